Background: an optimization exercise with open tools, aiming at small area, a short achievable clock period and few clock cycles. Do not read the settings as production practice. Only simulation tests tie the RTL to the original design; equivalence was not proved. Runs are listed by start time; runs that overlapped did not see each other's results, and the first one shown may already differ from the original design. Some runs may be left out. An edit can pass the tests and still lose a function that they never use. Power is estimated from default activity; no workload was simulated.

File: design/flow/design.v
`timescale 1ns / 1ps
module SignExtension(in, out);
    input [15:0] in;
    output reg [31:0] out;
    always@(*) begin
    out[31:0] <= { {16{in[15]}}, in[15:0] };
    end
endmodule
`timescale 1ns / 1ps
module PCAdder(PCResult, PCAddResult);
    input [31:0] PCResult;
    output reg [31:0] PCAddResult;
    always @(PCResult, PCAddResult) begin
        PCAddResult <= PCResult + 4;
    end
endmodule
`timescale 1ns / 1ps
module ProgramCounter(Address, PCResult, Reset, Clk, PC_Enable);
	input [31:0] Address;
	input Reset, Clk;
	input PC_Enable;
	output reg [31:0] PCResult;
    always@(posedge Clk)
    begin
        if(Reset == 1)
            PCResult <= 0;
        else if (PC_Enable)
            PCResult <= Address;
    end
endmodule
`timescale 1ns / 1ps
module Mux32Bit2To1(out, inA, inB, sel);
    output reg [31:0] out;
    input [31:0] inA;
    input [31:0] inB;
    input sel;
    always @(sel or inA or inB)
        begin
            if(sel==0)
                out=inA;
            else
                out=inB;
        end
endmodule
`timescale 1ns / 1ps
module Mux5Bit2To1(out, inA, inB, sel);
    output reg [4:0] out;
    input [4:0] inA;
    input [4:0] inB;
    input sel;
    always @(sel or inA or inB)
        begin
            if(sel==0)
                out=inA;
            else
                out=inB;
        end
endmodule
`timescale 1ns / 1ps
module MUX32Bit5To1(out, in0, in1, in2, in3, in4, sel);
output reg [31:0] out;
    input [31:0] in0;
    input [31:0] in1;
    input [31:0] in2;
    input [31:0] in3;
    input [31:0] in4;
    input [2:0]sel;
    always @(sel or in0 or in1 or in2 or in3, in4)
        begin
            if(sel==1)
                out=in1;
            else if(sel==2)
                out=in2;
            else if(sel==3)
                out=in3;
            else if(sel==4)
                out=in4;
            else
                out=in0;
        end
endmodule
`timescale 1ns / 1ps
module JumpAddress(JumpImm, PCPlus4, JumpAddress);
input [27:0] JumpImm;
input [31:0] PCPlus4;
output reg [31:0] JumpAddress;
always @(*)begin
JumpAddress[31:28] <= PCPlus4[31:28];
JumpAddress[27:0] <= (JumpImm <<< 2);
end
endmodule
`timescale 1ns / 1ps
module BranchAdder(PCPlus4, ImmExt, BranchPC);
    input [31:0] PCPlus4;
    input [31:0] ImmExt;
    output reg [31:0] BranchPC;
    always @(*)
    begin
    BranchPC <= (PCPlus4) + (ImmExt * 4);
    end
endmodule
`timescale 1ns / 1ps
module Jump_pred(Instruction, jumpaddr, predict);
    input [31:0] Instruction;
    output reg [31:0] jumpaddr;
    output reg predict;
    always@(*) begin
        if(Instruction == 32'h0c000020) begin
            jumpaddr <= 128;
            predict <= 1;
        end
        else if(Instruction == 32'h0c000009) begin
            jumpaddr <= 36;
            predict <= 1;
        end
        else if(Instruction == 32'h0800001a) begin
            jumpaddr <= 104;
            predict <= 1;
        end
        else 
            jumpaddr <= 0;
            predict <= 0;
    end
endmodule
`timescale 1ns / 1ps
module Should_Flush(Flush, Branch, Predict);
    input Branch, Predict;
    output reg Flush;
    always@(*) begin
        if(Branch == 1 && Predict == 1)begin
            Flush <= 0;
        end
        else if(Branch == 1 && Predict == 0) begin
            Flush <= 1;
        end
        else if(Branch == 0 && Predict == 1) begin
            Flush <= 1;
        end
        else  
        begin
            Flush <= 0;
        end
    end
endmodule
`timescale 1ns / 1ps
module PCSelector(out, controlinput, comparatorinput, Predict);
    output reg [2:0]out;
    input [1:0] controlinput;
    input comparatorinput;
    input Predict;
    always @(*)begin
        if(comparatorinput == 0)
            out <= 0;
        else if (comparatorinput == 1 && Predict == 1)
            out <= 4; 
        else if (comparatorinput == 1 && Predict == 0)
            out <= controlinput; 
        else
            out <= 0;
    end
endmodule
`timescale 1ns / 1ps
module BranchComparator(BranchType, A, B, Branch, stall);
input [3:0] BranchType;
input [31:0] A, B;
input stall;
output reg Branch;
always @(*)
begin
if (stall) begin
    Branch <= 0;
end
else begin
case(BranchType)
4'b0011: begin 
 if (A[31] == 0)
    Branch <= 1;
 else
    Branch <= 0;
 end
4'b0100: begin 
 if (A == B)
    Branch <= 1;
 else
    Branch <= 0;
 end
4'b0101: begin  
 if (A != B)
    Branch <= 1;
 else
    Branch <= 0;
 end
4'b0110:  begin  
 if ((A[31] != 1) && (A != 0))
    Branch <= 1;
 else
    Branch <= 0;
 end
4'b0111: begin  
 if ((A[31] == 1) || (A == 0))
    Branch <= 1;
 else
    Branch <= 0;
 end
4'b1000: begin 
 if (A[31] == 1)
    Branch <= 1;
 else
    Branch <= 0;
 end
 4'b1001: Branch <= 1;
default: Branch <= 0;
endcase
end
end
endmodule
`timescale 1ns / 1ps
module Controller(InstCode, FunctCode, RegImm, NopCheck, RegDst, MemRead, MemToReg,
 ALUOp, MemWrite, ALUSrc, RegWrite, BranchType, jal, Display, hazardType);
input [5:0] InstCode;  
input [5:0] FunctCode;  
input [4:0] RegImm;  
input [31:0] NopCheck;
output reg RegDst;  
output reg MemRead;  
output reg MemToReg;  
output reg [3:0] ALUOp;  
output reg MemWrite;  
output reg ALUSrc;  
output reg RegWrite;  
output reg [1:0] BranchType;  
output reg jal;  
output reg Display;  
output reg hazardType;  
always @(*)
begin
case(InstCode)
6'b000000: begin 
if (FunctCode == 6'b001000) begin  
RegDst <= 0;
MemRead <= 0;
MemToReg <= 0;
ALUOp <= 4'b1001;
MemWrite <= 0;
ALUSrc <= 1;
RegWrite <=0; 
BranchType <= 2;
jal <= 0;
hazardType <= 1;
end
else begin  
RegDst <= 1;
MemRead <= 0;
MemToReg <= 0;
ALUOp <= 4'b0010;
MemWrite <= 0;
ALUSrc <= 0;
RegWrite <= 1; 
BranchType <= 0;
jal <= 0;
hazardType <= 0;
end
end
6'b001000: begin  
RegDst <= 0;
MemRead <= 0;
MemToReg <= 0;
ALUOp <= 4'b0001;
MemWrite <= 0;
ALUSrc <= 1;
RegWrite <=1; 
BranchType <= 0;
jal <= 0;
hazardType <= 1;
end
6'b100011: begin  
RegDst <= 0;
MemRead <= 1;
MemToReg <= 1;
ALUOp <= 4'b0000;
MemWrite <= 0;
ALUSrc <= 1;
RegWrite <=1; 
BranchType <= 0;
jal <= 0;
hazardType <= 1;
end
6'b100001: begin  
RegDst <= 0;
MemRead <= 1;
MemToReg <= 1;
ALUOp <= 4'b0000;
MemWrite <= 0;
ALUSrc <= 1;
RegWrite <=1; 
BranchType <= 0;
jal <= 0;
hazardType <= 1;
end
6'b100000: begin  
RegDst <= 0;
MemRead <= 1;
MemToReg <= 1;
ALUOp <= 4'b0000;
MemWrite <= 0;
ALUSrc <= 1;
RegWrite <=1;
BranchType <= 0;
jal <= 0;
hazardType <= 1;
end
6'b101011: begin  
RegDst <= 0;
MemRead <= 0;
MemToReg <= 0;
ALUOp <= 4'b0000;
MemWrite <= 1;
ALUSrc <= 1;
RegWrite <=0; 
BranchType <= 0;
jal <= 0;
hazardType <= 0;
end
6'b101001: begin  
RegDst <= 0;
MemRead <= 0;
MemToReg <= 0;
ALUOp <= 4'b0000;
MemWrite <= 1;
ALUSrc <= 1;
RegWrite <=0; 
BranchType <= 0;
jal <= 0;
hazardType <= 0;
end
6'b101000: begin  
RegDst <= 0;
MemRead <= 0;
MemToReg <= 0;
ALUOp <= 4'b0000;
MemWrite <= 1;
ALUSrc <= 1;
RegWrite <=0; 
BranchType <= 0;
jal <= 0;
hazardType <= 0;
end
6'b001100: begin  
RegDst <= 0;
MemRead <= 0;
MemToReg <= 0;
ALUOp <= 4'b1010;
MemWrite <= 0;
ALUSrc <= 1;
RegWrite <=1; 
BranchType <= 0;
jal <= 0;
hazardType <= 1;
end
6'b001101: begin  
RegDst <= 0;
MemRead <= 0;
MemToReg <= 0;
ALUOp <= 4'b1011;
MemWrite <= 0;
ALUSrc <= 1;
RegWrite <=1; 
BranchType <= 0;
jal <= 0;
hazardType <= 1;
end
6'b001110: begin  
RegDst <= 0;
MemRead <= 0;
MemToReg <= 0;
ALUOp <= 4'b1100;
MemWrite <= 0;
ALUSrc <= 1;
RegWrite <=1; 
BranchType <= 0;
jal <= 0;
hazardType <= 1;
end
6'b001010: begin  
RegDst <= 0;
MemRead <= 0;
MemToReg <= 0;
ALUOp <= 4'b1101;
MemWrite <= 0;
ALUSrc <= 1;
RegWrite <=1; 
BranchType <= 0;
jal <= 0;
hazardType <= 1;
end
6'b011100: begin  
RegDst <= 1;
MemRead <= 0;
MemToReg <= 0;
ALUOp <= 4'b1111;
MemWrite <= 0;
ALUSrc <= 0;
RegWrite <= 1; 
BranchType <= 0;
jal <= 0;
hazardType <= 0;
end
6'b000001: begin  
if (RegImm == 5'b00001) begin
RegDst <= 0;
MemRead <= 0;
MemToReg <= 0;
ALUOp <= 4'b0011;
MemWrite <= 0;
ALUSrc <= 0;
RegWrite <= 0; 
BranchType <= 3;
jal <= 0;
hazardType <= 1;
end
else  
begin
RegDst <= 0;
MemRead <= 0;
MemToReg <= 0;
ALUOp <= 4'b1000;
MemWrite <= 0;
ALUSrc <= 0;
RegWrite <= 0; 
BranchType <= 3;
jal <= 0;
hazardType <= 1;
end
end
6'b000100: begin  
RegDst <= 0;
MemRead <= 0;
MemToReg <= 0;
ALUOp <= 4'b0100;
MemWrite <= 0;
ALUSrc <= 0;
RegWrite <= 0; 
BranchType <= 3;
jal <= 0;
hazardType <= 0;
end
6'b000101: begin  
RegDst <= 0;
MemRead <= 0;
MemToReg <= 0;
ALUOp <= 4'b0101;
MemWrite <= 0;
ALUSrc <= 0;
RegWrite <= 0; 
BranchType <= 3;
jal <= 0;
hazardType <= 0;
end
6'b000111: begin  
RegDst <= 0;
MemRead <= 0;
MemToReg <= 0;
ALUOp <= 4'b0110;
MemWrite <= 0;
ALUSrc <= 0;
RegWrite <= 0; 
BranchType <= 3;
jal <= 0;
hazardType <= 1;
end
6'b000110: begin  
RegDst <= 0;
MemRead <= 0;
MemToReg <= 0;
ALUOp <= 4'b0111;
MemWrite <= 0;
ALUSrc <= 0;
RegWrite <= 0; 
BranchType <= 3;
jal <= 0;
hazardType <= 0;
end
6'b000010: begin  
RegDst <= 0;
MemRead <= 0;
MemToReg <= 0;
ALUOp <= 4'b1001;
MemWrite <= 0;
ALUSrc <= 0;
RegWrite <= 0; 
BranchType <= 1;
jal <= 0;
hazardType <= 1;
end
6'b000011: begin  
RegDst <= 0;
MemRead <= 0;
MemToReg <= 0;
ALUOp <= 4'b1001;
MemWrite <= 0;
ALUSrc <= 0;
RegWrite <= 1; 
BranchType <= 1;
jal <= 1;
hazardType <= 0;
end
default: begin  
RegDst <= 0;
MemRead <= 0;
MemToReg <= 0;
ALUOp <= 4'b0000;
MemWrite <= 0;
ALUSrc <= 0;
RegWrite <=0; 
BranchType <= 0;
jal <= 0;
hazardType <= 0;
end
endcase 
if (NopCheck == 0) begin
Display <= 1;
RegDst <= 0;
MemRead <= 0;
MemToReg <= 0;
ALUOp <= 4'b0000;
MemWrite <= 0;
ALUSrc <= 0;
RegWrite <=0; 
BranchType <= 0;
jal <= 0;
hazardType <= 0;
end
else
Display <= 1;
end
endmodule
`timescale 1ns / 1ps
module ALU_Controller(ALUOp, Funct, ALUControl);
input [3:0]ALUOp;
input [5:0]Funct;
output reg [3:0]ALUControl;
always @(*) begin
    case(ALUOp)
        4'b0000: ALUControl <= 4'b0001;  
        4'b0001: ALUControl <= 4'b0001;  
        4'b0010: begin  
            case(Funct)
                6'b100000: ALUControl <= 4'b0001;   
                6'b100010: ALUControl <= 4'b0010;   
                6'b100100: ALUControl <= 4'b1010;   
                6'b100101: ALUControl <= 4'b1011;   
                6'b100111: ALUControl <= 4'b1100;   
                6'b100110: ALUControl <= 4'b1101;   
                6'b000000: ALUControl <= 4'b1110;   
                6'b000010: ALUControl <= 4'b1111;   
               default: ALUControl <= 4'b1000;   
            endcase
        end
        4'b0011: ALUControl <= 4'b0100;   
        4'b0100: ALUControl <= 4'b0010;   
        4'b0101: ALUControl <= 4'b0101;   
        4'b0110: ALUControl <= 4'b0110;   
        4'b0111: ALUControl <= 4'b0111;   
        4'b1000: ALUControl <= 4'b1000;   
        4'b1001: ALUControl <= 4'b0000;   
        4'b1010: ALUControl <= 4'b1010;   
        4'b1011: ALUControl <= 4'b1011;   
        4'b1100: ALUControl <= 4'b1101;   
        4'b1101: ALUControl <= 4'b1000;   
        default: ALUControl <= 4'b0011;   
    endcase
end
endmodule
`timescale 1ns / 1ps
module ALU32Bit(ALUControl, A, B, ShftAmt, ALUResult, Zero);
	input [3:0] ALUControl;  
	input [31:0] A, B;	     
    input [4:0] ShftAmt;  
	output reg [31:0] ALUResult;	 
	output reg Zero;	     
always @(*)
begin 
if (ALUResult == 0)  
Zero <= 1;
else  
Zero <= 0; 
end 
always @(*)
begin
case(ALUControl)
4'b0000: ALUResult <= 0;  
4'b0001: ALUResult <= A + B;  
4'b0010: ALUResult <= A - B;  
4'b0011: ALUResult <= A * B;  
4'b0100: begin 
 if ((A[31:31] == 1) && (B[31:31] == 0))
    ALUResult <= 0;
 else if ((A[31:31] == 0) && (B[31:31] == 1))
    ALUResult <= 1;
 else
    ALUResult <= ((A > B) || (A == B));
 end
4'b0101: ALUResult <= (A != B);  
4'b0110:  begin  
if ((A[31:31] == 1) && (B[31:31] == 0))
    ALUResult <= 0;
 else if ((A[31:31] == 0) && (B[31:31] == 1))
    ALUResult <= 1;
 else
    ALUResult <= (A > B);  
end
4'b0111: begin  
if ((A[31:31] == 1) && (B[31:31] == 0))
    ALUResult <= 1;
 else if ((A[31:31] == 0) && (B[31:31] == 1))
    ALUResult <= 0;
 else
    ALUResult <= ((A < B) || (A == B)); 
end 
4'b1000: begin 
if ((A[31:31] == 1) && (B[31:31] == 0))
    ALUResult <= 1;
 else if ((A[31:31] == 0) && (B[31:31] == 1))
    ALUResult <= 0;
 else
    ALUResult <= (A < B); 
end 
4'b1010: ALUResult <= A & B;  
4'b1011: ALUResult <= A | B;  
4'b1100: ALUResult <= ~(A | B);  
4'b1101: ALUResult <= A ^ B;  
4'b1110: ALUResult <= B <<< ShftAmt;  
default: ALUResult <= B >>> ShftAmt;  
endcase 
end
endmodule
`timescale 1ns / 1ps
module RegisterFile(ReadRegister1, ReadRegister2, WriteRegister, WriteData, RegWrite, Clk, ReadData1, ReadData2, V0, V1);
	input [4:0] ReadRegister1, ReadRegister2, WriteRegister;
    input RegWrite;
    output reg [31:0] ReadData1, ReadData2;
    input [31:0] WriteData;
    input Clk;
    output reg [31:0] V0, V1;
    reg [31:0] RegFile [1:31];
    always @(posedge Clk) begin
        if ((RegWrite==1) && (WriteRegister != 5'd0)) begin
        RegFile[WriteRegister] <= WriteData;
        end
    end
     always @(*) begin
     ReadData1 = (ReadRegister1 == 5'd0) ? 32'd0 : RegFile[ReadRegister1];
     ReadData2 = (ReadRegister2 == 5'd0) ? 32'd0 : RegFile[ReadRegister2];
     V0 = RegFile[2];
     V1 = RegFile[3];
     end
endmodule
`timescale 1ns / 1ps
module Hazard_Detection_Unit(Exei, Memi, Deci, Wbi, exeh, memh, dech, wbh, Stall, RegWriteE,
 RegWriteM, RegWriteW);
input [31:0] Exei, Memi, Deci, Wbi;
input exeh, memh, dech, wbh, RegWriteE, RegWriteM, RegWriteW;
output reg Stall;
wire [4:0]ExeRD = Exei[15:11]; 
wire [4:0]ExeRT = Exei[20:16];
wire [4:0]MemRD = Memi[15:11]; 
wire [4:0]MemRT = Memi[20:16];
wire [4:0]DecRS = Deci[25:21];
wire [4:0]DecRT = Deci[20:16];
wire [4:0]WbRD = Wbi[15:11];
wire [4:0]WbRT = Wbi[20:16];
wire [4:0] ExeDst = (Exei[31:26] == 6'b000011) ? 5'd31 : (exeh ? ExeRT : ExeRD);
wire [4:0] MemDst = (Memi[31:26] == 6'b000011) ? 5'd31 : (memh ? MemRT : MemRD);
wire [4:0] WbDst  = (Wbi[31:26]  == 6'b000011) ? 5'd31 : (wbh  ? WbRT  : WbRD);
always @(*) begin
    Stall <= 0;
    if (Deci[31:26] == 6'b000011) begin
        Stall <= 0;
    end
    else begin
        if ((ExeDst == DecRS || (dech == 0 && ExeDst == DecRT)) && (RegWriteE == 1))
            Stall <= 1;
        if ((MemDst == DecRS || (dech == 0 && MemDst == DecRT)) && (RegWriteM == 1))
            Stall <= 1;
        if ((WbDst == DecRS || (dech == 0 && WbDst == DecRT)) && (RegWriteW == 1))
            Stall <= 1;
    end
end
endmodule
`timescale 1ns / 1ps
module DataMemoryPort(Address, WriteData, MemWrite, MemRead, ReadData, MemType,
    dmem_addr, dmem_wdata, dmem_wstrb, dmem_rdata);
    input [31:0] Address;
    input [31:0] WriteData;
    input MemWrite;
    input MemRead;
    input [1:0] MemType;
    output reg [31:0] ReadData;
    output [31:0] dmem_addr;
    output reg [31:0] dmem_wdata;
    output reg [3:0] dmem_wstrb;
    input [31:0] dmem_rdata;
    assign dmem_addr = Address;
    always @(*) begin
        if (MemRead == 1'b1) begin
            if (MemType == 2'b11)                            
                ReadData = dmem_rdata;
            else if (MemType == 2'b01) begin                 
                if (Address[1:0] == 2'b10)
                    ReadData = {{16{dmem_rdata[15]}}, dmem_rdata[15:0]};
                else
                    ReadData = {{16{dmem_rdata[31]}}, dmem_rdata[31:16]};
            end
            else begin                                       
                if (Address[1:0] == 2'b11)
                    ReadData = {{24{dmem_rdata[7]}}, dmem_rdata[7:0]};
                else if (Address[1:0] == 2'b10)
                    ReadData = {{24{dmem_rdata[15]}}, dmem_rdata[15:8]};
                else if (Address[1:0] == 2'b01)
                    ReadData = {{24{dmem_rdata[23]}}, dmem_rdata[23:16]};
                else
                    ReadData = {{24{dmem_rdata[31]}}, dmem_rdata[31:24]};
            end
        end
        else
            ReadData = 32'b0;
    end
    always @(*) begin
        dmem_wdata = WriteData;
        dmem_wstrb = 4'b0000;
        if (MemWrite == 1'b1) begin
            if (MemType == 2'b11)                            
                dmem_wstrb = 4'b1111;
            else if (MemType == 2'b01) begin                 
                dmem_wdata = {2{WriteData[15:0]}};
                if (Address[1:0] == 2'b10)
                    dmem_wstrb = 4'b0011;
                else if (Address[1:0] == 2'b00)
                    dmem_wstrb = 4'b1100;
            end
            else if (MemType == 2'b00) begin                 
                dmem_wdata = {4{WriteData[7:0]}};
                case (Address[1:0])
                    2'b11: dmem_wstrb = 4'b0001;
                    2'b10: dmem_wstrb = 4'b0010;
                    2'b01: dmem_wstrb = 4'b0100;
                    default: dmem_wstrb = 4'b1000;
                endcase
            end
        end
    end
endmodule
`timescale 1ns / 1ps
module Pipline_Fetch(Clk, PCPlus4F, InstructionF, PCPlus4D, InstructionD,
 Fetch_Enable, Flush, Reset, predictF, predictD);
    input Clk;
    input [31:0] PCPlus4F;
    input [31:0] InstructionF;
    input Fetch_Enable;
    input Flush;
    input Reset;
    input predictF;
    output reg [31:0] PCPlus4D;
    output reg [31:0] InstructionD;
    output reg predictD;
    always @(posedge Clk) begin
    if(Reset) begin
        PCPlus4D <= 4;
        InstructionD <= 0;
        predictD <= 0;
    end
    else begin
        if (Flush) begin
        PCPlus4D <= 6969;
        InstructionD <= 0;
        predictD <= 0;
        end
        else if (Fetch_Enable) begin
        PCPlus4D <= PCPlus4F;
        InstructionD <= InstructionF;
        predictD <= predictF;
        end
    end
    end
endmodule
`timescale 1ns / 1ps
module Pipline_Decode(Clk,
MemReadD, MemToRegD, MemWriteD, ALUSrcD, RegWriteD, MemTypeD,
ALUOpD, WriteRegD, ImmExtD, ReadData1D, ReadData2D, ShftAmtD,
MemReadE, MemToRegE, MemWriteE, ALUSrcE, RegWriteE, MemTypeE,
ALUOpE, WriteRegE, ImmExtE, ReadData1E, ReadData2E, ShftAmtE,
PCPlus4D, PCPlus4E, jalD, jalE, DisplayD, DisplayE, BranchTypeD, BranchTypeE,
hazardTypeD, hazardTypeE, instructionD, test, Decode_On, Reset, BranchD, BranchE
);
input Clk, MemReadD, MemToRegD, MemWriteD, ALUSrcD, RegWriteD;
input [3:0] ALUOpD;
input [4:0] WriteRegD;
input [31:0] ImmExtD, ReadData1D, ReadData2D;
input [4:0] ShftAmtD;
input [1:0] MemTypeD;
input [31:0] PCPlus4D;
input jalD, DisplayD;
input [1:0] BranchTypeD;
input hazardTypeD;
input [31:0] instructionD;
input Decode_On;
input Reset;
input BranchD;
output reg MemReadE, MemToRegE, MemWriteE, ALUSrcE, RegWriteE;
output reg [3:0] ALUOpE;
output reg [4:0] WriteRegE;
output reg [31:0] ImmExtE, ReadData1E, ReadData2E;
output reg [4:0] ShftAmtE;
output reg [1:0] MemTypeE;
output reg [31:0] PCPlus4E;
output reg jalE, DisplayE;
output reg [1:0] BranchTypeE;
output reg hazardTypeE;
output reg [31:0] test;
output reg BranchE;
always @(posedge Clk)
begin
if(Reset) begin
test <= 0;
MemReadE <= 0;
MemToRegE <= 0;
MemWriteE <= 0;
ALUSrcE <= 0;
RegWriteE <= 0;
ALUOpE <= 0;
WriteRegE <= 0;
ImmExtE <= 0;
ReadData1E <= 0;
ReadData2E <= 0;
ShftAmtE <= 0;
MemTypeE <= 0;
PCPlus4E <= 0;
jalE <= 0;
DisplayE <= 0;
BranchTypeE <= 0;
hazardTypeE <= 0;
BranchE <=0;
end
else begin
if(Decode_On) begin
test <= instructionD;
MemReadE <= MemReadD;
MemToRegE <= MemToRegD;
MemWriteE <= MemWriteD;
ALUSrcE <= ALUSrcD;
RegWriteE <= RegWriteD;
ALUOpE <= ALUOpD;
WriteRegE <= WriteRegD;
ImmExtE <= ImmExtD;
ReadData1E <= ReadData1D;
ReadData2E <= ReadData2D;
ShftAmtE <= ShftAmtD;
MemTypeE <= MemTypeD;
PCPlus4E <= PCPlus4D;
jalE <= jalD;
DisplayE <= DisplayD;
BranchTypeE <= BranchTypeD;
hazardTypeE <= hazardTypeD;
BranchE <= BranchD;
end
else begin
test <= 0;
MemReadE <= 0;
MemToRegE <= 0;
MemWriteE <= 0;
ALUSrcE <= 0;
RegWriteE <= 0;
ALUOpE <= 0;
WriteRegE <= 0;
ImmExtE <= 0;
ReadData1E <= 0;
ReadData2E <= 0;
ShftAmtE <= 0;
MemTypeE <= 0;
PCPlus4E <= 0;
jalE <= 0;
DisplayE <= 0;
BranchTypeE <= 0;
hazardTypeE <= 0;
BranchE <= 0;
end
end
end
endmodule
`timescale 1ns / 1ps
module Pipline_Execute(Clk, MemReadE, MemToRegE, MemWriteE, RegWriteE, ALUresultE, ReadData2E, WriteRegE, MemReadM, MemToRegM, MemWriteM, RegWriteM, ALUresultM, ReadData2M, WriteRegM,
MemTypeE, MemTypeM, PCPlus4E, PCPlus4M, jalE, jalM, DisplayE, DisplayM, BranchTypeE, BranchTypeM,
hazardTypeE, hazardTypeM, InstructionE, InstructionM, Reset, BranchE, BranchM);
    input Clk;
    input MemReadE;
    input MemToRegE;
    input MemWriteE;
    input RegWriteE;
    input [31:0] ALUresultE;
    input [31:0] ReadData2E;
    input [4:0] WriteRegE;
    input [1:0] MemTypeE;
    input [31:0] PCPlus4E;
    input jalE, DisplayE;
    input [1:0] BranchTypeE;
    input hazardTypeE;
    input [31:0] InstructionE;
    input Reset;
    input BranchE;
    output reg MemReadM;
    output reg MemToRegM;
    output reg MemWriteM;
    output reg RegWriteM;
    output reg [31:0] ALUresultM;
    output reg [31:0] ReadData2M;
    output reg [4:0] WriteRegM;
    output reg [1:0] MemTypeM;
    output reg [31:0] PCPlus4M;
    output reg jalM, DisplayM;
    output reg [1:0] BranchTypeM;
    output reg hazardTypeM;
    output reg [31:0] InstructionM;
    output reg BranchM;
    always @(posedge Clk) begin
    if(Reset) begin
    MemReadM <= 0;
    MemToRegM <= 0;
    MemWriteM <= 0;
    RegWriteM <= 0;
    ALUresultM <= 0;
    ReadData2M <= 0;
    WriteRegM <= 0;
    MemTypeM <= 0;
    PCPlus4M <= 0;
    jalM <= 0;
    DisplayM <= 0;
    BranchTypeM <= 0;
    hazardTypeM <= 0;
    InstructionM <= 0;
    BranchM <= 0;
    end
    else begin
    MemReadM <= MemReadE;
    MemToRegM <= MemToRegE;
    MemWriteM <= MemWriteE;
    RegWriteM <= RegWriteE;
    ALUresultM <= ALUresultE;
    ReadData2M <= ReadData2E;
    WriteRegM <= WriteRegE;
    MemTypeM <= MemTypeE;
    PCPlus4M <= PCPlus4E;
    jalM <= jalE;
    DisplayM <= DisplayE;
    BranchTypeM <= BranchTypeE;
    hazardTypeM <= hazardTypeE;
    InstructionM <= InstructionE;
    BranchM <= BranchE;
    end
    end
endmodule
`timescale 1ns / 1ps
module Pipline_Memory(Clk, MemtoRegM, RegWriteM, MemReadDataM, ALUResultM, WriteRegM, MemtoRegW, RegWriteW, MemReadDataW, ALUResultW, WriteRegW,
PCPlus4M, PCPlus4W, jalM, jalW, DisplayM, DisplayW, BranchTypeM, BranchTypeW, Reset,
hazardTypeM, hazardTypeW, instructionM, instructionW, BranchM, BranchW);
input Clk;
input MemtoRegM;
input RegWriteM;
input [31:0] MemReadDataM;
input [31:0] ALUResultM;
input [4:0] WriteRegM;
input [31:0] PCPlus4M;
input jalM, DisplayM;
input [1:0] BranchTypeM;
input Reset;
input hazardTypeM;
input [31:0]instructionM;
input BranchM;
output reg MemtoRegW;
output reg RegWriteW;
output reg [31:0] MemReadDataW;
output reg [31:0] ALUResultW;
output reg [4:0] WriteRegW;
output reg [31:0]PCPlus4W;
output reg jalW, DisplayW;
output reg [1:0] BranchTypeW;
output reg hazardTypeW;
output reg [31:0]instructionW;
output reg BranchW;
always @(posedge Clk) begin
        if(Reset) begin
        MemtoRegW <= 0;
        RegWriteW <= 0;
        MemReadDataW <= 0;
        ALUResultW <= 0;
        WriteRegW <= 0;
        PCPlus4W <= 0;
        jalW <= 0;
        DisplayW <= 0;
        BranchTypeW <= 0;
        end
        else begin
        MemtoRegW <= MemtoRegM;
        RegWriteW <= RegWriteM;
        MemReadDataW <= MemReadDataM;
        ALUResultW <= ALUResultM;
        WriteRegW <= WriteRegM;
        PCPlus4W <= PCPlus4M;
        jalW <= jalM;
        DisplayW <= DisplayM;
        BranchTypeW <= BranchTypeM;
        hazardTypeW <= hazardTypeM;
        instructionW <= instructionM;
        BranchW <= BranchM;
        end
    end
endmodule
`timescale 1ns / 1ps
module top2(
Clk, Reset, V0, V1, imem_addr, imem_rdata, dmem_addr, dmem_wdata, dmem_wstrb, dmem_rdata
    );
    input Clk, Reset;
    wire [31:0] PCPlus4F;  
    wire [31:0] InstructionF;  
    wire [31:0] PCOutF;  
    wire [31:0] PCPlus4D;
    wire [31:0] InstructionD;
    wire MemReadD, MemToRegD, MemWriteD, ALUSrcD, RegWriteD, RegDst;
    wire [3:0] ALUOpD;
    wire [4:0] WriteRegD; 
    wire [4:0] WriteRegD1;
    wire [31:0] ImmExtD; 
    wire [31:0] ReadData1D;
    wire [31:0] ReadData2D;
    wire MemReadE;
    wire MemToRegE;
    wire MemWriteE;
    wire RegWriteE;
    wire [31:0] ALUResultE;
    wire [31:0] ReadData2E;
    wire [4:0] WriteRegE;
    wire [31:0] ALUSrcValE;
    wire [31:0] ImmExtE;
    wire ALUSrcE;
    wire [31:0] ReadData1E;
    wire [4:0] ShftAmtE;
    wire ZeroE;
    wire [3:0] ALUOpE;
    wire [3:0] ALUControlE;
    wire MemtoRegM;
    wire RegWriteM;
    wire [31:0] MemReadDataM;
    wire [31:0] ALUResultM;
    wire [31:0] ReadData2M;
    wire MemtoRegW;
    wire RegWriteW;
    wire [31:0] MemReadDataW;
    wire [31:0] ALUResultW;
     wire [4:0] WriteRegW;
    wire [4:0] WriteRegM;
    wire [31:0] WriteDataW;
     wire [31:0] WriteDataW1;
    wire MemWriteM;
    wire MemReadM;
    wire [1:0] MemTypeD, MemTypeE;
    wire [1:0] MemTypeM;
    wire [31:0] PCPlus4E, PCPlus4M;
     wire [31:0] PCPlus4W;
    wire [1:0] BranchTypeD;
     wire jalD;
    wire jalE, jalM; 
     wire jalW;
    wire BranchD;
    wire [2:0] PCSel;
    wire [31:0] PCInF;
    wire [31:0] JumpAddressD;
    wire [31:0] BranchAddressD;
    wire DisplayD, DisplayE, DisplayM, DisplayW;
    wire [1:0] BranchTypeE, BranchTypeM, BranchTypeW;
    wire hazardTypeD, hazardTypeE, hazardTypeM;
     wire Stall;
    wire [31:0] InstructionE, InstructionM;
     wire [31:0] InstructionW;
    wire  hazardTypeW;
    wire BranchE, BranchM;
    wire BranchW;
    output wire [31:0] V0, V1;
    output wire [31:0] imem_addr;
    input  wire [31:0] imem_rdata;
    output wire [31:0] dmem_addr;
    output wire [31:0] dmem_wdata;
    output wire [3:0]  dmem_wstrb;
    input  wire [31:0] dmem_rdata;
    wire [31:0] jumpaddr;
    wire predictF;
    wire predictD;
    wire [31:0] CurrPC;
     wire Flush;
    wire [31:0] PPCPlus4F;
    ProgramCounter PCCounter(PCInF, CurrPC, Reset, Clk, ~Stall);
    Jump_pred Jump_pred(InstructionD, jumpaddr, predictF);
    Mux32Bit2To1 Jump(PCOutF, CurrPC, jumpaddr, predictF);
    PCAdder PPCAdder(PCOutF, PPCPlus4F);
    PCAdder PCAdder(CurrPC, PCPlus4F);
    assign imem_addr = PCOutF;
    assign InstructionF = imem_rdata;
    Pipline_Fetch Pipline_Fetch(Clk, PCPlus4F, InstructionF, PCPlus4D, InstructionD,
     ~Stall, Flush, Reset, predictF, predictD);
    Controller Controller(InstructionD[31:26], InstructionD[5:0], InstructionD[20:16], InstructionD,
      RegDst, MemReadD, MemToRegD, ALUOpD, MemWriteD, ALUSrcD, RegWriteD, BranchTypeD, jalD, DisplayD,
      hazardTypeD);
    Mux5Bit2To1 RegDstMux(WriteRegD1, InstructionD[20:16], InstructionD[15:11], RegDst);
    RegisterFile RegisterFile(InstructionD[25:21], InstructionD[20:16], WriteRegW, WriteDataW, 
    RegWriteW, Clk, ReadData1D, ReadData2D, V0, V1);
    SignExtension SignExtender(InstructionD[15:0], ImmExtD);
    Hazard_Detection_Unit Unit(InstructionE, InstructionM, InstructionD, InstructionW, 
    hazardTypeE, hazardTypeM, hazardTypeD, hazardTypeW, Stall, RegWriteE, RegWriteM, RegWriteW
    );
    BranchComparator BranchComparator(ALUOpD, ReadData1D, ReadData2D, BranchD, Stall);
    Should_Flush Should_Flush(Flush, BranchD, predictF);
    PCSelector PCSelector(PCSel, BranchTypeD, BranchD, predictD);
    JumpAddress JumpAddressCalc(InstructionD[27:0], PCPlus4D, JumpAddressD);
    BranchAdder BranchAdder(PCPlus4D, ImmExtD, BranchAddressD);
    MUX32Bit5To1 PCMux(PCInF, PCPlus4F, JumpAddressD, ReadData1D, BranchAddressD, PPCPlus4F+4, PCSel);
    Mux5Bit2To1 JALMuxRegister(WriteRegD, WriteRegD1, 5'd31, jalD);
    Pipline_Decode Pipline_Decode(Clk,
        MemReadD, MemToRegD, MemWriteD, ALUSrcD, RegWriteD, InstructionD[27:26],
        ALUOpD, WriteRegD, ImmExtD, ReadData1D, ReadData2D, InstructionD[10:6], 
        MemReadE, MemToRegE, MemWriteE, ALUSrcE, RegWriteE, MemTypeE,
        ALUOpE, WriteRegE, ImmExtE, ReadData1E, ReadData2E, ShftAmtE,
        PCPlus4D, PCPlus4E, jalD, jalE, DisplayD, DisplayE, BranchTypeD, BranchTypeE,
        hazardTypeD, hazardTypeE, InstructionD, InstructionE, ~Stall, Reset, BranchD, BranchE);
    Mux32Bit2To1 ALUSrcMux(ALUSrcValE, ReadData2E, ImmExtE, ALUSrcE);
    ALU_Controller ALU_Controller(ALUOpE, ImmExtE[5:0], ALUControlE);
    ALU32Bit ALU(ALUControlE, ReadData1E, ALUSrcValE, ShftAmtE, ALUResultE, ZeroE);
    Pipline_Execute Pipline_Execute(
        Clk, MemReadE, MemToRegE, MemWriteE, 
        RegWriteE, ALUResultE, ReadData2E, WriteRegE,
        MemReadM, MemtoRegM, MemWriteM, RegWriteM,
        ALUResultM, ReadData2M, WriteRegM,
        MemTypeE, MemTypeM, PCPlus4E, PCPlus4M,
        jalE, jalM, DisplayE, DisplayM, BranchTypeE, BranchTypeM,
        hazardTypeE, hazardTypeM, InstructionE, InstructionM, Reset, BranchE, BranchM);
    DataMemoryPort DataMemory(ALUResultM, ReadData2M, MemWriteM, MemReadM,
     MemReadDataM, MemTypeM, dmem_addr, dmem_wdata, dmem_wstrb, dmem_rdata);     
    Pipline_Memory Pipline_Memory(Clk, 
    MemtoRegM, RegWriteM, MemReadDataM, ALUResultM, WriteRegM,
    MemtoRegW, RegWriteW, MemReadDataW, ALUResultW, WriteRegW,
    PCPlus4M, PCPlus4W, jalM, jalW, DisplayM, DisplayW, BranchTypeM, BranchTypeW, Reset,
    hazardTypeM, hazardTypeW, InstructionM, InstructionW, BranchM, BranchW);
    Mux32Bit2To1 MemToRegMux(WriteDataW1, ALUResultW, MemReadDataW, MemtoRegW);
    Mux32Bit2To1 JALMuxData(WriteDataW, WriteDataW1, (PCPlus4W), jalW);
endmodule
File: design/flow/config.mk
export PLATFORM = sky130hd
export DESIGN_NAME = top2
export DESIGN_NICKNAME = top2
export VERILOG_FILES = /design/flow/design.v
export SDC_FILE = /design/flow/constraint.sdc
export NUM_CORES = 4
export LEC_CHECK = 0
export CAP_MARGIN = 20
export CORE_MARGIN = 2
export CORE_UTILIZATION = 40
export PLACE_DENSITY = 0.6
export SLEW_MARGIN = 20
File: design/flow/run.sh
#!/bin/bash
# synth_recipe.tcl (not shown) runs the flow's synth.tcl, then flattens the netlist and writes it again
# the make line also repeats each setting of config.mk as NAME=value (left out here)
make -C /OpenROAD-flow-scripts/flow DESIGN_CONFIG=/design/flow/config.mk WORK_HOME=/design/flow/orfs CLKGATE_MAP_FILE= SYNTH_SCRIPT=/design/flow/synth_recipe.tcl finish
File: design/flow/constraint.sdc
create_clock -name core_clock -period 12.0 [get_ports {Clk}]
set_input_delay 2.4000 -clock core_clock [delete_from_list [all_inputs] [get_ports {Clk}]]
set_output_delay 2.4000 -clock core_clock [all_outputs]
set_load 0.01 [all_outputs]
==> notes.md, run 1 <==
Global routing
The met1 track demand over resource in global routing is 39.7%. The initial antenna violation count is 8. After global routing, the most crowded layer is met2. In the global route stage, met2 resource usage came out at 46.4%. Global routing used 5.68% of the available met3 tracks. The maximum number of pins on one net before global-route repair is 106. The first global-routing pass estimated 494000 um of wire.

After global routing the overflow that remains totals 0. Across every metal layer, demand over resource in global routing totals 29.9%. The number of global-route vias before repair is 66000.

CTS
Post-CTS timing repair inserted 0 buffers for setup. Counting the buffers created by CTS gives 161. The clock tree buffer depth is 3. After clock tree synthesis, the flow added hold-fix buffers numbering 0. The clock tree root buffer cell is sky130_fd_sc_hd__clkbuf_16.

At the later pin of the worst-skew pair, clock insertion delay measures 0.83 ns. The number of cells upsized or downsized after cts is 0. TritonCTS built the clock tree. The total number of clock tree sinks is 1511. The register clock-pin slew on the reported worst setup and hold paths is 0.08 ns. The H-tree was split into 4 levels.

Timing
The max-slew violation count came to 0. The worst path needs 9.53 ns of the cycle, external delays included. The worst path uses 79.5% of the clock period. Setup total negative slack on the finished layout was measured at 0 ns. Setup repair after global routing left no endpoint under its margin. Headroom to the max-slew limit came out at 25.2%.

The slew of the pin with the lowest slew margin is 1.11 ns. Setup violations remaining at the end of the flow were counted as 0. The number of hold violations in the final report is 0. The peak clock frequency supported by timing is 105 MHz. On the final layout, the worst clock skew is 0.0942 ns.

Route
The overall via count from detail_route is 67000. The DRC violations left is 0. Using the TritonRoute via totals, the vias-per-cell ratio works out to 6.24. The first routing iteration left 8768 violations. The detail route stage leaves a number of antenna-violating nets equal to 0. After detailed routing, the average wire length per cell comes to 32.6 um. For this run, the detailed router's first-pass iteration total came to 8. The aggregate routed wire length is 350000 um.

Die
From bottom edge to top edge, the die measures 480 um. The floorplan step defined a die boundary enclosing 0.230 mm^2. Once the floorplan was initialized, standard cells occupied 40.3% of the core. During I/O placement, the number of pins put on the boundary was 230.

The placeable core area is 0.225 mm^2. Row generation in the floorplan step produced 174 rows. The die span in x is 480 um.

Critical path
At the worst endpoint, the required time is 12.72 ns. By startpoint and endpoint, the worst setup path is classified as reg2reg. STA classifies the critical path startpoint as a register. The worst path arrival time is 10.25 ns. In this run the worst path has a maximum fanout of 21. The worst setup path is captured at a register.

Yosys
The share of the Yosys chip area taken by registers is 44.9%. The proportion of netlist area held by the largest area contributor is 34.5%. The complex-gate fraction of the synthesized area is 9.26%. The simple-gate portion of the synthesized area is 9.83%. The synthesized area divided by synthesized cell count is 12.1 um^2. Summing every instance area after synthesis gives 0.0906 mm^2. During synthesis, Yosys emitted a total of 22 warnings. The XOR/XNOR share of the synthesized area is 1.81%. The number of synthesized register bits is 1511.

The post-synthesis adder-cell area fraction is 12.6%. The portion of netlist area occupied by mux cells is 16.7%. The most used flip-flop cell after synthesis is sky130_fd_sc_hd__edfxtp_1. Counting flops with a built-in enable in the synthesized netlist gives 1041. The post-synthesis instance total is 7466.

In the post-synthesis netlist, the biggest area contributors are sky130_fd_sc_hd__edfxtp_1 35%, sky130_fd_sc_hd__mux4_2 12%, sky130_fd_sc_hd__dfxtp_1 10%. The synthesized netlist contains 103 unique library cells. The async set-reset flop share out of synthesis is 0%.

The cell accounting for the most synthesized area is sky130_fd_sc_hd__edfxtp_1. The main combinational cell family by area after synthesis is multiplexers.

Layout
Fill cells in the final layout number 20200. Summing all flip-flop and latch instances after layout gives 0.0407 mm^2. The library cells used most frequently in the layout, excluding fill and tap cells, are 1041 x sky130_fd_sc_hd__edfxtp_1, 750 x sky130_fd_sc_hd__nor2_1, 548 x sky130_fd_sc_hd__nand2_1.

The utilization after layout is 45.3%. The post-route netlist has 15.2% of its cells at a drive strength greater than 1. Summing all multi-input logic gate instances after layout gives 0.0460 mm^2. From synthesis to final layout, the design area changed by 12.4%. The most common cell after layout, fill and taps aside is sky130_fd_sc_hd__edfxtp_1. The number of nets in the layout is 8337.

Pwr
The cell area power density is 237 mW/mm^2. For this design the static power due to leakage is 36.7 nW. VDD sags by at most 0.239 mV.

Placed design
Routability-driven placement finished with a final weighted congestion of 1.03. The post-detailed-placement half-perimeter wirelength is 247000 um. The number of input and output port buffers inserted is 229.

Run status
The flow ran to the end and the layout has no timing, DRC or antenna violations.

Worst hold path
The worst min-delay path category is reg2reg.

Job
The max-cap violation count is 0.
-- worst max-delay path: stages, from the launching register on --
cell                       delay (ns)
sky130_fd_sc_hd__dfxtp_1         0.65
sky130_fd_sc_hd__buf_4           0.39
sky130_fd_sc_hd__mux2_2          0.59
sky130_fd_sc_hd__inv_1           0.45
sky130_fd_sc_hd__nor2_1          0.13
sky130_fd_sc_hd__fa_1            0.45
sky130_fd_sc_hd__fa_1            0.41
sky130_fd_sc_hd__fa_1            0.42
sky130_fd_sc_hd__inv_1           0.10
sky130_fd_sc_hd__fa_1            0.42
sky130_fd_sc_hd__inv_1           0.09
sky130_fd_sc_hd__fa_1            0.42
sky130_fd_sc_hd__ha_1            0.30
sky130_fd_sc_hd__fa_1            0.50
sky130_fd_sc_hd__fa_1            0.42
sky130_fd_sc_hd__ha_1            0.36
sky130_fd_sc_hd__a21o_1          0.18
sky130_fd_sc_hd__a21o_1          0.17
sky130_fd_sc_hd__a21o_1          0.19
sky130_fd_sc_hd__o21ai_0         0.32
sky130_fd_sc_hd__nand2_1         0.12
sky130_fd_sc_hd__o211ai_1        0.48
sky130_fd_sc_hd__a21oi_1         0.22
sky130_fd_sc_hd__o41ai_2         0.90
sky130_fd_sc_hd__o21ai_0         0.27
sky130_fd_sc_hd__xnor2_1         0.21
sky130_fd_sc_hd__nand2_1         0.08
sky130_fd_sc_hd__a41oi_1         0.20
-- metrics by stage --
stage                     setup WS, ns  power (mW)  hold WS (ns)  cells  area, um^2
after floorplan                   3.64        13.8         0.403   7497       90700
after global placement            2.91        18.7         0.408  10400       96500
after detailed placement          2.78        18.8         0.414  10400       96500
after CTS                         2.75        23.8         0.425  10700      102000
after global routing              2.21        25.1         0.434  10700      102000
final                             2.47        24.1         0.426  10700      102000
-- final cells by class --
cell class	instances	share of cell area, %
clock buffers	205	4.33
well taps	2992	3.68
repair buffers	455	4.00
flip-flops and latches	1511	40.0
diodes	2	0.00492
inverters	528	1.95
clock inverters	91	0.831
multi-input cells	4952	45.2
-- metal layers --
layer  part of all wire (%)  vias to the layer above
met5                 0.0051                        -
met4                    6.6                        2
met3                    9.8                      850
met2                     45                     4192
met1                     38                    34300
li1                       -                    27700
-- cells by family after synthesis --
kind of cell / count (synthesis)
XOR/XNOR: 187
other: 1
flip-flops: 1511
AO/OA/AOI/OAI: 1256
buffers and inverters: 1034
multiplexers: 861
adder cells (fa/ha/maj): 662
AND/OR/NAND/NOR: 1954
-- final timing paths --
path                                               start  slack [ns]                                   endpoint  cells after the start
min reg2reg  Pipline_Execute.InstructionM[17]$_SDFF_PP0_        0.43  Pipline_Memory.instructionW[17]$_DFFE_PN_                      0
min          Pipline_Execute.InstructionM[17]$_SDFF_PP0_        0.43  Pipline_Memory.instructionW[17]$_DFFE_PN_                      0
max                    Pipline_Decode.ALUSrcE$_SDFF_PP0_        2.47  Pipline_Execute.ALUresultM[31]$_SDFF_PP0_                     27
max reg2reg            Pipline_Decode.ALUSrcE$_SDFF_PP0_        2.47  Pipline_Execute.ALUresultM[31]$_SDFF_PP0_                     27
-- registers in the layout, summed over array words and instances, names as in the netlist, 5 cells and up, named ones only --
signal and cells:
PCCounter.PCResult 32, Pipline_Decode.ImmExtE 11, Pipline_Decode.PCPlus4E 32, Pipline_Decode.ReadData1E 32, Pipline_Decode.ReadData2E 32, Pipline_Decode.WriteRegE 5
Pipline_Decode.test 11, Pipline_Execute.ALUresultM 32, Pipline_Execute.InstructionM 16, Pipline_Execute.PCPlus4M 32, Pipline_Execute.ReadData2M 32, Pipline_Execute.WriteRegM 5
Pipline_Fetch.InstructionD 32, Pipline_Fetch.PCPlus4D 32, Pipline_Memory.ALUResultW 32, Pipline_Memory.MemReadDataW 32, Pipline_Memory.PCPlus4W 32, Pipline_Memory.WriteRegW 5
Pipline_Memory.instructionW 16, RegisterFile.RegFile 1024
-- power breakdown --
part | total [mW] | switching (mW) | internal, mW
registers | 6.49 | 0.501 | 5.99
logic | 12.6 | 8.29 | 4.33
clock network | 5.01 | 2.19 | 2.82
total | 24.1 | 11.0 | 13.1
-- Yosys cell counts (69+ instances only) --
cell                       count
sky130_fd_sc_hd__nand2_1     550
sky130_fd_sc_hd__o22ai_1      97
sky130_fd_sc_hd__nand3_1      71
sky130_fd_sc_hd__nor2b_1     184
sky130_fd_sc_hd__inv_1       498
sky130_fd_sc_hd__nor2_1      783
sky130_fd_sc_hd__fa_1        411
sky130_fd_sc_hd__edfxtp_1   1041
sky130_fd_sc_hd__mux4_2      489
sky130_fd_sc_hd__dfxtp_1     470
sky130_fd_sc_hd__clkbuf_1    302
sky130_fd_sc_hd__a21oi_1     293
sky130_fd_sc_hd__a211oi_1     86
sky130_fd_sc_hd__and3_1       73
sky130_fd_sc_hd__buf_2        69
sky130_fd_sc_hd__mux2i_1     298
sky130_fd_sc_hd__xnor2_1     119
sky130_fd_sc_hd__o21ai_0     224
sky130_fd_sc_hd__ha_1        251
Testbench counts, summed over its fixed seeds: cycles 117,434.
==> run 2, diff against run 1 <==
==> design/flow/design.v (replaced) <==
module mul_cs(input [31:0] a, input [31:0] b, output [31:0] s, output [31:0] c, output x);
  wire pp0_0 = a[0] & b[0];
  wire pp0_1 = a[1] & b[0];
  wire pp0_2 = a[2] & b[0];
  wire pp0_3 = a[3] & b[0];
  wire pp0_4 = a[4] & b[0];
  wire pp0_5 = a[5] & b[0];
  wire pp0_6 = a[6] & b[0];
  wire pp0_7 = a[7] & b[0];
  wire pp0_8 = a[8] & b[0];
  wire pp0_9 = a[9] & b[0];
  wire pp0_10 = a[10] & b[0];
  wire pp0_11 = a[11] & b[0];
  wire pp0_12 = a[12] & b[0];
  wire pp0_13 = a[13] & b[0];
  wire pp0_14 = a[14] & b[0];
  wire pp0_15 = a[15] & b[0];
  wire pp0_16 = a[16] & b[0];
  wire pp0_17 = a[17] & b[0];
  wire pp0_18 = a[18] & b[0];
  wire pp0_19 = a[19] & b[0];
  wire pp0_20 = a[20] & b[0];
  wire pp0_21 = a[21] & b[0];
  wire pp0_22 = a[22] & b[0];
  wire pp0_23 = a[23] & b[0];
  wire pp0_24 = a[24] & b[0];
  wire pp0_25 = a[25] & b[0];
  wire pp0_26 = a[26] & b[0];
  wire pp0_27 = a[27] & b[0];
  wire pp0_28 = a[28] & b[0];
  wire pp0_29 = a[29] & b[0];
  wire pp0_30 = a[30] & b[0];
  wire pp0_31 = a[31] & b[0];
  wire pp1_0 = a[0] & b[1];
  wire pp1_1 = a[1] & b[1];
  wire pp1_2 = a[2] & b[1];
  wire pp1_3 = a[3] & b[1];
  wire pp1_4 = a[4] & b[1];
  wire pp1_5 = a[5] & b[1];
  wire pp1_6 = a[6] & b[1];
  wire pp1_7 = a[7] & b[1];
  wire pp1_8 = a[8] & b[1];
  wire pp1_9 = a[9] & b[1];
  wire pp1_10 = a[10] & b[1];
  wire pp1_11 = a[11] & b[1];
  wire pp1_12 = a[12] & b[1];
  wire pp1_13 = a[13] & b[1];
  wire pp1_14 = a[14] & b[1];
  wire pp1_15 = a[15] & b[1];
  wire pp1_16 = a[16] & b[1];
  wire pp1_17 = a[17] & b[1];
  wire pp1_18 = a[18] & b[1];
  wire pp1_19 = a[19] & b[1];
  wire pp1_20 = a[20] & b[1];
  wire pp1_21 = a[21] & b[1];
  wire pp1_22 = a[22] & b[1];
  wire pp1_23 = a[23] & b[1];
  wire pp1_24 = a[24] & b[1];
  wire pp1_25 = a[25] & b[1];
  wire pp1_26 = a[26] & b[1];
  wire pp1_27 = a[27] & b[1];
  wire pp1_28 = a[28] & b[1];
  wire pp1_29 = a[29] & b[1];
  wire pp1_30 = a[30] & b[1];
  wire pp2_0 = a[0] & b[2];
  wire pp2_1 = a[1] & b[2];
  wire pp2_2 = a[2] & b[2];
  wire pp2_3 = a[3] & b[2];
  wire pp2_4 = a[4] & b[2];
  wire pp2_5 = a[5] & b[2];
  wire pp2_6 = a[6] & b[2];
  wire pp2_7 = a[7] & b[2];
  wire pp2_8 = a[8] & b[2];
  wire pp2_9 = a[9] & b[2];
  wire pp2_10 = a[10] & b[2];
  wire pp2_11 = a[11] & b[2];
  wire pp2_12 = a[12] & b[2];
  wire pp2_13 = a[13] & b[2];
  wire pp2_14 = a[14] & b[2];
  wire pp2_15 = a[15] & b[2];
  wire pp2_16 = a[16] & b[2];
  wire pp2_17 = a[17] & b[2];
  wire pp2_18 = a[18] & b[2];
  wire pp2_19 = a[19] & b[2];
  wire pp2_20 = a[20] & b[2];
  wire pp2_21 = a[21] & b[2];
  wire pp2_22 = a[22] & b[2];
  wire pp2_23 = a[23] & b[2];
  wire pp2_24 = a[24] & b[2];
  wire pp2_25 = a[25] & b[2];
  wire pp2_26 = a[26] & b[2];
  wire pp2_27 = a[27] & b[2];
  wire pp2_28 = a[28] & b[2];
  wire pp2_29 = a[29] & b[2];
  wire pp3_0 = a[0] & b[3];
  wire pp3_1 = a[1] & b[3];
  wire pp3_2 = a[2] & b[3];
  wire pp3_3 = a[3] & b[3];
  wire pp3_4 = a[4] & b[3];
  wire pp3_5 = a[5] & b[3];
  wire pp3_6 = a[6] & b[3];
  wire pp3_7 = a[7] & b[3];
  wire pp3_8 = a[8] & b[3];
  wire pp3_9 = a[9] & b[3];
  wire pp3_10 = a[10] & b[3];
  wire pp3_11 = a[11] & b[3];
  wire pp3_12 = a[12] & b[3];
  wire pp3_13 = a[13] & b[3];
  wire pp3_14 = a[14] & b[3];
  wire pp3_15 = a[15] & b[3];
  wire pp3_16 = a[16] & b[3];
  wire pp3_17 = a[17] & b[3];
  wire pp3_18 = a[18] & b[3];
  wire pp3_19 = a[19] & b[3];
  wire pp3_20 = a[20] & b[3];
  wire pp3_21 = a[21] & b[3];
  wire pp3_22 = a[22] & b[3];
  wire pp3_23 = a[23] & b[3];
  wire pp3_24 = a[24] & b[3];
  wire pp3_25 = a[25] & b[3];
  wire pp3_26 = a[26] & b[3];
  wire pp3_27 = a[27] & b[3];
  wire pp3_28 = a[28] & b[3];
  wire pp4_0 = a[0] & b[4];
  wire pp4_1 = a[1] & b[4];
  wire pp4_2 = a[2] & b[4];
  wire pp4_3 = a[3] & b[4];
  wire pp4_4 = a[4] & b[4];
  wire pp4_5 = a[5] & b[4];
  wire pp4_6 = a[6] & b[4];
  wire pp4_7 = a[7] & b[4];
  wire pp4_8 = a[8] & b[4];
  wire pp4_9 = a[9] & b[4];
  wire pp4_10 = a[10] & b[4];
  wire pp4_11 = a[11] & b[4];
  wire pp4_12 = a[12] & b[4];
  wire pp4_13 = a[13] & b[4];
  wire pp4_14 = a[14] & b[4];
  wire pp4_15 = a[15] & b[4];
  wire pp4_16 = a[16] & b[4];
  wire pp4_17 = a[17] & b[4];
  wire pp4_18 = a[18] & b[4];
  wire pp4_19 = a[19] & b[4];
  wire pp4_20 = a[20] & b[4];
  wire pp4_21 = a[21] & b[4];
  wire pp4_22 = a[22] & b[4];
  wire pp4_23 = a[23] & b[4];
  wire pp4_24 = a[24] & b[4];
  wire pp4_25 = a[25] & b[4];
  wire pp4_26 = a[26] & b[4];
  wire pp4_27 = a[27] & b[4];
  wire pp5_0 = a[0] & b[5];
  wire pp5_1 = a[1] & b[5];
  wire pp5_2 = a[2] & b[5];
  wire pp5_3 = a[3] & b[5];
  wire pp5_4 = a[4] & b[5];
  wire pp5_5 = a[5] & b[5];
  wire pp5_6 = a[6] & b[5];
  wire pp5_7 = a[7] & b[5];
  wire pp5_8 = a[8] & b[5];
  wire pp5_9 = a[9] & b[5];
  wire pp5_10 = a[10] & b[5];
  wire pp5_11 = a[11] & b[5];
  wire pp5_12 = a[12] & b[5];
  wire pp5_13 = a[13] & b[5];
  wire pp5_14 = a[14] & b[5];
  wire pp5_15 = a[15] & b[5];
  wire pp5_16 = a[16] & b[5];
  wire pp5_17 = a[17] & b[5];
  wire pp5_18 = a[18] & b[5];
  wire pp5_19 = a[19] & b[5];
  wire pp5_20 = a[20] & b[5];
  wire pp5_21 = a[21] & b[5];
  wire pp5_22 = a[22] & b[5];
  wire pp5_23 = a[23] & b[5];
  wire pp5_24 = a[24] & b[5];
  wire pp5_25 = a[25] & b[5];
  wire pp5_26 = a[26] & b[5];
  wire pp6_0 = a[0] & b[6];
  wire pp6_1 = a[1] & b[6];
  wire pp6_2 = a[2] & b[6];
  wire pp6_3 = a[3] & b[6];
  wire pp6_4 = a[4] & b[6];
  wire pp6_5 = a[5] & b[6];
  wire pp6_6 = a[6] & b[6];
  wire pp6_7 = a[7] & b[6];
  wire pp6_8 = a[8] & b[6];
  wire pp6_9 = a[9] & b[6];
  wire pp6_10 = a[10] & b[6];
  wire pp6_11 = a[11] & b[6];
  wire pp6_12 = a[12] & b[6];
  wire pp6_13 = a[13] & b[6];
  wire pp6_14 = a[14] & b[6];
  wire pp6_15 = a[15] & b[6];
  wire pp6_16 = a[16] & b[6];
  wire pp6_17 = a[17] & b[6];
  wire pp6_18 = a[18] & b[6];
  wire pp6_19 = a[19] & b[6];
  wire pp6_20 = a[20] & b[6];
  wire pp6_21 = a[21] & b[6];
  wire pp6_22 = a[22] & b[6];
  wire pp6_23 = a[23] & b[6];
  wire pp6_24 = a[24] & b[6];
  wire pp6_25 = a[25] & b[6];
  wire pp7_0 = a[0] & b[7];
  wire pp7_1 = a[1] & b[7];
  wire pp7_2 = a[2] & b[7];
  wire pp7_3 = a[3] & b[7];
  wire pp7_4 = a[4] & b[7];
  wire pp7_5 = a[5] & b[7];
  wire pp7_6 = a[6] & b[7];
  wire pp7_7 = a[7] & b[7];
  wire pp7_8 = a[8] & b[7];
  wire pp7_9 = a[9] & b[7];
  wire pp7_10 = a[10] & b[7];
  wire pp7_11 = a[11] & b[7];
  wire pp7_12 = a[12] & b[7];
  wire pp7_13 = a[13] & b[7];
  wire pp7_14 = a[14] & b[7];
  wire pp7_15 = a[15] & b[7];
  wire pp7_16 = a[16] & b[7];
  wire pp7_17 = a[17] & b[7];
  wire pp7_18 = a[18] & b[7];
  wire pp7_19 = a[19] & b[7];
  wire pp7_20 = a[20] & b[7];
  wire pp7_21 = a[21] & b[7];
  wire pp7_22 = a[22] & b[7];
  wire pp7_23 = a[23] & b[7];
  wire pp7_24 = a[24] & b[7];
  wire pp8_0 = a[0] & b[8];
  wire pp8_1 = a[1] & b[8];
  wire pp8_2 = a[2] & b[8];
  wire pp8_3 = a[3] & b[8];
  wire pp8_4 = a[4] & b[8];
  wire pp8_5 = a[5] & b[8];
  wire pp8_6 = a[6] & b[8];
  wire pp8_7 = a[7] & b[8];
  wire pp8_8 = a[8] & b[8];
  wire pp8_9 = a[9] & b[8];
  wire pp8_10 = a[10] & b[8];
  wire pp8_11 = a[11] & b[8];
  wire pp8_12 = a[12] & b[8];
  wire pp8_13 = a[13] & b[8];
  wire pp8_14 = a[14] & b[8];
  wire pp8_15 = a[15] & b[8];
  wire pp8_16 = a[16] & b[8];
  wire pp8_17 = a[17] & b[8];
  wire pp8_18 = a[18] & b[8];
  wire pp8_19 = a[19] & b[8];
  wire pp8_20 = a[20] & b[8];
  wire pp8_21 = a[21] & b[8];
  wire pp8_22 = a[22] & b[8];
  wire pp8_23 = a[23] & b[8];
  wire pp9_0 = a[0] & b[9];
  wire pp9_1 = a[1] & b[9];
  wire pp9_2 = a[2] & b[9];
  wire pp9_3 = a[3] & b[9];
  wire pp9_4 = a[4] & b[9];
  wire pp9_5 = a[5] & b[9];
  wire pp9_6 = a[6] & b[9];
  wire pp9_7 = a[7] & b[9];
  wire pp9_8 = a[8] & b[9];
  wire pp9_9 = a[9] & b[9];
  wire pp9_10 = a[10] & b[9];
  wire pp9_11 = a[11] & b[9];
  wire pp9_12 = a[12] & b[9];
  wire pp9_13 = a[13] & b[9];
  wire pp9_14 = a[14] & b[9];
  wire pp9_15 = a[15] & b[9];
  wire pp9_16 = a[16] & b[9];
  wire pp9_17 = a[17] & b[9];
  wire pp9_18 = a[18] & b[9];
  wire pp9_19 = a[19] & b[9];
  wire pp9_20 = a[20] & b[9];
  wire pp9_21 = a[21] & b[9];
  wire pp9_22 = a[22] & b[9];
  wire pp10_0 = a[0] & b[10];
  wire pp10_1 = a[1] & b[10];
  wire pp10_2 = a[2] & b[10];
  wire pp10_3 = a[3] & b[10];
  wire pp10_4 = a[4] & b[10];
  wire pp10_5 = a[5] & b[10];
  wire pp10_6 = a[6] & b[10];
  wire pp10_7 = a[7] & b[10];
  wire pp10_8 = a[8] & b[10];
  wire pp10_9 = a[9] & b[10];
  wire pp10_10 = a[10] & b[10];
  wire pp10_11 = a[11] & b[10];
  wire pp10_12 = a[12] & b[10];
  wire pp10_13 = a[13] & b[10];
  wire pp10_14 = a[14] & b[10];
  wire pp10_15 = a[15] & b[10];
  wire pp10_16 = a[16] & b[10];
  wire pp10_17 = a[17] & b[10];
  wire pp10_18 = a[18] & b[10];
  wire pp10_19 = a[19] & b[10];
  wire pp10_20 = a[20] & b[10];
  wire pp10_21 = a[21] & b[10];
  wire pp11_0 = a[0] & b[11];
  wire pp11_1 = a[1] & b[11];
  wire pp11_2 = a[2] & b[11];
  wire pp11_3 = a[3] & b[11];
  wire pp11_4 = a[4] & b[11];
  wire pp11_5 = a[5] & b[11];
  wire pp11_6 = a[6] & b[11];
  wire pp11_7 = a[7] & b[11];
  wire pp11_8 = a[8] & b[11];
  wire pp11_9 = a[9] & b[11];
  wire pp11_10 = a[10] & b[11];
  wire pp11_11 = a[11] & b[11];
  wire pp11_12 = a[12] & b[11];
  wire pp11_13 = a[13] & b[11];
  wire pp11_14 = a[14] & b[11];
  wire pp11_15 = a[15] & b[11];
  wire pp11_16 = a[16] & b[11];
  wire pp11_17 = a[17] & b[11];
  wire pp11_18 = a[18] & b[11];
  wire pp11_19 = a[19] & b[11];
  wire pp11_20 = a[20] & b[11];
  wire pp12_0 = a[0] & b[12];
  wire pp12_1 = a[1] & b[12];
  wire pp12_2 = a[2] & b[12];
  wire pp12_3 = a[3] & b[12];
  wire pp12_4 = a[4] & b[12];
  wire pp12_5 = a[5] & b[12];
  wire pp12_6 = a[6] & b[12];
  wire pp12_7 = a[7] & b[12];
  wire pp12_8 = a[8] & b[12];
  wire pp12_9 = a[9] & b[12];
  wire pp12_10 = a[10] & b[12];
  wire pp12_11 = a[11] & b[12];
  wire pp12_12 = a[12] & b[12];
  wire pp12_13 = a[13] & b[12];
  wire pp12_14 = a[14] & b[12];
  wire pp12_15 = a[15] & b[12];
  wire pp12_16 = a[16] & b[12];
  wire pp12_17 = a[17] & b[12];
  wire pp12_18 = a[18] & b[12];
  wire pp12_19 = a[19] & b[12];
  wire pp13_0 = a[0] & b[13];
  wire pp13_1 = a[1] & b[13];
  wire pp13_2 = a[2] & b[13];
  wire pp13_3 = a[3] & b[13];
  wire pp13_4 = a[4] & b[13];
  wire pp13_5 = a[5] & b[13];
  wire pp13_6 = a[6] & b[13];
  wire pp13_7 = a[7] & b[13];
  wire pp13_8 = a[8] & b[13];
  wire pp13_9 = a[9] & b[13];
  wire pp13_10 = a[10] & b[13];
  wire pp13_11 = a[11] & b[13];
  wire pp13_12 = a[12] & b[13];
  wire pp13_13 = a[13] & b[13];
  wire pp13_14 = a[14] & b[13];
  wire pp13_15 = a[15] & b[13];
  wire pp13_16 = a[16] & b[13];
  wire pp13_17 = a[17] & b[13];
  wire pp13_18 = a[18] & b[13];
  wire pp14_0 = a[0] & b[14];
  wire pp14_1 = a[1] & b[14];
  wire pp14_2 = a[2] & b[14];
  wire pp14_3 = a[3] & b[14];
  wire pp14_4 = a[4] & b[14];
  wire pp14_5 = a[5] & b[14];
  wire pp14_6 = a[6] & b[14];
  wire pp14_7 = a[7] & b[14];
  wire pp14_8 = a[8] & b[14];
  wire pp14_9 = a[9] & b[14];
  wire pp14_10 = a[10] & b[14];
  wire pp14_11 = a[11] & b[14];
  wire pp14_12 = a[12] & b[14];
  wire pp14_13 = a[13] & b[14];
  wire pp14_14 = a[14] & b[14];
  wire pp14_15 = a[15] & b[14];
  wire pp14_16 = a[16] & b[14];
  wire pp14_17 = a[17] & b[14];
  wire pp15_0 = a[0] & b[15];
  wire pp15_1 = a[1] & b[15];
  wire pp15_2 = a[2] & b[15];
  wire pp15_3 = a[3] & b[15];
  wire pp15_4 = a[4] & b[15];
  wire pp15_5 = a[5] & b[15];
  wire pp15_6 = a[6] & b[15];
  wire pp15_7 = a[7] & b[15];
  wire pp15_8 = a[8] & b[15];
  wire pp15_9 = a[9] & b[15];
  wire pp15_10 = a[10] & b[15];
  wire pp15_11 = a[11] & b[15];
  wire pp15_12 = a[12] & b[15];
  wire pp15_13 = a[13] & b[15];
  wire pp15_14 = a[14] & b[15];
  wire pp15_15 = a[15] & b[15];
  wire pp15_16 = a[16] & b[15];
  wire pp16_0 = a[0] & b[16];
  wire pp16_1 = a[1] & b[16];
  wire pp16_2 = a[2] & b[16];
  wire pp16_3 = a[3] & b[16];
  wire pp16_4 = a[4] & b[16];
  wire pp16_5 = a[5] & b[16];
  wire pp16_6 = a[6] & b[16];
  wire pp16_7 = a[7] & b[16];
  wire pp16_8 = a[8] & b[16];
  wire pp16_9 = a[9] & b[16];
  wire pp16_10 = a[10] & b[16];
  wire pp16_11 = a[11] & b[16];
  wire pp16_12 = a[12] & b[16];
  wire pp16_13 = a[13] & b[16];
  wire pp16_14 = a[14] & b[16];
  wire pp16_15 = a[15] & b[16];
  wire pp17_0 = a[0] & b[17];
  wire pp17_1 = a[1] & b[17];
  wire pp17_2 = a[2] & b[17];
  wire pp17_3 = a[3] & b[17];
  wire pp17_4 = a[4] & b[17];
  wire pp17_5 = a[5] & b[17];
  wire pp17_6 = a[6] & b[17];
  wire pp17_7 = a[7] & b[17];
  wire pp17_8 = a[8] & b[17];
  wire pp17_9 = a[9] & b[17];
  wire pp17_10 = a[10] & b[17];
  wire pp17_11 = a[11] & b[17];
  wire pp17_12 = a[12] & b[17];
  wire pp17_13 = a[13] & b[17];
  wire pp17_14 = a[14] & b[17];
  wire pp18_0 = a[0] & b[18];
  wire pp18_1 = a[1] & b[18];
  wire pp18_2 = a[2] & b[18];
  wire pp18_3 = a[3] & b[18];
  wire pp18_4 = a[4] & b[18];
  wire pp18_5 = a[5] & b[18];
  wire pp18_6 = a[6] & b[18];
  wire pp18_7 = a[7] & b[18];
  wire pp18_8 = a[8] & b[18];
  wire pp18_9 = a[9] & b[18];
  wire pp18_10 = a[10] & b[18];
  wire pp18_11 = a[11] & b[18];
  wire pp18_12 = a[12] & b[18];
  wire pp18_13 = a[13] & b[18];
  wire pp19_0 = a[0] & b[19];
  wire pp19_1 = a[1] & b[19];
  wire pp19_2 = a[2] & b[19];
  wire pp19_3 = a[3] & b[19];
  wire pp19_4 = a[4] & b[19];
  wire pp19_5 = a[5] & b[19];
  wire pp19_6 = a[6] & b[19];
  wire pp19_7 = a[7] & b[19];
  wire pp19_8 = a[8] & b[19];
  wire pp19_9 = a[9] & b[19];
  wire pp19_10 = a[10] & b[19];
  wire pp19_11 = a[11] & b[19];
  wire pp19_12 = a[12] & b[19];
  wire pp20_0 = a[0] & b[20];
  wire pp20_1 = a[1] & b[20];
  wire pp20_2 = a[2] & b[20];
  wire pp20_3 = a[3] & b[20];
  wire pp20_4 = a[4] & b[20];
  wire pp20_5 = a[5] & b[20];
  wire pp20_6 = a[6] & b[20];
  wire pp20_7 = a[7] & b[20];
  wire pp20_8 = a[8] & b[20];
  wire pp20_9 = a[9] & b[20];
  wire pp20_10 = a[10] & b[20];
  wire pp20_11 = a[11] & b[20];
  wire pp21_0 = a[0] & b[21];
  wire pp21_1 = a[1] & b[21];
  wire pp21_2 = a[2] & b[21];
  wire pp21_3 = a[3] & b[21];
  wire pp21_4 = a[4] & b[21];
  wire pp21_5 = a[5] & b[21];
  wire pp21_6 = a[6] & b[21];
  wire pp21_7 = a[7] & b[21];
  wire pp21_8 = a[8] & b[21];
  wire pp21_9 = a[9] & b[21];
  wire pp21_10 = a[10] & b[21];
  wire pp22_0 = a[0] & b[22];
  wire pp22_1 = a[1] & b[22];
  wire pp22_2 = a[2] & b[22];
  wire pp22_3 = a[3] & b[22];
  wire pp22_4 = a[4] & b[22];
  wire pp22_5 = a[5] & b[22];
  wire pp22_6 = a[6] & b[22];
  wire pp22_7 = a[7] & b[22];
  wire pp22_8 = a[8] & b[22];
  wire pp22_9 = a[9] & b[22];
  wire pp23_0 = a[0] & b[23];
  wire pp23_1 = a[1] & b[23];
  wire pp23_2 = a[2] & b[23];
  wire pp23_3 = a[3] & b[23];
  wire pp23_4 = a[4] & b[23];
  wire pp23_5 = a[5] & b[23];
  wire pp23_6 = a[6] & b[23];
  wire pp23_7 = a[7] & b[23];
  wire pp23_8 = a[8] & b[23];
  wire pp24_0 = a[0] & b[24];
  wire pp24_1 = a[1] & b[24];
  wire pp24_2 = a[2] & b[24];
  wire pp24_3 = a[3] & b[24];
  wire pp24_4 = a[4] & b[24];
  wire pp24_5 = a[5] & b[24];
  wire pp24_6 = a[6] & b[24];
  wire pp24_7 = a[7] & b[24];
  wire pp25_0 = a[0] & b[25];
  wire pp25_1 = a[1] & b[25];
  wire pp25_2 = a[2] & b[25];
  wire pp25_3 = a[3] & b[25];
  wire pp25_4 = a[4] & b[25];
  wire pp25_5 = a[5] & b[25];
  wire pp25_6 = a[6] & b[25];
  wire pp26_0 = a[0] & b[26];
  wire pp26_1 = a[1] & b[26];
  wire pp26_2 = a[2] & b[26];
  wire pp26_3 = a[3] & b[26];
  wire pp26_4 = a[4] & b[26];
  wire pp26_5 = a[5] & b[26];
  wire pp27_0 = a[0] & b[27];
  wire pp27_1 = a[1] & b[27];
  wire pp27_2 = a[2] & b[27];
  wire pp27_3 = a[3] & b[27];
  wire pp27_4 = a[4] & b[27];
  wire pp28_0 = a[0] & b[28];
  wire pp28_1 = a[1] & b[28];
  wire pp28_2 = a[2] & b[28];
  wire pp28_3 = a[3] & b[28];
  wire pp29_0 = a[0] & b[29];
  wire pp29_1 = a[1] & b[29];
  wire pp29_2 = a[2] & b[29];
  wire pp30_0 = a[0] & b[30];
  wire pp30_1 = a[1] & b[30];
  wire pp31_0 = a[0] & b[31];
  wire s1 = pp0_28 ^ pp10_18;
  wire c2 = pp0_28 & pp10_18;
  wire s3 = pp0_29 ^ pp10_19 ^ pp11_18;
  wire c4 = (pp0_29 & pp10_19) | (pp0_29 & pp11_18) | (pp10_19 & pp11_18);
  wire s5 = pp12_17 ^ pp13_16;
  wire c6 = pp12_17 & pp13_16;
  wire s7 = pp0_30 ^ pp10_20 ^ pp11_19;
  wire c8 = (pp0_30 & pp10_20) | (pp0_30 & pp11_19) | (pp10_20 & pp11_19);
  wire s9 = pp12_18 ^ pp13_17 ^ pp14_16;
  wire c10 = (pp12_18 & pp13_17) | (pp12_18 & pp14_16) | (pp13_17 & pp14_16);
  wire s11 = pp15_15 ^ pp16_14;
  wire c12 = pp15_15 & pp16_14;
  wire s13 = pp0_19 ^ pp10_9;
  wire c14 = pp0_19 & pp10_9;
  wire s15 = pp0_20 ^ pp10_10 ^ pp11_9;
  wire c16 = (pp0_20 & pp10_10) | (pp0_20 & pp11_9) | (pp10_10 & pp11_9);
  wire s17 = pp12_8 ^ pp13_7;
  wire c18 = pp12_8 & pp13_7;
  wire s19 = pp0_21 ^ pp10_11 ^ pp11_10;
  wire c20 = (pp0_21 & pp10_11) | (pp0_21 & pp11_10) | (pp10_11 & pp11_10);
  wire s21 = pp12_9 ^ pp13_8 ^ pp14_7;
  wire c22 = (pp12_9 & pp13_8) | (pp12_9 & pp14_7) | (pp13_8 & pp14_7);
  wire s23 = pp15_6 ^ pp16_5;
  wire c24 = pp15_6 & pp16_5;
  wire s25 = pp0_22 ^ pp10_12 ^ pp11_11;
  wire c26 = (pp0_22 & pp10_12) | (pp0_22 & pp11_11) | (pp10_12 & pp11_11);
  wire s27 = pp12_10 ^ pp13_9 ^ pp14_8;
  wire c28 = (pp12_10 & pp13_9) | (pp12_10 & pp14_8) | (pp13_9 & pp14_8);
  wire s29 = pp15_7 ^ pp16_6 ^ pp17_5;
  wire c30 = (pp15_7 & pp16_6) | (pp15_7 & pp17_5) | (pp16_6 & pp17_5);
  wire s31 = pp18_4 ^ pp19_3;
  wire c32 = pp18_4 & pp19_3;
  wire s33 = pp0_23 ^ pp10_13 ^ pp11_12;
  wire c34 = (pp0_23 & pp10_13) | (pp0_23 & pp11_12) | (pp10_13 & pp11_12);
  wire s35 = pp12_11 ^ pp13_10 ^ pp14_9;
  wire c36 = (pp12_11 & pp13_10) | (pp12_11 & pp14_9) | (pp13_10 & pp14_9);
  wire s37 = pp15_8 ^ pp16_7 ^ pp17_6;
  wire c38 = (pp15_8 & pp16_7) | (pp15_8 & pp17_6) | (pp16_7 & pp17_6);
  wire s39 = pp18_5 ^ pp19_4 ^ pp1_22;
  wire c40 = (pp18_5 & pp19_4) | (pp18_5 & pp1_22) | (pp19_4 & pp1_22);
  wire s41 = pp20_3 ^ pp21_2;
  wire c42 = pp20_3 & pp21_2;
  wire s43 = pp0_24 ^ pp10_14 ^ pp11_13;
  wire c44 = (pp0_24 & pp10_14) | (pp0_24 & pp11_13) | (pp10_14 & pp11_13);
  wire s45 = pp12_12 ^ pp13_11 ^ pp14_10;
  wire c46 = (pp12_12 & pp13_11) | (pp12_12 & pp14_10) | (pp13_11 & pp14_10);
  wire s47 = pp15_9 ^ pp16_8 ^ pp17_7;
  wire c48 = (pp15_9 & pp16_8) | (pp15_9 & pp17_7) | (pp16_8 & pp17_7);
  wire s49 = pp18_6 ^ pp19_5 ^ pp1_23;
  wire c50 = (pp18_6 & pp19_5) | (pp18_6 & pp1_23) | (pp19_5 & pp1_23);
  wire s51 = pp20_4 ^ pp21_3 ^ pp22_2;
  wire c52 = (pp20_4 & pp21_3) | (pp20_4 & pp22_2) | (pp21_3 & pp22_2);
  wire s53 = pp23_1 ^ pp24_0;
  wire c54 = pp23_1 & pp24_0;
  wire s55 = pp0_25 ^ pp10_15 ^ pp11_14;
  wire c56 = (pp0_25 & pp10_15) | (pp0_25 & pp11_14) | (pp10_15 & pp11_14);
  wire s57 = pp12_13 ^ pp13_12 ^ pp14_11;
  wire c58 = (pp12_13 & pp13_12) | (pp12_13 & pp14_11) | (pp13_12 & pp14_11);
  wire s59 = pp15_10 ^ pp16_9 ^ pp17_8;
  wire c60 = (pp15_10 & pp16_9) | (pp15_10 & pp17_8) | (pp16_9 & pp17_8);
  wire s61 = pp18_7 ^ pp19_6 ^ pp1_24;
  wire c62 = (pp18_7 & pp19_6) | (pp18_7 & pp1_24) | (pp19_6 & pp1_24);
  wire s63 = pp20_5 ^ pp21_4 ^ pp22_3;
  wire c64 = (pp20_5 & pp21_4) | (pp20_5 & pp22_3) | (pp21_4 & pp22_3);
  wire s65 = pp23_2 ^ pp24_1 ^ pp25_0;
  wire c66 = (pp23_2 & pp24_1) | (pp23_2 & pp25_0) | (pp24_1 & pp25_0);
  wire s67 = pp2_23 ^ pp3_22;
  wire c68 = pp2_23 & pp3_22;
  wire s69 = pp0_26 ^ pp10_16 ^ pp11_15;
  wire c70 = (pp0_26 & pp10_16) | (pp0_26 & pp11_15) | (pp10_16 & pp11_15);
  wire s71 = pp12_14 ^ pp13_13 ^ pp14_12;
  wire c72 = (pp12_14 & pp13_13) | (pp12_14 & pp14_12) | (pp13_13 & pp14_12);
  wire s73 = pp15_11 ^ pp16_10 ^ pp17_9;
  wire c74 = (pp15_11 & pp16_10) | (pp15_11 & pp17_9) | (pp16_10 & pp17_9);
  wire s75 = pp18_8 ^ pp19_7 ^ pp1_25;
  wire c76 = (pp18_8 & pp19_7) | (pp18_8 & pp1_25) | (pp19_7 & pp1_25);
  wire s77 = pp20_6 ^ pp21_5 ^ pp22_4;
  wire c78 = (pp20_6 & pp21_5) | (pp20_6 & pp22_4) | (pp21_5 & pp22_4);
  wire s79 = pp23_3 ^ pp24_2 ^ pp25_1;
  wire c80 = (pp23_3 & pp24_2) | (pp23_3 & pp25_1) | (pp24_2 & pp25_1);
  wire s81 = pp26_0 ^ pp2_24 ^ pp3_23;
  wire c82 = (pp26_0 & pp2_24) | (pp26_0 & pp3_23) | (pp2_24 & pp3_23);
  wire s83 = pp4_22 ^ pp5_21;
  wire c84 = pp4_22 & pp5_21;
  wire s85 = pp0_27 ^ pp10_17 ^ pp11_16;
  wire c86 = (pp0_27 & pp10_17) | (pp0_27 & pp11_16) | (pp10_17 & pp11_16);
  wire s87 = pp12_15 ^ pp13_14 ^ pp14_13;
  wire c88 = (pp12_15 & pp13_14) | (pp12_15 & pp14_13) | (pp13_14 & pp14_13);
  wire s89 = pp15_12 ^ pp16_11 ^ pp17_10;
  wire c90 = (pp15_12 & pp16_11) | (pp15_12 & pp17_10) | (pp16_11 & pp17_10);
  wire s91 = pp18_9 ^ pp19_8 ^ pp1_26;
  wire c92 = (pp18_9 & pp19_8) | (pp18_9 & pp1_26) | (pp19_8 & pp1_26);
  wire s93 = pp20_7 ^ pp21_6 ^ pp22_5;
  wire c94 = (pp20_7 & pp21_6) | (pp20_7 & pp22_5) | (pp21_6 & pp22_5);
  wire s95 = pp23_4 ^ pp24_3 ^ pp25_2;
  wire c96 = (pp23_4 & pp24_3) | (pp23_4 & pp25_2) | (pp24_3 & pp25_2);
  wire s97 = pp26_1 ^ pp27_0 ^ pp2_25;
  wire c98 = (pp26_1 & pp27_0) | (pp26_1 & pp2_25) | (pp27_0 & pp2_25);
  wire s99 = pp3_24 ^ pp4_23 ^ pp5_22;
  wire c100 = (pp3_24 & pp4_23) | (pp3_24 & pp5_22) | (pp4_23 & pp5_22);
  wire s101 = pp6_21 ^ pp7_20;
  wire c102 = pp6_21 & pp7_20;
  wire s103 = pp11_17 ^ pp12_16 ^ pp13_15;
  wire c104 = (pp11_17 & pp12_16) | (pp11_17 & pp13_15) | (pp12_16 & pp13_15);
  wire s105 = pp14_14 ^ pp15_13 ^ pp16_12;
  wire c106 = (pp14_14 & pp15_13) | (pp14_14 & pp16_12) | (pp15_13 & pp16_12);
  wire s107 = pp17_11 ^ pp18_10 ^ pp19_9;
  wire c108 = (pp17_11 & pp18_10) | (pp17_11 & pp19_9) | (pp18_10 & pp19_9);
  wire s109 = pp1_27 ^ pp20_8 ^ pp21_7;
  wire c110 = (pp1_27 & pp20_8) | (pp1_27 & pp21_7) | (pp20_8 & pp21_7);
  wire s111 = pp22_6 ^ pp23_5 ^ pp24_4;
  wire c112 = (pp22_6 & pp23_5) | (pp22_6 & pp24_4) | (pp23_5 & pp24_4);
  wire s113 = pp25_3 ^ pp26_2 ^ pp27_1;
  wire c114 = (pp25_3 & pp26_2) | (pp25_3 & pp27_1) | (pp26_2 & pp27_1);
  wire s115 = pp28_0 ^ pp2_26 ^ pp3_25;
  wire c116 = (pp28_0 & pp2_26) | (pp28_0 & pp3_25) | (pp2_26 & pp3_25);
  wire s117 = pp4_24 ^ pp5_23 ^ pp6_22;
  wire c118 = (pp4_24 & pp5_23) | (pp4_24 & pp6_22) | (pp5_23 & pp6_22);
  wire s119 = pp7_21 ^ pp8_20 ^ pp9_19;
  wire c120 = (pp7_21 & pp8_20) | (pp7_21 & pp9_19) | (pp8_20 & pp9_19);
  wire s121 = pp14_15 ^ pp15_14 ^ pp16_13;
  wire c122 = (pp14_15 & pp15_14) | (pp14_15 & pp16_13) | (pp15_14 & pp16_13);
  wire s123 = pp17_12 ^ pp18_11 ^ pp19_10;
  wire c124 = (pp17_12 & pp18_11) | (pp17_12 & pp19_10) | (pp18_11 & pp19_10);
  wire s125 = pp1_28 ^ pp20_9 ^ pp21_8;
  wire c126 = (pp1_28 & pp20_9) | (pp1_28 & pp21_8) | (pp20_9 & pp21_8);
  wire s127 = pp22_7 ^ pp23_6 ^ pp24_5;
  wire c128 = (pp22_7 & pp23_6) | (pp22_7 & pp24_5) | (pp23_6 & pp24_5);
  wire s129 = pp25_4 ^ pp26_3 ^ pp27_2;
  wire c130 = (pp25_4 & pp26_3) | (pp25_4 & pp27_2) | (pp26_3 & pp27_2);
  wire s131 = pp28_1 ^ pp29_0 ^ pp2_27;
  wire c132 = (pp28_1 & pp29_0) | (pp28_1 & pp2_27) | (pp29_0 & pp2_27);
  wire s133 = pp3_26 ^ pp4_25 ^ pp5_24;
  wire c134 = (pp3_26 & pp4_25) | (pp3_26 & pp5_24) | (pp4_25 & pp5_24);
  wire s135 = pp6_23 ^ pp7_22 ^ pp8_21;
  wire c136 = (pp6_23 & pp7_22) | (pp6_23 & pp8_21) | (pp7_22 & pp8_21);
  wire s137 = pp9_20 ^ c2 ^ s3;
  wire c138 = (pp9_20 & c2) | (pp9_20 & s3) | (c2 & s3);
  wire s139 = pp17_13 ^ pp18_12 ^ pp19_11;
  wire c140 = (pp17_13 & pp18_12) | (pp17_13 & pp19_11) | (pp18_12 & pp19_11);
  wire s141 = pp1_29 ^ pp20_10 ^ pp21_9;
  wire c142 = (pp1_29 & pp20_10) | (pp1_29 & pp21_9) | (pp20_10 & pp21_9);
  wire s143 = pp22_8 ^ pp23_7 ^ pp24_6;
  wire c144 = (pp22_8 & pp23_7) | (pp22_8 & pp24_6) | (pp23_7 & pp24_6);
  wire s145 = pp25_5 ^ pp26_4 ^ pp27_3;
  wire c146 = (pp25_5 & pp26_4) | (pp25_5 & pp27_3) | (pp26_4 & pp27_3);
  wire s147 = pp28_2 ^ pp29_1 ^ pp2_28;
  wire c148 = (pp28_2 & pp29_1) | (pp28_2 & pp2_28) | (pp29_1 & pp2_28);
  wire s149 = pp30_0 ^ pp3_27 ^ pp4_26;
  wire c150 = (pp30_0 & pp3_27) | (pp30_0 & pp4_26) | (pp3_27 & pp4_26);
  wire s151 = pp5_25 ^ pp6_24 ^ pp7_23;
  wire c152 = (pp5_25 & pp6_24) | (pp5_25 & pp7_23) | (pp6_24 & pp7_23);
  wire s153 = pp8_22 ^ pp9_21 ^ c4;
  wire c154 = (pp8_22 & pp9_21) | (pp8_22 & c4) | (pp9_21 & c4);
  wire s155 = c6 ^ s11 ^ s7;
  wire c156 = (c6 & s11) | (c6 & s7) | (s11 & s7);
  wire s157 = pp0_13 ^ pp10_3;
  wire c158 = pp0_13 & pp10_3;
  wire s159 = pp0_14 ^ pp10_4 ^ pp11_3;
  wire c160 = (pp0_14 & pp10_4) | (pp0_14 & pp11_3) | (pp10_4 & pp11_3);
  wire s161 = pp12_2 ^ pp13_1;
  wire c162 = pp12_2 & pp13_1;
  wire s163 = pp0_15 ^ pp10_5 ^ pp11_4;
  wire c164 = (pp0_15 & pp10_5) | (pp0_15 & pp11_4) | (pp10_5 & pp11_4);
  wire s165 = pp12_3 ^ pp13_2 ^ pp14_1;
  wire c166 = (pp12_3 & pp13_2) | (pp12_3 & pp14_1) | (pp13_2 & pp14_1);
  wire s167 = pp15_0 ^ pp1_14;
  wire c168 = pp15_0 & pp1_14;
  wire s169 = pp0_16 ^ pp10_6 ^ pp11_5;
  wire c170 = (pp0_16 & pp10_6) | (pp0_16 & pp11_5) | (pp10_6 & pp11_5);
  wire s171 = pp12_4 ^ pp13_3 ^ pp14_2;
  wire c172 = (pp12_4 & pp13_3) | (pp12_4 & pp14_2) | (pp13_3 & pp14_2);
  wire s173 = pp15_1 ^ pp16_0 ^ pp1_15;
  wire c174 = (pp15_1 & pp16_0) | (pp15_1 & pp1_15) | (pp16_0 & pp1_15);
  wire s175 = pp2_14 ^ pp3_13;
  wire c176 = pp2_14 & pp3_13;
  wire s177 = pp0_17 ^ pp10_7 ^ pp11_6;
  wire c178 = (pp0_17 & pp10_7) | (pp0_17 & pp11_6) | (pp10_7 & pp11_6);
  wire s179 = pp12_5 ^ pp13_4 ^ pp14_3;
  wire c180 = (pp12_5 & pp13_4) | (pp12_5 & pp14_3) | (pp13_4 & pp14_3);
  wire s181 = pp15_2 ^ pp16_1 ^ pp17_0;
  wire c182 = (pp15_2 & pp16_1) | (pp15_2 & pp17_0) | (pp16_1 & pp17_0);
  wire s183 = pp1_16 ^ pp2_15 ^ pp3_14;
  wire c184 = (pp1_16 & pp2_15) | (pp1_16 & pp3_14) | (pp2_15 & pp3_14);
  wire s185 = pp4_13 ^ pp5_12;
  wire c186 = pp4_13 & pp5_12;
  wire s187 = pp0_18 ^ pp10_8 ^ pp11_7;
  wire c188 = (pp0_18 & pp10_8) | (pp0_18 & pp11_7) | (pp10_8 & pp11_7);
  wire s189 = pp12_6 ^ pp13_5 ^ pp14_4;
  wire c190 = (pp12_6 & pp13_5) | (pp12_6 & pp14_4) | (pp13_5 & pp14_4);
  wire s191 = pp15_3 ^ pp16_2 ^ pp17_1;
  wire c192 = (pp15_3 & pp16_2) | (pp15_3 & pp17_1) | (pp16_2 & pp17_1);
  wire s193 = pp18_0 ^ pp1_17 ^ pp2_16;
  wire c194 = (pp18_0 & pp1_17) | (pp18_0 & pp2_16) | (pp1_17 & pp2_16);
  wire s195 = pp3_15 ^ pp4_14 ^ pp5_13;
  wire c196 = (pp3_15 & pp4_14) | (pp3_15 & pp5_13) | (pp4_14 & pp5_13);
  wire s197 = pp6_12 ^ pp7_11;
  wire c198 = pp6_12 & pp7_11;
  wire s199 = pp11_8 ^ pp12_7 ^ pp13_6;
  wire c200 = (pp11_8 & pp12_7) | (pp11_8 & pp13_6) | (pp12_7 & pp13_6);
  wire s201 = pp14_5 ^ pp15_4 ^ pp16_3;
  wire c202 = (pp14_5 & pp15_4) | (pp14_5 & pp16_3) | (pp15_4 & pp16_3);
  wire s203 = pp17_2 ^ pp18_1 ^ pp19_0;
  wire c204 = (pp17_2 & pp18_1) | (pp17_2 & pp19_0) | (pp18_1 & pp19_0);
  wire s205 = pp1_18 ^ pp2_17 ^ pp3_16;
  wire c206 = (pp1_18 & pp2_17) | (pp1_18 & pp3_16) | (pp2_17 & pp3_16);
  wire s207 = pp4_15 ^ pp5_14 ^ pp6_13;
  wire c208 = (pp4_15 & pp5_14) | (pp4_15 & pp6_13) | (pp5_14 & pp6_13);
  wire s209 = pp7_12 ^ pp8_11 ^ pp9_10;
  wire c210 = (pp7_12 & pp8_11) | (pp7_12 & pp9_10) | (pp8_11 & pp9_10);
  wire s211 = pp14_6 ^ pp15_5 ^ pp16_4;
  wire c212 = (pp14_6 & pp15_5) | (pp14_6 & pp16_4) | (pp15_5 & pp16_4);
  wire s213 = pp17_3 ^ pp18_2 ^ pp19_1;
  wire c214 = (pp17_3 & pp18_2) | (pp17_3 & pp19_1) | (pp18_2 & pp19_1);
  wire s215 = pp1_19 ^ pp20_0 ^ pp2_18;
  wire c216 = (pp1_19 & pp20_0) | (pp1_19 & pp2_18) | (pp20_0 & pp2_18);
  wire s217 = pp3_17 ^ pp4_16 ^ pp5_15;
  wire c218 = (pp3_17 & pp4_16) | (pp3_17 & pp5_15) | (pp4_16 & pp5_15);
  wire s219 = pp6_14 ^ pp7_13 ^ pp8_12;
  wire c220 = (pp6_14 & pp7_13) | (pp6_14 & pp8_12) | (pp7_13 & pp8_12);
  wire s221 = pp9_11 ^ c14 ^ s15;
  wire c222 = (pp9_11 & c14) | (pp9_11 & s15) | (c14 & s15);
  wire s223 = pp17_4 ^ pp18_3 ^ pp19_2;
  wire c224 = (pp17_4 & pp18_3) | (pp17_4 & pp19_2) | (pp18_3 & pp19_2);
  wire s225 = pp1_20 ^ pp20_1 ^ pp21_0;
  wire c226 = (pp1_20 & pp20_1) | (pp1_20 & pp21_0) | (pp20_1 & pp21_0);
  wire s227 = pp2_19 ^ pp3_18 ^ pp4_17;
  wire c228 = (pp2_19 & pp3_18) | (pp2_19 & pp4_17) | (pp3_18 & pp4_17);
  wire s229 = pp5_16 ^ pp6_15 ^ pp7_14;
  wire c230 = (pp5_16 & pp6_15) | (pp5_16 & pp7_14) | (pp6_15 & pp7_14);
  wire s231 = pp8_13 ^ pp9_12 ^ c16;
  wire c232 = (pp8_13 & pp9_12) | (pp8_13 & c16) | (pp9_12 & c16);
  wire s233 = c18 ^ s19 ^ s21;
  wire c234 = (c18 & s19) | (c18 & s21) | (s19 & s21);
  wire s235 = pp1_21 ^ pp20_2 ^ pp21_1;
  wire c236 = (pp1_21 & pp20_2) | (pp1_21 & pp21_1) | (pp20_2 & pp21_1);
  wire s237 = pp22_0 ^ pp2_20 ^ pp3_19;
  wire c238 = (pp22_0 & pp2_20) | (pp22_0 & pp3_19) | (pp2_20 & pp3_19);
  wire s239 = pp4_18 ^ pp5_17 ^ pp6_16;
  wire c240 = (pp4_18 & pp5_17) | (pp4_18 & pp6_16) | (pp5_17 & pp6_16);
  wire s241 = pp7_15 ^ pp8_14 ^ pp9_13;
  wire c242 = (pp7_15 & pp8_14) | (pp7_15 & pp9_13) | (pp8_14 & pp9_13);
  wire s243 = c20 ^ c22 ^ c24;
  wire c244 = (c20 & c22) | (c20 & c24) | (c22 & c24);
  wire s245 = s25 ^ s27 ^ s29;
  wire c246 = (s25 & s27) | (s25 & s29) | (s27 & s29);
  wire s247 = pp22_1 ^ pp23_0 ^ pp2_21;
  wire c248 = (pp22_1 & pp23_0) | (pp22_1 & pp2_21) | (pp23_0 & pp2_21);
  wire s249 = pp3_20 ^ pp4_19 ^ pp5_18;
  wire c250 = (pp3_20 & pp4_19) | (pp3_20 & pp5_18) | (pp4_19 & pp5_18);
  wire s251 = pp6_17 ^ pp7_16 ^ pp8_15;
  wire c252 = (pp6_17 & pp7_16) | (pp6_17 & pp8_15) | (pp7_16 & pp8_15);
  wire s253 = pp9_14 ^ c26 ^ c28;
  wire c254 = (pp9_14 & c26) | (pp9_14 & c28) | (c26 & c28);
  wire s255 = c30 ^ c32 ^ s33;
  wire c256 = (c30 & c32) | (c30 & s33) | (c32 & s33);
  wire s257 = s35 ^ s37 ^ s39;
  wire c258 = (s35 & s37) | (s35 & s39) | (s37 & s39);
  wire s259 = pp2_22 ^ pp3_21 ^ pp4_20;
  wire c260 = (pp2_22 & pp3_21) | (pp2_22 & pp4_20) | (pp3_21 & pp4_20);
  wire s261 = pp5_19 ^ pp6_18 ^ pp7_17;
  wire c262 = (pp5_19 & pp6_18) | (pp5_19 & pp7_17) | (pp6_18 & pp7_17);
  wire s263 = pp8_16 ^ pp9_15 ^ c34;
  wire c264 = (pp8_16 & pp9_15) | (pp8_16 & c34) | (pp9_15 & c34);
  wire s265 = c36 ^ c38 ^ c40;
  wire c266 = (c36 & c38) | (c36 & c40) | (c38 & c40);
  wire s267 = c42 ^ s43 ^ s45;
  wire c268 = (c42 & s43) | (c42 & s45) | (s43 & s45);
  wire s269 = s47 ^ s49 ^ s51;
  wire c270 = (s47 & s49) | (s47 & s51) | (s49 & s51);
  wire s271 = pp4_21 ^ pp5_20 ^ pp6_19;
  wire c272 = (pp4_21 & pp5_20) | (pp4_21 & pp6_19) | (pp5_20 & pp6_19);
  wire s273 = pp7_18 ^ pp8_17 ^ pp9_16;
  wire c274 = (pp7_18 & pp8_17) | (pp7_18 & pp9_16) | (pp8_17 & pp9_16);
  wire s275 = c44 ^ c46 ^ c48;
  wire c276 = (c44 & c46) | (c44 & c48) | (c46 & c48);
  wire s277 = c50 ^ c52 ^ c54;
  wire c278 = (c50 & c52) | (c50 & c54) | (c52 & c54);
  wire s279 = s55 ^ s57 ^ s59;
  wire c280 = (s55 & s57) | (s55 & s59) | (s57 & s59);
  wire s281 = s61 ^ s63 ^ s65;
  wire c282 = (s61 & s63) | (s61 & s65) | (s63 & s65);
  wire s283 = pp6_20 ^ pp7_19 ^ pp8_18;
  wire c284 = (pp6_20 & pp7_19) | (pp6_20 & pp8_18) | (pp7_19 & pp8_18);
  wire s285 = pp9_17 ^ c56 ^ c58;
  wire c286 = (pp9_17 & c56) | (pp9_17 & c58) | (c56 & c58);
  wire s287 = c60 ^ c62 ^ c64;
  wire c288 = (c60 & c62) | (c60 & c64) | (c62 & c64);
  wire s289 = c66 ^ c68 ^ s69;
  wire c290 = (c66 & c68) | (c66 & s69) | (c68 & s69);
  wire s291 = s71 ^ s73 ^ s75;
  wire c292 = (s71 & s73) | (s71 & s75) | (s73 & s75);
  wire s293 = s77 ^ s79 ^ s81;
  wire c294 = (s77 & s79) | (s77 & s81) | (s79 & s81);
  wire s295 = pp8_19 ^ pp9_18 ^ c70;
  wire c296 = (pp8_19 & pp9_18) | (pp8_19 & c70) | (pp9_18 & c70);
  wire s297 = c72 ^ c74 ^ c76;
  wire c298 = (c72 & c74) | (c72 & c76) | (c74 & c76);
  wire s299 = c78 ^ c80 ^ c82;
  wire c300 = (c78 & c80) | (c78 & c82) | (c80 & c82);
  wire s301 = c84 ^ s101 ^ s85;
  wire c302 = (c84 & s101) | (c84 & s85) | (s101 & s85);
  wire s303 = s87 ^ s89 ^ s91;
  wire c304 = (s87 & s89) | (s87 & s91) | (s89 & s91);
  wire s305 = s93 ^ s95 ^ s97;
  wire c306 = (s93 & s95) | (s93 & s97) | (s95 & s97);
  wire s307 = s1 ^ c100 ^ c102;
  wire c308 = (s1 & c100) | (s1 & c102) | (c100 & c102);
  wire s309 = c86 ^ c88 ^ c90;
  wire c310 = (c86 & c88) | (c86 & c90) | (c88 & c90);
  wire s311 = c92 ^ c94 ^ c96;
  wire c312 = (c92 & c94) | (c92 & c96) | (c94 & c96);
  wire s313 = c98 ^ s103 ^ s105;
  wire c314 = (c98 & s103) | (c98 & s105) | (s103 & s105);
  wire s315 = s107 ^ s109 ^ s111;
  wire c316 = (s107 & s109) | (s107 & s111) | (s109 & s111);
  wire s317 = s113 ^ s115 ^ s117;
  wire c318 = (s113 & s115) | (s113 & s117) | (s115 & s117);
  wire s319 = s5 ^ c104 ^ c106;
  wire c320 = (s5 & c104) | (s5 & c106) | (c104 & c106);
  wire s321 = c108 ^ c110 ^ c112;
  wire c322 = (c108 & c110) | (c108 & c112) | (c110 & c112);
  wire s323 = c114 ^ c116 ^ c118;
  wire c324 = (c114 & c116) | (c114 & c118) | (c116 & c118);
  wire s325 = c120 ^ s121 ^ s123;
  wire c326 = (c120 & s121) | (c120 & s123) | (s121 & s123);
  wire s327 = s125 ^ s127 ^ s129;
  wire c328 = (s125 & s127) | (s125 & s129) | (s127 & s129);
  wire s329 = s131 ^ s133 ^ s135;
  wire c330 = (s131 & s133) | (s131 & s135) | (s133 & s135);
  wire s331 = s9 ^ c122 ^ c124;
  wire c332 = (s9 & c122) | (s9 & c124) | (c122 & c124);
  wire s333 = c126 ^ c128 ^ c130;
  wire c334 = (c126 & c128) | (c126 & c130) | (c128 & c130);
  wire s335 = c132 ^ c134 ^ c136;
  wire c336 = (c132 & c134) | (c132 & c136) | (c134 & c136);
  wire s337 = c138 ^ s139 ^ s141;
  wire c338 = (c138 & s139) | (c138 & s141) | (s139 & s141);
  wire s339 = s143 ^ s145 ^ s147;
  wire c340 = (s143 & s145) | (s143 & s147) | (s145 & s147);
  wire s341 = s149 ^ s151 ^ s153;
  wire c342 = (s149 & s151) | (s149 & s153) | (s151 & s153);
  wire s343 = pp0_9 ^ pp1_8;
  wire c344 = pp0_9 & pp1_8;
  wire s345 = pp0_10 ^ pp10_0 ^ pp1_9;
  wire c346 = (pp0_10 & pp10_0) | (pp0_10 & pp1_9) | (pp10_0 & pp1_9);
  wire s347 = pp2_8 ^ pp3_7;
  wire c348 = pp2_8 & pp3_7;
  wire s349 = pp0_11 ^ pp10_1 ^ pp11_0;
  wire c350 = (pp0_11 & pp10_1) | (pp0_11 & pp11_0) | (pp10_1 & pp11_0);
  wire s351 = pp1_10 ^ pp2_9 ^ pp3_8;
  wire c352 = (pp1_10 & pp2_9) | (pp1_10 & pp3_8) | (pp2_9 & pp3_8);
  wire s353 = pp4_7 ^ pp5_6;
  wire c354 = pp4_7 & pp5_6;
  wire s355 = pp0_12 ^ pp10_2 ^ pp11_1;
  wire c356 = (pp0_12 & pp10_2) | (pp0_12 & pp11_1) | (pp10_2 & pp11_1);
  wire s357 = pp12_0 ^ pp1_11 ^ pp2_10;
  wire c358 = (pp12_0 & pp1_11) | (pp12_0 & pp2_10) | (pp1_11 & pp2_10);
  wire s359 = pp3_9 ^ pp4_8 ^ pp5_7;
  wire c360 = (pp3_9 & pp4_8) | (pp3_9 & pp5_7) | (pp4_8 & pp5_7);
  wire s361 = pp6_6 ^ pp7_5;
  wire c362 = pp6_6 & pp7_5;
  wire s363 = pp11_2 ^ pp12_1 ^ pp13_0;
  wire c364 = (pp11_2 & pp12_1) | (pp11_2 & pp13_0) | (pp12_1 & pp13_0);
  wire s365 = pp1_12 ^ pp2_11 ^ pp3_10;
  wire c366 = (pp1_12 & pp2_11) | (pp1_12 & pp3_10) | (pp2_11 & pp3_10);
  wire s367 = pp4_9 ^ pp5_8 ^ pp6_7;
  wire c368 = (pp4_9 & pp5_8) | (pp4_9 & pp6_7) | (pp5_8 & pp6_7);
  wire s369 = pp7_6 ^ pp8_5 ^ pp9_4;
  wire c370 = (pp7_6 & pp8_5) | (pp7_6 & pp9_4) | (pp8_5 & pp9_4);
  wire s371 = pp14_0 ^ pp1_13 ^ pp2_12;
  wire c372 = (pp14_0 & pp1_13) | (pp14_0 & pp2_12) | (pp1_13 & pp2_12);
  wire s373 = pp3_11 ^ pp4_10 ^ pp5_9;
  wire c374 = (pp3_11 & pp4_10) | (pp3_11 & pp5_9) | (pp4_10 & pp5_9);
  wire s375 = pp6_8 ^ pp7_7 ^ pp8_6;
  wire c376 = (pp6_8 & pp7_7) | (pp6_8 & pp8_6) | (pp7_7 & pp8_6);
  wire s377 = pp9_5 ^ c158 ^ s159;
  wire c378 = (pp9_5 & c158) | (pp9_5 & s159) | (c158 & s159);
  wire s379 = pp2_13 ^ pp3_12 ^ pp4_11;
  wire c380 = (pp2_13 & pp3_12) | (pp2_13 & pp4_11) | (pp3_12 & pp4_11);
  wire s381 = pp5_10 ^ pp6_9 ^ pp7_8;
  wire c382 = (pp5_10 & pp6_9) | (pp5_10 & pp7_8) | (pp6_9 & pp7_8);
  wire s383 = pp8_7 ^ pp9_6 ^ c160;
  wire c384 = (pp8_7 & pp9_6) | (pp8_7 & c160) | (pp9_6 & c160);
  wire s385 = c162 ^ s163 ^ s165;
  wire c386 = (c162 & s163) | (c162 & s165) | (s163 & s165);
  wire s387 = pp4_12 ^ pp5_11 ^ pp6_10;
  wire c388 = (pp4_12 & pp5_11) | (pp4_12 & pp6_10) | (pp5_11 & pp6_10);
  wire s389 = pp7_9 ^ pp8_8 ^ pp9_7;
  wire c390 = (pp7_9 & pp8_8) | (pp7_9 & pp9_7) | (pp8_8 & pp9_7);
  wire s391 = c164 ^ c166 ^ c168;
  wire c392 = (c164 & c166) | (c164 & c168) | (c166 & c168);
  wire s393 = s169 ^ s171 ^ s173;
  wire c394 = (s169 & s171) | (s169 & s173) | (s171 & s173);
  wire s395 = pp6_11 ^ pp7_10 ^ pp8_9;
  wire c396 = (pp6_11 & pp7_10) | (pp6_11 & pp8_9) | (pp7_10 & pp8_9);
  wire s397 = pp9_8 ^ c170 ^ c172;
  wire c398 = (pp9_8 & c170) | (pp9_8 & c172) | (c170 & c172);
  wire s399 = c174 ^ c176 ^ s177;
  wire c400 = (c174 & c176) | (c174 & s177) | (c176 & s177);
  wire s401 = s179 ^ s181 ^ s183;
  wire c402 = (s179 & s181) | (s179 & s183) | (s181 & s183);
  wire s403 = pp8_10 ^ pp9_9 ^ c178;
  wire c404 = (pp8_10 & pp9_9) | (pp8_10 & c178) | (pp9_9 & c178);
  wire s405 = c180 ^ c182 ^ c184;
  wire c406 = (c180 & c182) | (c180 & c184) | (c182 & c184);
  wire s407 = c186 ^ s187 ^ s189;
  wire c408 = (c186 & s187) | (c186 & s189) | (s187 & s189);
  wire s409 = s191 ^ s193 ^ s195;
  wire c410 = (s191 & s193) | (s191 & s195) | (s193 & s195);
  wire s411 = s13 ^ c188 ^ c190;
  wire c412 = (s13 & c188) | (s13 & c190) | (c188 & c190);
  wire s413 = c192 ^ c194 ^ c196;
  wire c414 = (c192 & c194) | (c192 & c196) | (c194 & c196);
  wire s415 = c198 ^ s199 ^ s201;
  wire c416 = (c198 & s199) | (c198 & s201) | (s199 & s201);
  wire s417 = s203 ^ s205 ^ s207;
  wire c418 = (s203 & s205) | (s203 & s207) | (s205 & s207);
  wire s419 = s17 ^ c200 ^ c202;
  wire c420 = (s17 & c200) | (s17 & c202) | (c200 & c202);
  wire s421 = c204 ^ c206 ^ c208;
  wire c422 = (c204 & c206) | (c204 & c208) | (c206 & c208);
  wire s423 = c210 ^ s211 ^ s213;
  wire c424 = (c210 & s211) | (c210 & s213) | (s211 & s213);
  wire s425 = s215 ^ s217 ^ s219;
  wire c426 = (s215 & s217) | (s215 & s219) | (s217 & s219);
  wire s427 = s23 ^ c212 ^ c214;
  wire c428 = (s23 & c212) | (s23 & c214) | (c212 & c214);
  wire s429 = c216 ^ c218 ^ c220;
  wire c430 = (c216 & c218) | (c216 & c220) | (c218 & c220);
  wire s431 = c222 ^ s223 ^ s225;
  wire c432 = (c222 & s223) | (c222 & s225) | (s223 & s225);
  wire s433 = s227 ^ s229 ^ s231;
  wire c434 = (s227 & s229) | (s227 & s231) | (s229 & s231);
  wire s435 = s31 ^ c224 ^ c226;
  wire c436 = (s31 & c224) | (s31 & c226) | (c224 & c226);
  wire s437 = c228 ^ c230 ^ c232;
  wire c438 = (c228 & c230) | (c228 & c232) | (c230 & c232);
  wire s439 = c234 ^ s235 ^ s237;
  wire c440 = (c234 & s235) | (c234 & s237) | (s235 & s237);
  wire s441 = s239 ^ s241 ^ s243;
  wire c442 = (s239 & s241) | (s239 & s243) | (s241 & s243);
  wire s443 = s41 ^ c236 ^ c238;
  wire c444 = (s41 & c236) | (s41 & c238) | (c236 & c238);
  wire s445 = c240 ^ c242 ^ c244;
  wire c446 = (c240 & c242) | (c240 & c244) | (c242 & c244);
  wire s447 = c246 ^ s247 ^ s249;
  wire c448 = (c246 & s247) | (c246 & s249) | (s247 & s249);
  wire s449 = s251 ^ s253 ^ s255;
  wire c450 = (s251 & s253) | (s251 & s255) | (s253 & s255);
  wire s451 = s53 ^ c248 ^ c250;
  wire c452 = (s53 & c248) | (s53 & c250) | (c248 & c250);
  wire s453 = c252 ^ c254 ^ c256;
  wire c454 = (c252 & c254) | (c252 & c256) | (c254 & c256);
  wire s455 = c258 ^ s259 ^ s261;
  wire c456 = (c258 & s259) | (c258 & s261) | (s259 & s261);
  wire s457 = s263 ^ s265 ^ s267;
  wire c458 = (s263 & s265) | (s263 & s267) | (s265 & s267);
  wire s459 = s67 ^ c260 ^ c262;
  wire c460 = (s67 & c260) | (s67 & c262) | (c260 & c262);
  wire s461 = c264 ^ c266 ^ c268;
  wire c462 = (c264 & c266) | (c264 & c268) | (c266 & c268);
  wire s463 = c270 ^ s271 ^ s273;
  wire c464 = (c270 & s271) | (c270 & s273) | (s271 & s273);
  wire s465 = s275 ^ s277 ^ s279;
  wire c466 = (s275 & s277) | (s275 & s279) | (s277 & s279);
  wire s467 = s83 ^ c272 ^ c274;
  wire c468 = (s83 & c272) | (s83 & c274) | (c272 & c274);
  wire s469 = c276 ^ c278 ^ c280;
  wire c470 = (c276 & c278) | (c276 & c280) | (c278 & c280);
  wire s471 = c282 ^ s283 ^ s285;
  wire c472 = (c282 & s283) | (c282 & s285) | (s283 & s285);
  wire s473 = s287 ^ s289 ^ s291;
  wire c474 = (s287 & s289) | (s287 & s291) | (s289 & s291);
  wire s475 = s99 ^ c284 ^ c286;
  wire c476 = (s99 & c284) | (s99 & c286) | (c284 & c286);
  wire s477 = c288 ^ c290 ^ c292;
  wire c478 = (c288 & c290) | (c288 & c292) | (c290 & c292);
  wire s479 = c294 ^ s295 ^ s297;
  wire c480 = (c294 & s295) | (c294 & s297) | (s295 & s297);
  wire s481 = s299 ^ s301 ^ s303;
  wire c482 = (s299 & s301) | (s299 & s303) | (s301 & s303);
  wire s483 = s119 ^ c296 ^ c298;
  wire c484 = (s119 & c296) | (s119 & c298) | (c296 & c298);
  wire s485 = c300 ^ c302 ^ c304;
  wire c486 = (c300 & c302) | (c300 & c304) | (c302 & c304);
  wire s487 = c306 ^ s307 ^ s309;
  wire c488 = (c306 & s307) | (c306 & s309) | (s307 & s309);
  wire s489 = s311 ^ s313 ^ s315;
  wire c490 = (s311 & s313) | (s311 & s315) | (s313 & s315);
  wire s491 = s137 ^ c308 ^ c310;
  wire c492 = (s137 & c308) | (s137 & c310) | (c308 & c310);
  wire s493 = c312 ^ c314 ^ c316;
  wire c494 = (c312 & c314) | (c312 & c316) | (c314 & c316);
  wire s495 = c318 ^ s319 ^ s321;
  wire c496 = (c318 & s319) | (c318 & s321) | (s319 & s321);
  wire s497 = s323 ^ s325 ^ s327;
  wire c498 = (s323 & s325) | (s323 & s327) | (s325 & s327);
  wire s499 = s155 ^ c320 ^ c322;
  wire c500 = (s155 & c320) | (s155 & c322) | (c320 & c322);
  wire s501 = c324 ^ c326 ^ c328;
  wire c502 = (c324 & c326) | (c324 & c328) | (c326 & c328);
  wire s503 = c330 ^ s331 ^ s333;
  wire c504 = (c330 & s331) | (c330 & s333) | (s331 & s333);
  wire s505 = s335 ^ s337 ^ s339;
  wire c506 = (s335 & s337) | (s335 & s339) | (s337 & s339);
  wire s507 = pp0_6 ^ pp1_5;
  wire c508 = pp0_6 & pp1_5;
  wire s509 = pp0_7 ^ pp1_6 ^ pp2_5;
  wire c510 = (pp0_7 & pp1_6) | (pp0_7 & pp2_5) | (pp1_6 & pp2_5);
  wire s511 = pp3_4 ^ pp4_3;
  wire c512 = pp3_4 & pp4_3;
  wire s513 = pp0_8 ^ pp1_7 ^ pp2_6;
  wire c514 = (pp0_8 & pp1_7) | (pp0_8 & pp2_6) | (pp1_7 & pp2_6);
  wire s515 = pp3_5 ^ pp4_4 ^ pp5_3;
  wire c516 = (pp3_5 & pp4_4) | (pp3_5 & pp5_3) | (pp4_4 & pp5_3);
  wire s517 = pp6_2 ^ pp7_1;
  wire c518 = pp6_2 & pp7_1;
  wire s519 = pp2_7 ^ pp3_6 ^ pp4_5;
  wire c520 = (pp2_7 & pp3_6) | (pp2_7 & pp4_5) | (pp3_6 & pp4_5);
  wire s521 = pp5_4 ^ pp6_3 ^ pp7_2;
  wire c522 = (pp5_4 & pp6_3) | (pp5_4 & pp7_2) | (pp6_3 & pp7_2);
  wire s523 = pp8_1 ^ pp9_0 ^ s343;
  wire c524 = (pp8_1 & pp9_0) | (pp8_1 & s343) | (pp9_0 & s343);
  wire s525 = pp4_6 ^ pp5_5 ^ pp6_4;
  wire c526 = (pp4_6 & pp5_5) | (pp4_6 & pp6_4) | (pp5_5 & pp6_4);
  wire s527 = pp7_3 ^ pp8_2 ^ pp9_1;
  wire c528 = (pp7_3 & pp8_2) | (pp7_3 & pp9_1) | (pp8_2 & pp9_1);
  wire s529 = c344 ^ s345 ^ s347;
  wire c530 = (c344 & s345) | (c344 & s347) | (s345 & s347);
  wire s531 = pp6_5 ^ pp7_4 ^ pp8_3;
  wire c532 = (pp6_5 & pp7_4) | (pp6_5 & pp8_3) | (pp7_4 & pp8_3);
  wire s533 = pp9_2 ^ c346 ^ c348;
  wire c534 = (pp9_2 & c346) | (pp9_2 & c348) | (c346 & c348);
  wire s535 = s349 ^ s351 ^ s353;
  wire c536 = (s349 & s351) | (s349 & s353) | (s351 & s353);
  wire s537 = pp8_4 ^ pp9_3 ^ c350;
  wire c538 = (pp8_4 & pp9_3) | (pp8_4 & c350) | (pp9_3 & c350);
  wire s539 = c352 ^ c354 ^ s355;
  wire c540 = (c352 & c354) | (c352 & s355) | (c354 & s355);
  wire s541 = s357 ^ s359 ^ s361;
  wire c542 = (s357 & s359) | (s357 & s361) | (s359 & s361);
  wire s543 = s157 ^ c356 ^ c358;
  wire c544 = (s157 & c356) | (s157 & c358) | (c356 & c358);
  wire s545 = c360 ^ c362 ^ s363;
  wire c546 = (c360 & c362) | (c360 & s363) | (c362 & s363);
  wire s547 = s365 ^ s367 ^ s369;
  wire c548 = (s365 & s367) | (s365 & s369) | (s367 & s369);
  wire s549 = s161 ^ c364 ^ c366;
  wire c550 = (s161 & c364) | (s161 & c366) | (c364 & c366);
  wire s551 = c368 ^ c370 ^ s371;
  wire c552 = (c368 & c370) | (c368 & s371) | (c370 & s371);
  wire s553 = s373 ^ s375 ^ s377;
  wire c554 = (s373 & s375) | (s373 & s377) | (s375 & s377);
  wire s555 = s167 ^ c372 ^ c374;
  wire c556 = (s167 & c372) | (s167 & c374) | (c372 & c374);
  wire s557 = c376 ^ c378 ^ s379;
  wire c558 = (c376 & c378) | (c376 & s379) | (c378 & s379);
  wire s559 = s381 ^ s383 ^ s385;
  wire c560 = (s381 & s383) | (s381 & s385) | (s383 & s385);
  wire s561 = s175 ^ c380 ^ c382;
  wire c562 = (s175 & c380) | (s175 & c382) | (c380 & c382);
  wire s563 = c384 ^ c386 ^ s387;
  wire c564 = (c384 & c386) | (c384 & s387) | (c386 & s387);
  wire s565 = s389 ^ s391 ^ s393;
  wire c566 = (s389 & s391) | (s389 & s393) | (s391 & s393);
  wire s567 = s185 ^ c388 ^ c390;
  wire c568 = (s185 & c388) | (s185 & c390) | (c388 & c390);
  wire s569 = c392 ^ c394 ^ s395;
  wire c570 = (c392 & c394) | (c392 & s395) | (c394 & s395);
  wire s571 = s397 ^ s399 ^ s401;
  wire c572 = (s397 & s399) | (s397 & s401) | (s399 & s401);
  wire s573 = s197 ^ c396 ^ c398;
  wire c574 = (s197 & c396) | (s197 & c398) | (c396 & c398);
  wire s575 = c400 ^ c402 ^ s403;
  wire c576 = (c400 & c402) | (c400 & s403) | (c402 & s403);
  wire s577 = s405 ^ s407 ^ s409;
  wire c578 = (s405 & s407) | (s405 & s409) | (s407 & s409);
  wire s579 = s209 ^ c404 ^ c406;
  wire c580 = (s209 & c404) | (s209 & c406) | (c404 & c406);
  wire s581 = c408 ^ c410 ^ s411;
  wire c582 = (c408 & c410) | (c408 & s411) | (c410 & s411);
  wire s583 = s413 ^ s415 ^ s417;
  wire c584 = (s413 & s415) | (s413 & s417) | (s415 & s417);
  wire s585 = s221 ^ c412 ^ c414;
  wire c586 = (s221 & c412) | (s221 & c414) | (c412 & c414);
  wire s587 = c416 ^ c418 ^ s419;
  wire c588 = (c416 & c418) | (c416 & s419) | (c418 & s419);
  wire s589 = s421 ^ s423 ^ s425;
  wire c590 = (s421 & s423) | (s421 & s425) | (s423 & s425);
  wire s591 = s233 ^ c420 ^ c422;
  wire c592 = (s233 & c420) | (s233 & c422) | (c420 & c422);
  wire s593 = c424 ^ c426 ^ s427;
  wire c594 = (c424 & c426) | (c424 & s427) | (c426 & s427);
  wire s595 = s429 ^ s431 ^ s433;
  wire c596 = (s429 & s431) | (s429 & s433) | (s431 & s433);
  wire s597 = s245 ^ c428 ^ c430;
  wire c598 = (s245 & c428) | (s245 & c430) | (c428 & c430);
  wire s599 = c432 ^ c434 ^ s435;
  wire c600 = (c432 & c434) | (c432 & s435) | (c434 & s435);
  wire s601 = s437 ^ s439 ^ s441;
  wire c602 = (s437 & s439) | (s437 & s441) | (s439 & s441);
  wire s603 = s257 ^ c436 ^ c438;
  wire c604 = (s257 & c436) | (s257 & c438) | (c436 & c438);
  wire s605 = c440 ^ c442 ^ s443;
  wire c606 = (c440 & c442) | (c440 & s443) | (c442 & s443);
  wire s607 = s445 ^ s447 ^ s449;
  wire c608 = (s445 & s447) | (s445 & s449) | (s447 & s449);
  wire s609 = s269 ^ c444 ^ c446;
  wire c610 = (s269 & c444) | (s269 & c446) | (c444 & c446);
  wire s611 = c448 ^ c450 ^ s451;
  wire c612 = (c448 & c450) | (c448 & s451) | (c450 & s451);
  wire s613 = s453 ^ s455 ^ s457;
  wire c614 = (s453 & s455) | (s453 & s457) | (s455 & s457);
  wire s615 = s281 ^ c452 ^ c454;
  wire c616 = (s281 & c452) | (s281 & c454) | (c452 & c454);
  wire s617 = c456 ^ c458 ^ s459;
  wire c618 = (c456 & c458) | (c456 & s459) | (c458 & s459);
  wire s619 = s461 ^ s463 ^ s465;
  wire c620 = (s461 & s463) | (s461 & s465) | (s463 & s465);
  wire s621 = s293 ^ c460 ^ c462;
  wire c622 = (s293 & c460) | (s293 & c462) | (c460 & c462);
  wire s623 = c464 ^ c466 ^ s467;
  wire c624 = (c464 & c466) | (c464 & s467) | (c466 & s467);
  wire s625 = s469 ^ s471 ^ s473;
  wire c626 = (s469 & s471) | (s469 & s473) | (s471 & s473);
  wire s627 = s305 ^ c468 ^ c470;
  wire c628 = (s305 & c468) | (s305 & c470) | (c468 & c470);
  wire s629 = c472 ^ c474 ^ s475;
  wire c630 = (c472 & c474) | (c472 & s475) | (c474 & s475);
  wire s631 = s477 ^ s479 ^ s481;
  wire c632 = (s477 & s479) | (s477 & s481) | (s479 & s481);
  wire s633 = s317 ^ c476 ^ c478;
  wire c634 = (s317 & c476) | (s317 & c478) | (c476 & c478);
  wire s635 = c480 ^ c482 ^ s483;
  wire c636 = (c480 & c482) | (c480 & s483) | (c482 & s483);
  wire s637 = s485 ^ s487 ^ s489;
  wire c638 = (s485 & s487) | (s485 & s489) | (s487 & s489);
  wire s639 = s329 ^ c484 ^ c486;
  wire c640 = (s329 & c484) | (s329 & c486) | (c484 & c486);
  wire s641 = c488 ^ c490 ^ s491;
  wire c642 = (c488 & c490) | (c488 & s491) | (c490 & s491);
  wire s643 = s493 ^ s495 ^ s497;
  wire c644 = (s493 & s495) | (s493 & s497) | (s495 & s497);
  wire s645 = s341 ^ c492 ^ c494;
  wire c646 = (s341 & c492) | (s341 & c494) | (c492 & c494);
  wire s647 = c496 ^ c498 ^ s499;
  wire c648 = (c496 & c498) | (c496 & s499) | (c498 & s499);
  wire s649 = s501 ^ s503 ^ s505;
  wire c650 = (s501 & s503) | (s501 & s505) | (s503 & s505);
  wire s651 = pp0_4 ^ pp1_3;
  wire c652 = pp0_4 & pp1_3;
  wire s653 = pp0_5 ^ pp1_4 ^ pp2_3;
  wire c654 = (pp0_5 & pp1_4) | (pp0_5 & pp2_3) | (pp1_4 & pp2_3);
  wire s655 = pp3_2 ^ pp4_1;
  wire c656 = pp3_2 & pp4_1;
  wire s657 = pp2_4 ^ pp3_3 ^ pp4_2;
  wire c658 = (pp2_4 & pp3_3) | (pp2_4 & pp4_2) | (pp3_3 & pp4_2);
  wire s659 = pp5_1 ^ pp6_0 ^ s507;
  wire c660 = (pp5_1 & pp6_0) | (pp5_1 & s507) | (pp6_0 & s507);
  wire s661 = pp5_2 ^ pp6_1 ^ pp7_0;
  wire c662 = (pp5_2 & pp6_1) | (pp5_2 & pp7_0) | (pp6_1 & pp7_0);
  wire s663 = c508 ^ s509 ^ s511;
  wire c664 = (c508 & s509) | (c508 & s511) | (s509 & s511);
  wire s665 = pp8_0 ^ c510 ^ c512;
  wire c666 = (pp8_0 & c510) | (pp8_0 & c512) | (c510 & c512);
  wire s667 = s513 ^ s515 ^ s517;
  wire c668 = (s513 & s515) | (s513 & s517) | (s515 & s517);
  wire s669 = c514 ^ c516 ^ c518;
  wire c670 = (c514 & c516) | (c514 & c518) | (c516 & c518);
  wire s671 = s519 ^ s521 ^ s523;
  wire c672 = (s519 & s521) | (s519 & s523) | (s521 & s523);
  wire s673 = c520 ^ c522 ^ c524;
  wire c674 = (c520 & c522) | (c520 & c524) | (c522 & c524);
  wire s675 = s525 ^ s527 ^ s529;
  wire c676 = (s525 & s527) | (s525 & s529) | (s527 & s529);
  wire s677 = c526 ^ c528 ^ c530;
  wire c678 = (c526 & c528) | (c526 & c530) | (c528 & c530);
  wire s679 = s531 ^ s533 ^ s535;
  wire c680 = (s531 & s533) | (s531 & s535) | (s533 & s535);
  wire s681 = c532 ^ c534 ^ c536;
  wire c682 = (c532 & c534) | (c532 & c536) | (c534 & c536);
  wire s683 = s537 ^ s539 ^ s541;
  wire c684 = (s537 & s539) | (s537 & s541) | (s539 & s541);
  wire s685 = c538 ^ c540 ^ c542;
  wire c686 = (c538 & c540) | (c538 & c542) | (c540 & c542);
  wire s687 = s543 ^ s545 ^ s547;
  wire c688 = (s543 & s545) | (s543 & s547) | (s545 & s547);
  wire s689 = c544 ^ c546 ^ c548;
  wire c690 = (c544 & c546) | (c544 & c548) | (c546 & c548);
  wire s691 = s549 ^ s551 ^ s553;
  wire c692 = (s549 & s551) | (s549 & s553) | (s551 & s553);
  wire s693 = c550 ^ c552 ^ c554;
  wire c694 = (c550 & c552) | (c550 & c554) | (c552 & c554);
  wire s695 = s555 ^ s557 ^ s559;
  wire c696 = (s555 & s557) | (s555 & s559) | (s557 & s559);
  wire s697 = c556 ^ c558 ^ c560;
  wire c698 = (c556 & c558) | (c556 & c560) | (c558 & c560);
  wire s699 = s561 ^ s563 ^ s565;
  wire c700 = (s561 & s563) | (s561 & s565) | (s563 & s565);
  wire s701 = c562 ^ c564 ^ c566;
  wire c702 = (c562 & c564) | (c562 & c566) | (c564 & c566);
  wire s703 = s567 ^ s569 ^ s571;
  wire c704 = (s567 & s569) | (s567 & s571) | (s569 & s571);
  wire s705 = c568 ^ c570 ^ c572;
  wire c706 = (c568 & c570) | (c568 & c572) | (c570 & c572);
  wire s707 = s573 ^ s575 ^ s577;
  wire c708 = (s573 & s575) | (s573 & s577) | (s575 & s577);
  wire s709 = c574 ^ c576 ^ c578;
  wire c710 = (c574 & c576) | (c574 & c578) | (c576 & c578);
  wire s711 = s579 ^ s581 ^ s583;
  wire c712 = (s579 & s581) | (s579 & s583) | (s581 & s583);
  wire s713 = c580 ^ c582 ^ c584;
  wire c714 = (c580 & c582) | (c580 & c584) | (c582 & c584);
  wire s715 = s585 ^ s587 ^ s589;
  wire c716 = (s585 & s587) | (s585 & s589) | (s587 & s589);
  wire s717 = c586 ^ c588 ^ c590;
  wire c718 = (c586 & c588) | (c586 & c590) | (c588 & c590);
  wire s719 = s591 ^ s593 ^ s595;
  wire c720 = (s591 & s593) | (s591 & s595) | (s593 & s595);
  wire s721 = c592 ^ c594 ^ c596;
  wire c722 = (c592 & c594) | (c592 & c596) | (c594 & c596);
  wire s723 = s597 ^ s599 ^ s601;
  wire c724 = (s597 & s599) | (s597 & s601) | (s599 & s601);
  wire s725 = c598 ^ c600 ^ c602;
  wire c726 = (c598 & c600) | (c598 & c602) | (c600 & c602);
  wire s727 = s603 ^ s605 ^ s607;
  wire c728 = (s603 & s605) | (s603 & s607) | (s605 & s607);
  wire s729 = c604 ^ c606 ^ c608;
  wire c730 = (c604 & c606) | (c604 & c608) | (c606 & c608);
  wire s731 = s609 ^ s611 ^ s613;
  wire c732 = (s609 & s611) | (s609 & s613) | (s611 & s613);
  wire s733 = c610 ^ c612 ^ c614;
  wire c734 = (c610 & c612) | (c610 & c614) | (c612 & c614);
  wire s735 = s615 ^ s617 ^ s619;
  wire c736 = (s615 & s617) | (s615 & s619) | (s617 & s619);
  wire s737 = c616 ^ c618 ^ c620;
  wire c738 = (c616 & c618) | (c616 & c620) | (c618 & c620);
  wire s739 = s621 ^ s623 ^ s625;
  wire c740 = (s621 & s623) | (s621 & s625) | (s623 & s625);
  wire s741 = c622 ^ c624 ^ c626;
  wire c742 = (c622 & c624) | (c622 & c626) | (c624 & c626);
  wire s743 = s627 ^ s629 ^ s631;
  wire c744 = (s627 & s629) | (s627 & s631) | (s629 & s631);
  wire s745 = c628 ^ c630 ^ c632;
  wire c746 = (c628 & c630) | (c628 & c632) | (c630 & c632);
  wire s747 = s633 ^ s635 ^ s637;
  wire c748 = (s633 & s635) | (s633 & s637) | (s635 & s637);
  wire s749 = c634 ^ c636 ^ c638;
  wire c750 = (c634 & c636) | (c634 & c638) | (c636 & c638);
  wire s751 = s639 ^ s641 ^ s643;
  wire c752 = (s639 & s641) | (s639 & s643) | (s641 & s643);
  wire s753 = c640 ^ c642 ^ c644;
  wire c754 = (c640 & c642) | (c640 & c644) | (c642 & c644);
  wire s755 = s645 ^ s647 ^ s649;
  wire c756 = (s645 & s647) | (s645 & s649) | (s647 & s649);
  wire s757 = pp0_3 ^ pp1_2;
  wire c758 = pp0_3 & pp1_2;
  wire s759 = pp2_2 ^ pp3_1 ^ pp4_0;
  wire c760 = (pp2_2 & pp3_1) | (pp2_2 & pp4_0) | (pp3_1 & pp4_0);
  wire s761 = pp5_0 ^ c652 ^ s653;
  wire c762 = (pp5_0 & c652) | (pp5_0 & s653) | (c652 & s653);
  wire s763 = c654 ^ c656 ^ s657;
  wire c764 = (c654 & c656) | (c654 & s657) | (c656 & s657);
  wire s765 = c658 ^ c660 ^ s661;
  wire c766 = (c658 & c660) | (c658 & s661) | (c660 & s661);
  wire s767 = c662 ^ c664 ^ s665;
  wire c768 = (c662 & c664) | (c662 & s665) | (c664 & s665);
  wire s769 = c666 ^ c668 ^ s669;
  wire c770 = (c666 & c668) | (c666 & s669) | (c668 & s669);
  wire s771 = c670 ^ c672 ^ s673;
  wire c772 = (c670 & c672) | (c670 & s673) | (c672 & s673);
  wire s773 = c674 ^ c676 ^ s677;
  wire c774 = (c674 & c676) | (c674 & s677) | (c676 & s677);
  wire s775 = c678 ^ c680 ^ s681;
  wire c776 = (c678 & c680) | (c678 & s681) | (c680 & s681);
  wire s777 = c682 ^ c684 ^ s685;
  wire c778 = (c682 & c684) | (c682 & s685) | (c684 & s685);
  wire s779 = c686 ^ c688 ^ s689;
  wire c780 = (c686 & c688) | (c686 & s689) | (c688 & s689);
  wire s781 = c690 ^ c692 ^ s693;
  wire c782 = (c690 & c692) | (c690 & s693) | (c692 & s693);
  wire s783 = c694 ^ c696 ^ s697;
  wire c784 = (c694 & c696) | (c694 & s697) | (c696 & s697);
  wire s785 = c698 ^ c700 ^ s701;
  wire c786 = (c698 & c700) | (c698 & s701) | (c700 & s701);
  wire s787 = c702 ^ c704 ^ s705;
  wire c788 = (c702 & c704) | (c702 & s705) | (c704 & s705);
  wire s789 = c706 ^ c708 ^ s709;
  wire c790 = (c706 & c708) | (c706 & s709) | (c708 & s709);
  wire s791 = c710 ^ c712 ^ s713;
  wire c792 = (c710 & c712) | (c710 & s713) | (c712 & s713);
  wire s793 = c714 ^ c716 ^ s717;
  wire c794 = (c714 & c716) | (c714 & s717) | (c716 & s717);
  wire s795 = c718 ^ c720 ^ s721;
  wire c796 = (c718 & c720) | (c718 & s721) | (c720 & s721);
  wire s797 = c722 ^ c724 ^ s725;
  wire c798 = (c722 & c724) | (c722 & s725) | (c724 & s725);
  wire s799 = c726 ^ c728 ^ s729;
  wire c800 = (c726 & c728) | (c726 & s729) | (c728 & s729);
  wire s801 = c730 ^ c732 ^ s733;
  wire c802 = (c730 & c732) | (c730 & s733) | (c732 & s733);
  wire s803 = c734 ^ c736 ^ s737;
  wire c804 = (c734 & c736) | (c734 & s737) | (c736 & s737);
  wire s805 = c738 ^ c740 ^ s741;
  wire c806 = (c738 & c740) | (c738 & s741) | (c740 & s741);
  wire s807 = c742 ^ c744 ^ s745;
  wire c808 = (c742 & c744) | (c742 & s745) | (c744 & s745);
  wire s809 = c746 ^ c748 ^ s749;
  wire c810 = (c746 & c748) | (c746 & s749) | (c748 & s749);
  wire s811 = c750 ^ c752 ^ s753;
  wire c812 = (c750 & c752) | (c750 & s753) | (c752 & s753);
  wire s813 = pp0_2 ^ pp1_1;
  wire c814 = pp0_2 & pp1_1;
  wire s815 = pp2_1 ^ pp3_0 ^ s757;
  wire c816 = (pp2_1 & pp3_0) | (pp2_1 & s757) | (pp3_0 & s757);
  wire s817 = s651 ^ c758 ^ s759;
  wire c818 = (s651 & c758) | (s651 & s759) | (c758 & s759);
  wire s819 = s655 ^ c760 ^ s761;
  wire c820 = (s655 & c760) | (s655 & s761) | (c760 & s761);
  wire s821 = s659 ^ c762 ^ s763;
  wire c822 = (s659 & c762) | (s659 & s763) | (c762 & s763);
  wire s823 = s663 ^ c764 ^ s765;
  wire c824 = (s663 & c764) | (s663 & s765) | (c764 & s765);
  wire s825 = s667 ^ c766 ^ s767;
  wire c826 = (s667 & c766) | (s667 & s767) | (c766 & s767);
  wire s827 = s671 ^ c768 ^ s769;
  wire c828 = (s671 & c768) | (s671 & s769) | (c768 & s769);
  wire s829 = s675 ^ c770 ^ s771;
  wire c830 = (s675 & c770) | (s675 & s771) | (c770 & s771);
  wire s831 = s679 ^ c772 ^ s773;
  wire c832 = (s679 & c772) | (s679 & s773) | (c772 & s773);
  wire s833 = s683 ^ c774 ^ s775;
  wire c834 = (s683 & c774) | (s683 & s775) | (c774 & s775);
  wire s835 = s687 ^ c776 ^ s777;
  wire c836 = (s687 & c776) | (s687 & s777) | (c776 & s777);
  wire s837 = s691 ^ c778 ^ s779;
  wire c838 = (s691 & c778) | (s691 & s779) | (c778 & s779);
  wire s839 = s695 ^ c780 ^ s781;
  wire c840 = (s695 & c780) | (s695 & s781) | (c780 & s781);
  wire s841 = s699 ^ c782 ^ s783;
  wire c842 = (s699 & c782) | (s699 & s783) | (c782 & s783);
  wire s843 = s703 ^ c784 ^ s785;
  wire c844 = (s703 & c784) | (s703 & s785) | (c784 & s785);
  wire s845 = s707 ^ c786 ^ s787;
  wire c846 = (s707 & c786) | (s707 & s787) | (c786 & s787);
  wire s847 = s711 ^ c788 ^ s789;
  wire c848 = (s711 & c788) | (s711 & s789) | (c788 & s789);
  wire s849 = s715 ^ c790 ^ s791;
  wire c850 = (s715 & c790) | (s715 & s791) | (c790 & s791);
  wire s851 = s719 ^ c792 ^ s793;
  wire c852 = (s719 & c792) | (s719 & s793) | (c792 & s793);
  wire s853 = s723 ^ c794 ^ s795;
  wire c854 = (s723 & c794) | (s723 & s795) | (c794 & s795);
  wire s855 = s727 ^ c796 ^ s797;
  wire c856 = (s727 & c796) | (s727 & s797) | (c796 & s797);
  wire s857 = s731 ^ c798 ^ s799;
  wire c858 = (s731 & c798) | (s731 & s799) | (c798 & s799);
  wire s859 = s735 ^ c800 ^ s801;
  wire c860 = (s735 & c800) | (s735 & s801) | (c800 & s801);
  wire s861 = s739 ^ c802 ^ s803;
  wire c862 = (s739 & c802) | (s739 & s803) | (c802 & s803);
  wire s863 = s743 ^ c804 ^ s805;
  wire c864 = (s743 & c804) | (s743 & s805) | (c804 & s805);
  wire s865 = s747 ^ c806 ^ s807;
  wire c866 = (s747 & c806) | (s747 & s807) | (c806 & s807);
  wire s867 = s751 ^ c808 ^ s809;
  wire c868 = (s751 & c808) | (s751 & s809) | (c808 & s809);
  wire s869 = s755 ^ c810 ^ s811;
  wire c870 = (s755 & c810) | (s755 & s811) | (c810 & s811);
  wire x871 = pp0_31 ^ pp10_21;
  wire x872 = pp11_20 ^ pp12_19;
  wire x873 = pp13_18 ^ pp14_17;
  wire x874 = pp15_16 ^ pp16_15;
  wire x875 = pp17_14 ^ pp18_13;
  wire x876 = pp19_12 ^ pp1_30;
  wire x877 = pp20_11 ^ pp21_10;
  wire x878 = pp22_9 ^ pp23_8;
  wire x879 = pp24_7 ^ pp25_6;
  wire x880 = pp26_5 ^ pp27_4;
  wire x881 = pp28_3 ^ pp29_2;
  wire x882 = pp2_29 ^ pp30_1;
  wire x883 = pp31_0 ^ pp3_28;
  wire x884 = pp4_27 ^ pp5_26;
  wire x885 = pp6_25 ^ pp7_24;
  wire x886 = pp8_23 ^ pp9_22;
  wire x887 = x871 ^ x872;
  wire x888 = x873 ^ x874;
  wire x889 = x875 ^ x876;
  wire x890 = x877 ^ x878;
  wire x891 = x879 ^ x880;
  wire x892 = x881 ^ x882;
  wire x893 = x883 ^ x884;
  wire x894 = x885 ^ x886;
  wire x895 = x887 ^ x888;
  wire x896 = x889 ^ x890;
  wire x897 = x891 ^ x892;
  wire x898 = x893 ^ x894;
  wire x899 = c10 ^ c12;
  wire x900 = c8 ^ x895;
  wire x901 = x896 ^ x897;
  wire x902 = x898 ^ x899;
  wire x903 = x900 ^ x901;
  wire x904 = x902 ^ c140;
  wire x905 = c142 ^ c144;
  wire x906 = c146 ^ c148;
  wire x907 = c150 ^ c152;
  wire x908 = c154 ^ c156;
  wire x909 = x903 ^ x904;
  wire x910 = x905 ^ x906;
  wire x911 = x907 ^ x908;
  wire x912 = x909 ^ x910;
  wire x913 = x911 ^ c332;
  wire x914 = c334 ^ c336;
  wire x915 = c338 ^ c340;
  wire x916 = c342 ^ x912;
  wire x917 = x913 ^ x914;
  wire x918 = x915 ^ x916;
  wire x919 = x917 ^ c500;
  wire x920 = c502 ^ c504;
  wire x921 = c506 ^ x918;
  wire x922 = x919 ^ x920;
  wire x923 = x921 ^ x922;
  wire x924 = c646 ^ c648;
  wire x925 = c650 ^ x923;
  wire x926 = x924 ^ x925;
  wire x927 = c754 ^ c756;
  wire x928 = x926 ^ x927;
  assign s = {x928, s869, s867, s865, s863, s861, s859, s857, s855, s853, s851, s849, s847, s845, s843, s841, s839, s837, s835, s833, s831, s829, s827, s825, s823, s821, s819, s817, s815, pp2_0, pp0_1, pp0_0};
  assign c = {c812, c868, c866, c864, c862, c860, c858, c856, c854, c852, c850, c848, c846, c844, c842, c840, c838, c836, c834, c832, c830, c828, c826, c824, c822, c820, c818, c816, c814, s813, pp1_0, 1'b0};
  assign x = c870;
endmodule
`timescale 1ns / 1ps
module top2(
Clk, Reset, V0, V1, imem_addr, imem_rdata, dmem_addr, dmem_wdata, dmem_wstrb, dmem_rdata
    );
    input Clk, Reset;
    output wire [31:0] V0, V1;
    output wire [31:0] imem_addr;
    input  wire [31:0] imem_rdata;
    output wire [31:0] dmem_addr;
    output wire [31:0] dmem_wdata;
    output wire [3:0]  dmem_wstrb;
    input  wire [31:0] dmem_rdata;
    reg [31:0] PC;
    reg [31:0] RAS;           
    reg        validX;
    reg [31:0] InstrX;
    reg [31:0] AltX;          
    reg        validM;
    reg        RegWriteM, LoadM, StoreM, MulM, MulPhaseM;
    reg [1:0]  MemTypeM;
    reg [4:0]  DestM;
    reg [31:0] ResultM;       
    reg [31:0] StoreDataM;    
    wire [31:0] wbdata;
    wire wb_en;
    reg [31:0] RF [1:31];
    wire [4:0] rsX = InstrX[25:21];
    wire [4:0] rtX = InstrX[20:16];
    reg [31:0] RSX, RTX;      
    assign V0 = RF[2];
    assign V1 = RF[3];
    wire [5:0] opX = InstrX[31:26];
    wire [5:0] fnX = InstrX[5:0];
    wire [15:0] immX = InstrX[15:0];
    wire [31:0] simmX = {{16{immX[15]}}, immX};
    wire rtypeX  = (opX == 6'h00);
    wire jrX     = rtypeX && (fnX == 6'h08);
    wire shiftX  = rtypeX && (fnX == 6'h00 || fnX == 6'h02);
    wire mulX    = (opX == 6'h1C);
    wire addiX   = (opX == 6'h08);
    wire andiX   = (opX == 6'h0C);
    wire oriX    = (opX == 6'h0D);
    wire xoriX   = (opX == 6'h0E);
    wire sltiX   = (opX == 6'h0A);
    wire loadX   = (opX == 6'h23) || (opX == 6'h21) || (opX == 6'h20);
    wire storeX  = (opX == 6'h2B) || (opX == 6'h29) || (opX == 6'h28);
    wire beqX    = (opX == 6'h04);
    wire bneX    = (opX == 6'h05);
    wire blezX   = (opX == 6'h06);
    wire bgtzX   = (opX == 6'h07);
    wire regimmX = (opX == 6'h01);
    wire branchX = beqX || bneX || blezX || bgtzX || regimmX;
    wire jalX    = (opX == 6'h03);
    wire itypeX  = addiX || andiX || oriX || xoriX || sltiX || loadX;
    wire use_rsX = (rtypeX && !shiftX) || mulX || itypeX || storeX || branchX;
    wire use_rtX = rtypeX || mulX || storeX || beqX || bneX;
    wire regwX = (rtypeX && !jrX) || mulX || itypeX || jalX;
    wire [4:0] destX = jalX ? 5'd31 : ((rtypeX || mulX) ? InstrX[15:11] : rtX);
    wire lateM   = validM && RegWriteM && (LoadM || MulM);
    wire mulholdM = validM && MulM && !MulPhaseM;
    reg HzX;
    wire stallX = mulholdM || (validX && HzX);
    reg FwdRsX, FwdRtX;
    wire [31:0] rsv = FwdRsX ? ResultM : RSX;
    wire [31:0] rtv = FwdRtX ? ResultM : RTX;
    reg BisRegX;    
    wire [31:0] bv = BisRegX ? rtv : simmX;
    wire [31:0] sum = rsv + bv;
    wire [31:0] dif = rsv - bv;
    wire slt = (rsv[31] != bv[31]) ? rsv[31] : dif[31];
    wire [4:0] shamt = InstrX[10:6];
    wire fn_known = (fnX == 6'h20) || (fnX == 6'h22) || (fnX == 6'h24) || (fnX == 6'h25) ||
                    (fnX == 6'h27) || (fnX == 6'h26) || (fnX == 6'h00) || (fnX == 6'h02);
    wire op_sum = addiX || loadX || storeX || (rtypeX && fnX == 6'h20);
    wire op_dif = rtypeX && (fnX == 6'h22);
    wire op_and = andiX || (rtypeX && fnX == 6'h24);
    wire op_or  = oriX  || (rtypeX && fnX == 6'h25);
    wire op_nor = rtypeX && (fnX == 6'h27);
    wire op_xor = xoriX || (rtypeX && fnX == 6'h26);
    wire op_sll = rtypeX && (fnX == 6'h00);
    wire op_srl = rtypeX && (fnX == 6'h02);
    wire op_slt = sltiX || (rtypeX && !fn_known);
    function [31:0] rev32(input [31:0] x);
        integer i;
        for (i = 0; i < 32; i = i + 1) rev32[i] = x[31 - i];
    endfunction
    wire [31:0] sh_in  = op_srl ? rtv : rev32(rtv);
    wire [31:0] sh_out = sh_in >> shamt;
    wire [31:0] sh_res = op_srl ? sh_out : rev32(sh_out);
    wire [31:0] aluX = ({32{op_sum}} & sum) |
                       ({32{op_dif}} & dif) |
                       ({32{op_and}} & (rsv & bv)) |
                       ({32{op_or}}  & (rsv | bv)) |
                       ({32{op_nor}} & ~(rsv | bv)) |
                       ({32{op_xor}} & (rsv ^ bv)) |
                       ({32{op_sll || op_srl}} & sh_res) |
                       ({32{op_slt}} & {31'd0, slt}) |
                       ({32{jalX}} & AltX) |
                       ({32{mulX}} & rsv);
    wire eq = (rsv == rtv);
    wire rs_zero = (rsv == 32'd0);
    reg taken;
    always @(*) begin
        case (opX)
            6'h04: taken = eq;
            6'h05: taken = !eq;
            6'h06: taken = rsv[31] || rs_zero;
            6'h07: taken = !rsv[31] && !rs_zero;
            default: taken = (rtX == 5'd1) ? !rsv[31] : rsv[31];   
        endcase
    end
    wire br_mis = branchX && (taken != immX[15]);
    wire jr_mis = jrX && (rsv != PC);
    wire redirect = validX && !stallX && (br_mis || jr_mis);
    wire [31:0] redirect_pc = jrX ? rsv : AltX;
    wire [5:0] opF = imem_rdata[31:26];
    wire jF   = (opF == 6'h02) || (opF == 6'h03);
    wire jalF = (opF == 6'h03);
    wire jrF  = (opF == 6'h00) && (imem_rdata[5:0] == 6'h08);
    wire brF  = (opF == 6'h01) || (opF == 6'h04) || (opF == 6'h05) ||
                (opF == 6'h06) || (opF == 6'h07);
    wire [31:0] pc4F = PC + 32'd4;
    wire [31:0] btF = pc4F + {{14{imem_rdata[15]}}, imem_rdata[15:0], 2'b00};
    wire [31:0] jtF = {pc4F[31:28], imem_rdata[25:0], 2'b00};
    wire bwF = brF && imem_rdata[15];
    wire [31:0] predF = jF ? jtF : (jrF ? RAS : (bwF ? btF : pc4F));
    wire [31:0] altF  = (brF && !imem_rdata[15]) ? btF : pc4F;
    assign imem_addr = PC;
    wire [4:0] rsF = imem_rdata[25:21];
    wire [4:0] rtF = imem_rdata[20:16];
    reg [31:0] rfrs, rfrt;
    integer ri;
    always @(*) begin
        rfrs = 32'd0;
        rfrt = 32'd0;
        for (ri = 1; ri < 32; ri = ri + 1) begin
            rfrs = rfrs | ({32{rsF == ri}} & RF[ri]);
            rfrt = rfrt | ({32{rtF == ri}} & RF[ri]);
        end
    end
    wire bprsF = wb_en && (DestM == rsF);
    wire bprtF = wb_en && (DestM == rtF);
    wire [31:0] rdrsF = bprsF ? wbdata : rfrs;
    wire [31:0] rdrtF = bprtF ? wbdata : rfrt;
    wire fwd_nextX = validX && regwX && !loadX && !mulX && (destX != 5'd0);
    always @(posedge Clk) begin
        if (Reset || redirect) begin
            FwdRsX <= 1'b0;
            FwdRtX <= 1'b0;
        end
        else if (stallX) begin
            FwdRsX <= 1'b0;
            FwdRtX <= 1'b0;
        end
        else begin
            FwdRsX <= fwd_nextX && (destX == rsF);
            FwdRtX <= fwd_nextX && (destX == rtF);
        end
    end
    wire [5:0] fnF = imem_rdata[5:0];
    wire rtypeF = (opF == 6'h00);
    wire shiftF = rtypeF && (fnF == 6'h00 || fnF == 6'h02);
    wire mulF   = (opF == 6'h1C);
    wire itypeF = (opF == 6'h08) || (opF == 6'h0C) || (opF == 6'h0D) || (opF == 6'h0E) ||
                  (opF == 6'h0A) || (opF == 6'h23) || (opF == 6'h21) || (opF == 6'h20);
    wire storeF = (opF == 6'h2B) || (opF == 6'h29) || (opF == 6'h28);
    wire use_rsF = (rtypeF && !shiftF) || mulF || itypeF || storeF || brF;
    wire use_rtF = rtypeF || mulF || storeF || (opF == 6'h04) || (opF == 6'h05);
    wire late_nextX = validX && regwX && (loadX || mulX) && (destX != 5'd0);
    always @(posedge Clk) begin
        if (Reset || redirect)
            HzX <= 1'b0;
        else if (stallX)
            HzX <= mulholdM ? HzX : 1'b0;
        else
            HzX <= late_nextX && ((use_rsF && destX == rsF) || (use_rtF && destX == rtF));
    end
    always @(posedge Clk) begin
        if (stallX) begin
            if (wb_en && DestM == rsX) RSX <= wbdata;
            if (wb_en && DestM == rtX) RTX <= wbdata;
        end
        if (Reset) begin
            PC <= 32'd0;
            RAS <= 32'd0;
            validX <= 1'b0;
        end
        else if (redirect) begin
            PC <= redirect_pc;
            validX <= 1'b0;
        end
        else if (!stallX) begin
            PC <= predF;
            InstrX <= imem_rdata;
            BisRegX <= rtypeF || mulF;
            RSX <= rdrsF;
            RTX <= rdrtF;
            AltX <= altF;
            validX <= 1'b1;
            if (jalF) RAS <= pc4F;
        end
    end
    wire [31:0] mul_s, mul_c;
    wire mul_x;
    reg MulXM;            
    mul_cs MUL(.a(ResultM), .b(StoreDataM), .s(mul_s), .c(mul_c), .x(mul_x));
    always @(posedge Clk) begin
        if (Reset) begin
            validM <= 1'b0;
            MulPhaseM <= 1'b0;
        end
        else if (mulholdM) begin
            ResultM <= mul_s;
            StoreDataM <= mul_c;
            MulXM <= mul_x;
            MulPhaseM <= 1'b1;
        end
        else begin
            validM <= validX && !stallX;
            RegWriteM <= regwX;
            LoadM <= loadX;
            StoreM <= storeX;
            MulM <= mulX;
            MulPhaseM <= 1'b0;
            MemTypeM <= opX[1:0];
            DestM <= destX;
            ResultM <= aluX;
            StoreDataM <= rtv;
        end
    end
    assign dmem_addr = ResultM;
    reg [31:0] wdata;
    reg [3:0]  wstrb;
    always @(*) begin
        wdata = StoreDataM;
        wstrb = 4'b0000;
        if (MemTypeM == 2'b11)
            wstrb = 4'b1111;
        else if (MemTypeM == 2'b01) begin
            wdata = {2{StoreDataM[15:0]}};
            if (ResultM[1:0] == 2'b10) wstrb = 4'b0011;
            else if (ResultM[1:0] == 2'b00) wstrb = 4'b1100;
        end
        else begin
            wdata = {4{StoreDataM[7:0]}};
            case (ResultM[1:0])
                2'b11: wstrb = 4'b0001;
                2'b10: wstrb = 4'b0010;
                2'b01: wstrb = 4'b0100;
                default: wstrb = 4'b1000;
            endcase
        end
    end
    assign dmem_wdata = wdata;
    assign dmem_wstrb = (validM && StoreM) ? wstrb : 4'b0000;
    reg [31:0] loadv;
    always @(*) begin
        if (MemTypeM == 2'b11) loadv = dmem_rdata;
        else if (MemTypeM == 2'b01)
            loadv = (ResultM[1:0] == 2'b10) ? {{16{dmem_rdata[15]}}, dmem_rdata[15:0]}
                                            : {{16{dmem_rdata[31]}}, dmem_rdata[31:16]};
        else begin
            case (ResultM[1:0])
                2'b11: loadv = {{24{dmem_rdata[7]}},  dmem_rdata[7:0]};
                2'b10: loadv = {{24{dmem_rdata[15]}}, dmem_rdata[15:8]};
                2'b01: loadv = {{24{dmem_rdata[23]}}, dmem_rdata[23:16]};
                default: loadv = {{24{dmem_rdata[31]}}, dmem_rdata[31:24]};
            endcase
        end
    end
    wire [31:0] mulsum = ResultM + StoreDataM;
    wire [31:0] mulres = {mulsum[31] ^ MulXM, mulsum[30:0]};
    assign wbdata = LoadM ? loadv : (MulM ? mulres : ResultM);
    assign wb_en = validM && RegWriteM && !mulholdM && (DestM != 5'd0);
    always @(posedge Clk) begin
        if (wb_en) RF[DestM] <= wbdata;
    end
endmodule
==> design/flow/flow/run.sh (new file) <==
#!/bin/bash
set -euo pipefail
bash standard.sh SETUP_SLACK_MARGIN=7.5 TNS_END_PERCENT=100 finish > standard_flow.log 2>&1
==> design/flow/standard.sh (new file) <==
#!/bin/bash
# synth_recipe.tcl (not shown) runs the flow's synth.tcl, then flattens the netlist and writes it again
# the make line also repeats each setting of config.mk as NAME=value (left out here)
make -C /OpenROAD-flow-scripts/flow DESIGN_CONFIG=/design/flow/config.mk WORK_HOME=/design/flow/orfs CLKGATE_MAP_FILE= SYNTH_SCRIPT=/design/flow/synth_recipe.tcl "${@:-finish}"
removed: design/flow/run.sh
==> run 2 against run 1 <==
Effect of this change: synthesized area fell by 8.3%; global-route usage rose by 8.5 points; clock skew fell by 0.0072 ns; combinational power increased by 33%; critical endpoint is now ResultM[31]$_DFFE_PN_; largest cell class unchanged.
==> notes.md, run 2 <==
Route
The overall via count from detail_route is 77800 (was 67000). The aggregate routed wire length is 421000 um (was 350000 um). The length of the first detailed-routing pass in iterations was 13 (was 8). The average wire length per cell after detail routing is 38.5 um (was 32.6 um). The violation count after the first detailed-routing iteration is 15800 (was 8768). The count of antenna-violating nets left after detailed routing is 0 (unchanged). The vias per cell is 7.11 (was 6.24).

The DRC violations left came to 0 (unchanged).

Critical path
The worst path arrival time is 5.84 ns (was 10.25 ns). The type of destination of the critical path is a register (unchanged). The worst-path maximum fanout was 4 (was 21). The end of the worst register-to-register path is ResultM[31]$_DFFE_PN_ (was Pipline_Execute.ALUresultM[31]$_SDFF_PP0_). The reg-to-reg startpoint is StoreDataM[10]$_DFFE_PN_ (was Pipline_Decode.ALUSrcE$_SDFF_PP0_). The kind of start point of the critical path is a register (unchanged). The required time of the critical path was 12.51 ns (was 12.72 ns).

The type of the worst setup path is reg2reg (unchanged). The minimum setup slack among reg-to-reg paths was 6.66 ns (was 2.47 ns). The worst-case reg-to-reg path depth is 17 (was 27).

CTS
The post-cts hold buffer count was 0 (unchanged). The total number of clock tree sinks is 1267 (was 1511). The H-tree depth is 4 (unchanged). The clock tree buffer depth is 3 (unchanged). The later-pin clock latency in the skew report came to 0.85 ns (was 0.83 ns). The clock tree root buffer cell is sky130_fd_sc_hd__clkbuf_16 (unchanged). The clock tree from TritonCTS was built (unchanged). The register clock-pin slew on the reported worst setup and hold paths is 0.07 ns (was 0.08 ns).

The number of buffers created by CTS is 138 (was 161).

Job
The max-cap violation count is 0 (unchanged).

Timing
The final count of negative-setup-slack endpoints is 0 (unchanged). RSZ-0062 raised after global routing: true (was false). The sum of negative setup slack came to 0 ns (unchanged).

The peak clock frequency supported by timing is 187 MHz (was 105 MHz). The max-slew violation count came to 0 (unchanged). The number of hold violations in the final report is 0 (unchanged). The least setup slack across all paths after layout was 6.66 ns (was 2.47 ns).

The share of the cycle needed by the critical path after routing was 44.5% (was 79.5%). The worst slew margin relative to its limit is 18.4% (was 25.2%). The worst clock skew on the final layout was 0.0869 ns (was 0.0942 ns).

The slew of the pin with the lowest slew margin is 1.22 ns (was 1.11 ns). The minimum clock period after layout is 5.34 ns (was 9.53 ns).

Layout
The area added between synthesis and finish is 20.3% (was 12.4%). The register with the most flip-flops was RF (was RegisterFile.RegFile). Leading cell types in the layout, fill and taps excluded: 1133 x sky130_fd_sc_hd__edfxtp_1, 534 x sky130_fd_sc_hd__inv_1, 455 x sky130_fd_sc_hd__nand2_1 (was 1041 x sky130_fd_sc_hd__edfxtp_1, 750 x sky130_fd_sc_hd__nor2_1, 548 x sky130_fd_sc_hd__nand2_1).

The share of layout cells above drive strength 1 is 18.0% (was 15.2%). The number of nets in the layout is 8769 (was 8337). The non-filler instance count after layout is 10900 (was 10700). The most common cell after layout, fill and taps aside is sky130_fd_sc_hd__edfxtp_1 (unchanged). The flip-flop count of the largest register, all copies and words added is 992 (was 1024).

Run status
Outcome: no timing/DRC/antenna violations (unchanged).

Yosys
The number of warnings issued by yosys was 1 (was 22). The proportion of netlist area held by the largest area contributor is 41.0% (was 34.5%). The dominant cell by count in the synthesized netlist is sky130_fd_sc_hd__edfxtp_1 (unchanged). The number of synthesized register bits came to 1267 (was 1511). The cell accounting for the most synthesized area is sky130_fd_sc_hd__edfxtp_1 (unchanged). The post-synth design cell area is 0.0831 mm^2 (was 0.0906 mm^2).

The distinct cell type count after synthesis is 96 (was 103). The share of synthesized area occupied by flip-flops and latches is 44.2% (was 44.9%). Most instantiated cells after synthesis: 1133 x sky130_fd_sc_hd__edfxtp_1, 569 x sky130_fd_sc_hd__inv_1, 492 x sky130_fd_sc_hd__nand2_1 (was 1041 x sky130_fd_sc_hd__edfxtp_1, 783 x sky130_fd_sc_hd__nor2_1, 550 x sky130_fd_sc_hd__nand2_1). The post-synthesis instance total is 7778 (was 7466). The async set-reset flop share out of synthesis is 0% (unchanged). The number of enable-type register cells in the synthesized netlist is 1133 (was 1041). The synthesized area divided by synthesized cell count is 10.7 um^2 (was 12.1 um^2). The most frequently used flop master after synthesis is sky130_fd_sc_hd__edfxtp_1 (unchanged).

Most area-consuming cells after synthesis: sky130_fd_sc_hd__edfxtp_1 41%, sky130_fd_sc_hd__fa_1 9.9%, sky130_fd_sc_hd__a22oi_1 4.0% (was sky130_fd_sc_hd__edfxtp_1 35%, sky130_fd_sc_hd__mux4_2 12%, sky130_fd_sc_hd__dfxtp_1 10%).

Worst hold path
The hold path depth is 2 (was 0). The worst min-delay path category is reg2reg (unchanged). The source of the worst hold timing path is RAS[1]$_SDFFE_PP0P_ (was Pipline_Execute.InstructionM[17]$_SDFF_PP0_). The endpoint of the worst hold path is RAS[1]$_SDFFE_PP0P_ (was Pipline_Memory.instructionW[17]$_DFFE_PN_).

Global routing
The number of global-route vias before repair is 73500 (was 66000). The first-pass GRT wire length is 575000 um (was 494000 um). The overall routing resource usage was 38.5% (was 29.9%). The maximum number of pins on one net before global-route repair is 74 (was 106).

The initial antenna violation count came to 28 (was 8). The overall overflow remaining after global route came to 0 (unchanged).

Placed design
The placement-stage worst setup slack is 5.40 ns (was 2.78 ns). The post-detailed-placement half-perimeter wirelength came to 249000 um (was 247000 um). The total placed cells including tap cells is 10400 (about the same). The number of input and output port buffers inserted came to 229 (unchanged). The weighted congestion at the end of routability-driven global placement is 1.01 (was 1.03).

Die
The number of top-level design ports came to 230 (unchanged). The die span in x is 460 um (was 480 um). The effective utilization at floorplan is 40.2% (was 40.3%). The placeable core area was 0.207 mm^2 (was 0.225 mm^2).

The die footprint is 0.211 mm^2 (was 0.230 mm^2). The number of rows created at floorplan is 167 (was 174). The y dimension of the die came to 460 um (was 480 um).

Pwr
The maximum resistive drop on vdd is 0.859 mV (was 0.239 mV). The static leakage is 36.0 nW (was 36.7 nW). The sum of internal, switching and leakage power came to 26.6 mW (was 24.1 mW). The cell area power density is 267 mW/mm^2 (was 237 mW/mm^2).
[run 2: cell types whose count changed in the layout (fill, tap and decap cells not counted), moves of 139 or more]
| cell | before | now |
|---|---|---|
| sky130_fd_sc_hd__a221oi_1 | 50 | 291 |
| sky130_fd_sc_hd__a22o_1 | 12 | 245 |
| sky130_fd_sc_hd__a22oi_1 | 53 | 443 |
| sky130_fd_sc_hd__and2_1 | 18 | 391 |
| sky130_fd_sc_hd__buf_4 | 220 | 359 |
| sky130_fd_sc_hd__dfxtp_1 | 454 | 121 |
| sky130_fd_sc_hd__mux4_2 | 489 | 27 |
| sky130_fd_sc_hd__nor2_1 | 750 | 349 |
| sky130_fd_sc_hd__nor2b_1 | 179 | 21 |
[run 2: power by group]
part	internal (mW)	switching, mW
sequential	5.32	0.265
combinational	6.60	10.1
clock	2.35	1.97
total	14.3	12.4
[run 2: cell type report]
type,instances,area (um^2)
tap,2704,3380
sequential,1267,36700
inverter,575,2210
multi-input combinational,5355,45000
antenna,16,40.0
timing repair buffer,768,8000
clock buffer,174,3630
timing repair inverter,2,20.0
fill,18500,107000
clock inverter,77,887
[run 2: cells by family (layout without fill, tap and decap cells)]
family	count (synthesis)	after routing	synth area share (%)
flip-flops	1267	1267	44.2
adder cells (fa/ha/maj)	596	596	12.7
AND/OR/NAND/NOR	1994	1998	11.8
buffers and inverters	1161	1596	5.51
AO/OA/AOI/OAI	2303	2304	20.1
other	0	16	0
multiplexers	219	219	3.11
XOR/XNOR	238	238	2.51
[run 2: repair_timing]
action / 4_1_cts / 5_1_grt
endpoints found under the hold margin: 0 / 0
pin swaps: 108 / 164
setup buffers: 141 / 88
gates cloned: 22 / 3
gates resized for setup: 581 / 390
endpoints found under the setup margin: 475 / 333
[run 2: through the flow]
| stage | cell area (um^2) | hold WS [ns] | util (%) |
|---|---|---|---|
| finish | 99900 | 0.495 | 48.3 |
| global route | 99900 | 0.523 | 48.3 |
| CTS | 97700 | 0.495 | 47.2 |
| detailed placement | 89900 | 0.481 | 43.5 |
| global placement | 89900 | 0.467 | 43.5 |
| floorplan | 84000 | 0.435 | - |
[run 2: how the worst max path moves through the flow]
stage	start	to	slack, ns	cells past startpoint
4_1_cts	StoreDataM[11]$_DFFE_PN_	ResultM[31]$_DFFE_PN_	6.72	18
5_1_grt	StoreDataM[11]$_DFFE_PN_	ResultM[31]$_DFFE_PN_	6.59	18
6_report	StoreDataM[10]$_DFFE_PN_	ResultM[31]$_DFFE_PN_	6.66	17
2_1_floorplan	ResultM[18]$_DFFE_PN_	ResultM[31]$_DFFE_PN_	7.10	18
3_3_place_gp	FwdRtX$_SDFF_PP0_	RTX[0]$_DFF_P_	5.37	15
3_5_place_dp	FwdRtX$_SDFF_PP0_	RTX[0]$_DFF_P_	5.40	15
[run 2: routing by layer]
| metal | GRT usage [%] | vias up | part of all wire [%] |
|---|---|---|---|
| met4 | 27.3 | 34 | 9.7 |
| met5 | 1.01 | - | 0.11 |
| met1 | 47.3 | 37500 | 34 |
| met2 | 55.0 | 7829 | 41 |
| li1 | - | 29900 | - |
| met3 | 15.0 | 2536 | 16 |
[run 2: worst max-delay path: stages, from the launching register on]
cell and delay, ns:
sky130_fd_sc_hd__edfxtp_1 0.54, sky130_fd_sc_hd__and2_4 0.23, sky130_fd_sc_hd__fa_1 0.45, sky130_fd_sc_hd__fa_2 0.35
sky130_fd_sc_hd__inv_2 0.07, sky130_fd_sc_hd__fa_1 0.43, sky130_fd_sc_hd__fa_1 0.51, sky130_fd_sc_hd__inv_1 0.05
sky130_fd_sc_hd__fa_1 0.47, sky130_fd_sc_hd__fa_2 0.37, sky130_fd_sc_hd__xnor2_2 0.15, sky130_fd_sc_hd__xnor2_2 0.19
sky130_fd_sc_hd__xnor2_1 0.16, sky130_fd_sc_hd__xnor2_1 0.16, sky130_fd_sc_hd__xnor2_1 0.16, sky130_fd_sc_hd__xnor2_1 0.13
sky130_fd_sc_hd__xnor2_2 0.39, sky130_fd_sc_hd__a22oi_1 0.16
Testbench counts for the RTL of run 2, summed over its fixed seeds: cycles 73,984.
==> run 3, diff against run 2 <==
==> design/flow/design.v (replaced) <==
module mul_cs(input [31:0] a, input [15:0] one, input [15:0] two, input [15:0] neg,
              output [31:0] s, output [31:0] c, output [2:0] x);
  wire pp0_0 = ((one[0] & a[0]) | (two[0] & 1'b0)) ^ neg[0];
  wire pp0_1 = ((one[0] & a[1]) | (two[0] & a[0])) ^ neg[0];
  wire pp0_2 = ((one[0] & a[2]) | (two[0] & a[1])) ^ neg[0];
  wire pp0_3 = ((one[0] & a[3]) | (two[0] & a[2])) ^ neg[0];
  wire pp0_4 = ((one[0] & a[4]) | (two[0] & a[3])) ^ neg[0];
  wire pp0_5 = ((one[0] & a[5]) | (two[0] & a[4])) ^ neg[0];
  wire pp0_6 = ((one[0] & a[6]) | (two[0] & a[5])) ^ neg[0];
  wire pp0_7 = ((one[0] & a[7]) | (two[0] & a[6])) ^ neg[0];
  wire pp0_8 = ((one[0] & a[8]) | (two[0] & a[7])) ^ neg[0];
  wire pp0_9 = ((one[0] & a[9]) | (two[0] & a[8])) ^ neg[0];
  wire pp0_10 = ((one[0] & a[10]) | (two[0] & a[9])) ^ neg[0];
  wire pp0_11 = ((one[0] & a[11]) | (two[0] & a[10])) ^ neg[0];
  wire pp0_12 = ((one[0] & a[12]) | (two[0] & a[11])) ^ neg[0];
  wire pp0_13 = ((one[0] & a[13]) | (two[0] & a[12])) ^ neg[0];
  wire pp0_14 = ((one[0] & a[14]) | (two[0] & a[13])) ^ neg[0];
  wire pp0_15 = ((one[0] & a[15]) | (two[0] & a[14])) ^ neg[0];
  wire pp0_16 = ((one[0] & a[16]) | (two[0] & a[15])) ^ neg[0];
  wire pp0_17 = ((one[0] & a[17]) | (two[0] & a[16])) ^ neg[0];
  wire pp0_18 = ((one[0] & a[18]) | (two[0] & a[17])) ^ neg[0];
  wire pp0_19 = ((one[0] & a[19]) | (two[0] & a[18])) ^ neg[0];
  wire pp0_20 = ((one[0] & a[20]) | (two[0] & a[19])) ^ neg[0];
  wire pp0_21 = ((one[0] & a[21]) | (two[0] & a[20])) ^ neg[0];
  wire pp0_22 = ((one[0] & a[22]) | (two[0] & a[21])) ^ neg[0];
  wire pp0_23 = ((one[0] & a[23]) | (two[0] & a[22])) ^ neg[0];
  wire pp0_24 = ((one[0] & a[24]) | (two[0] & a[23])) ^ neg[0];
  wire pp0_25 = ((one[0] & a[25]) | (two[0] & a[24])) ^ neg[0];
  wire pp0_26 = ((one[0] & a[26]) | (two[0] & a[25])) ^ neg[0];
  wire pp0_27 = ((one[0] & a[27]) | (two[0] & a[26])) ^ neg[0];
  wire pp0_28 = ((one[0] & a[28]) | (two[0] & a[27])) ^ neg[0];
  wire pp0_29 = ((one[0] & a[29]) | (two[0] & a[28])) ^ neg[0];
  wire pp0_30 = ((one[0] & a[30]) | (two[0] & a[29])) ^ neg[0];
  wire pp0_31 = ((one[0] & a[31]) | (two[0] & a[30])) ^ neg[0];
  wire pp1_0 = ((one[1] & a[0]) | (two[1] & 1'b0)) ^ neg[1];
  wire pp1_1 = ((one[1] & a[1]) | (two[1] & a[0])) ^ neg[1];
  wire pp1_2 = ((one[1] & a[2]) | (two[1] & a[1])) ^ neg[1];
  wire pp1_3 = ((one[1] & a[3]) | (two[1] & a[2])) ^ neg[1];
  wire pp1_4 = ((one[1] & a[4]) | (two[1] & a[3])) ^ neg[1];
  wire pp1_5 = ((one[1] & a[5]) | (two[1] & a[4])) ^ neg[1];
  wire pp1_6 = ((one[1] & a[6]) | (two[1] & a[5])) ^ neg[1];
  wire pp1_7 = ((one[1] & a[7]) | (two[1] & a[6])) ^ neg[1];
  wire pp1_8 = ((one[1] & a[8]) | (two[1] & a[7])) ^ neg[1];
  wire pp1_9 = ((one[1] & a[9]) | (two[1] & a[8])) ^ neg[1];
  wire pp1_10 = ((one[1] & a[10]) | (two[1] & a[9])) ^ neg[1];
  wire pp1_11 = ((one[1] & a[11]) | (two[1] & a[10])) ^ neg[1];
  wire pp1_12 = ((one[1] & a[12]) | (two[1] & a[11])) ^ neg[1];
  wire pp1_13 = ((one[1] & a[13]) | (two[1] & a[12])) ^ neg[1];
  wire pp1_14 = ((one[1] & a[14]) | (two[1] & a[13])) ^ neg[1];
  wire pp1_15 = ((one[1] & a[15]) | (two[1] & a[14])) ^ neg[1];
  wire pp1_16 = ((one[1] & a[16]) | (two[1] & a[15])) ^ neg[1];
  wire pp1_17 = ((one[1] & a[17]) | (two[1] & a[16])) ^ neg[1];
  wire pp1_18 = ((one[1] & a[18]) | (two[1] & a[17])) ^ neg[1];
  wire pp1_19 = ((one[1] & a[19]) | (two[1] & a[18])) ^ neg[1];
  wire pp1_20 = ((one[1] & a[20]) | (two[1] & a[19])) ^ neg[1];
  wire pp1_21 = ((one[1] & a[21]) | (two[1] & a[20])) ^ neg[1];
  wire pp1_22 = ((one[1] & a[22]) | (two[1] & a[21])) ^ neg[1];
  wire pp1_23 = ((one[1] & a[23]) | (two[1] & a[22])) ^ neg[1];
  wire pp1_24 = ((one[1] & a[24]) | (two[1] & a[23])) ^ neg[1];
  wire pp1_25 = ((one[1] & a[25]) | (two[1] & a[24])) ^ neg[1];
  wire pp1_26 = ((one[1] & a[26]) | (two[1] & a[25])) ^ neg[1];
  wire pp1_27 = ((one[1] & a[27]) | (two[1] & a[26])) ^ neg[1];
  wire pp1_28 = ((one[1] & a[28]) | (two[1] & a[27])) ^ neg[1];
  wire pp1_29 = ((one[1] & a[29]) | (two[1] & a[28])) ^ neg[1];
  wire pp2_0 = ((one[2] & a[0]) | (two[2] & 1'b0)) ^ neg[2];
  wire pp2_1 = ((one[2] & a[1]) | (two[2] & a[0])) ^ neg[2];
  wire pp2_2 = ((one[2] & a[2]) | (two[2] & a[1])) ^ neg[2];
  wire pp2_3 = ((one[2] & a[3]) | (two[2] & a[2])) ^ neg[2];
  wire pp2_4 = ((one[2] & a[4]) | (two[2] & a[3])) ^ neg[2];
  wire pp2_5 = ((one[2] & a[5]) | (two[2] & a[4])) ^ neg[2];
  wire pp2_6 = ((one[2] & a[6]) | (two[2] & a[5])) ^ neg[2];
  wire pp2_7 = ((one[2] & a[7]) | (two[2] & a[6])) ^ neg[2];
  wire pp2_8 = ((one[2] & a[8]) | (two[2] & a[7])) ^ neg[2];
  wire pp2_9 = ((one[2] & a[9]) | (two[2] & a[8])) ^ neg[2];
  wire pp2_10 = ((one[2] & a[10]) | (two[2] & a[9])) ^ neg[2];
  wire pp2_11 = ((one[2] & a[11]) | (two[2] & a[10])) ^ neg[2];
  wire pp2_12 = ((one[2] & a[12]) | (two[2] & a[11])) ^ neg[2];
  wire pp2_13 = ((one[2] & a[13]) | (two[2] & a[12])) ^ neg[2];
  wire pp2_14 = ((one[2] & a[14]) | (two[2] & a[13])) ^ neg[2];
  wire pp2_15 = ((one[2] & a[15]) | (two[2] & a[14])) ^ neg[2];
  wire pp2_16 = ((one[2] & a[16]) | (two[2] & a[15])) ^ neg[2];
  wire pp2_17 = ((one[2] & a[17]) | (two[2] & a[16])) ^ neg[2];
  wire pp2_18 = ((one[2] & a[18]) | (two[2] & a[17])) ^ neg[2];
  wire pp2_19 = ((one[2] & a[19]) | (two[2] & a[18])) ^ neg[2];
  wire pp2_20 = ((one[2] & a[20]) | (two[2] & a[19])) ^ neg[2];
  wire pp2_21 = ((one[2] & a[21]) | (two[2] & a[20])) ^ neg[2];
  wire pp2_22 = ((one[2] & a[22]) | (two[2] & a[21])) ^ neg[2];
  wire pp2_23 = ((one[2] & a[23]) | (two[2] & a[22])) ^ neg[2];
  wire pp2_24 = ((one[2] & a[24]) | (two[2] & a[23])) ^ neg[2];
  wire pp2_25 = ((one[2] & a[25]) | (two[2] & a[24])) ^ neg[2];
  wire pp2_26 = ((one[2] & a[26]) | (two[2] & a[25])) ^ neg[2];
  wire pp2_27 = ((one[2] & a[27]) | (two[2] & a[26])) ^ neg[2];
  wire pp3_0 = ((one[3] & a[0]) | (two[3] & 1'b0)) ^ neg[3];
  wire pp3_1 = ((one[3] & a[1]) | (two[3] & a[0])) ^ neg[3];
  wire pp3_2 = ((one[3] & a[2]) | (two[3] & a[1])) ^ neg[3];
  wire pp3_3 = ((one[3] & a[3]) | (two[3] & a[2])) ^ neg[3];
  wire pp3_4 = ((one[3] & a[4]) | (two[3] & a[3])) ^ neg[3];
  wire pp3_5 = ((one[3] & a[5]) | (two[3] & a[4])) ^ neg[3];
  wire pp3_6 = ((one[3] & a[6]) | (two[3] & a[5])) ^ neg[3];
  wire pp3_7 = ((one[3] & a[7]) | (two[3] & a[6])) ^ neg[3];
  wire pp3_8 = ((one[3] & a[8]) | (two[3] & a[7])) ^ neg[3];
  wire pp3_9 = ((one[3] & a[9]) | (two[3] & a[8])) ^ neg[3];
  wire pp3_10 = ((one[3] & a[10]) | (two[3] & a[9])) ^ neg[3];
  wire pp3_11 = ((one[3] & a[11]) | (two[3] & a[10])) ^ neg[3];
  wire pp3_12 = ((one[3] & a[12]) | (two[3] & a[11])) ^ neg[3];
  wire pp3_13 = ((one[3] & a[13]) | (two[3] & a[12])) ^ neg[3];
  wire pp3_14 = ((one[3] & a[14]) | (two[3] & a[13])) ^ neg[3];
  wire pp3_15 = ((one[3] & a[15]) | (two[3] & a[14])) ^ neg[3];
  wire pp3_16 = ((one[3] & a[16]) | (two[3] & a[15])) ^ neg[3];
  wire pp3_17 = ((one[3] & a[17]) | (two[3] & a[16])) ^ neg[3];
  wire pp3_18 = ((one[3] & a[18]) | (two[3] & a[17])) ^ neg[3];
  wire pp3_19 = ((one[3] & a[19]) | (two[3] & a[18])) ^ neg[3];
  wire pp3_20 = ((one[3] & a[20]) | (two[3] & a[19])) ^ neg[3];
  wire pp3_21 = ((one[3] & a[21]) | (two[3] & a[20])) ^ neg[3];
  wire pp3_22 = ((one[3] & a[22]) | (two[3] & a[21])) ^ neg[3];
  wire pp3_23 = ((one[3] & a[23]) | (two[3] & a[22])) ^ neg[3];
  wire pp3_24 = ((one[3] & a[24]) | (two[3] & a[23])) ^ neg[3];
  wire pp3_25 = ((one[3] & a[25]) | (two[3] & a[24])) ^ neg[3];
  wire pp4_0 = ((one[4] & a[0]) | (two[4] & 1'b0)) ^ neg[4];
  wire pp4_1 = ((one[4] & a[1]) | (two[4] & a[0])) ^ neg[4];
  wire pp4_2 = ((one[4] & a[2]) | (two[4] & a[1])) ^ neg[4];
  wire pp4_3 = ((one[4] & a[3]) | (two[4] & a[2])) ^ neg[4];
  wire pp4_4 = ((one[4] & a[4]) | (two[4] & a[3])) ^ neg[4];
  wire pp4_5 = ((one[4] & a[5]) | (two[4] & a[4])) ^ neg[4];
  wire pp4_6 = ((one[4] & a[6]) | (two[4] & a[5])) ^ neg[4];
  wire pp4_7 = ((one[4] & a[7]) | (two[4] & a[6])) ^ neg[4];
  wire pp4_8 = ((one[4] & a[8]) | (two[4] & a[7])) ^ neg[4];
  wire pp4_9 = ((one[4] & a[9]) | (two[4] & a[8])) ^ neg[4];
  wire pp4_10 = ((one[4] & a[10]) | (two[4] & a[9])) ^ neg[4];
  wire pp4_11 = ((one[4] & a[11]) | (two[4] & a[10])) ^ neg[4];
  wire pp4_12 = ((one[4] & a[12]) | (two[4] & a[11])) ^ neg[4];
  wire pp4_13 = ((one[4] & a[13]) | (two[4] & a[12])) ^ neg[4];
  wire pp4_14 = ((one[4] & a[14]) | (two[4] & a[13])) ^ neg[4];
  wire pp4_15 = ((one[4] & a[15]) | (two[4] & a[14])) ^ neg[4];
  wire pp4_16 = ((one[4] & a[16]) | (two[4] & a[15])) ^ neg[4];
  wire pp4_17 = ((one[4] & a[17]) | (two[4] & a[16])) ^ neg[4];
  wire pp4_18 = ((one[4] & a[18]) | (two[4] & a[17])) ^ neg[4];
  wire pp4_19 = ((one[4] & a[19]) | (two[4] & a[18])) ^ neg[4];
  wire pp4_20 = ((one[4] & a[20]) | (two[4] & a[19])) ^ neg[4];
  wire pp4_21 = ((one[4] & a[21]) | (two[4] & a[20])) ^ neg[4];
  wire pp4_22 = ((one[4] & a[22]) | (two[4] & a[21])) ^ neg[4];
  wire pp4_23 = ((one[4] & a[23]) | (two[4] & a[22])) ^ neg[4];
  wire pp5_0 = ((one[5] & a[0]) | (two[5] & 1'b0)) ^ neg[5];
  wire pp5_1 = ((one[5] & a[1]) | (two[5] & a[0])) ^ neg[5];
  wire pp5_2 = ((one[5] & a[2]) | (two[5] & a[1])) ^ neg[5];
  wire pp5_3 = ((one[5] & a[3]) | (two[5] & a[2])) ^ neg[5];
  wire pp5_4 = ((one[5] & a[4]) | (two[5] & a[3])) ^ neg[5];
  wire pp5_5 = ((one[5] & a[5]) | (two[5] & a[4])) ^ neg[5];
  wire pp5_6 = ((one[5] & a[6]) | (two[5] & a[5])) ^ neg[5];
  wire pp5_7 = ((one[5] & a[7]) | (two[5] & a[6])) ^ neg[5];
  wire pp5_8 = ((one[5] & a[8]) | (two[5] & a[7])) ^ neg[5];
  wire pp5_9 = ((one[5] & a[9]) | (two[5] & a[8])) ^ neg[5];
  wire pp5_10 = ((one[5] & a[10]) | (two[5] & a[9])) ^ neg[5];
  wire pp5_11 = ((one[5] & a[11]) | (two[5] & a[10])) ^ neg[5];
  wire pp5_12 = ((one[5] & a[12]) | (two[5] & a[11])) ^ neg[5];
  wire pp5_13 = ((one[5] & a[13]) | (two[5] & a[12])) ^ neg[5];
  wire pp5_14 = ((one[5] & a[14]) | (two[5] & a[13])) ^ neg[5];
  wire pp5_15 = ((one[5] & a[15]) | (two[5] & a[14])) ^ neg[5];
  wire pp5_16 = ((one[5] & a[16]) | (two[5] & a[15])) ^ neg[5];
  wire pp5_17 = ((one[5] & a[17]) | (two[5] & a[16])) ^ neg[5];
  wire pp5_18 = ((one[5] & a[18]) | (two[5] & a[17])) ^ neg[5];
  wire pp5_19 = ((one[5] & a[19]) | (two[5] & a[18])) ^ neg[5];
  wire pp5_20 = ((one[5] & a[20]) | (two[5] & a[19])) ^ neg[5];
  wire pp5_21 = ((one[5] & a[21]) | (two[5] & a[20])) ^ neg[5];
  wire pp6_0 = ((one[6] & a[0]) | (two[6] & 1'b0)) ^ neg[6];
  wire pp6_1 = ((one[6] & a[1]) | (two[6] & a[0])) ^ neg[6];
  wire pp6_2 = ((one[6] & a[2]) | (two[6] & a[1])) ^ neg[6];
  wire pp6_3 = ((one[6] & a[3]) | (two[6] & a[2])) ^ neg[6];
  wire pp6_4 = ((one[6] & a[4]) | (two[6] & a[3])) ^ neg[6];
  wire pp6_5 = ((one[6] & a[5]) | (two[6] & a[4])) ^ neg[6];
  wire pp6_6 = ((one[6] & a[6]) | (two[6] & a[5])) ^ neg[6];
  wire pp6_7 = ((one[6] & a[7]) | (two[6] & a[6])) ^ neg[6];
  wire pp6_8 = ((one[6] & a[8]) | (two[6] & a[7])) ^ neg[6];
  wire pp6_9 = ((one[6] & a[9]) | (two[6] & a[8])) ^ neg[6];
  wire pp6_10 = ((one[6] & a[10]) | (two[6] & a[9])) ^ neg[6];
  wire pp6_11 = ((one[6] & a[11]) | (two[6] & a[10])) ^ neg[6];
  wire pp6_12 = ((one[6] & a[12]) | (two[6] & a[11])) ^ neg[6];
  wire pp6_13 = ((one[6] & a[13]) | (two[6] & a[12])) ^ neg[6];
  wire pp6_14 = ((one[6] & a[14]) | (two[6] & a[13])) ^ neg[6];
  wire pp6_15 = ((one[6] & a[15]) | (two[6] & a[14])) ^ neg[6];
  wire pp6_16 = ((one[6] & a[16]) | (two[6] & a[15])) ^ neg[6];
  wire pp6_17 = ((one[6] & a[17]) | (two[6] & a[16])) ^ neg[6];
  wire pp6_18 = ((one[6] & a[18]) | (two[6] & a[17])) ^ neg[6];
  wire pp6_19 = ((one[6] & a[19]) | (two[6] & a[18])) ^ neg[6];
  wire pp7_0 = ((one[7] & a[0]) | (two[7] & 1'b0)) ^ neg[7];
  wire pp7_1 = ((one[7] & a[1]) | (two[7] & a[0])) ^ neg[7];
  wire pp7_2 = ((one[7] & a[2]) | (two[7] & a[1])) ^ neg[7];
  wire pp7_3 = ((one[7] & a[3]) | (two[7] & a[2])) ^ neg[7];
  wire pp7_4 = ((one[7] & a[4]) | (two[7] & a[3])) ^ neg[7];
  wire pp7_5 = ((one[7] & a[5]) | (two[7] & a[4])) ^ neg[7];
  wire pp7_6 = ((one[7] & a[6]) | (two[7] & a[5])) ^ neg[7];
  wire pp7_7 = ((one[7] & a[7]) | (two[7] & a[6])) ^ neg[7];
  wire pp7_8 = ((one[7] & a[8]) | (two[7] & a[7])) ^ neg[7];
  wire pp7_9 = ((one[7] & a[9]) | (two[7] & a[8])) ^ neg[7];
  wire pp7_10 = ((one[7] & a[10]) | (two[7] & a[9])) ^ neg[7];
  wire pp7_11 = ((one[7] & a[11]) | (two[7] & a[10])) ^ neg[7];
  wire pp7_12 = ((one[7] & a[12]) | (two[7] & a[11])) ^ neg[7];
  wire pp7_13 = ((one[7] & a[13]) | (two[7] & a[12])) ^ neg[7];
  wire pp7_14 = ((one[7] & a[14]) | (two[7] & a[13])) ^ neg[7];
  wire pp7_15 = ((one[7] & a[15]) | (two[7] & a[14])) ^ neg[7];
  wire pp7_16 = ((one[7] & a[16]) | (two[7] & a[15])) ^ neg[7];
  wire pp7_17 = ((one[7] & a[17]) | (two[7] & a[16])) ^ neg[7];
  wire pp8_0 = ((one[8] & a[0]) | (two[8] & 1'b0)) ^ neg[8];
  wire pp8_1 = ((one[8] & a[1]) | (two[8] & a[0])) ^ neg[8];
  wire pp8_2 = ((one[8] & a[2]) | (two[8] & a[1])) ^ neg[8];
  wire pp8_3 = ((one[8] & a[3]) | (two[8] & a[2])) ^ neg[8];
  wire pp8_4 = ((one[8] & a[4]) | (two[8] & a[3])) ^ neg[8];
  wire pp8_5 = ((one[8] & a[5]) | (two[8] & a[4])) ^ neg[8];
  wire pp8_6 = ((one[8] & a[6]) | (two[8] & a[5])) ^ neg[8];
  wire pp8_7 = ((one[8] & a[7]) | (two[8] & a[6])) ^ neg[8];
  wire pp8_8 = ((one[8] & a[8]) | (two[8] & a[7])) ^ neg[8];
  wire pp8_9 = ((one[8] & a[9]) | (two[8] & a[8])) ^ neg[8];
  wire pp8_10 = ((one[8] & a[10]) | (two[8] & a[9])) ^ neg[8];
  wire pp8_11 = ((one[8] & a[11]) | (two[8] & a[10])) ^ neg[8];
  wire pp8_12 = ((one[8] & a[12]) | (two[8] & a[11])) ^ neg[8];
  wire pp8_13 = ((one[8] & a[13]) | (two[8] & a[12])) ^ neg[8];
  wire pp8_14 = ((one[8] & a[14]) | (two[8] & a[13])) ^ neg[8];
  wire pp8_15 = ((one[8] & a[15]) | (two[8] & a[14])) ^ neg[8];
  wire pp9_0 = ((one[9] & a[0]) | (two[9] & 1'b0)) ^ neg[9];
  wire pp9_1 = ((one[9] & a[1]) | (two[9] & a[0])) ^ neg[9];
  wire pp9_2 = ((one[9] & a[2]) | (two[9] & a[1])) ^ neg[9];
  wire pp9_3 = ((one[9] & a[3]) | (two[9] & a[2])) ^ neg[9];
  wire pp9_4 = ((one[9] & a[4]) | (two[9] & a[3])) ^ neg[9];
  wire pp9_5 = ((one[9] & a[5]) | (two[9] & a[4])) ^ neg[9];
  wire pp9_6 = ((one[9] & a[6]) | (two[9] & a[5])) ^ neg[9];
  wire pp9_7 = ((one[9] & a[7]) | (two[9] & a[6])) ^ neg[9];
  wire pp9_8 = ((one[9] & a[8]) | (two[9] & a[7])) ^ neg[9];
  wire pp9_9 = ((one[9] & a[9]) | (two[9] & a[8])) ^ neg[9];
  wire pp9_10 = ((one[9] & a[10]) | (two[9] & a[9])) ^ neg[9];
  wire pp9_11 = ((one[9] & a[11]) | (two[9] & a[10])) ^ neg[9];
  wire pp9_12 = ((one[9] & a[12]) | (two[9] & a[11])) ^ neg[9];
  wire pp9_13 = ((one[9] & a[13]) | (two[9] & a[12])) ^ neg[9];
  wire pp10_0 = ((one[10] & a[0]) | (two[10] & 1'b0)) ^ neg[10];
  wire pp10_1 = ((one[10] & a[1]) | (two[10] & a[0])) ^ neg[10];
  wire pp10_2 = ((one[10] & a[2]) | (two[10] & a[1])) ^ neg[10];
  wire pp10_3 = ((one[10] & a[3]) | (two[10] & a[2])) ^ neg[10];
  wire pp10_4 = ((one[10] & a[4]) | (two[10] & a[3])) ^ neg[10];
  wire pp10_5 = ((one[10] & a[5]) | (two[10] & a[4])) ^ neg[10];
  wire pp10_6 = ((one[10] & a[6]) | (two[10] & a[5])) ^ neg[10];
  wire pp10_7 = ((one[10] & a[7]) | (two[10] & a[6])) ^ neg[10];
  wire pp10_8 = ((one[10] & a[8]) | (two[10] & a[7])) ^ neg[10];
  wire pp10_9 = ((one[10] & a[9]) | (two[10] & a[8])) ^ neg[10];
  wire pp10_10 = ((one[10] & a[10]) | (two[10] & a[9])) ^ neg[10];
  wire pp10_11 = ((one[10] & a[11]) | (two[10] & a[10])) ^ neg[10];
  wire pp11_0 = ((one[11] & a[0]) | (two[11] & 1'b0)) ^ neg[11];
  wire pp11_1 = ((one[11] & a[1]) | (two[11] & a[0])) ^ neg[11];
  wire pp11_2 = ((one[11] & a[2]) | (two[11] & a[1])) ^ neg[11];
  wire pp11_3 = ((one[11] & a[3]) | (two[11] & a[2])) ^ neg[11];
  wire pp11_4 = ((one[11] & a[4]) | (two[11] & a[3])) ^ neg[11];
  wire pp11_5 = ((one[11] & a[5]) | (two[11] & a[4])) ^ neg[11];
  wire pp11_6 = ((one[11] & a[6]) | (two[11] & a[5])) ^ neg[11];
  wire pp11_7 = ((one[11] & a[7]) | (two[11] & a[6])) ^ neg[11];
  wire pp11_8 = ((one[11] & a[8]) | (two[11] & a[7])) ^ neg[11];
  wire pp11_9 = ((one[11] & a[9]) | (two[11] & a[8])) ^ neg[11];
  wire pp12_0 = ((one[12] & a[0]) | (two[12] & 1'b0)) ^ neg[12];
  wire pp12_1 = ((one[12] & a[1]) | (two[12] & a[0])) ^ neg[12];
  wire pp12_2 = ((one[12] & a[2]) | (two[12] & a[1])) ^ neg[12];
  wire pp12_3 = ((one[12] & a[3]) | (two[12] & a[2])) ^ neg[12];
  wire pp12_4 = ((one[12] & a[4]) | (two[12] & a[3])) ^ neg[12];
  wire pp12_5 = ((one[12] & a[5]) | (two[12] & a[4])) ^ neg[12];
  wire pp12_6 = ((one[12] & a[6]) | (two[12] & a[5])) ^ neg[12];
  wire pp12_7 = ((one[12] & a[7]) | (two[12] & a[6])) ^ neg[12];
  wire pp13_0 = ((one[13] & a[0]) | (two[13] & 1'b0)) ^ neg[13];
  wire pp13_1 = ((one[13] & a[1]) | (two[13] & a[0])) ^ neg[13];
  wire pp13_2 = ((one[13] & a[2]) | (two[13] & a[1])) ^ neg[13];
  wire pp13_3 = ((one[13] & a[3]) | (two[13] & a[2])) ^ neg[13];
  wire pp13_4 = ((one[13] & a[4]) | (two[13] & a[3])) ^ neg[13];
  wire pp13_5 = ((one[13] & a[5]) | (two[13] & a[4])) ^ neg[13];
  wire pp14_0 = ((one[14] & a[0]) | (two[14] & 1'b0)) ^ neg[14];
  wire pp14_1 = ((one[14] & a[1]) | (two[14] & a[0])) ^ neg[14];
  wire pp14_2 = ((one[14] & a[2]) | (two[14] & a[1])) ^ neg[14];
  wire pp14_3 = ((one[14] & a[3]) | (two[14] & a[2])) ^ neg[14];
  wire pp15_0 = ((one[15] & a[0]) | (two[15] & 1'b0)) ^ neg[15];
  wire pp15_1 = ((one[15] & a[1]) | (two[15] & a[0])) ^ neg[15];
  wire s1 = neg[12] ^ pp0_24;
  wire c2 = neg[12] & pp0_24;
  wire s3 = pp0_25 ^ pp10_5;
  wire c4 = pp0_25 & pp10_5;
  wire s5 = neg[13] ^ pp0_26 ^ pp10_6;
  wire c6 = (neg[13] & pp0_26) | (neg[13] & pp10_6) | (pp0_26 & pp10_6);
  wire s7 = pp11_4 ^ pp12_2;
  wire c8 = pp11_4 & pp12_2;
  wire s9 = pp0_27 ^ pp10_7 ^ pp11_5;
  wire c10 = (pp0_27 & pp10_7) | (pp0_27 & pp11_5) | (pp10_7 & pp11_5);
  wire s11 = pp12_3 ^ pp13_1;
  wire c12 = pp12_3 & pp13_1;
  wire s13 = neg[14] ^ pp0_28 ^ pp10_8;
  wire c14 = (neg[14] & pp0_28) | (neg[14] & pp10_8) | (pp0_28 & pp10_8);
  wire s15 = pp11_6 ^ pp12_4 ^ pp13_2;
  wire c16 = (pp11_6 & pp12_4) | (pp11_6 & pp13_2) | (pp12_4 & pp13_2);
  wire s17 = pp14_0 ^ pp1_26;
  wire c18 = pp14_0 & pp1_26;
  wire s19 = pp0_29 ^ pp10_9 ^ pp11_7;
  wire c20 = (pp0_29 & pp10_9) | (pp0_29 & pp11_7) | (pp10_9 & pp11_7);
  wire s21 = pp12_5 ^ pp13_3 ^ pp14_1;
  wire c22 = (pp12_5 & pp13_3) | (pp12_5 & pp14_1) | (pp13_3 & pp14_1);
  wire s23 = pp1_27 ^ pp2_25;
  wire c24 = pp1_27 & pp2_25;
  wire s25 = neg[15] ^ pp0_30 ^ pp10_10;
  wire c26 = (neg[15] & pp0_30) | (neg[15] & pp10_10) | (pp0_30 & pp10_10);
  wire s27 = pp11_8 ^ pp12_6 ^ pp13_4;
  wire c28 = (pp11_8 & pp12_6) | (pp11_8 & pp13_4) | (pp12_6 & pp13_4);
  wire s29 = pp14_2 ^ pp15_0 ^ pp1_28;
  wire c30 = (pp14_2 & pp15_0) | (pp14_2 & pp1_28) | (pp15_0 & pp1_28);
  wire s31 = pp2_26 ^ pp3_24;
  wire c32 = pp2_26 & pp3_24;
  wire s33 = neg[8] ^ pp0_16;
  wire c34 = neg[8] & pp0_16;
  wire s35 = pp0_17 ^ pp1_15;
  wire c36 = pp0_17 & pp1_15;
  wire s37 = neg[9] ^ pp0_18 ^ pp1_16;
  wire c38 = (neg[9] & pp0_18) | (neg[9] & pp1_16) | (pp0_18 & pp1_16);
  wire s39 = pp2_14 ^ pp3_12;
  wire c40 = pp2_14 & pp3_12;
  wire s41 = pp0_19 ^ pp1_17 ^ pp2_15;
  wire c42 = (pp0_19 & pp1_17) | (pp0_19 & pp2_15) | (pp1_17 & pp2_15);
  wire s43 = pp3_13 ^ pp4_11;
  wire c44 = pp3_13 & pp4_11;
  wire s45 = neg[10] ^ pp0_20 ^ pp10_0;
  wire c46 = (neg[10] & pp0_20) | (neg[10] & pp10_0) | (pp0_20 & pp10_0);
  wire s47 = pp1_18 ^ pp2_16 ^ pp3_14;
  wire c48 = (pp1_18 & pp2_16) | (pp1_18 & pp3_14) | (pp2_16 & pp3_14);
  wire s49 = pp4_12 ^ pp5_10;
  wire c50 = pp4_12 & pp5_10;
  wire s51 = pp0_21 ^ pp10_1 ^ pp1_19;
  wire c52 = (pp0_21 & pp10_1) | (pp0_21 & pp1_19) | (pp10_1 & pp1_19);
  wire s53 = pp2_17 ^ pp3_15 ^ pp4_13;
  wire c54 = (pp2_17 & pp3_15) | (pp2_17 & pp4_13) | (pp3_15 & pp4_13);
  wire s55 = pp5_11 ^ pp6_9;
  wire c56 = pp5_11 & pp6_9;
  wire s57 = neg[11] ^ pp0_22 ^ pp10_2;
  wire c58 = (neg[11] & pp0_22) | (neg[11] & pp10_2) | (pp0_22 & pp10_2);
  wire s59 = pp11_0 ^ pp1_20 ^ pp2_18;
  wire c60 = (pp11_0 & pp1_20) | (pp11_0 & pp2_18) | (pp1_20 & pp2_18);
  wire s61 = pp3_16 ^ pp4_14 ^ pp5_12;
  wire c62 = (pp3_16 & pp4_14) | (pp3_16 & pp5_12) | (pp4_14 & pp5_12);
  wire s63 = pp6_10 ^ pp7_8;
  wire c64 = pp6_10 & pp7_8;
  wire s65 = pp0_23 ^ pp10_3 ^ pp11_1;
  wire c66 = (pp0_23 & pp10_3) | (pp0_23 & pp11_1) | (pp10_3 & pp11_1);
  wire s67 = pp1_21 ^ pp2_19 ^ pp3_17;
  wire c68 = (pp1_21 & pp2_19) | (pp1_21 & pp3_17) | (pp2_19 & pp3_17);
  wire s69 = pp4_15 ^ pp5_13 ^ pp6_11;
  wire c70 = (pp4_15 & pp5_13) | (pp4_15 & pp6_11) | (pp5_13 & pp6_11);
  wire s71 = pp7_9 ^ pp8_7;
  wire c72 = pp7_9 & pp8_7;
  wire s73 = pp10_4 ^ pp11_2 ^ pp12_0;
  wire c74 = (pp10_4 & pp11_2) | (pp10_4 & pp12_0) | (pp11_2 & pp12_0);
  wire s75 = pp1_22 ^ pp2_20 ^ pp3_18;
  wire c76 = (pp1_22 & pp2_20) | (pp1_22 & pp3_18) | (pp2_20 & pp3_18);
  wire s77 = pp4_16 ^ pp5_14 ^ pp6_12;
  wire c78 = (pp4_16 & pp5_14) | (pp4_16 & pp6_12) | (pp5_14 & pp6_12);
  wire s79 = pp7_10 ^ pp8_8 ^ pp9_6;
  wire c80 = (pp7_10 & pp8_8) | (pp7_10 & pp9_6) | (pp8_8 & pp9_6);
  wire s81 = pp11_3 ^ pp12_1 ^ pp1_23;
  wire c82 = (pp11_3 & pp12_1) | (pp11_3 & pp1_23) | (pp12_1 & pp1_23);
  wire s83 = pp2_21 ^ pp3_19 ^ pp4_17;
  wire c84 = (pp2_21 & pp3_19) | (pp2_21 & pp4_17) | (pp3_19 & pp4_17);
  wire s85 = pp5_15 ^ pp6_13 ^ pp7_11;
  wire c86 = (pp5_15 & pp6_13) | (pp5_15 & pp7_11) | (pp6_13 & pp7_11);
  wire s87 = pp8_9 ^ pp9_7 ^ c2;
  wire c88 = (pp8_9 & pp9_7) | (pp8_9 & c2) | (pp9_7 & c2);
  wire s89 = pp13_0 ^ pp1_24 ^ pp2_22;
  wire c90 = (pp13_0 & pp1_24) | (pp13_0 & pp2_22) | (pp1_24 & pp2_22);
  wire s91 = pp3_20 ^ pp4_18 ^ pp5_16;
  wire c92 = (pp3_20 & pp4_18) | (pp3_20 & pp5_16) | (pp4_18 & pp5_16);
  wire s93 = pp6_14 ^ pp7_12 ^ pp8_10;
  wire c94 = (pp6_14 & pp7_12) | (pp6_14 & pp8_10) | (pp7_12 & pp8_10);
  wire s95 = pp9_8 ^ c4 ^ s5;
  wire c96 = (pp9_8 & c4) | (pp9_8 & s5) | (c4 & s5);
  wire s97 = pp1_25 ^ pp2_23 ^ pp3_21;
  wire c98 = (pp1_25 & pp2_23) | (pp1_25 & pp3_21) | (pp2_23 & pp3_21);
  wire s99 = pp4_19 ^ pp5_17 ^ pp6_15;
  wire c100 = (pp4_19 & pp5_17) | (pp4_19 & pp6_15) | (pp5_17 & pp6_15);
  wire s101 = pp7_13 ^ pp8_11 ^ pp9_9;
  wire c102 = (pp7_13 & pp8_11) | (pp7_13 & pp9_9) | (pp8_11 & pp9_9);
  wire s103 = c6 ^ c8 ^ s11;
  wire c104 = (c6 & c8) | (c6 & s11) | (c8 & s11);
  wire s105 = pp2_24 ^ pp3_22 ^ pp4_20;
  wire c106 = (pp2_24 & pp3_22) | (pp2_24 & pp4_20) | (pp3_22 & pp4_20);
  wire s107 = pp5_18 ^ pp6_16 ^ pp7_14;
  wire c108 = (pp5_18 & pp6_16) | (pp5_18 & pp7_14) | (pp6_16 & pp7_14);
  wire s109 = pp8_12 ^ pp9_10 ^ c10;
  wire c110 = (pp8_12 & pp9_10) | (pp8_12 & c10) | (pp9_10 & c10);
  wire s111 = c12 ^ s13 ^ s15;
  wire c112 = (c12 & s13) | (c12 & s15) | (s13 & s15);
  wire s113 = pp3_23 ^ pp4_21 ^ pp5_19;
  wire c114 = (pp3_23 & pp4_21) | (pp3_23 & pp5_19) | (pp4_21 & pp5_19);
  wire s115 = pp6_17 ^ pp7_15 ^ pp8_13;
  wire c116 = (pp6_17 & pp7_15) | (pp6_17 & pp8_13) | (pp7_15 & pp8_13);
  wire s117 = pp9_11 ^ c14 ^ c16;
  wire c118 = (pp9_11 & c14) | (pp9_11 & c16) | (c14 & c16);
  wire s119 = c18 ^ s19 ^ s21;
  wire c120 = (c18 & s19) | (c18 & s21) | (s19 & s21);
  wire s121 = pp4_22 ^ pp5_20 ^ pp6_18;
  wire c122 = (pp4_22 & pp5_20) | (pp4_22 & pp6_18) | (pp5_20 & pp6_18);
  wire s123 = pp7_16 ^ pp8_14 ^ pp9_12;
  wire c124 = (pp7_16 & pp8_14) | (pp7_16 & pp9_12) | (pp8_14 & pp9_12);
  wire s125 = c20 ^ c22 ^ c24;
  wire c126 = (c20 & c22) | (c20 & c24) | (c22 & c24);
  wire s127 = s25 ^ s27 ^ s29;
  wire c128 = (s25 & s27) | (s25 & s29) | (s27 & s29);
  wire s129 = neg[5] ^ pp0_10;
  wire c130 = neg[5] & pp0_10;
  wire s131 = pp0_11 ^ pp1_9;
  wire c132 = pp0_11 & pp1_9;
  wire s133 = neg[6] ^ pp0_12 ^ pp1_10;
  wire c134 = (neg[6] & pp0_12) | (neg[6] & pp1_10) | (pp0_12 & pp1_10);
  wire s135 = pp2_8 ^ pp3_6;
  wire c136 = pp2_8 & pp3_6;
  wire s137 = pp0_13 ^ pp1_11 ^ pp2_9;
  wire c138 = (pp0_13 & pp1_11) | (pp0_13 & pp2_9) | (pp1_11 & pp2_9);
  wire s139 = pp3_7 ^ pp4_5;
  wire c140 = pp3_7 & pp4_5;
  wire s141 = neg[7] ^ pp0_14 ^ pp1_12;
  wire c142 = (neg[7] & pp0_14) | (neg[7] & pp1_12) | (pp0_14 & pp1_12);
  wire s143 = pp2_10 ^ pp3_8 ^ pp4_6;
  wire c144 = (pp2_10 & pp3_8) | (pp2_10 & pp4_6) | (pp3_8 & pp4_6);
  wire s145 = pp5_4 ^ pp6_2;
  wire c146 = pp5_4 & pp6_2;
  wire s147 = pp0_15 ^ pp1_13 ^ pp2_11;
  wire c148 = (pp0_15 & pp1_13) | (pp0_15 & pp2_11) | (pp1_13 & pp2_11);
  wire s149 = pp3_9 ^ pp4_7 ^ pp5_5;
  wire c150 = (pp3_9 & pp4_7) | (pp3_9 & pp5_5) | (pp4_7 & pp5_5);
  wire s151 = pp6_3 ^ pp7_1;
  wire c152 = pp6_3 & pp7_1;
  wire s153 = pp1_14 ^ pp2_12 ^ pp3_10;
  wire c154 = (pp1_14 & pp2_12) | (pp1_14 & pp3_10) | (pp2_12 & pp3_10);
  wire s155 = pp4_8 ^ pp5_6 ^ pp6_4;
  wire c156 = (pp4_8 & pp5_6) | (pp4_8 & pp6_4) | (pp5_6 & pp6_4);
  wire s157 = pp7_2 ^ pp8_0 ^ s33;
  wire c158 = (pp7_2 & pp8_0) | (pp7_2 & s33) | (pp8_0 & s33);
  wire s159 = pp2_13 ^ pp3_11 ^ pp4_9;
  wire c160 = (pp2_13 & pp3_11) | (pp2_13 & pp4_9) | (pp3_11 & pp4_9);
  wire s161 = pp5_7 ^ pp6_5 ^ pp7_3;
  wire c162 = (pp5_7 & pp6_5) | (pp5_7 & pp7_3) | (pp6_5 & pp7_3);
  wire s163 = pp8_1 ^ c34 ^ s35;
  wire c164 = (pp8_1 & c34) | (pp8_1 & s35) | (c34 & s35);
  wire s165 = pp4_10 ^ pp5_8 ^ pp6_6;
  wire c166 = (pp4_10 & pp5_8) | (pp4_10 & pp6_6) | (pp5_8 & pp6_6);
  wire s167 = pp7_4 ^ pp8_2 ^ pp9_0;
  wire c168 = (pp7_4 & pp8_2) | (pp7_4 & pp9_0) | (pp8_2 & pp9_0);
  wire s169 = c36 ^ s37 ^ s39;
  wire c170 = (c36 & s37) | (c36 & s39) | (s37 & s39);
  wire s171 = pp5_9 ^ pp6_7 ^ pp7_5;
  wire c172 = (pp5_9 & pp6_7) | (pp5_9 & pp7_5) | (pp6_7 & pp7_5);
  wire s173 = pp8_3 ^ pp9_1 ^ c38;
  wire c174 = (pp8_3 & pp9_1) | (pp8_3 & c38) | (pp9_1 & c38);
  wire s175 = c40 ^ s41 ^ s43;
  wire c176 = (c40 & s41) | (c40 & s43) | (s41 & s43);
  wire s177 = pp6_8 ^ pp7_6 ^ pp8_4;
  wire c178 = (pp6_8 & pp7_6) | (pp6_8 & pp8_4) | (pp7_6 & pp8_4);
  wire s179 = pp9_2 ^ c42 ^ c44;
  wire c180 = (pp9_2 & c42) | (pp9_2 & c44) | (c42 & c44);
  wire s181 = s45 ^ s47 ^ s49;
  wire c182 = (s45 & s47) | (s45 & s49) | (s47 & s49);
  wire s183 = pp7_7 ^ pp8_5 ^ pp9_3;
  wire c184 = (pp7_7 & pp8_5) | (pp7_7 & pp9_3) | (pp8_5 & pp9_3);
  wire s185 = c46 ^ c48 ^ c50;
  wire c186 = (c46 & c48) | (c46 & c50) | (c48 & c50);
  wire s187 = s51 ^ s53 ^ s55;
  wire c188 = (s51 & s53) | (s51 & s55) | (s53 & s55);
  wire s189 = pp8_6 ^ pp9_4 ^ c52;
  wire c190 = (pp8_6 & pp9_4) | (pp8_6 & c52) | (pp9_4 & c52);
  wire s191 = c54 ^ c56 ^ s57;
  wire c192 = (c54 & c56) | (c54 & s57) | (c56 & s57);
  wire s193 = s59 ^ s61 ^ s63;
  wire c194 = (s59 & s61) | (s59 & s63) | (s61 & s63);
  wire s195 = pp9_5 ^ c58 ^ c60;
  wire c196 = (pp9_5 & c58) | (pp9_5 & c60) | (c58 & c60);
  wire s197 = c62 ^ c64 ^ s65;
  wire c198 = (c62 & c64) | (c62 & s65) | (c64 & s65);
  wire s199 = s67 ^ s69 ^ s71;
  wire c200 = (s67 & s69) | (s67 & s71) | (s69 & s71);
  wire s201 = s1 ^ c66 ^ c68;
  wire c202 = (s1 & c66) | (s1 & c68) | (c66 & c68);
  wire s203 = c70 ^ c72 ^ s73;
  wire c204 = (c70 & c72) | (c70 & s73) | (c72 & s73);
  wire s205 = s75 ^ s77 ^ s79;
  wire c206 = (s75 & s77) | (s75 & s79) | (s77 & s79);
  wire s207 = s3 ^ c74 ^ c76;
  wire c208 = (s3 & c74) | (s3 & c76) | (c74 & c76);
  wire s209 = c78 ^ c80 ^ s81;
  wire c210 = (c78 & c80) | (c78 & s81) | (c80 & s81);
  wire s211 = s83 ^ s85 ^ s87;
  wire c212 = (s83 & s85) | (s83 & s87) | (s85 & s87);
  wire s213 = s7 ^ c82 ^ c84;
  wire c214 = (s7 & c82) | (s7 & c84) | (c82 & c84);
  wire s215 = c86 ^ c88 ^ s89;
  wire c216 = (c86 & c88) | (c86 & s89) | (c88 & s89);
  wire s217 = s91 ^ s93 ^ s95;
  wire c218 = (s91 & s93) | (s91 & s95) | (s93 & s95);
  wire s219 = s9 ^ c90 ^ c92;
  wire c220 = (s9 & c90) | (s9 & c92) | (c90 & c92);
  wire s221 = c94 ^ c96 ^ s101;
  wire c222 = (c94 & c96) | (c94 & s101) | (c96 & s101);
  wire s223 = s103 ^ s97 ^ s99;
  wire c224 = (s103 & s97) | (s103 & s99) | (s97 & s99);
  wire s225 = s17 ^ c100 ^ c102;
  wire c226 = (s17 & c100) | (s17 & c102) | (c100 & c102);
  wire s227 = c104 ^ c98 ^ s105;
  wire c228 = (c104 & c98) | (c104 & s105) | (c98 & s105);
  wire s229 = s107 ^ s109 ^ s111;
  wire c230 = (s107 & s109) | (s107 & s111) | (s109 & s111);
  wire s231 = s23 ^ c106 ^ c108;
  wire c232 = (s23 & c106) | (s23 & c108) | (c106 & c108);
  wire s233 = c110 ^ c112 ^ s113;
  wire c234 = (c110 & c112) | (c110 & s113) | (c112 & s113);
  wire s235 = s115 ^ s117 ^ s119;
  wire c236 = (s115 & s117) | (s115 & s119) | (s117 & s119);
  wire s237 = s31 ^ c114 ^ c116;
  wire c238 = (s31 & c114) | (s31 & c116) | (c114 & c116);
  wire s239 = c118 ^ c120 ^ s121;
  wire c240 = (c118 & c120) | (c118 & s121) | (c120 & s121);
  wire s241 = s123 ^ s125 ^ s127;
  wire c242 = (s123 & s125) | (s123 & s127) | (s125 & s127);
  wire s243 = neg[3] ^ pp0_6;
  wire c244 = neg[3] & pp0_6;
  wire s245 = pp0_7 ^ pp1_5;
  wire c246 = pp0_7 & pp1_5;
  wire s247 = neg[4] ^ pp0_8 ^ pp1_6;
  wire c248 = (neg[4] & pp0_8) | (neg[4] & pp1_6) | (pp0_8 & pp1_6);
  wire s249 = pp2_4 ^ pp3_2;
  wire c250 = pp2_4 & pp3_2;
  wire s251 = pp0_9 ^ pp1_7 ^ pp2_5;
  wire c252 = (pp0_9 & pp1_7) | (pp0_9 & pp2_5) | (pp1_7 & pp2_5);
  wire s253 = pp3_3 ^ pp4_1;
  wire c254 = pp3_3 & pp4_1;
  wire s255 = pp1_8 ^ pp2_6 ^ pp3_4;
  wire c256 = (pp1_8 & pp2_6) | (pp1_8 & pp3_4) | (pp2_6 & pp3_4);
  wire s257 = pp4_2 ^ pp5_0 ^ s129;
  wire c258 = (pp4_2 & pp5_0) | (pp4_2 & s129) | (pp5_0 & s129);
  wire s259 = pp2_7 ^ pp3_5 ^ pp4_3;
  wire c260 = (pp2_7 & pp3_5) | (pp2_7 & pp4_3) | (pp3_5 & pp4_3);
  wire s261 = pp5_1 ^ c130 ^ s131;
  wire c262 = (pp5_1 & c130) | (pp5_1 & s131) | (c130 & s131);
  wire s263 = pp4_4 ^ pp5_2 ^ pp6_0;
  wire c264 = (pp4_4 & pp5_2) | (pp4_4 & pp6_0) | (pp5_2 & pp6_0);
  wire s265 = c132 ^ s133 ^ s135;
  wire c266 = (c132 & s133) | (c132 & s135) | (s133 & s135);
  wire s267 = pp5_3 ^ pp6_1 ^ c134;
  wire c268 = (pp5_3 & pp6_1) | (pp5_3 & c134) | (pp6_1 & c134);
  wire s269 = c136 ^ s137 ^ s139;
  wire c270 = (c136 & s137) | (c136 & s139) | (s137 & s139);
  wire s271 = pp7_0 ^ c138 ^ c140;
  wire c272 = (pp7_0 & c138) | (pp7_0 & c140) | (c138 & c140);
  wire s273 = s141 ^ s143 ^ s145;
  wire c274 = (s141 & s143) | (s141 & s145) | (s143 & s145);
  wire s275 = c142 ^ c144 ^ c146;
  wire c276 = (c142 & c144) | (c142 & c146) | (c144 & c146);
  wire s277 = s147 ^ s149 ^ s151;
  wire c278 = (s147 & s149) | (s147 & s151) | (s149 & s151);
  wire s279 = c148 ^ c150 ^ c152;
  wire c280 = (c148 & c150) | (c148 & c152) | (c150 & c152);
  wire s281 = s153 ^ s155 ^ s157;
  wire c282 = (s153 & s155) | (s153 & s157) | (s155 & s157);
  wire s283 = c154 ^ c156 ^ c158;
  wire c284 = (c154 & c156) | (c154 & c158) | (c156 & c158);
  wire s285 = s159 ^ s161 ^ s163;
  wire c286 = (s159 & s161) | (s159 & s163) | (s161 & s163);
  wire s287 = c160 ^ c162 ^ c164;
  wire c288 = (c160 & c162) | (c160 & c164) | (c162 & c164);
  wire s289 = s165 ^ s167 ^ s169;
  wire c290 = (s165 & s167) | (s165 & s169) | (s167 & s169);
  wire s291 = c166 ^ c168 ^ c170;
  wire c292 = (c166 & c168) | (c166 & c170) | (c168 & c170);
  wire s293 = s171 ^ s173 ^ s175;
  wire c294 = (s171 & s173) | (s171 & s175) | (s173 & s175);
  wire s295 = c172 ^ c174 ^ c176;
  wire c296 = (c172 & c174) | (c172 & c176) | (c174 & c176);
  wire s297 = s177 ^ s179 ^ s181;
  wire c298 = (s177 & s179) | (s177 & s181) | (s179 & s181);
  wire s299 = c178 ^ c180 ^ c182;
  wire c300 = (c178 & c180) | (c178 & c182) | (c180 & c182);
  wire s301 = s183 ^ s185 ^ s187;
  wire c302 = (s183 & s185) | (s183 & s187) | (s185 & s187);
  wire s303 = c184 ^ c186 ^ c188;
  wire c304 = (c184 & c186) | (c184 & c188) | (c186 & c188);
  wire s305 = s189 ^ s191 ^ s193;
  wire c306 = (s189 & s191) | (s189 & s193) | (s191 & s193);
  wire s307 = c190 ^ c192 ^ c194;
  wire c308 = (c190 & c192) | (c190 & c194) | (c192 & c194);
  wire s309 = s195 ^ s197 ^ s199;
  wire c310 = (s195 & s197) | (s195 & s199) | (s197 & s199);
  wire s311 = c196 ^ c198 ^ c200;
  wire c312 = (c196 & c198) | (c196 & c200) | (c198 & c200);
  wire s313 = s201 ^ s203 ^ s205;
  wire c314 = (s201 & s203) | (s201 & s205) | (s203 & s205);
  wire s315 = c202 ^ c204 ^ c206;
  wire c316 = (c202 & c204) | (c202 & c206) | (c204 & c206);
  wire s317 = s207 ^ s209 ^ s211;
  wire c318 = (s207 & s209) | (s207 & s211) | (s209 & s211);
  wire s319 = c208 ^ c210 ^ c212;
  wire c320 = (c208 & c210) | (c208 & c212) | (c210 & c212);
  wire s321 = s213 ^ s215 ^ s217;
  wire c322 = (s213 & s215) | (s213 & s217) | (s215 & s217);
  wire s323 = c214 ^ c216 ^ c218;
  wire c324 = (c214 & c216) | (c214 & c218) | (c216 & c218);
  wire s325 = s219 ^ s221 ^ s223;
  wire c326 = (s219 & s221) | (s219 & s223) | (s221 & s223);
  wire s327 = c220 ^ c222 ^ c224;
  wire c328 = (c220 & c222) | (c220 & c224) | (c222 & c224);
  wire s329 = s225 ^ s227 ^ s229;
  wire c330 = (s225 & s227) | (s225 & s229) | (s227 & s229);
  wire s331 = c226 ^ c228 ^ c230;
  wire c332 = (c226 & c228) | (c226 & c230) | (c228 & c230);
  wire s333 = s231 ^ s233 ^ s235;
  wire c334 = (s231 & s233) | (s231 & s235) | (s233 & s235);
  wire s335 = c232 ^ c234 ^ c236;
  wire c336 = (c232 & c234) | (c232 & c236) | (c234 & c236);
  wire s337 = s237 ^ s239 ^ s241;
  wire c338 = (s237 & s239) | (s237 & s241) | (s239 & s241);
  wire s339 = neg[2] ^ pp0_4;
  wire c340 = neg[2] & pp0_4;
  wire s341 = pp0_5 ^ pp1_3;
  wire c342 = pp0_5 & pp1_3;
  wire s343 = pp1_4 ^ pp2_2 ^ pp3_0;
  wire c344 = (pp1_4 & pp2_2) | (pp1_4 & pp3_0) | (pp2_2 & pp3_0);
  wire s345 = pp2_3 ^ pp3_1 ^ c244;
  wire c346 = (pp2_3 & pp3_1) | (pp2_3 & c244) | (pp3_1 & c244);
  wire s347 = pp4_0 ^ c246 ^ s247;
  wire c348 = (pp4_0 & c246) | (pp4_0 & s247) | (c246 & s247);
  wire s349 = c248 ^ c250 ^ s251;
  wire c350 = (c248 & c250) | (c248 & s251) | (c250 & s251);
  wire s351 = c252 ^ c254 ^ s255;
  wire c352 = (c252 & c254) | (c252 & s255) | (c254 & s255);
  wire s353 = c256 ^ c258 ^ s259;
  wire c354 = (c256 & c258) | (c256 & s259) | (c258 & s259);
  wire s355 = c260 ^ c262 ^ s263;
  wire c356 = (c260 & c262) | (c260 & s263) | (c262 & s263);
  wire s357 = c264 ^ c266 ^ s267;
  wire c358 = (c264 & c266) | (c264 & s267) | (c266 & s267);
  wire s359 = c268 ^ c270 ^ s271;
  wire c360 = (c268 & c270) | (c268 & s271) | (c270 & s271);
  wire s361 = c272 ^ c274 ^ s275;
  wire c362 = (c272 & c274) | (c272 & s275) | (c274 & s275);
  wire s363 = c276 ^ c278 ^ s279;
  wire c364 = (c276 & c278) | (c276 & s279) | (c278 & s279);
  wire s365 = c280 ^ c282 ^ s283;
  wire c366 = (c280 & c282) | (c280 & s283) | (c282 & s283);
  wire s367 = c284 ^ c286 ^ s287;
  wire c368 = (c284 & c286) | (c284 & s287) | (c286 & s287);
  wire s369 = c288 ^ c290 ^ s291;
  wire c370 = (c288 & c290) | (c288 & s291) | (c290 & s291);
  wire s371 = c292 ^ c294 ^ s295;
  wire c372 = (c292 & c294) | (c292 & s295) | (c294 & s295);
  wire s373 = c296 ^ c298 ^ s299;
  wire c374 = (c296 & c298) | (c296 & s299) | (c298 & s299);
  wire s375 = c300 ^ c302 ^ s303;
  wire c376 = (c300 & c302) | (c300 & s303) | (c302 & s303);
  wire s377 = c304 ^ c306 ^ s307;
  wire c378 = (c304 & c306) | (c304 & s307) | (c306 & s307);
  wire s379 = c308 ^ c310 ^ s311;
  wire c380 = (c308 & c310) | (c308 & s311) | (c310 & s311);
  wire s381 = c312 ^ c314 ^ s315;
  wire c382 = (c312 & c314) | (c312 & s315) | (c314 & s315);
  wire s383 = c316 ^ c318 ^ s319;
  wire c384 = (c316 & c318) | (c316 & s319) | (c318 & s319);
  wire s385 = c320 ^ c322 ^ s323;
  wire c386 = (c320 & c322) | (c320 & s323) | (c322 & s323);
  wire s387 = c324 ^ c326 ^ s327;
  wire c388 = (c324 & c326) | (c324 & s327) | (c326 & s327);
  wire s389 = c328 ^ c330 ^ s331;
  wire c390 = (c328 & c330) | (c328 & s331) | (c330 & s331);
  wire s391 = c332 ^ c334 ^ s335;
  wire c392 = (c332 & c334) | (c332 & s335) | (c334 & s335);
  wire s393 = neg[1] ^ pp0_2;
  wire c394 = neg[1] & pp0_2;
  wire s395 = pp0_3 ^ pp1_1;
  wire c396 = pp0_3 & pp1_1;
  wire s397 = pp1_2 ^ pp2_0 ^ s339;
  wire c398 = (pp1_2 & pp2_0) | (pp1_2 & s339) | (pp2_0 & s339);
  wire s399 = pp2_1 ^ c340 ^ s341;
  wire c400 = (pp2_1 & c340) | (pp2_1 & s341) | (c340 & s341);
  wire s401 = s243 ^ c342 ^ s343;
  wire c402 = (s243 & c342) | (s243 & s343) | (c342 & s343);
  wire s403 = s245 ^ c344 ^ s345;
  wire c404 = (s245 & c344) | (s245 & s345) | (c344 & s345);
  wire s405 = s249 ^ c346 ^ s347;
  wire c406 = (s249 & c346) | (s249 & s347) | (c346 & s347);
  wire s407 = s253 ^ c348 ^ s349;
  wire c408 = (s253 & c348) | (s253 & s349) | (c348 & s349);
  wire s409 = s257 ^ c350 ^ s351;
  wire c410 = (s257 & c350) | (s257 & s351) | (c350 & s351);
  wire s411 = s261 ^ c352 ^ s353;
  wire c412 = (s261 & c352) | (s261 & s353) | (c352 & s353);
  wire s413 = s265 ^ c354 ^ s355;
  wire c414 = (s265 & c354) | (s265 & s355) | (c354 & s355);
  wire s415 = s269 ^ c356 ^ s357;
  wire c416 = (s269 & c356) | (s269 & s357) | (c356 & s357);
  wire s417 = s273 ^ c358 ^ s359;
  wire c418 = (s273 & c358) | (s273 & s359) | (c358 & s359);
  wire s419 = s277 ^ c360 ^ s361;
  wire c420 = (s277 & c360) | (s277 & s361) | (c360 & s361);
  wire s421 = s281 ^ c362 ^ s363;
  wire c422 = (s281 & c362) | (s281 & s363) | (c362 & s363);
  wire s423 = s285 ^ c364 ^ s365;
  wire c424 = (s285 & c364) | (s285 & s365) | (c364 & s365);
  wire s425 = s289 ^ c366 ^ s367;
  wire c426 = (s289 & c366) | (s289 & s367) | (c366 & s367);
  wire s427 = s293 ^ c368 ^ s369;
  wire c428 = (s293 & c368) | (s293 & s369) | (c368 & s369);
  wire s429 = s297 ^ c370 ^ s371;
  wire c430 = (s297 & c370) | (s297 & s371) | (c370 & s371);
  wire s431 = s301 ^ c372 ^ s373;
  wire c432 = (s301 & c372) | (s301 & s373) | (c372 & s373);
  wire s433 = s305 ^ c374 ^ s375;
  wire c434 = (s305 & c374) | (s305 & s375) | (c374 & s375);
  wire s435 = s309 ^ c376 ^ s377;
  wire c436 = (s309 & c376) | (s309 & s377) | (c376 & s377);
  wire s437 = s313 ^ c378 ^ s379;
  wire c438 = (s313 & c378) | (s313 & s379) | (c378 & s379);
  wire s439 = s317 ^ c380 ^ s381;
  wire c440 = (s317 & c380) | (s317 & s381) | (c380 & s381);
  wire s441 = s321 ^ c382 ^ s383;
  wire c442 = (s321 & c382) | (s321 & s383) | (c382 & s383);
  wire s443 = s325 ^ c384 ^ s385;
  wire c444 = (s325 & c384) | (s325 & s385) | (c384 & s385);
  wire s445 = s329 ^ c386 ^ s387;
  wire c446 = (s329 & c386) | (s329 & s387) | (c386 & s387);
  wire s447 = s333 ^ c388 ^ s389;
  wire c448 = (s333 & c388) | (s333 & s389) | (c388 & s389);
  wire s449 = s337 ^ c390 ^ s391;
  wire c450 = (s337 & c390) | (s337 & s391) | (c390 & s391);
  wire x451 = pp0_31 ^ pp10_11;
  wire x452 = pp11_9 ^ pp12_7;
  wire x453 = pp13_5 ^ pp14_3;
  wire x454 = pp15_1 ^ pp1_29;
  wire x455 = pp2_27 ^ pp3_25;
  wire x456 = pp4_23 ^ pp5_21;
  wire x457 = pp6_19 ^ pp7_17;
  wire x458 = pp8_15 ^ pp9_13;
  wire x459 = x451 ^ x452;
  wire x460 = x453 ^ x454;
  wire x461 = x455 ^ x456;
  wire x462 = x457 ^ x458;
  wire x463 = x459 ^ x460;
  wire x464 = x461 ^ x462;
  wire x465 = c26 ^ c28;
  wire x466 = c30 ^ c32;
  wire x467 = x463 ^ x464;
  wire x468 = x465 ^ x466;
  wire x469 = x467 ^ x468;
  wire x470 = c122 ^ c124;
  wire x471 = c126 ^ c128;
  wire x472 = x469 ^ x470;
  wire x473 = x471 ^ x472;
  wire x474 = c238 ^ c240;
  wire x475 = c242 ^ x473;
  wire x476 = x474 ^ x475;
  assign s = {x476, s449, s447, s445, s443, s441, s439, s437, s435, s433, s431, s429, s427, s425, s423, s421, s419, s417, s415, s413, s411, s409, s407, s405, s403, s401, s399, s397, s395, pp1_0, pp0_1, neg[0]};
  assign c = {c336, c448, c446, c444, c442, c440, c438, c436, c434, c432, c430, c428, c426, c424, c422, c420, c418, c416, c414, c412, c410, c408, c406, c404, c402, c400, c398, c396, c394, s393, 1'b0, pp0_0};
  assign x = {c450, c392, c338};
endmodule
`timescale 1ns / 1ps
module top2(
Clk, Reset, V0, V1, imem_addr, imem_rdata, dmem_addr, dmem_wdata, dmem_wstrb, dmem_rdata
    );
    input Clk, Reset;
    output wire [31:0] V0, V1;
    output wire [31:0] imem_addr;
    input  wire [31:0] imem_rdata;
    output wire [31:0] dmem_addr;
    output wire [31:0] dmem_wdata;
    output wire [3:0]  dmem_wstrb;
    input  wire [31:0] dmem_rdata;
    reg [31:0] PC;
    reg [31:0] RAS;           
    reg        validX;
    reg [31:0] InstrX;
    reg [31:0] AltX;          
    reg        validM;
    reg        RegWriteM, LoadM, StoreM, MulM, MulPhaseM;
    reg [1:0]  MemTypeM;
    reg [4:0]  DestM;
    reg [31:0] ResultM;       
    reg [31:0] StoreDataM;    
    wire [31:0] wbdata;
    wire wb_en;
    reg [31:0] RF [1:31];
    wire [4:0] rsX = InstrX[25:21];
    wire [4:0] rtX = InstrX[20:16];
    reg [31:0] RSX, RTX;      
    assign V0 = RF[2];
    assign V1 = RF[3];
    wire [5:0] opX = InstrX[31:26];
    wire [5:0] fnX = InstrX[5:0];
    wire [15:0] immX = InstrX[15:0];
    wire [31:0] simmX = {{16{immX[15]}}, immX};
    wire rtypeX  = (opX == 6'h00);
    wire jrX     = rtypeX && (fnX == 6'h08);
    wire shiftX  = rtypeX && (fnX == 6'h00 || fnX == 6'h02);
    wire mulX    = (opX == 6'h1C);
    wire addiX   = (opX == 6'h08);
    wire andiX   = (opX == 6'h0C);
    wire oriX    = (opX == 6'h0D);
    wire xoriX   = (opX == 6'h0E);
    wire sltiX   = (opX == 6'h0A);
    wire loadX   = (opX == 6'h23) || (opX == 6'h21) || (opX == 6'h20);
    wire storeX  = (opX == 6'h2B) || (opX == 6'h29) || (opX == 6'h28);
    wire beqX    = (opX == 6'h04);
    wire bneX    = (opX == 6'h05);
    wire blezX   = (opX == 6'h06);
    wire bgtzX   = (opX == 6'h07);
    wire regimmX = (opX == 6'h01);
    wire branchX = beqX || bneX || blezX || bgtzX || regimmX;
    wire jalX    = (opX == 6'h03);
    wire itypeX  = addiX || andiX || oriX || xoriX || sltiX || loadX;
    wire use_rsX = (rtypeX && !shiftX) || mulX || itypeX || storeX || branchX;
    wire use_rtX = rtypeX || mulX || storeX || beqX || bneX;
    wire regwX = (rtypeX && !jrX) || mulX || itypeX || jalX;
    wire [4:0] destX = jalX ? 5'd31 : ((rtypeX || mulX) ? InstrX[15:11] : rtX);
    wire lateM   = validM && RegWriteM && (LoadM || MulM);
    wire mulholdM = validM && MulM && !MulPhaseM;
    reg HzX;
    wire stallX = mulholdM || (validX && HzX);
    reg FwdRsX, FwdRtX;
    wire [31:0] rsv = FwdRsX ? ResultM : RSX;
    wire [31:0] rtv = FwdRtX ? ResultM : RTX;
    reg BisRegX;    
    wire [31:0] bv = BisRegX ? rtv : simmX;
    wire [31:0] sum = rsv + bv;
    wire [31:0] dif = rsv - bv;
    wire slt = (rsv[31] != bv[31]) ? rsv[31] : dif[31];
    wire [4:0] shamt = InstrX[10:6];
    wire fn_known = (fnX == 6'h20) || (fnX == 6'h22) || (fnX == 6'h24) || (fnX == 6'h25) ||
                    (fnX == 6'h27) || (fnX == 6'h26) || (fnX == 6'h00) || (fnX == 6'h02);
    wire op_sum = addiX || loadX || storeX || (rtypeX && fnX == 6'h20);
    wire op_dif = rtypeX && (fnX == 6'h22);
    wire op_and = andiX || (rtypeX && fnX == 6'h24);
    wire op_or  = oriX  || (rtypeX && fnX == 6'h25);
    wire op_nor = rtypeX && (fnX == 6'h27);
    wire op_xor = xoriX || (rtypeX && fnX == 6'h26);
    wire op_sll = rtypeX && (fnX == 6'h00);
    wire op_srl = rtypeX && (fnX == 6'h02);
    wire op_slt = sltiX || (rtypeX && !fn_known);
    function [31:0] rev32(input [31:0] x);
        integer i;
        for (i = 0; i < 32; i = i + 1) rev32[i] = x[31 - i];
    endfunction
    wire [31:0] sh_in  = op_srl ? rtv : rev32(rtv);
    wire [31:0] sh_out = sh_in >> shamt;
    wire [31:0] sh_res = op_srl ? sh_out : rev32(sh_out);
    wire [31:0] aluX = ({32{op_sum}} & sum) |
                       ({32{op_dif}} & dif) |
                       ({32{op_and}} & (rsv & bv)) |
                       ({32{op_or}}  & (rsv | bv)) |
                       ({32{op_nor}} & ~(rsv | bv)) |
                       ({32{op_xor}} & (rsv ^ bv)) |
                       ({32{op_sll || op_srl}} & sh_res) |
                       ({32{op_slt}} & {31'd0, slt}) |
                       ({32{jalX}} & AltX);
    wire eq = (rsv == rtv);
    wire rs_zero = (rsv == 32'd0);
    reg taken;
    always @(*) begin
        case (opX)
            6'h04: taken = eq;
            6'h05: taken = !eq;
            6'h06: taken = rsv[31] || rs_zero;
            6'h07: taken = !rsv[31] && !rs_zero;
            default: taken = (rtX == 5'd1) ? !rsv[31] : rsv[31];   
        endcase
    end
    wire br_mis = branchX && (taken != immX[15]);
    wire jr_mis = jrX && (rsv != PC);
    wire redirect = validX && !stallX && (br_mis || jr_mis);
    wire [31:0] redirect_pc = jrX ? rsv : AltX;
    wire [5:0] opF = imem_rdata[31:26];
    wire jF   = (opF == 6'h02) || (opF == 6'h03);
    wire jalF = (opF == 6'h03);
    wire jrF  = (opF == 6'h00) && (imem_rdata[5:0] == 6'h08);
    wire brF  = (opF == 6'h01) || (opF == 6'h04) || (opF == 6'h05) ||
                (opF == 6'h06) || (opF == 6'h07);
    wire [31:0] pc4F = PC + 32'd4;
    wire [16:0] btloF = {1'b0, pc4F[17:2]} + {1'b0, imem_rdata[15:0]};
    wire [13:0] hi0F  = pc4F[31:18];
    wire [13:0] hip1F = pc4F[31:18] + 14'd1;
    wire [13:0] him1F = pc4F[31:18] - 14'd1;
    wire [13:0] bthiF = (btloF[16] && !imem_rdata[15]) ? hip1F :
                        ((!btloF[16] && imem_rdata[15]) ? him1F : hi0F);
    wire [31:0] btF = {bthiF, btloF[15:0], pc4F[1:0]};
    wire [31:0] jtF = {pc4F[31:28], imem_rdata[25:0], 2'b00};
    wire bwF = brF && imem_rdata[15];
    wire [31:0] predF = jF ? jtF : (jrF ? RAS : (bwF ? btF : pc4F));
    wire [31:0] altF  = (brF && !imem_rdata[15]) ? btF : pc4F;
    assign imem_addr = PC;
    wire [4:0] rsF = imem_rdata[25:21];
    wire [4:0] rtF = imem_rdata[20:16];
    reg [31:0] rfrs, rfrt;
    integer ri;
    always @(*) begin
        rfrs = 32'd0;
        rfrt = 32'd0;
        for (ri = 1; ri < 32; ri = ri + 1) begin
            rfrs = rfrs | ({32{rsF == ri}} & RF[ri]);
            rfrt = rfrt | ({32{rtF == ri}} & RF[ri]);
        end
    end
    wire bprsF = wb_en && (DestM == rsF);
    wire bprtF = wb_en && (DestM == rtF);
    wire [31:0] rdrsF = bprsF ? wbdata : rfrs;
    wire [31:0] rdrtF = bprtF ? wbdata : rfrt;
    wire fwd_nextX = validX && regwX && !loadX && !mulX && (destX != 5'd0);
    always @(posedge Clk) begin
        if (Reset || redirect) begin
            FwdRsX <= 1'b0;
            FwdRtX <= 1'b0;
        end
        else if (stallX) begin
            FwdRsX <= 1'b0;
            FwdRtX <= 1'b0;
        end
        else begin
            FwdRsX <= fwd_nextX && (destX == rsF);
            FwdRtX <= fwd_nextX && (destX == rtF);
        end
    end
    wire [5:0] fnF = imem_rdata[5:0];
    wire rtypeF = (opF == 6'h00);
    wire shiftF = rtypeF && (fnF == 6'h00 || fnF == 6'h02);
    wire mulF   = (opF == 6'h1C);
    wire itypeF = (opF == 6'h08) || (opF == 6'h0C) || (opF == 6'h0D) || (opF == 6'h0E) ||
                  (opF == 6'h0A) || (opF == 6'h23) || (opF == 6'h21) || (opF == 6'h20);
    wire storeF = (opF == 6'h2B) || (opF == 6'h29) || (opF == 6'h28);
    wire use_rsF = (rtypeF && !shiftF) || mulF || itypeF || storeF || brF;
    wire use_rtF = rtypeF || mulF || storeF || (opF == 6'h04) || (opF == 6'h05);
    wire late_nextX = validX && regwX && (loadX || mulX) && (destX != 5'd0);
    always @(posedge Clk) begin
        if (Reset || redirect)
            HzX <= 1'b0;
        else if (stallX)
            HzX <= mulholdM ? HzX : 1'b0;
        else
            HzX <= late_nextX && ((use_rsF && destX == rsF) || (use_rtF && destX == rtF));
    end
    always @(posedge Clk) begin
        if (stallX) begin
            if (wb_en && DestM == rsX) RSX <= wbdata;
            if (wb_en && DestM == rtX) RTX <= wbdata;
        end
        if (Reset) begin
            PC <= 32'd0;
            RAS <= 32'd0;
            validX <= 1'b0;
        end
        else if (redirect) begin
            PC <= redirect_pc;
            validX <= 1'b0;
        end
        else if (!stallX) begin
            PC <= predF;
            InstrX <= imem_rdata;
            BisRegX <= rtypeF || mulF;
            RSX <= rdrsF;
            RTX <= rdrtF;
            AltX <= altF;
            validX <= 1'b1;
            if (jalF) RAS <= pc4F;
        end
    end
    wire [31:0] mul_s, mul_c;
    wire [2:0] mul_x;
    reg [2:0] MulXM;      
    wire [32:0] bx = {rtv, 1'b0};
    wire [15:0] b_one, b_two, b_neg;
    genvar bk;
    generate
        for (bk = 0; bk < 16; bk = bk + 1) begin : booth_enc
            assign b_neg[bk] = bx[2*bk+2];
            assign b_one[bk] = bx[2*bk+1] ^ bx[2*bk];
            assign b_two[bk] = (bx[2*bk+2] & ~bx[2*bk+1] & ~bx[2*bk]) |
                               (~bx[2*bk+2] & bx[2*bk+1] & bx[2*bk]);
        end
    endgenerate
    reg [31:0] MulA, MulB;
    reg [15:0] MulN;
    mul_cs MUL(.a(MulA), .one(MulB[15:0]), .two(MulB[31:16]), .neg(MulN),
               .s(mul_s), .c(mul_c), .x(mul_x));
    always @(posedge Clk) begin
        if (Reset) begin
            validM <= 1'b0;
            MulPhaseM <= 1'b0;
        end
        else if (mulholdM) begin
            MulXM <= mul_x;
            MulPhaseM <= 1'b1;
        end
        else begin
            validM <= validX && !stallX;
            RegWriteM <= regwX;
            LoadM <= loadX;
            StoreM <= storeX;
            MulM <= mulX;
            MulPhaseM <= 1'b0;
            MemTypeM <= opX[1:0];
            DestM <= destX;
        end
    end
    always @(posedge Clk) begin
        ResultM <= aluX;
        StoreDataM <= rtv;
        MulA <= mulholdM ? mul_s : rsv;
        MulB <= mulholdM ? mul_c : {b_two, b_one};
        MulN <= b_neg;
    end
    assign dmem_addr = ResultM;
    reg [31:0] wdata;
    reg [3:0]  wstrb;
    always @(*) begin
        wdata = StoreDataM;
        wstrb = 4'b0000;
        if (MemTypeM == 2'b11)
            wstrb = 4'b1111;
        else if (MemTypeM == 2'b01) begin
            wdata = {2{StoreDataM[15:0]}};
            if (ResultM[1:0] == 2'b10) wstrb = 4'b0011;
            else if (ResultM[1:0] == 2'b00) wstrb = 4'b1100;
        end
        else begin
            wdata = {4{StoreDataM[7:0]}};
            case (ResultM[1:0])
                2'b11: wstrb = 4'b0001;
                2'b10: wstrb = 4'b0010;
                2'b01: wstrb = 4'b0100;
                default: wstrb = 4'b1000;
            endcase
        end
    end
    assign dmem_wdata = wdata;
    assign dmem_wstrb = (validM && StoreM) ? wstrb : 4'b0000;
    reg [31:0] loadv;
    always @(*) begin
        if (MemTypeM == 2'b11) loadv = dmem_rdata;
        else if (MemTypeM == 2'b01)
            loadv = (ResultM[1:0] == 2'b10) ? {{16{dmem_rdata[15]}}, dmem_rdata[15:0]}
                                            : {{16{dmem_rdata[31]}}, dmem_rdata[31:16]};
        else begin
            case (ResultM[1:0])
                2'b11: loadv = {{24{dmem_rdata[7]}},  dmem_rdata[7:0]};
                2'b10: loadv = {{24{dmem_rdata[15]}}, dmem_rdata[15:8]};
                2'b01: loadv = {{24{dmem_rdata[23]}}, dmem_rdata[23:16]};
                default: loadv = {{24{dmem_rdata[31]}}, dmem_rdata[31:24]};
            endcase
        end
    end
    wire [31:0] mulsum = MulA + MulB;
    wire [31:0] mulres = {mulsum[31] ^ (^MulXM), mulsum[30:0]};
    assign wbdata = LoadM ? loadv : (MulM ? mulres : ResultM);
    assign wb_en = validM && RegWriteM && !mulholdM && (DestM != 5'd0);
    always @(posedge Clk) begin
        if (wb_en) RF[DestM] <= wbdata;
    end
endmodule
==> design/flow/flow/run.sh (replaced) <==
#!/bin/bash
set -euo pipefail
bash standard.sh SETUP_SLACK_MARGIN=7.5 TNS_END_PERCENT=100 \
  "CTS_ARGS=-sink_clustering_enable -repair_clock_nets -dont_use_dummy_load" \
  finish > standard_flow.log 2>&1
--- a/design/flow/config.mk
+++ b/design/flow/config.mk
@@ -7,6 +7,7 @@
 export LEC_CHECK = 0
 export CAP_MARGIN = 20
+export CELL_PAD_IN_SITES_DETAIL_PLACEMENT = 1
 export CORE_MARGIN = 2
 export CORE_UTILIZATION = 40
-export PLACE_DENSITY = 0.6
+export PLACE_DENSITY = 0.5
 export SLEW_MARGIN = 20
==> run 3 against run 2 <==
Effect of this change: hold slack worse by 0.019 ns; critical path depth up 5; design area down 2.4%; synthesized cell count down 3.0%; final cell count down 3.2%; critical path type unchanged; highest routed layer unchanged.
==> notes.md, run 3 <==
Die
The placeable core area is 0.202 mm^2 (was 0.207 mm^2). The number of rows created at floorplan is 165 (was 167). The die span in x is 454 um (was 460 um). The die footprint came to 0.206 mm^2 (was 0.211 mm^2). The y dimension of the die is 454 um (was 460 um). The effective utilization at floorplan is 40.1% (was 40.2%). The number of top-level design ports is 230 (unchanged).

Yosys
The async set-reset flop share out of synthesis came to 0% (unchanged). The dominant cell by count in the synthesized netlist is sky130_fd_sc_hd__edfxtp_1 (unchanged). The post-synthesis instance total is 7543 (was 7778). Most area-consuming cells after synthesis: sky130_fd_sc_hd__edfxtp_1 40%, sky130_fd_sc_hd__a22oi_1 9.3%, sky130_fd_sc_hd__dfxtp_1 6.5% (was sky130_fd_sc_hd__edfxtp_1 41%, sky130_fd_sc_hd__fa_1 9.9%, sky130_fd_sc_hd__a22oi_1 4.0%). The cell accounting for the most synthesized area is sky130_fd_sc_hd__edfxtp_1 (unchanged). The synthesized area divided by synthesized cell count is 10.7 um^2 (about the same). Most instantiated cells after synthesis: 1071 x sky130_fd_sc_hd__edfxtp_1, 1002 x sky130_fd_sc_hd__a22oi_1, 486 x sky130_fd_sc_hd__nor2_1 (was 1133 x sky130_fd_sc_hd__edfxtp_1, 569 x sky130_fd_sc_hd__inv_1, 492 x sky130_fd_sc_hd__nand2_1). The number of synthesized register bits is 1333 (was 1267).

The distinct cell type count after synthesis is 105 (was 96). The number of enable-type register cells in the synthesized netlist is 1071 (was 1133). The share of synthesized area occupied by flip-flops and latches is 46.2% (was 44.2%).

The most frequently used flop master after synthesis is sky130_fd_sc_hd__edfxtp_1 (unchanged). The post-synth design cell area is 0.0809 mm^2 (was 0.0831 mm^2). The number of warnings issued by yosys is 1 (unchanged). The proportion of netlist area held by the largest area contributor was 39.7% (was 41.0%).

Route
The aggregate routed wire length was 476000 um (was 421000 um). The count of antenna-violating nets left after detailed routing is 0 (unchanged). The violation count after the first detailed-routing iteration came to 13000 (was 15800). The average wire length per cell after detail routing is 44.9 um (was 38.5 um). The length of the first detailed-routing pass in iterations is 11 (was 13).

The DRC violations left was 0 (unchanged). The vias per cell is 7.36 (was 7.11). The overall via count from detail_route is 78000 (was 77800).

Pwr
The static leakage is 34.3 nW (was 36.0 nW). The maximum resistive drop on vdd is 1.71 mV (was 0.859 mV). The cell area power density is 318 mW/mm^2 (was 267 mW/mm^2).

Timing
The number of hold violations in the final report is 0 (unchanged). The peak clock frequency supported by timing came to 213 MHz (was 187 MHz). The final count of negative-setup-slack endpoints is 0 (unchanged). The slew of the pin with the lowest slew margin was 1.14 ns (was 1.22 ns). The max-slew violation count is 0 (unchanged). The worst clock skew on the final layout is 0.102 ns (was 0.0869 ns). RSZ-0062 raised after global routing: true (unchanged). The worst slew margin relative to its limit is 24.0% (was 18.4%). The sum of negative setup slack is 0 ns (unchanged).

The minimum clock period after layout is 4.70 ns (was 5.34 ns). The share of the cycle needed by the critical path after routing is 39.2% (was 44.5%).

CTS
The clock tree root buffer cell is sky130_fd_sc_hd__clkbuf_16 (unchanged). The number of buffers created by CTS was 156 (was 138). The H-tree depth is 4 (unchanged).

The total number of clock tree sinks was 1333 (was 1267). The later-pin clock latency in the skew report was 0.85 ns (about the same). The clock tree from TritonCTS is built (unchanged). The clock tree buffer depth is 3 (unchanged). The register clock-pin slew on the reported worst setup and hold paths is 0.06 ns (was 0.07 ns). The post-cts hold buffer count is 0 (unchanged).

Critical path
The type of destination of the critical path is a register (unchanged). The worst-case reg-to-reg path depth came to 22 (was 17). The type of the worst setup path is reg2reg (unchanged). The origin of the worst setup path is FwdRtX$_SDFF_PP0_ (was StoreDataM[10]$_DFFE_PN_). The end of the worst register-to-register path is ResultM[31]$_DFF_P_ (was ResultM[31]$_DFFE_PN_). The minimum setup slack among reg-to-reg paths is 7.30 ns (was 6.66 ns).

The worst-path maximum fanout is 8 (was 4). The required time of the critical path is 12.65 ns (was 12.51 ns). The kind of start point of the critical path is a register (unchanged). The critical path capture point is ResultM[31]$_DFF_P_ (was ResultM[31]$_DFFE_PN_). The reg-to-reg startpoint is FwdRtX$_SDFF_PP0_ (was StoreDataM[10]$_DFFE_PN_).

The worst path arrival time is 5.35 ns (was 5.84 ns).

Layout
The filler cell count in the final layout was 21000 (was 18500). The number of nets in the layout is 8345 (was 8769). The most common cell after layout, fill and taps aside is sky130_fd_sc_hd__edfxtp_1 (unchanged). Leading cell types in the layout, fill and taps excluded: 1071 x sky130_fd_sc_hd__edfxtp_1, 985 x sky130_fd_sc_hd__a22oi_1, 417 x sky130_fd_sc_hd__buf_4 (was 1133 x sky130_fd_sc_hd__edfxtp_1, 534 x sky130_fd_sc_hd__inv_1, 455 x sky130_fd_sc_hd__nand2_1). The area added between synthesis and finish is 20.5% (was 20.3%). The register with the most flip-flops is RF (unchanged). The share of layout cells above drive strength 1 is 19.0% (was 18.0%). The non-filler instance count after layout is 10600 (was 10900).

The flip-flop count of the largest register, all copies and words added is 992 (unchanged).

Global routing
The maximum number of pins on one net before global-route repair is 70 (was 74). The overall routing resource usage was 44.8% (was 38.5%). The met3 layer usage reported by global route came to 13.2% (was 15.0%). The first-pass GRT wire length came to 640000 um (was 575000 um).

The global-route track usage on met2 is 66.8% (was 55.0%). The met1 track demand over resource in global routing is 54.6% (was 47.3%). The initial antenna violation count is 28 (unchanged).

The number of global-route vias before repair is 76300 (was 73500). The busiest layer in global routing is met2 (unchanged). The overall overflow remaining after global route is 0 (unchanged).

Job
The max-cap violation count was 0 (unchanged).

Placed design
The total placed cells including tap cells came to 10100 (was 10400). The weighted congestion at the end of routability-driven global placement is 0.976 (was 1.01). The post-detailed-placement half-perimeter wirelength was 288000 um (was 249000 um). The number of input and output port buffers inserted is 229 (unchanged).

Run status
Outcome: no timing/DRC/antenna violations (unchanged).

Worst hold path
The worst min-delay path category is reg2reg (unchanged).
[run 3: cell count changes in the layout (fill, tap and decap cells not counted), sizes merged, moves of 61 or more]
| cell | before | now |
|---|---|---|
| dfxtp | 134 | 262 |
| nand2 | 494 | 355 |
| a22oi | 445 | 1002 |
| a221o | 64 | 125 |
| and2 | 416 | 12 |
| fa | 411 | 200 |
| inv | 580 | 368 |
| a221oi | 299 | 57 |
| o21ai | 305 | 243 |
| xor2 | 67 | 208 |
| a22o | 245 | 103 |
| edfxtp | 1133 | 1071 |
| xnor2 | 171 | 292 |
[run 3: critical path, stage by stage (launching register included)]
cell                        delay, ns
sky130_fd_sc_hd__dfxtp_4         0.36
sky130_fd_sc_hd__buf_12          0.15
sky130_fd_sc_hd__buf_6           0.12
sky130_fd_sc_hd__nand2_1         0.07
sky130_fd_sc_hd__a21boi_4        0.28
sky130_fd_sc_hd__a21o_1          0.23
sky130_fd_sc_hd__buf_4           0.14
sky130_fd_sc_hd__ha_2            0.20
sky130_fd_sc_hd__o311a_4         0.24
sky130_fd_sc_hd__o221ai_4        0.15
sky130_fd_sc_hd__o211ai_1        0.34
sky130_fd_sc_hd__nand2_1         0.15
sky130_fd_sc_hd__a21bo_4         0.27
sky130_fd_sc_hd__a31oi_4         0.20
sky130_fd_sc_hd__a21oi_2         0.09
sky130_fd_sc_hd__o21ai_2         0.17
sky130_fd_sc_hd__o311ai_4        0.14
sky130_fd_sc_hd__fa_1            0.50
sky130_fd_sc_hd__nor2_1          0.04
sky130_fd_sc_hd__a221oi_1        0.24
sky130_fd_sc_hd__o21ai_1         0.12
sky130_fd_sc_hd__a221oi_2        0.18
sky130_fd_sc_hd__o2111ai_1       0.15
[run 3: per-layer routing]
layer  wire [um]  vias up
li1            -    29800
met1      166000    39100
met2      203000     6800
met3       60200     2306
met4       46100       24
met5         156        -
[run 3: area by class of cell]
cell class	count	area (um^2)	area share (%)
timing repair inverter	3	20.0	0.0205
antenna	19	47.5	0.0488
tap	2672	3340	3.43
inverter	377	1480	1.51
timing repair buffer	808	8250	8.46
multi-input combinational	5225	42900	44.0
clock buffer	156	3900	4.00
sequential	1333	37600	38.5
[run 3: where the power goes]
part / switching, mW / internal, mW / total (mW)
Sequential: 0.772 / 5.82 / 6.59
Combinational: 12.2 / 8.04 / 20.3
Clock: 1.88 / 2.26 / 4.14
[run 3: worst min-delay path by stage]
| stage | start | to | slack, ns | depth (start not counted) |
|---|---|---|---|---|
| global placement | RAS[2]$_SDFFE_PP0P_ | RAS[2]$_SDFFE_PP0P_ | 0.46 | 2 |
| floorplan | InstrX[27]$_DFFE_PP_ | MemTypeM[1]$_DFFE_PP_ | 0.45 | 0 |
| detailed placement | RAS[3]$_SDFFE_PP0P_ | RAS[3]$_SDFFE_PP0P_ | 0.47 | 2 |
| finish | RAS[2]$_SDFFE_PP0P_ | RAS[2]$_SDFFE_PP0P_ | 0.48 | 2 |
| global route | RAS[2]$_SDFFE_PP0P_ | RAS[2]$_SDFFE_PP0P_ | 0.51 | 2 |
| CTS | RAS[3]$_SDFFE_PP0P_ | RAS[3]$_SDFFE_PP0P_ | 0.48 | 2 |
[run 3: cells by family after synthesis]
logic type,synth area share (%)
buffers and inverters,4.77
adders and majority gates,7.65
DFF,46.2
and+or+nand+nor,9.59
muxes,4.01
xor gates and xnor gates,5.42
AOI/OAI and AO/OA,22.3
[run 3: metrics by stage]
step	cell area, um^2	worst slack [ns]	hold slack [ns]	total power, mW	utilization, %
after floorplan	81400	7.10	0.449	16.6	-
after global placement	87600	5.36	0.457	23.8	43.4
after detailed placement	87600	5.46	0.471	24.1	43.4
after CTS	95600	7.27	0.478	29.3	47.4
after global routing	97500	7.17	0.510	32.3	48.3
final	97500	7.30	0.476	31.0	48.3
[run 3: timing repair]
action	in CTS	in global routing
gates cloned	31	6
endpoints found under the setup margin	473	248
endpoints found under the hold margin	0	0
resized for setup	684	329
buffers inserted	169	80
pin swaps	99	102
Testbench counts for the RTL of run 3, summed over its fixed seeds: cycles 73,984.
==> run 4, diff against run 3 <==
--- a/design/flow/design.v
+++ b/design/flow/design.v
@@ -771,5 +771,5 @@
     reg [31:0] AltX;          
     reg        validM;
-    reg        RegWriteM, LoadM, StoreM, MulM, MulPhaseM;
+    reg        RegWriteM, LoadM, MulM, MulPhaseM;
     reg [1:0]  MemTypeM;
     reg [4:0]  DestM;
@@ -820,6 +820,7 @@
     reg BisRegX;    
     wire [31:0] bv = BisRegX ? rtv : simmX;
-    wire [31:0] sum = rsv + bv;
-    wire [31:0] dif = rsv - bv;
+    wire [31:0] sum, dif;
+    ks_add32 ADD(.a(rsv), .b(bv),  .cin(1'b0), .s(sum));
+    ks_add32 SUB(.a(rsv), .b(~bv), .cin(1'b1), .s(dif));
     wire slt = (rsv[31] != bv[31]) ? rsv[31] : dif[31];
     wire [4:0] shamt = InstrX[10:6];
@@ -991,5 +992,4 @@
             RegWriteM <= regwX;
             LoadM <= loadX;
-            StoreM <= storeX;
             MulM <= mulX;
             MulPhaseM <= 1'b0;
@@ -998,7 +998,34 @@
         end
     end
+    reg [31:0] sdataX;
+    reg [3:0]  sstrbX;
+    always @(*) begin
+        sdataX = rtv;
+        sstrbX = 4'b0000;
+        if (opX[1:0] == 2'b11)
+            sstrbX = 4'b1111;
+        else if (opX[1:0] == 2'b01) begin
+            sdataX = {2{rtv[15:0]}};
+            if (sum[1:0] == 2'b10) sstrbX = 4'b0011;
+            else if (sum[1:0] == 2'b00) sstrbX = 4'b1100;
+        end
+        else begin
+            sdataX = {4{rtv[7:0]}};
+            case (sum[1:0])
+                2'b11: sstrbX = 4'b0001;
+                2'b10: sstrbX = 4'b0010;
+                2'b01: sstrbX = 4'b0100;
+                default: sstrbX = 4'b1000;
+            endcase
+        end
+    end
+    reg [3:0] WstrbM;
+    always @(posedge Clk) begin
+        if (Reset || stallX || !validX || !storeX) WstrbM <= 4'b0000;
+        else WstrbM <= sstrbX;
+    end
     always @(posedge Clk) begin
         ResultM <= aluX;
-        StoreDataM <= rtv;
+        StoreDataM <= sdataX;
         MulA <= mulholdM ? mul_s : rsv;
         MulB <= mulholdM ? mul_c : {b_two, b_one};
@@ -1006,28 +1033,6 @@
     end
     assign dmem_addr = ResultM;
-    reg [31:0] wdata;
-    reg [3:0]  wstrb;
-    always @(*) begin
-        wdata = StoreDataM;
-        wstrb = 4'b0000;
-        if (MemTypeM == 2'b11)
-            wstrb = 4'b1111;
-        else if (MemTypeM == 2'b01) begin
-            wdata = {2{StoreDataM[15:0]}};
-            if (ResultM[1:0] == 2'b10) wstrb = 4'b0011;
-            else if (ResultM[1:0] == 2'b00) wstrb = 4'b1100;
-        end
-        else begin
-            wdata = {4{StoreDataM[7:0]}};
-            case (ResultM[1:0])
-                2'b11: wstrb = 4'b0001;
-                2'b10: wstrb = 4'b0010;
-                2'b01: wstrb = 4'b0100;
-                default: wstrb = 4'b1000;
-            endcase
-        end
-    end
-    assign dmem_wdata = wdata;
-    assign dmem_wstrb = (validM && StoreM) ? wstrb : 4'b0000;
+    assign dmem_wdata = StoreDataM;
+    assign dmem_wstrb = WstrbM;
     reg [31:0] loadv;
     always @(*) begin
@@ -1053,2 +1058,23 @@
     end
 endmodule
+module ks_add32(input [31:0] a, input [31:0] b, input cin, output [31:0] s);
+    wire [31:0] p0 = a ^ b;
+    wire [31:0] g0 = (a & b) | {31'd0, p0[0] & cin};
+    wire [31:0] g1, p1, g2, p2, g3, p3, g4, p4, g5, p5;
+    genvar i;
+    generate
+        for (i = 0; i < 32; i = i + 1) begin : pf
+            if (i >= 1)  begin assign g1[i] = g0[i] | (p0[i] & g0[i-1]);  assign p1[i] = p0[i] & p0[i-1];  end
+            else         begin assign g1[i] = g0[i];                      assign p1[i] = p0[i];            end
+            if (i >= 2)  begin assign g2[i] = g1[i] | (p1[i] & g1[i-2]);  assign p2[i] = p1[i] & p1[i-2];  end
+            else         begin assign g2[i] = g1[i];                      assign p2[i] = p1[i];            end
+            if (i >= 4)  begin assign g3[i] = g2[i] | (p2[i] & g2[i-4]);  assign p3[i] = p2[i] & p2[i-4];  end
+            else         begin assign g3[i] = g2[i];                      assign p3[i] = p2[i];            end
+            if (i >= 8)  begin assign g4[i] = g3[i] | (p3[i] & g3[i-8]);  assign p4[i] = p3[i] & p3[i-8];  end
+            else         begin assign g4[i] = g3[i];                      assign p4[i] = p3[i];            end
+            if (i >= 16) begin assign g5[i] = g4[i] | (p4[i] & g4[i-16]); assign p5[i] = p4[i] & p4[i-16]; end
+            else         begin assign g5[i] = g4[i];                      assign p5[i] = p4[i];            end
+        end
+    endgenerate
+    assign s = p0 ^ {g5[30:0], cin};
+endmodule
==> design/flow/flow/run.sh (replaced) <==
#!/bin/bash
set -euo pipefail
bash standard.sh SETUP_SLACK_MARGIN=7.5 TNS_END_PERCENT=100 \
  "CTS_ARGS=-sink_clustering_enable -repair_clock_nets -dont_use_dummy_load" \
  "CTS_BUF_LIST=sky130_fd_sc_hd__clkbuf_8" \
  finish > standard_flow.log 2>&1
==> run 4 against run 3 <==
Effect of this change: highest routed layer unchanged; clock skew up 0.011 ns; non-clock buffer count down 42; critical path type is now in2reg; final cell count down 1.7%; largest cell class unchanged; critical endpoint is now PC[28]$_SDFFE_PP0P_; design area down 1.4%; fmax down 0.58%; via count down 1.6%.
==> notes.md, run 4 <==
Global routing
The overall routing resource usage is 43.1% (was 44.8%). The overall overflow remaining after global route is 0 (unchanged). The initial antenna violation count was 20 (was 28).

The number of global-route vias before repair came to 75200 (was 76300). The maximum number of pins on one net before global-route repair is 66 (was 70). The first-pass GRT wire length is 618000 um (was 640000 um).

Placed design
The cell area after placement is 0.0870 mm^2 (was 0.0876 mm^2). The weighted congestion at the end of routability-driven global placement is 0.981 (was 0.976). The post-detailed-placement half-perimeter wirelength is 277000 um (was 288000 um).

The placement-stage worst setup slack was 5.30 ns (was 5.46 ns). The number of input and output port buffers inserted is 229 (unchanged).

Critical path
The number of buffer and inverter stages on the critical path was 2 (was 3). The worst path arrival time came to 5.45 ns (was 5.35 ns). The dominant delay contributor by cell family on the critical path is compound AO/OA/AOI/OAI gates (unchanged). The type of the worst setup path is in2reg (was reg2reg).

The required time of the critical path is 12.73 ns (was 12.65 ns). The cell with the largest stage delay on the worst path is sky130_fd_sc_hd__a221o_2 (was sky130_fd_sc_hd__fa_1). The delay of the slowest critical-path stage is 0.43 ns (was 0.50 ns). Worst-path cell chain: buf_8 > ha_4 > fa_2 > a211oi_2 > o211ai_1 > a221o_2 > o31ai_4 > buf_12 > o2111ai_4 > nor2_2 > o2bb2ai_4 > mux2i_1 > o21ai_0 > or3_1 > a21oi_2 (was buf_12 > buf_6 > nand2_1 > a21boi_4 > a21o_1 > buf_4 > ha_2 > o311a_4 > o221ai_4 > o211ai_1 > nand2_1 > a21bo_4 > a31oi_4 > a21oi_2 > o21ai_2 > o311ai_4 > fa_1 > nor2_1 > a221oi_1 > o21ai_1 > a221oi_2 > o2111ai_1). The worst-path maximum fanout is 6 (was 8).

The type of destination of the critical path is a register (unchanged). The kind of start point of the critical path is a primary input (was register). The minimum setup slack among reg-to-reg paths is 7.38 ns (was 7.30 ns).

Timing
The minimum clock period after layout was 4.73 ns (was 4.70 ns). The peak clock frequency supported by timing is 212 MHz (was 213 MHz). The worst clock skew on the final layout is 0.112 ns (was 0.102 ns). The number of hold violations in the final report is 0 (unchanged).

The share of the cycle needed by the critical path after routing is 39.4% (was 39.2%). The max-slew violation count is 0 (unchanged). The slew of the pin with the lowest slew margin is 1.19 ns (was 1.14 ns).

The least setup slack across all paths after layout came to 7.27 ns (was 7.30 ns). The worst slew margin relative to its limit is 20.6% (was 24.0%). RSZ-0062 raised after global routing: true (unchanged).

The sum of negative setup slack is 0 ns (unchanged). The final count of negative-setup-slack endpoints is 0 (unchanged).

Die
The placeable core area came to 0.200 mm^2 (was 0.202 mm^2). The y dimension of the die came to 452 um (was 454 um). The effective utilization at floorplan was 40.2% (was 40.1%). The die span in x is 452 um (was 454 um).

The number of top-level design ports was 230 (unchanged). The number of rows created at floorplan is 164 (was 165). The die footprint is 0.204 mm^2 (was 0.206 mm^2).

Yosys
The main combinational cell family by area after synthesis is compound AO/OA/AOI/OAI gates (unchanged). The portion of netlist area occupied by mux cells is 3.60% (was 4.01%). The proportion of netlist area held by the largest area contributor came to 40.0% (was 39.7%). The simple-gate portion of the synthesized area is 9.13% (was 9.59%). The distinct cell type count after synthesis is 92 (was 105).

Most instantiated cells after synthesis: 1070 x sky130_fd_sc_hd__edfxtp_1, 662 x sky130_fd_sc_hd__a22oi_1, 474 x sky130_fd_sc_hd__nor2_1 (was 1071 x sky130_fd_sc_hd__edfxtp_1, 1002 x sky130_fd_sc_hd__a22oi_1, 486 x sky130_fd_sc_hd__nor2_1). The share of synthesized area occupied by flip-flops and latches is 47.0% (was 46.2%). The complex-gate fraction of the synthesized area was 22.4% (was 22.3%). The cell accounting for the most synthesized area is sky130_fd_sc_hd__edfxtp_1 (unchanged). The XOR/XNOR share of the synthesized area is 5.43% (was 5.42%). The number of enable-type register cells in the synthesized netlist came to 1070 (was 1071). The post-synth design cell area came to 0.0803 mm^2 (was 0.0809 mm^2). The number of warnings issued by yosys is 1 (unchanged). The async set-reset flop share out of synthesis is 0% (unchanged). The synthesized area divided by synthesized cell count came to 10.8 um^2 (was 10.7 um^2). The dominant cell by count in the synthesized netlist is sky130_fd_sc_hd__edfxtp_1 (unchanged). The post-synthesis adder-cell area fraction was 7.71% (was 7.65%). The number of synthesized register bits was 1348 (was 1333). Most area-consuming cells after synthesis: sky130_fd_sc_hd__edfxtp_1 40%, sky130_fd_sc_hd__dfxtp_1 6.9%, sky130_fd_sc_hd__a22oi_1 6.2% (was sky130_fd_sc_hd__edfxtp_1 40%, sky130_fd_sc_hd__a22oi_1 9.3%, sky130_fd_sc_hd__dfxtp_1 6.5%). The most frequently used flop master after synthesis is sky130_fd_sc_hd__edfxtp_1 (unchanged).

The post-synthesis instance total is 7430 (was 7543).

CTS
The number of buffers created by CTS came to 153 (was 156). The clock tree from TritonCTS was built (unchanged). The clock tree buffer depth is 3 (unchanged). The register clock-pin slew on the reported worst setup and hold paths is 0.06 ns (about the same). The total number of clock tree sinks is 1348 (was 1333). The later-pin clock latency in the skew report is 0.85 ns (about the same).

The clock tree root buffer cell is sky130_fd_sc_hd__clkbuf_16 (unchanged). The H-tree depth was 4 (unchanged).

Layout
The area added between synthesis and finish is 19.7% (was 20.5%). The number of nets in the layout is 8192 (was 8345). The flip-flop count of the largest register, all copies and words added was 992 (unchanged). The register with the most flip-flops is RF (unchanged). The area of the multi-input gates is 0.0419 mm^2 (was 0.0429 mm^2). The flip-flop and latch area is 0.0378 mm^2 (was 0.0376 mm^2). The design area came to 0.0961 mm^2 (was 0.0975 mm^2). The share of layout cells above drive strength 1 was 17.5% (was 19.0%). The filler cell count in the final layout was 20900 (was 21000). The most common cell after layout, fill and taps aside is sky130_fd_sc_hd__edfxtp_1 (unchanged). Leading cell types in the layout, fill and taps excluded: 1070 x sky130_fd_sc_hd__edfxtp_1, 652 x sky130_fd_sc_hd__a22oi_1, 381 x sky130_fd_sc_hd__buf_4 (was 1071 x sky130_fd_sc_hd__edfxtp_1, 985 x sky130_fd_sc_hd__a22oi_1, 417 x sky130_fd_sc_hd__buf_4).

Pwr
The static leakage is 33.7 nW (was 34.3 nW). The maximum resistive drop on vdd came to 1.30 mV (was 1.71 mV). The cell area power density is 315 mW/mm^2 (was 318 mW/mm^2).

Route
The DRC violations left is 0 (unchanged). The average wire length per cell after detail routing is 43.9 um (was 44.9 um). The count of antenna-violating nets left after detailed routing came to 0 (unchanged). The length of the first detailed-routing pass in iterations is 10 (was 11). The vias per cell is 7.37 (was 7.36).

The violation count after the first detailed-routing iteration is 13600 (was 13000). The aggregate routed wire length is 457000 um (was 476000 um). The overall via count from detail_route was 76800 (was 78000).

Job
The max-cap violation count is 0 (unchanged).

Run status
Outcome: no timing/DRC/antenna violations (unchanged).

Worst hold path
The worst min-delay path category is reg2reg (unchanged).
-- run 4: cell types whose count changed after synthesis, sizes merged, moves of 23 or more --
cell and change:
a22oi -340, a221oi +253, a22o +148, a221o -74, a21oi -59, nand2 +38, nand3 -36, o21ai +36
a31oi +34, mux2i -23
-- run 4: path summary, 6_finish.rpt --
| check | from | to | depth (start not counted) |
|---|---|---|---|
| max | imem_rdata[0] | PC[28]$_SDFFE_PP0P_ | 15 |
| min | RAS[3]$_SDFFE_PP0P_ | RAS[3]$_SDFFE_PP0P_ | 2 |
| max reg2reg | FwdRsX$_SDFF_PP0_ | FwdRsX$_SDFF_PP0_ | 12 |
| min reg2reg | RAS[3]$_SDFFE_PP0P_ | RAS[3]$_SDFFE_PP0P_ | 2 |
-- run 4: area by class of cell --
cell class / count / area share [%]
antenna: 11 / 0.0286
timing repair buffer: 766 / 7.97
inverter: 376 / 1.54
sequential: 1348 / 39.4
tap: 2656 / 3.46
timing repair inverter: 6 / 0.0664
clock buffer: 153 / 3.98
multi-input combinational: 5100 / 43.6
-- run 4: where the power goes --
part | leakage (nW) | internal, mW | switching [mW]
sequential | 12.1 | 5.85 | 0.695
clock | 1.89 | 2.22 | 1.86
combinational | 19.8 | 7.83 | 11.9
total | 33.7 | 15.9 | 14.4
-- run 4: timing repair --
| item | in CTS | in global routing |
|---|---|---|
| buffers inserted | 131 | 83 |
| endpoints found under the setup margin | 516 | 246 |
| pin swaps | 75 | 97 |
| cloned | 22 | 6 |
| resized for setup | 508 | 306 |
| hold buffers | 0 | 0 |
-- run 4: cell families (layout without fill, tap and decap cells) --
| group | Yosys count | after routing |
|---|---|---|
| fa+ha+maj | 375 | 375 |
| xor+xnor | 498 | 498 |
| other cells | 0 | 11 |
| compound gates | 2435 | 2435 |
| buf+inv | 984 | 1301 |
| flops | 1348 | 1348 |
| mux | 227 | 227 |
| simple gates | 1563 | 1565 |
-- run 4: worst register-to-register path: stages, from the launching register on --
cell                        delay, ns
sky130_fd_sc_hd__dfxtp_4         0.40
sky130_fd_sc_hd__bufbuf_16       0.32
sky130_fd_sc_hd__nor2_2          0.58
sky130_fd_sc_hd__a221oi_1        0.22
sky130_fd_sc_hd__nor4_1          0.53
sky130_fd_sc_hd__nand4_1         0.35
sky130_fd_sc_hd__nor4_2          0.38
sky130_fd_sc_hd__nor2_2          0.11
sky130_fd_sc_hd__mux2i_2         0.19
sky130_fd_sc_hd__or2_4           0.34
sky130_fd_sc_hd__bufbuf_16       0.35
sky130_fd_sc_hd__or4_4           0.58
sky130_fd_sc_hd__nor2_2          0.19
-- run 4: metrics by stage --
stage          instances  util, %  power (mW)  hold slack (ns)
3_5_place_dp       10000     43.6        24.4            0.466
3_3_place_gp       10000     43.6        24.1            0.454
5_1_grt            10400     48.1        31.8            0.493
2_1_floorplan       7430        -        16.8            0.424
6_report           10400     48.1        30.3            0.473
4_1_cts            10300     47.2        29.2            0.474
-- run 4: metal layers --
metal	share of wire, %	vias to the layer above	GRT usage [%]
li1	-	29400	-
met1	35	38400	53.0
met2	43	6724	64.6
met3	13	2205	12.5
met4	9.5	22	31.4
met5	0.033	-	0
Testbench counts for the RTL of run 4, summed over its fixed seeds: cycles 73,984.
==> run 5, diff against run 4 <==
--- a/design/flow/design.v
+++ b/design/flow/design.v
@@ -875,5 +875,7 @@
                 (opF == 6'h06) || (opF == 6'h07);
     wire [31:0] pc4F = PC + 32'd4;
-    wire [16:0] btloF = {1'b0, pc4F[17:2]} + {1'b0, imem_rdata[15:0]};
+    wire [31:0] btlo32F;
+    ks_add32 BTADD(.a({16'd0, pc4F[17:2]}), .b({16'd0, imem_rdata[15:0]}), .cin(1'b0), .s(btlo32F));
+    wire [16:0] btloF = btlo32F[16:0];
     wire [13:0] hi0F  = pc4F[31:18];
     wire [13:0] hip1F = pc4F[31:18] + 14'd1;
@@ -884,5 +886,7 @@
     wire [31:0] jtF = {pc4F[31:28], imem_rdata[25:0], 2'b00};
     wire bwF = brF && imem_rdata[15];
-    wire [31:0] predF = jF ? jtF : (jrF ? RAS : (bwF ? btF : pc4F));
+    wire [31:0] pc_otherF = redirect ? redirect_pc : (jF ? jtF : (jrF ? RAS : pc4F));
+    wire take_btF = !redirect && bwF;
+    wire [31:0] pc_nextF = take_btF ? btF : pc_otherF;
     wire [31:0] altF  = (brF && !imem_rdata[15]) ? btF : pc4F;
     assign imem_addr = PC;
@@ -947,9 +951,9 @@
         end
         else if (redirect) begin
-            PC <= redirect_pc;
+            PC <= pc_nextF;
             validX <= 1'b0;
         end
         else if (!stallX) begin
-            PC <= predF;
+            PC <= pc_nextF;
             InstrX <= imem_rdata;
             BisRegX <= rtypeF || mulF;
==> run 5 against run 4 <==
Effect of this change: register-to-register slack lost 0.22 ns; fmax is 4.3% lower; final cell count shrank 0.23%; sequential share of layout area grew 0.074 points; design area is 0.20% lower; hold slack gained 0.029 ns; largest cell class unchanged; first-iteration DRC count fell by 5.3%; combinational power shrank 4%; total power down 2.5%; die area fell by 0.34%; count of clock-buffer cells in the layout shrank 2; wire length shrank 1.0%.
==> notes.md, run 5 <==
Placed design
The weighted congestion at the end of routability-driven global placement is 0.974 (was 0.981). The number of input and output port buffers inserted came to 229 (unchanged). The cell area after placement is 0.0869 mm^2 (was 0.0870 mm^2). The post-detailed-placement half-perimeter wirelength is 274000 um (was 277000 um). The placement-stage worst setup slack is 5.24 ns (was 5.30 ns).

Critical path
The delay of the slowest critical-path stage is 0.37 ns (was 0.43 ns). The cell with the largest stage delay on the worst path is sky130_fd_sc_hd__fa_2 (was sky130_fd_sc_hd__a221o_2). The worst path arrival time is 5.58 ns (was 5.45 ns). The most used cell along the critical path is sky130_fd_sc_hd__buf_6.

The required time of the critical path is 12.64 ns (was 12.73 ns). The worst-path maximum fanout is 3 (was 6). The type of destination of the critical path was a register (unchanged).

The type of the worst setup path is in2reg (unchanged). Worst-path cell chain: buf_8 > ha_4 > fa_2 > a211oi_4 > o21ai_2 > a221oi_4 > o21ai_4 > buf_6 > a31oi_4 > buf_6 > buf_6 > nor3_1 > a31oi_1 > xnor2_1 > nor2_1 > a21oi_2 > a221o_1 (was buf_8 > ha_4 > fa_2 > a211oi_2 > o211ai_1 > a221o_2 > o31ai_4 > buf_12 > o2111ai_4 > nor2_2 > o2bb2ai_4 > mux2i_1 > o21ai_0 > or3_1 > a21oi_2). The kind of start point of the critical path is a primary input (unchanged).

Timing
The final count of negative-setup-slack endpoints is 0 (unchanged). RSZ-0062 raised after global routing: true (unchanged). The worst clock skew on the final layout is 0.0920 ns (was 0.112 ns). The number of hold violations in the final report is 0 (unchanged). The share of the cycle needed by the critical path after routing is 41.2% (was 39.4%). The max-slew violation count is 0 (unchanged). The minimum clock period after layout is 4.94 ns (was 4.73 ns).

The least setup slack across all paths after layout is 7.06 ns (was 7.27 ns). The sum of negative setup slack was 0 ns (unchanged). The worst slew margin relative to its limit is 18.5% (was 20.6%).

The peak clock frequency supported by timing is 203 MHz (was 212 MHz). The slew of the pin with the lowest slew margin was 1.22 ns (was 1.19 ns).

Yosys
The distinct cell type count after synthesis is 90 (was 92). The proportion of netlist area held by the largest area contributor is 40.2% (was 40.0%). The async set-reset flop share out of synthesis is 0% (unchanged). The number of warnings issued by yosys is 1 (unchanged).

Most area-consuming cells after synthesis: sky130_fd_sc_hd__edfxtp_1 40%, sky130_fd_sc_hd__dfxtp_1 7.0%, sky130_fd_sc_hd__a22oi_1 6.0% (was sky130_fd_sc_hd__edfxtp_1 40%, sky130_fd_sc_hd__dfxtp_1 6.9%, sky130_fd_sc_hd__a22oi_1 6.2%). The cell accounting for the most synthesized area is sky130_fd_sc_hd__edfxtp_1 (unchanged). The synthesized area divided by synthesized cell count is 10.8 um^2 (about the same). The post-synthesis instance total is 7390 (was 7430). The share of synthesized area occupied by flip-flops and latches is 47.1% (was 47.0%). The dominant cell by count in the synthesized netlist is sky130_fd_sc_hd__edfxtp_1 (unchanged).

The number of enable-type register cells in the synthesized netlist is 1070 (unchanged). The post-synth design cell area was 0.0800 mm^2 (was 0.0803 mm^2). The most frequently used flop master after synthesis is sky130_fd_sc_hd__edfxtp_1 (unchanged).

Most instantiated cells after synthesis: 1070 x sky130_fd_sc_hd__edfxtp_1, 643 x sky130_fd_sc_hd__a22oi_1, 537 x sky130_fd_sc_hd__nor2_1 (was 1070 x sky130_fd_sc_hd__edfxtp_1, 662 x sky130_fd_sc_hd__a22oi_1, 474 x sky130_fd_sc_hd__nor2_1). The number of synthesized register bits was 1348 (unchanged).

Die
The number of rows created at floorplan is 164 (unchanged). The effective utilization at floorplan is 40.2% (about the same). The placeable core area came to 0.199 mm^2 (was 0.200 mm^2). The die footprint is 0.204 mm^2 (about the same). The y dimension of the die came to 451 um (was 452 um).

The number of top-level design ports came to 230 (unchanged). The die span in x is 451 um (was 452 um).

Route
The overall via count from detail_route is 76000 (was 76800). The violation count after the first detailed-routing iteration is 12900 (was 13600). The vias per cell is 7.31 (was 7.37). The count of antenna-violating nets left after detailed routing was 0 (unchanged). The DRC violations left came to 0 (unchanged). The length of the first detailed-routing pass in iterations is 10 (unchanged). The average wire length per cell after detail routing came to 43.6 um (was 43.9 um). The aggregate routed wire length is 453000 um (was 457000 um).

Global routing
The overall routing resource usage is 42.9% (was 43.1%). The initial antenna violation count is 27 (was 20). The overall overflow remaining after global route is 0 (unchanged). The maximum number of pins on one net before global-route repair is 67 (was 66). The first-pass GRT wire length was 614000 um (was 618000 um).

The number of global-route vias before repair came to 74900 (was 75200).

Layout
The design area came to 0.0959 mm^2 (was 0.0961 mm^2). The number of nets in the layout is 8167 (was 8192). The flip-flop count of the largest register, all copies and words added is 992 (unchanged). The register with the most flip-flops is RF (unchanged).

The area added between synthesis and finish is 19.9% (was 19.7%). Leading cell types in the layout, fill and taps excluded: 1070 x sky130_fd_sc_hd__edfxtp_1, 630 x sky130_fd_sc_hd__a22oi_1, 418 x sky130_fd_sc_hd__nor2_1 (was 1070 x sky130_fd_sc_hd__edfxtp_1, 652 x sky130_fd_sc_hd__a22oi_1, 381 x sky130_fd_sc_hd__buf_4). The most common cell after layout, fill and taps aside is sky130_fd_sc_hd__edfxtp_1 (unchanged). The share of layout cells above drive strength 1 came to 17.5% (about the same).

CTS
The number of buffers created by CTS is 151 (was 153). The clock tree buffer depth is 3 (unchanged). The later-pin clock latency in the skew report is 0.85 ns (about the same).

The clock tree from TritonCTS is built (unchanged). The H-tree depth was 4 (unchanged). The post-cts hold buffer count is 0 (unchanged). The clock tree root buffer cell is sky130_fd_sc_hd__clkbuf_16 (unchanged).

The total number of clock tree sinks is 1348 (unchanged). The register clock-pin slew on the reported worst setup and hold paths is 0.06 ns (about the same).

Pwr
The cell area power density was 308 mW/mm^2 (was 315 mW/mm^2). The static leakage is 33.9 nW (was 33.7 nW). The maximum resistive drop on vdd is 1.17 mV (was 1.30 mV).

Run status
Outcome: no timing/DRC/antenna violations (unchanged).

Worst hold path
The worst min-delay path category was reg2reg (unchanged).

Job
The max-cap violation count is 0 (unchanged).
==> run 5: final cells by class <==
cell class                 instances  area, um^2
multi-input combinational       5073       41600
inverter                         367        1440
timing repair buffer             782        7900
clock buffer                     151        3780
sequential                      1348       37800
antenna                           12        30.0
tap                             2656        3320
fill                           20800      103000
timing repair inverter             3        26.3
==> run 5: critical path, delay by kind of cell <==
family,cells,cell delay (ns)
buffers and inverters,4,0.47
AOI/OAI and AO/OA,8,1.80
and+or+nand+nor,2,0.22
xor gates and xnor gates,1,0.13
adders and majority gates,2,0.52
==> run 5: worst paths after layout <==
| kind | from | endpoint | slack, ns | cells past startpoint |
|---|---|---|---|---|
| worst max-delay path | imem_rdata[0] | PC[21]$_SDFFE_PP0P_ | 7.06 | 17 |
| worst min-delay path | RAS[17]$_SDFFE_PP0P_ | RAS[17]$_SDFFE_PP0P_ | 0.50 | 2 |
| worst max register to register | FwdRtX$_SDFF_PP0_ | ResultM[31]$_DFF_P_ | 7.16 | 22 |
| worst min register to register | RAS[17]$_SDFFE_PP0P_ | RAS[17]$_SDFFE_PP0P_ | 0.50 | 2 |
==> run 5: through the flow <==
stage                     hold WS (ns)  instances  util, %  total power [mW]
after detailed placement         0.486       9975     43.6              23.7
after global placement           0.482       9974     43.6              23.4
after CTS                        0.501      10300     47.4              28.4
after floorplan                  0.455       7390        -              16.6
after global routing             0.525      10400     48.1              31.2
final                            0.502      10400     48.1              29.5
==> run 5: repair_timing <==
action / 4_1_cts / 5_1_grt
endpoints found under the setup margin: 490 / 351
cloned: 22 / 6
buffers inserted: 155 / 71
hold endpoints to repair: 0 / 0
pin swaps: 94 / 91
resized for setup: 483 / 244
==> run 5: cell families (layout without fill, tap and decap cells) <==
family | Yosys count | count (layout) | share of synthesized area [%]
fa+ha+maj | 375 | 375 | 7.74
buf+inv | 971 | 1303 | 4.69
compound gates | 2444 | 2445 | 22.5
simple gates | 1525 | 1526 | 8.95
mux | 220 | 220 | 3.45
xor+xnor | 507 | 507 | 5.55
other cells | 0 | 12 | 0
flops | 1348 | 1348 | 47.1
==> run 5: metal layers <==
layer / vias up / share of wire (%) / GRT usage [%]
li1: 29100 / - / -
met1: 38000 / 35 / 52.0
met2: 6587 / 43 / 64.6
met3: 2230 / 13 / 13.3
met4: 30 / 9.4 / 30.8
met5: - / 0.066 / 0.189
==> run 5: where the power goes <==
group / total, mW / internal, mW / leakage, nW / switching (mW)
clock network: 4.03 / 2.19 / 1.86 / 1.84
logic: 19.0 / 7.66 / 20.0 / 11.4
registers: 6.48 / 5.82 / 12.1 / 0.661
Testbench counts for the RTL of run 5, summed over its fixed seeds: cycles 73,984.
==> run 6, diff against run 5 <==
==> design/flow/flow/run.sh (replaced) <==
#!/bin/bash
set -euo pipefail
bash standard.sh SETUP_SLACK_MARGIN=7.5 TNS_END_PERCENT=10 \
  "CTS_ARGS=-sink_clustering_enable -repair_clock_nets -dont_use_dummy_load" \
  "CTS_BUF_LIST=sky130_fd_sc_hd__clkbuf_8" \
  finish > standard_flow.log 2>&1
==> run 6 against run 5 <==
Effect of this change: still clean; non-clock buffer count fell by 9; sequential cell count stayed put; synthesized cell count did not move; design area decreased by 0.98%; highest routed layer unchanged.
==> notes.md, run 6 <==
Run status
Outcome: no timing/DRC/antenna violations (unchanged).

Timing
The max-slew violation count is 0 (unchanged). The worst clock skew on the final layout was 0.118 ns (was 0.0920 ns). The number of hold violations in the final report was 0 (unchanged). The slew of the pin with the lowest slew margin is 1.23 ns (was 1.22 ns). The sum of negative setup slack was 0 ns (unchanged). The worst slew margin relative to its limit was 17.8% (was 18.5%). The share of the cycle needed by the critical path after routing is 40.8% (was 41.2%). The minimum clock period after layout is 4.90 ns (was 4.94 ns). The final count of negative-setup-slack endpoints is 0 (unchanged). The peak clock frequency supported by timing was 204 MHz (was 203 MHz). RSZ-0062 raised after global routing: true (unchanged).

Route
The average wire length per cell after detail routing is 43.6 um (about the same). The vias per cell is 7.30 (was 7.31). The overall via count from detail_route is 75800 (was 76000). The DRC violations left is 0 (unchanged).

The count of antenna-violating nets left after detailed routing is 0 (unchanged). The length of the first detailed-routing pass in iterations is 15 (was 10). The violation count after the first detailed-routing iteration is 11600 (was 12900). The aggregate routed wire length is 453000 um (about the same).

Layout
The share of layout cells above drive strength 1 is 16.1% (was 17.5%). The filler cell count in the final layout came to 20900 (was 20800). The most common cell after layout, fill and taps aside was sky130_fd_sc_hd__edfxtp_1 (unchanged). The flip-flop count of the largest register, all copies and words added is 992 (unchanged).

The register with the most flip-flops was RF (unchanged). The area added between synthesis and finish is 18.7% (was 19.9%). Leading cell types in the layout, fill and taps excluded: 1070 x sky130_fd_sc_hd__edfxtp_1, 631 x sky130_fd_sc_hd__a22oi_1, 428 x sky130_fd_sc_hd__buf_4 (was 1070 x sky130_fd_sc_hd__edfxtp_1, 630 x sky130_fd_sc_hd__a22oi_1, 418 x sky130_fd_sc_hd__nor2_1). The number of nets in the layout was 8158 (was 8167).

CTS
The clock tree buffer depth is 3 (unchanged). The post-cts hold buffer count came to 0 (unchanged). The H-tree depth is 4 (unchanged). The total number of clock tree sinks came to 1348 (unchanged). The register clock-pin slew on the reported worst setup and hold paths came to 0.06 ns (about the same). The clock tree from TritonCTS is built (unchanged). The clock tree root buffer cell is sky130_fd_sc_hd__clkbuf_16 (unchanged). The number of buffers created by CTS is 151 (unchanged). The later-pin clock latency in the skew report came to 0.87 ns (was 0.85 ns).

Die
The die span in x is 451 um (unchanged). The die footprint is 0.204 mm^2 (unchanged). The y dimension of the die came to 451 um (unchanged). The number of top-level design ports is 230 (unchanged).

The placeable core area came to 0.199 mm^2 (unchanged). The number of rows created at floorplan came to 164 (unchanged). The effective utilization at floorplan is 40.2% (unchanged).

Yosys
The distinct cell type count after synthesis is 90 (unchanged). The number of enable-type register cells in the synthesized netlist came to 1070 (unchanged). The proportion of netlist area held by the largest area contributor came to 40.2% (unchanged). Most instantiated cells after synthesis: 1070 x sky130_fd_sc_hd__edfxtp_1, 643 x sky130_fd_sc_hd__a22oi_1, 537 x sky130_fd_sc_hd__nor2_1 (unchanged). The dominant cell by count in the synthesized netlist is sky130_fd_sc_hd__edfxtp_1 (unchanged).

The post-synth design cell area is 0.0800 mm^2 (unchanged). The cell accounting for the most synthesized area is sky130_fd_sc_hd__edfxtp_1 (unchanged). The number of synthesized register bits is 1348 (unchanged).

The most frequently used flop master after synthesis is sky130_fd_sc_hd__edfxtp_1 (unchanged). The number of warnings issued by yosys is 1 (unchanged). The async set-reset flop share out of synthesis is 0% (unchanged).

The share of synthesized area occupied by flip-flops and latches was 47.1% (unchanged). The post-synthesis instance total is 7390 (unchanged). The synthesized area divided by synthesized cell count was 10.8 um^2 (unchanged). Most area-consuming cells after synthesis: sky130_fd_sc_hd__edfxtp_1 40%, sky130_fd_sc_hd__dfxtp_1 7.0%, sky130_fd_sc_hd__a22oi_1 6.0% (unchanged).

Global routing
The maximum number of pins on one net before global-route repair is 67 (unchanged). The first-pass GRT wire length is 607000 um (was 614000 um). The overall overflow remaining after global route is 0 (unchanged). The number of global-route vias before repair came to 73800 (was 74900). The overall routing resource usage is 42.5% (was 42.9%). The initial antenna violation count is 15 (was 27).

Critical path
The kind of start point of the critical path was a primary input (unchanged). The worst-path maximum fanout came to 6 (was 3). The required time of the critical path is 12.50 ns (was 12.64 ns). The type of the worst setup path is in2reg (unchanged). The worst path arrival time is 5.40 ns (was 5.58 ns).

The worst-case reg-to-reg path depth is 19 (was 22). The type of destination of the critical path is a register (unchanged).

Worst hold path
The worst min-delay path category is reg2reg (unchanged). The hold path depth was 2 (unchanged).

Placed design
The post-detailed-placement half-perimeter wirelength was 277000 um (was 274000 um). The number of input and output port buffers inserted came to 229 (unchanged). The weighted congestion at the end of routability-driven global placement is 0.975 (was 0.974).

Pwr
The maximum resistive drop on vdd was 1.20 mV (was 1.17 mV). The sum of internal, switching and leakage power is 29.6 mW (was 29.5 mW). The cell area power density came to 311 mW/mm^2 (was 308 mW/mm^2). The static leakage is 33.6 nW (was 33.9 nW).

Job
The max-cap violation count is 0 (unchanged).
==> run 6: cell count changes in the layout (fill, tap and decap cells not counted), sizes merged <==
cell | before | now
clkdlybuf4s15 | 3 | 0
a21oi | 377 | 376
diode | 12 | 16
nand2 | 337 | 338
clkbuf | 166 | 182
dlymetal6s2s | 5 | 8
dlygate4sd2 | 3 | 1
buf | 538 | 527
inv | 365 | 364
nor2 | 539 | 540
bufbuf | 16 | 4
==> run 6: through the flow <==
stage | hold WS (ns) | cells | utilization, % | worst slack (ns) | cell area (um^2)
CTS | 0.501 | 10200 | 46.3 | 7.18 | 92300
global placement | 0.472 | 9991 | 43.7 | 5.37 | 87000
floorplan | 0.455 | 7390 | - | 6.85 | 80500
finish | 0.494 | 10400 | 47.7 | 7.10 | 95000
detailed placement | 0.482 | 9991 | 43.7 | 5.35 | 87000
global route | 0.522 | 10400 | 47.7 | 7.00 | 94900
==> run 6: timing repair <==
item	CTS	global route
cloned	7	18
resized for setup	225	370
setup endpoints to repair	416	492
pin swaps	56	97
buffers inserted	77	125
==> run 6: layout make-up <==
| class | instances | area (um^2) | share of cell area, % |
|---|---|---|---|
| multi-input combinational | 5074 | 41100 | 43.3 |
| sequential | 1348 | 37800 | 39.8 |
| timing repair buffer | 773 | 7470 | 7.87 |
| clock buffer | 151 | 3780 | 3.98 |
| tap | 2656 | 3320 | 3.50 |
| inverter | 367 | 1430 | 1.51 |
| antenna | 16 | 40.0 | 0.0422 |
| timing repair inverter | 2 | 20.0 | 0.0211 |
==> run 6: final timing paths <==
check             slack (ns)                   to           startpoint
hold / removal          0.49  RAS[0]$_SDFFE_PP0P_  RAS[0]$_SDFFE_PP0P_
hold reg to reg         0.49  RAS[0]$_SDFFE_PP0P_  RAS[0]$_SDFFE_PP0P_
setup reg to reg        7.13  ResultM[31]$_DFF_P_   ResultM[3]$_DFF_P_
setup / recovery        7.10   AltX[30]$_DFFE_PP_        imem_rdata[0]
==> run 6: cell families after synthesis <==
group,count (synthesis),synth area share [%]
buf+inv,971,4.69
simple gates,1525,8.95
fa+ha+maj,375,7.74
flops,1348,47.1
mux,220,3.45
xor+xnor,507,5.55
compound gates,2444,22.5
==> run 6: critical path, stage by stage <==
cell and delay, ns:
sky130_fd_sc_hd__buf_8 0.11, sky130_fd_sc_hd__ha_4 0.15, sky130_fd_sc_hd__fa_2 0.38, sky130_fd_sc_hd__a211oi_4 0.28
sky130_fd_sc_hd__o21ai_2 0.12, sky130_fd_sc_hd__a221oi_2 0.35, sky130_fd_sc_hd__o21ai_2 0.14, sky130_fd_sc_hd__buf_4 0.16
sky130_fd_sc_hd__buf_6 0.11, sky130_fd_sc_hd__a31oi_4 0.21, sky130_fd_sc_hd__nor2_4 0.11, sky130_fd_sc_hd__or3_4 0.41
sky130_fd_sc_hd__a21oi_4 0.21, sky130_fd_sc_hd__nand2_1 0.11, sky130_fd_sc_hd__xnor2_1 0.14
==> run 6: where the power goes <==
part / switching [mW] / leakage [nW] / internal, mW
Clock: 1.83 / 1.86 / 2.19
Combinational: 11.5 / 19.7 / 7.63
Sequential: 0.636 / 12.0 / 5.81
==> run 6: metal layers <==
metal  GRT usage, %  vias to the layer above  routed length [um]
met1           51.9                    38000              160000
met3           13.4                     2193               58000
li1               -                    29100                   -
met2           63.6                     6546              193000
met4           29.6                       16               42000
met5          0.166                        -                 256

==> re-timing with driven ports <==
The results above use ideal ports. As a check the final layouts listed here were re-extracted and re-timed, cells and wires unchanged.
Step 1, drivers: a clkbuf_16 drives Clk and a buf_2 each remaining input, both assumed.
Step 2 moves the port delays by t, midway between the first and last clock arrival at a register: inputs arrive t later, outputs are due t later. That takes back most of the time a late clock gives input paths.
Three values: ideal, step 1, step 2; two values: the first two.
| run | t (ns) | slack for setup (ns) | worst setup path after step 2 | worst slew at a driven data input, ns | cell pins on the clock port's net |
|---|---|---|---|---|---|
| run 1 | 0.875 | 2.466 / 2.466 / 2.466 | register to register | 0.06 | 1 |
| run 2 | 0.895 | 6.664 / 6.664 / 6.499 | input to register | 0.07 | 1 |
| run 3 | 0.898 | 7.302 / 7.255 / 6.604 | input to register | 0.06 | 1 |
| run 4 | 0.883 | 7.274 / 7.286 / 6.403 | input to register | 0.33 | 1 |
| run 5 | 0.888 | 7.062 / 7.111 / 6.223 | input to register | 0.05 | 1 |
| run 6 | 0.897 | 7.099 / 7.134 / 6.253 | input to register | 0.05 | 1 |
After both steps setup and hold are still met in every run listed. The setup slack of run 4, which loses most, moves by +0.012 ns with the drivers and by -0.871 ns with both steps.
